This is an optimization exercise on Yosys and OpenROAD, whose aim is small area, a short achievable clock period and few clock cycles per item, not a production implementation.
Where RTL was checked, it was by simulation tests only, not by an equivalence proof against the original.
Runs are listed by start time; runs that overlapped did not see each other's results, and the first one shown may already differ from the original design.
Some runs may be left out. An edit can pass the tests and still lose a function that they never use.
Function not checked in run 7: the RTL went through the layout flow alone.

[design.v]
module GaussFilter #(parameter rows = 8, cols = 8, ksize = 3, data_width = 8) (
    input wire clk,
    input wire rst,
    input wire start,
    input wire [data_width*rows*cols-1:0] image_in,
    output wire [data_width*rows*cols-1:0] image_out,
    output reg image_out_valid,
    output reg done,
    input wire image_ready
);
    reg waiting;
    wire go = (start | waiting) & image_ready;
    always @(posedge clk or posedge rst) begin
        if (rst) begin
            waiting <= 1'b0;
            image_out_valid <= 1'b0;
            done <= 1'b0;
        end else begin
            waiting <= (start | waiting) & ~image_ready;
            image_out_valid <= go;
            done <= image_out_valid;
        end
    end
    wire sel = image_out_valid;
    function [7:0] px;
        input [511:0] img;
        input integer r, c;
        px = img[8*(8*r+c) +: 8];
    endfunction
    wire [7:0]  x   [0:3][0:7];
    wire [8:0]  pp  [0:3][0:7];
    wire [9:0]  v   [0:3][0:7];
    wire [10:0] q   [0:3][0:6];
    wire [11:0] h   [0:3][0:7];
    reg  [7:0]  top [0:3][0:7];
    genvar u, c;
    generate
        for (u = 0; u < 4; u = u + 1) begin : g_row
            for (c = 0; c < 8; c = c + 1) begin : g_col
                assign x[u][c] = sel ? px(image_in, 7-u, c) : px(image_in, u, c);
                if (u < 3) begin : g_pp
                    assign pp[u][c] = x[u][c] + x[u+1][c];
                end else begin : g_pp3
                    assign pp[u][c] = px(image_in, 3, c) + px(image_in, 4, c);
                end
                if (u == 0) begin : g_v0
                    assign v[u][c] = pp[0][c] + (sel ? {x[0][c], 1'b0} : pp[0][c]);
                end else begin : g_v
                    assign v[u][c] = pp[u-1][c] + pp[u][c];
                end
                if (c < 7) begin : g_q
                    assign q[u][c] = v[u][c] + v[u][c+1];
                end
                if (c == 0) begin : g_h0
                    assign h[u][c] = {q[u][0], 1'b0};
                end else if (c < 7) begin : g_h
                    assign h[u][c] = q[u][c-1] + q[u][c];
                end else begin : g_h7
                    assign h[u][c] = q[u][6] + {v[u][7], 1'b0};
                end
                always @(posedge clk) top[u][c] <= h[u][c][11:4];
                assign image_out[8*(8*u+c) +: 8] = top[u][c];
                assign image_out[8*(8*(7-u)+c) +: 8] = h[u][c][11:4];
            end
        end
    endgenerate
endmodule
[run.sh]
#!/bin/bash
# synth_recipe.tcl (not shown) runs the flow's synth.tcl, then flattens the netlist and writes it again
# the make line also repeats each setting of config.mk as NAME=value (left out here)
make -C /OpenROAD-flow-scripts/flow DESIGN_CONFIG=/design/flow/config.mk WORK_HOME=/design/flow/orfs CLKGATE_MAP_FILE= SYNTH_SCRIPT=/design/flow/synth_recipe.tcl finish
[config.mk]
export PLATFORM = sky130hd
export DESIGN_NAME = GaussFilter
export DESIGN_NICKNAME = GaussFilter
export VERILOG_FILES = /design/flow/design.v
export SDC_FILE = /design/flow/constraint.sdc
export NUM_CORES = 4
export LEC_CHECK = 0
export CAP_MARGIN = 20
export CORE_MARGIN = 2
export CORE_UTILIZATION = 40
export PLACE_DENSITY = 0.6
export SLEW_MARGIN = 20
[constraint.sdc]
create_clock -name core_clock -period 12.0 [get_ports {clk}]
set_input_delay 2.4000 -clock core_clock [delete_from_list [all_inputs] [get_ports {clk}]]
set_output_delay 2.4000 -clock core_clock [all_outputs]
set_load 0.01 [all_outputs]
==> flow_metrics.env, run 1 <==
export IMPL_synth_area_mm2=0.0449
export IMPL_r2r_slack_ns=4.54
export IMPL_yosys_warnings=2
export IMPL_slew_headroom_pct=39.9
export IMPL_routedWlPerCell_um=22.9
export IMPL_root_buffer="clkbuf_16"
export IMPL_slew_violations=0
export IMPL_wl_met3_mm=10.3
export IMPL_synth_avg_cell_area_um2=8.44
export IMPL_die_area_mm2=0.115
export IMPL_met2_length_mm=84.4
export IMPL_grt_max_degree=71
export IMPL_whs_path_depth=2
export IMPL_r2r_end="top[19][6]$_DFF_P_"
export IMPL_num_fill_cells=10600
export IMPL_drt_met1_wl_mm=82.1
export IMPL_cts_sinks=259
export IMPL_drv_cap=0
export IMPL_cts_clk_slew_worst_paths_ns=0.06
export IMPL_dpl_instance_area_mm2=0.0574
export IMPL_drt_initial_drc_count=2497
export IMPL_cts_tree="done"
export IMPL_cts_resized=0
export IMPL_synth_common_cells="ha_1 (982), inv_1 (561), a21oi_1 (521)"
export IMPL_synthMostInstantiatedCell="ha_1"
export IMPL_skew_ns=0.0141
export IMPL_cts_buffers=30
export IMPL_synthFlopType="dfxtp_1"
export IMPL_initial_core_util_pct=40.5
export IMPL_hold_end="waiting$_DFF_PP0_"
export IMPL_rr_worst_depth=23
export IMPL_max_freq_ghz=0.0855
export IMPL_arrival_ns=9.30
export IMPL_outcome="timing/DRC/antenna clean"
export IMPL_ys_seq_elements=259
export IMPL_synth_edf_count=0
export IMPL_netlist_instances=5320
export IMPL_gp_congestion=0.974
export IMPL_post_cts_setup_buffers=0
export IMPL_hold_viol_final=0
export IMPL_min_path_type="register to register"
export IMPL_top_layer_used="met5"
export IMPL_start_kind="input port"
export IMPL_port_buffers=1029
export IMPL_vias=42200
export IMPL_first_global_vias=41000
export IMPL_fp_row_count=122
export IMPL_end_kind="primary output"
export IMPL_place_hpwl_mm=164
export IMPL_synth_top_area_share_pct=27.4
export IMPL_min_from="waiting$_DFF_PP0_"
export IMPL_htreeDepth=1
export IMPL_drcViolationCount=0
export IMPL_ys_types=69
export IMPL_core_area_mm2=0.111
export IMPL_synthToLayoutAreaGrowth_pct=30.4
export IMPL_clkLatencyLatePin_ns=0.60
export IMPL_cts_hold_buf=0
export IMPL_fp_dieH_um=339
export IMPL_setup_worst_path_class="input port to primary output"
export IMPL_antenna_found_initial=41
export IMPL_final_net_count=8072
export IMPL_finalCritPeriodShare_pct=97.5
export IMPL_tns_ns=0
export IMPL_worstPathMaxFanout=4
export IMPL_design_area_mm2=0.0586
export IMPL_setup_viol=0
export IMPL_wl_mm=181
export IMPL_synth_top_cell_by_area="ha_1"
export IMPL_worst_pin_slew_ns=0.902
export IMPL_cp_required_ns=9.60
export IMPL_pin_count=1030
export IMPL_r2r_start="image_out_valid$_DFF_PP0_"
export IMPL_hold_ws_ns=0.487
export IMPL_async_flop_share_pct=1.16
export IMPL_first_pass_iters=7
export IMPL_dieWidth_um=339
export IMPL_via_per_inst=5.32
export IMPL_ys_seq_area_share_pct=11.6
export IMPL_grt_use_total_pct=30.2
export IMPL_ant_nets=0
export IMPL_grt_pass1_wl_mm=260
export IMPL_grt_overflow=0
export IMPL_timing_final_crit_period_ns=11.70
export IMPL_clk_path_buf_depth=3
export IMPL_layout_drive_gt1_share_pct=5.67
export IMPL_synth_area_leaders="ha_1 (27%), dfxtp_1 (11%), xnor2_1 (8.5%), fa_1 (7.9%), a21oi_1 (5.8%)"
-- how the worst max path moves through the flow --
stage | start | endpoint | slack, ns
final | image_in[208] | image_out[278] | 0.30
after global routing | image_in[240] | image_out[310] | -0.06
after CTS | image_in[200] | image_out[270] | 0.03
after detailed placement | image_in[200] | image_out[270] | 0.04
after global placement | image_in[136] | image_out[270] | 0.22
after floorplan | image_in[200] | image_out[270] | 1.43
-- layout by cell type, fill, tap and decap left out, drive strengths merged, types with 26 or more instances in the layout --
| cell type | n |
|---|---|
| clkdlybuf4s50 | 1029 |
| ha | 982 |
| inv | 564 |
| a21oi | 521 |
| xnor2 | 436 |
| nand2 | 328 |
| o21ai | 302 |
| nor2 | 283 |
| dfxtp | 256 |
| xor2 | 223 |
| a21o | 186 |
| fa | 177 |
| mux2 | 169 |
| o21bai | 166 |
| nor3 | 91 |
| nor2b | 67 |
| nand2b | 65 |
| buf | 62 |
| nand3 | 49 |
| o21a | 39 |
| clkbuf | 38 |
| a31o | 26 |
-- registers in the layout, summed over array words and instances (netlist names) --
signal	cells
done	1
image_out_valid	1
top	256
waiting	1
-- per-layer routing --
metal	vias to the layer above	GRT usage, %
li1	20900	-
met1	19800	40.7
met2	1296	51.0
met3	178	3.87
met4	16	7.06
met5	-	0
-- through the flow --
| step | cells | worst slack, ns | util, % |
|---|---|---|---|
| final | 7929 | 0.301 | 52.8 |
| after global routing | 7925 | -0.0648 | 52.8 |
| after CTS | 7904 | 0.0333 | 52.6 |
| after detailed placement | 7853 | 0.0435 | 51.7 |
| after global placement | 7853 | 0.216 | 51.7 |
| after floorplan | 5320 | 1.43 | - |
-- cells by family (layout without fill, tap and decap cells) --
group	after synthesis	after routing	synth area share [%]
AND/OR/NAND/NOR	1010	1010	10.5
multiplexers	187	187	4.64
XOR/XNOR	660	660	12.9
flip-flops	259	259	11.6
other	0	25	0
AO/OA/AOI/OAI	1429	1429	19.8
buffers and inverters	608	1704	5.09
adder cells (fa/ha/maj)	1167	1167	35.4
-- critical path: stages --
cell and delay (ns):
clkdlybuf4s50_1 0.56, inv_1 0.11, o21ai_0 0.27, ha_1 0.22, inv_1 0.07, fa_1 0.59, inv_1 0.11, fa_1 0.44
ha_1 0.23, fa_1 0.56, ha_1 0.37, a21o_1 0.19, a21oi_1 0.24, o21bai_1 0.10, a21oi_1 0.23, o21bai_1 0.12
maj3_1 0.40, xor2_1 0.20, ha_1 0.26, a2111oi_2 0.39, nor4b_1 0.10, buf_4 0.16, o21ai_0 0.20, o31a_1 0.22
clkdlybuf4s50_1 0.55
-- layout make-up --
type	instances	area (um^2)	share of cell area [%]
Multi-Input combinational cell	4453	37600	64.2
Tap cell	1488	1860	3.18
Timing Repair Buffer	1091	10800	18.4
Sequential cell	259	5200	8.89
Clock buffer	38	862	1.47
Inverter	562	2110	3.60
Clock inverter	13	100	0.171
Antenna cell	25	62.6	0.107
Testbench counts, summed over its fixed seeds: cycles 120, frames 64.
Power of run 1 is left out: the tool's default activity adds up to more than one toggle a clock period on the data nets, which glitch-free logic cannot reach.
==> inputs of run 2 (changes only) <==
==> flow/run.sh (new file) <==
#!/bin/bash
set -e
export BUFFER_PORTS_ARGS="-buffer_cell sky130_fd_sc_hd__buf_1"
bash standard.sh > standard.log 2>&1
==> standard.sh (new file) <==
#!/bin/bash
# synth_recipe.tcl (not shown) runs the flow's synth.tcl, then flattens the netlist and writes it again
# the make line also repeats each setting of config.mk as NAME=value (left out here)
make -C /OpenROAD-flow-scripts/flow DESIGN_CONFIG=/design/flow/config.mk WORK_HOME=/design/flow/orfs CLKGATE_MAP_FILE= SYNTH_SCRIPT=/design/flow/synth_recipe.tcl "${@:-finish}"
--- a/config.mk
+++ b/config.mk
@@ -8,5 +8,5 @@
 export CAP_MARGIN = 20
 export CORE_MARGIN = 2
-export CORE_UTILIZATION = 40
-export PLACE_DENSITY = 0.6
+export CORE_UTILIZATION = 55
+export PLACE_DENSITY = 0.7
 export SLEW_MARGIN = 20
removed: run.sh
==> run 2 against run 1 <==
Against the previous run: still clean; flip-flop and latch count unchanged; maximum frequency increased by 4.4%; setup slack improved by 0.50 ns; non-clock buffer count decreased by 45; clock skew decreased by 0.0013 ns; critical endpoint is now image_out[271]; largest cell class unchanged; highest routed layer unchanged.
==> flow_metrics.env, run 2 <==
export IMPL_core_area_mm2=0.0807
export IMPL_fp_row_count=104
export IMPL_setup_slack_ns=0.799
export IMPL_outcome="timing/DRC/antenna clean"
export IMPL_cts_hold_buf=0
export IMPL_port_buffers=1029
export IMPL_use_met2_pct=61.8
export IMPL_finalCritPeriodShare_pct=93.3
export IMPL_synth_top_area_share_pct=27.4
export IMPL_path_buf_inv=6
export IMPL_grt_util_met3_pct=5.70
export IMPL_synth_edf_count=0
export IMPL_synth_area_mm2=0.0449
export IMPL_worst_pin_slew_ns=1.11
export IMPL_drv_cap=0
export IMPL_cts_buffers=29
export IMPL_min_path_type="register to register"
export IMPL_end_kind="primary output"
export IMPL_wl_mm=167
export IMPL_ys_seq_elements=259
export IMPL_drcViolationCount=0
export IMPL_mostFrequentLayoutCells="buf_1 (1029), ha_1 (982), inv_1 (561)"
export IMPL_via_per_inst=5.75
export IMPL_drt_initial_drc_count=2927
export IMPL_netlist_instances=5320
export IMPL_setup_worst_path_class="input port to primary output"
export IMPL_max_flop_register="top"
export IMPL_first_pass_iters=6
export IMPL_root_buffer="clkbuf_16"
export IMPL_cts_sinks=259
export IMPL_arrival_ns=8.80
export IMPL_htreeDepth=1
export IMPL_async_flop_share_pct=1.16
export IMPL_busiest_layer="met2"
export IMPL_ys_types=69
export IMPL_layout_drive_gt1_share_pct=4.61
export IMPL_antenna_found_initial=17
export IMPL_design_area_mm2=0.0510
export IMPL_final_net_count=8026
export IMPL_grt_overflow=0
export IMPL_dieWidth_um=290
export IMPL_place_hpwl_mm=150
export IMPL_crit_top_cell="o21ai_0"
export IMPL_slew_headroom_pct=25.3
export IMPL_yosys_warnings=2
export IMPL_clkLatencyLatePin_ns=0.60
export IMPL_initial_core_util_pct=55.6
export IMPL_slew_violations=0
export IMPL_start_kind="input port"
export IMPL_final_common_cell="buf_1"
export IMPL_critPathTopFamily="adder cells"
export IMPL_gp_congestion=1.00
export IMPL_fp_dieH_um=290
export IMPL_post_cts_setup_buffers=0
export IMPL_synth_avg_cell_area_um2=8.44
export IMPL_first_global_vias=40000
export IMPL_cp_required_ns=9.60
export IMPL_grt_setup_unrepaired="no"
export IMPL_synth_common_cells="ha_1 (982), inv_1 (561), a21oi_1 (521)"
export IMPL_synthToLayoutAreaGrowth_pct=13.6
export IMPL_utilization_pct=63.2
export IMPL_worstPathMaxFanout=5
export IMPL_timing_final_crit_period_ns=11.20
export IMPL_synthMostInstantiatedCell="ha_1"
export IMPL_ant_nets=0
export IMPL_cpPeakStageDelay_ns=0.55
export IMPL_synthFlopType="dfxtp_1"
export IMPL_grt_use_total_pct=38.1
export IMPL_clk_path_buf_depth=3
export IMPL_grt_max_degree=113
export IMPL_grt_use_met1_pct=51.5
export IMPL_die_area_mm2=0.0839
export IMPL_grt_pass1_wl_mm=240
export IMPL_skew_ns=0.0128
export IMPL_largest_reg_flops=256
export IMPL_synth_area_leaders="ha_1 (27%), dfxtp_1 (11%), xnor2_1 (8.5%), fa_1 (7.9%), a21oi_1 (5.8%)"
export IMPL_synth_top_cell_by_area="ha_1"
export IMPL_ys_seq_area_share_pct=11.6
export IMPL_cts_clk_slew_worst_paths_ns=0.06
export IMPL_max_freq_ghz=0.0893
export IMPL_vias=42800
export IMPL_cp_slowest_cell="nor4b_1"
export IMPL_hold_viol_final=0
export IMPL_pin_count=1030
export IMPL_preCtsSetupSlack_ns=0.809
export IMPL_cts_resized=0
export IMPL_routedWlPerCell_um=22.4
export IMPL_cts_tree="done"
export IMPL_dpl_instance_area_mm2=0.0501
export IMPL_setup_viol=0
export IMPL_tns_ns=0
-- run 2: metal layers --
layer,wire length [um],vias to the layer above
li1,-,20800
met1,72800,20000
met2,74900,1676
met3,13000,251
met4,6380,4
met5,27,-
-- run 2: logic make-up after synthesis --
| kind of cell | count (synthesis) | share of synthesized area, % |
|---|---|---|
| AND/OR/NAND/NOR | 1010 | 10.5 |
| adder cells (fa/ha/maj) | 1167 | 35.4 |
| flip-flops | 259 | 11.6 |
| buffers and inverters | 608 | 5.09 |
| XOR/XNOR | 660 | 12.9 |
| multiplexers | 187 | 4.64 |
| AO/OA/AOI/OAI | 1429 | 19.8 |
-- run 2: final timing paths --
path / cells after the start / startpoint / end / slack (ns)
setup / recovery: 29 / image_in[200] / image_out[271] / 0.80
hold / removal: 2 / waiting$_DFF_PP0_ / waiting$_DFF_PP0_ / 0.49
setup reg to reg: 26 / image_out_valid$_DFF_PP0_ / top[1][6]$_DFF_P_ / 4.13
hold reg to reg: 2 / waiting$_DFF_PP0_ / waiting$_DFF_PP0_ / 0.49
max in group asynchronous: 2 / rst / image_out_valid$_DFF_PP0_ / 10.14
min in group asynchronous: 2 / rst / image_out_valid$_DFF_PP0_ / 1.67
-- run 2: final cells by class --
class / instances / area [um^2]
diodes: 9 / 22.5
clock buffers: 36 / 792
clock inverters: 17 / 116
fillers: 7328 / 29700
inverters: 562 / 2110
multi-input cells: 4453 / 37400
flip-flops and latches: 259 / 5200
well taps: 1060 / 1330
repair buffers: 1046 / 4000
-- run 2: worst register-to-register path: cells and delay by family, from the launching register on --
kind                     cells  cell delay, ns
buffers and inverters        4            0.91
AND/OR/NAND/NOR              4            0.93
AO/OA/AOI/OAI               11            2.19
XOR/XNOR                     1            0.35
flip-flops                   1            0.90
multiplexers                 1            0.46
adder cells (fa/ha/maj)      5            2.00
-- run 2: through the flow --
step	cells	hold slack, ns
2_1_floorplan	5320	0.450
3_3_place_gp	7380	0.465
3_5_place_dp	7380	0.478
4_1_cts	7433	0.491
5_1_grt	7440	0.535
6_report	7442	0.489
Power of run 2 is left out for the same reason.
==> inputs of run 3 (changes only) <==
--- a/design.v
+++ b/design.v
@@ -40,22 +40,22 @@
                 assign x[u][c] = sel ? px(image_in, 7-u, c) : px(image_in, u, c);
                 if (u < 3) begin : g_pp
-                    assign pp[u][c] = x[u][c] + x[u+1][c];
+                    rca #(8) a_pp (.a(x[u][c]), .b(x[u+1][c]), .s(pp[u][c]));
                 end else begin : g_pp3
-                    assign pp[u][c] = px(image_in, 3, c) + px(image_in, 4, c);
+                    rca #(8) a_pp (.a(px(image_in, 3, c)), .b(px(image_in, 4, c)), .s(pp[u][c]));
                 end
                 if (u == 0) begin : g_v0
-                    assign v[u][c] = pp[0][c] + (sel ? {x[0][c], 1'b0} : pp[0][c]);
+                    rca #(9) a_v (.a(pp[0][c]), .b(sel ? {x[0][c], 1'b0} : pp[0][c]), .s(v[u][c]));
                 end else begin : g_v
-                    assign v[u][c] = pp[u-1][c] + pp[u][c];
+                    rca #(9) a_v (.a(pp[u-1][c]), .b(pp[u][c]), .s(v[u][c]));
                 end
                 if (c < 7) begin : g_q
-                    assign q[u][c] = v[u][c] + v[u][c+1];
+                    rca #(10) a_q (.a(v[u][c]), .b(v[u][c+1]), .s(q[u][c]));
                 end
                 if (c == 0) begin : g_h0
                     assign h[u][c] = {q[u][0], 1'b0};
                 end else if (c < 7) begin : g_h
-                    assign h[u][c] = q[u][c-1] + q[u][c];
+                    rca #(11) a_h (.a(q[u][c-1]), .b(q[u][c]), .s(h[u][c]));
                 end else begin : g_h7
-                    assign h[u][c] = q[u][6] + {v[u][7], 1'b0};
+                    rca #(11) a_h (.a(q[u][6]), .b({v[u][7], 1'b0}), .s(h[u][c]));
                 end
                 always @(posedge clk) top[u][c] <= h[u][c][11:4];
@@ -66,2 +66,18 @@
     endgenerate
 endmodule
+module rca #(parameter W = 8) (
+    input wire [W-1:0] a,
+    input wire [W-1:0] b,
+    output wire [W:0] s
+);
+    wire [W:0] cy;
+    assign cy[0] = 1'b0;
+    genvar i;
+    generate
+        for (i = 0; i < W; i = i + 1) begin : g_bit
+            assign s[i] = a[i] ^ b[i] ^ cy[i];
+            assign cy[i+1] = (a[i] & b[i]) | (cy[i] & (a[i] ^ b[i]));
+        end
+    endgenerate
+    assign s[W] = cy[W];
+endmodule
==> run 3 against run 2 <==
Against the previous run: the run now fails in I/O pin placement (3_2_place_iop); synthesized cell count fell by 47%; area after synthesis fell by 26%.
==> flow_metrics.env, run 3 <==
export IMPL_synthMostInstantiatedCell="fa_1"
export IMPL_initial_core_util_pct=55.4
export IMPL_synthFlopType="dfxtp_1"
export IMPL_lastStage="I/O pin placement (3_2_place_iop)"
export IMPL_synth_top_area_share_pct=54.1
export IMPL_synth_area_leaders="fa_1 (54%), dfxtp_1 (15%), inv_1 (9.1%), ha_1 (7.3%), mux2_2 (4.5%)"
export IMPL_netlist_instances=2829
export IMPL_yosys_warnings=3
export IMPL_synth_edf_count=0
export IMPL_fp_row_count=90
export IMPL_synth_common_cells="fa_1 (898), inv_1 (802), dfxtp_1 (256)"
export IMPL_ys_seq_area_share_pct=15.6
export IMPL_synth_top_cell_by_area="fa_1"
export IMPL_async_flop_share_pct=1.16
export IMPL_ys_seq_elements=259
export IMPL_fp_dieH_um=250
export IMPL_ys_types=27
export IMPL_dieWidth_um=250
export IMPL_synth_avg_cell_area_um2=11.7
export IMPL_outcome="stopped before the end"
export IMPL_firstError="[ERROR PPL-0024] Number of IO pins (1030) exceeds maximum number of available positions (900). Increase the die perimeter from 999.24um to 1400.80um."
export IMPL_synth_area_mm2=0.0332
-- run 3: cell types whose count changed after synthesis, moves of 43 or more --
cell	delta
fa_1	+721
xor2_1	-211
a21o_1	-173
nand2b_1	-63
nor2_1	-254
xnor2_1	-417
nor2b_1	-60
o21bai_1	-162
nor3_1	-43
nand2_1	-230
a21oi_1	-500
o21ai_0	-161
inv_1	+241
ha_1	-788
-- run 3: kinds of logic after synthesis --
group                      share of synthesized area [%]
adders and majority gates                           61.4
buffers and inverters                               9.98
DFF                                                 15.6
and+or+nand+nor                                     2.90
AOI/OAI and AO/OA                                   3.45
muxes                                               5.84
xor gates and xnor gates                           0.791
Testbench counts for the RTL of run 3, summed over its fixed seeds: cycles 120, frames 64.
==> inputs of run 4 (changes only) <==
--- a/config.mk
+++ b/config.mk
@@ -10,3 +10,4 @@
 export CORE_UTILIZATION = 55
 export PLACE_DENSITY = 0.7
+export SETUP_SLACK_MARGIN = 1.5
 export SLEW_MARGIN = 20
==> run 4 against run 3 <==
Against the previous run: the run again fails in I/O pin placement (3_2_place_iop); area after synthesis unchanged; synthesized cell count did not move.
==> flow_metrics.env, run 4 <==
export IMPL_synth_common_cells="fa_1 (898), inv_1 (802), dfxtp_1 (256)"
export IMPL_synthSimpleGateAreaFrac_pct=2.90
export IMPL_synth_edf_count=0
export IMPL_synth_compound_area_share_pct=3.45
export IMPL_synth_avg_cell_area_um2=11.7
export IMPL_synth_area_leaders="fa_1 (54%), dfxtp_1 (15%), inv_1 (9.1%), ha_1 (7.3%), mux2_2 (4.5%)"
export IMPL_fp_dieH_um=250
export IMPL_synthMostInstantiatedCell="fa_1"
export IMPL_synthXorXnorAreaFrac_pct=0.791
export IMPL_ys_seq_elements=259
export IMPL_netlist_instances=2829
export IMPL_synth_top_area_share_pct=54.1
export IMPL_ys_types=27
export IMPL_synth_top_family_by_area="adder cells"
export IMPL_initial_core_util_pct=55.4
export IMPL_outcome="stopped before the end"
export IMPL_yosys_warnings=3
export IMPL_synthFlopType="dfxtp_1"
export IMPL_ys_seq_area_share_pct=15.6
export IMPL_fp_row_count=90
export IMPL_lastStage="I/O pin placement (3_2_place_iop)"
export IMPL_synth_top_cell_by_area="fa_1"
export IMPL_synth_fa_ha_area_share_pct=61.4
export IMPL_dieWidth_um=250
export IMPL_firstError="[ERROR PPL-0024] Number of IO pins (1030) exceeds maximum number of available positions (900). Increase the die perimeter from 999.24um to 1400.80um."
export IMPL_synth_area_mm2=0.0332
export IMPL_muxShareOfSynthArea_pct=5.84
export IMPL_async_flop_share_pct=1.16
-- run 4: cell counts after synthesis --
No cell type changed its count.
-- run 4: kinds of logic after synthesis --
group,count (synthesis)
multiplexers,177
adder cells (fa/ha/maj),1092
XOR/XNOR,30
AO/OA/AOI/OAI,202
buffers and inverters,850
AND/OR/NAND/NOR,219
flip-flops,259
==> inputs of run 5 (changes only) <==
--- a/config.mk
+++ b/config.mk
@@ -7,7 +7,6 @@
 export LEC_CHECK = 0
 export CAP_MARGIN = 20
-export CORE_MARGIN = 2
-export CORE_UTILIZATION = 55
-export PLACE_DENSITY = 0.7
-export SETUP_SLACK_MARGIN = 1.5
+export CORE_AREA = 4 4 356 356
+export DIE_AREA = 0 0 360 360
+export PLACE_DENSITY = 0.6
 export SLEW_MARGIN = 20
==> run 5 against run 4 <==
Against the previous run: the run now finishes clean; area after synthesis is the same; synthesized cell count is the same.
==> flow_metrics.env, run 5 <==
export IMPL_netlist_instances=2829
export IMPL_design_area_mm2=0.0441
export IMPL_setup_viol=0
export IMPL_synth_edf_count=0
export IMPL_core_area_mm2=0.122
export IMPL_synthFlopType="dfxtp_1"
export IMPL_r2r_start="image_out_valid$_DFF_PP0_"
export IMPL_drcViolationCount=0
export IMPL_cts_tree="done"
export IMPL_cp_endpoint="image_out[270]"
export IMPL_start_kind="input port"
export IMPL_max_flop_register="top"
export IMPL_fp_row_count=128
export IMPL_setup_slack_ns=0.132
export IMPL_arrival_ns=9.47
export IMPL_antenna_found_initial=62
export IMPL_seqCellArea_mm2=0.00520
export IMPL_async_flop_share_pct=1.16
export IMPL_mostFrequentLayoutCells="buf_1 (1005), inv_1 (784), fa_1 (507)"
export IMPL_setup_worst_path_class="input port to primary output"
export IMPL_vias=25000
export IMPL_cp_required_ns=9.60
export IMPL_largest_reg_flops=256
export IMPL_synth_top_cell_by_area="fa_1"
export IMPL_drv_cap=0
export IMPL_drt_initial_drc_count=1252
export IMPL_skew_ns=0.0199
export IMPL_min_path_type="register to register"
export IMPL_clk_path_buf_depth=3
export IMPL_hold_viol_final=0
export IMPL_outcome="timing/DRC/antenna clean"
export IMPL_top_layer_used="met5"
export IMPL_r2r_end="top[17][6]$_DFF_P_"
export IMPL_yosys_warnings=3
export IMPL_layout_drive_gt1_share_pct=24.2
export IMPL_slew_violations=0
export IMPL_grt_pass1_wl_mm=214
export IMPL_synthToLayoutAreaGrowth_pct=32.6
export IMPL_cts_clk_slew_worst_paths_ns=0.05
export IMPL_multiInputGateArea_mm2=0.0259
export IMPL_routedWlPerCell_um=26.4
export IMPL_gp_congestion=0.978
export IMPL_cts_hold_buf=0
export IMPL_root_buffer="clkbuf_16"
export IMPL_htreeDepth=2
export IMPL_finalCritPeriodShare_pct=98.9
export IMPL_ys_types=27
export IMPL_pin_count=1030
export IMPL_synth_area_leaders="fa_1 (54%), dfxtp_1 (15%), inv_1 (9.1%), ha_1 (7.3%), mux2_2 (4.5%)"
export IMPL_slew_headroom_pct=45.9
export IMPL_wl_mm=155
export IMPL_first_global_vias=28100
export IMPL_via_per_inst=4.26
export IMPL_synth_area_mm2=0.0332
export IMPL_port_buffers=1029
export IMPL_final_common_cell="buf_1"
export IMPL_die_area_mm2=0.130
export IMPL_dieWidth_um=360
export IMPL_final_net_count=5801
export IMPL_num_fill_cells=12400
export IMPL_synth_avg_cell_area_um2=11.7
export IMPL_synth_common_cells="fa_1 (898), inv_1 (802), dfxtp_1 (256)"
export IMPL_ant_nets=0
export IMPL_ys_seq_area_share_pct=15.6
export IMPL_r2r_slack_ns=3.60
export IMPL_cts_buffers=35
export IMPL_initial_core_util_pct=27.2
export IMPL_cts_sinks=259
export IMPL_max_freq_ghz=0.0843
export IMPL_synthMostInstantiatedCell="fa_1"
export IMPL_end_kind="primary output"
export IMPL_grt_max_degree=66
export IMPL_clkLatencyLatePin_ns=0.63
export IMPL_rr_worst_depth=23
export IMPL_preCtsSetupSlack_ns=-0.810
export IMPL_crit_start="image_in[264]"
export IMPL_worst_pin_slew_ns=0.789
export IMPL_grt_overflow=0
export IMPL_fp_dieH_um=360
export IMPL_place_hpwl_mm=144
export IMPL_grt_use_total_pct=23.6
export IMPL_first_pass_iters=5
export IMPL_met2_length_mm=72.9
export IMPL_ys_seq_elements=259
export IMPL_timing_final_crit_period_ns=11.87
export IMPL_dpl_instance_area_mm2=0.0413
export IMPL_synth_top_area_share_pct=54.1
export IMPL_wl_met3_mm=12.7
export IMPL_hold_ws_ns=0.486
export IMPL_drt_met1_wl_mm=66.1
export IMPL_worstPathMaxFanout=3
==> run 5: area by class of cell <==
type                       count  share of cell area (%)
antenna                       25                   0.142
sequential                   259                    11.8
inverter                     802                    6.83
clock inverter                19                   0.656
clock buffer                  44                    2.18
tap                         1625                    4.61
timing repair buffer        1375                    15.0
multi-input combinational   1720                    58.8
==> run 5: critical path, stage by stage <==
cell and delay, ns:
buf_1 0.11, mux2_2 0.28, ha_1 0.22, fa_1 0.45, fa_2 0.51, fa_1 0.46
fa_2 0.63, inv_1 0.08, fa_1 0.41, fa_1 0.49, fa_1 0.46, fa_1 0.44
fa_1 0.43, fa_1 0.40, fa_1 0.51, xor2_1 0.17, ha_1 0.18, o21bai_1 0.16
fa_1 0.50, buf_1 0.17
==> run 5: stage by stage <==
stage	setup TNS, ns	std cells	utilization [%]
after floorplan	0	2829	-
after detailed placement	-20.05	5758	33.8
final	0	5869	36.0
after global placement	-16.73	5758	33.8
after global routing	-0.0987	5852	36.0
after CTS	0	5832	35.4
==> run 5: metal layers <==
layer,up-vias,GRT usage [%]
li1,11200,-
met1,12700,32.0
met2,921,38.3
met3,144,6.77
met4,32,4.11
met5,-,0
==> run 5: worst min path at each step <==
stage / startpoint / to / cells after the start
after floorplan: waiting$_DFF_PP0_ / waiting$_DFF_PP0_ / 2
after global placement: waiting$_DFF_PP0_ / waiting$_DFF_PP0_ / 2
after detailed placement: waiting$_DFF_PP0_ / waiting$_DFF_PP0_ / 2
after CTS: waiting$_DFF_PP0_ / waiting$_DFF_PP0_ / 2
after global routing: waiting$_DFF_PP0_ / waiting$_DFF_PP0_ / 2
final: waiting$_DFF_PP0_ / waiting$_DFF_PP0_ / 2
==> run 5: what timing repair did <==
item	in CTS	in global routing
endpoints found under the setup margin	56	51
pin swaps	96	150
endpoints found under the hold margin	0	0
resized for setup	310	224
buffers inserted	11	12
==> run 5: logic make-up after synthesis <==
group	synth area share [%]
DFF	15.6
adders and majority gates	61.4
buffers and inverters	9.98
muxes	5.84
and+or+nand+nor	2.90
xor gates and xnor gates	0.791
AOI/OAI and AO/OA	3.45
Power of run 5 is left out for the same reason.
==> inputs of run 6 (changes only) <==
--- a/config.mk
+++ b/config.mk
@@ -10,3 +10,4 @@
 export DIE_AREA = 0 0 360 360
 export PLACE_DENSITY = 0.6
+export SETUP_SLACK_MARGIN = 1.5
 export SLEW_MARGIN = 20
==> run 6 against run 5 <==
Against the previous run: synthesized cell count is the same; maximum frequency grew 1.9%; critical path depth grew 3; hold slack gained 0.0014 ns; flip-flop and latch count is the same; die area is the same; first-iteration DRC count grew 4.3%; cell count shrank 2.0%; register-to-register slack gained 0.22 ns; global-route usage grew 0.39 points; critical endpoint is now image_out[478].
==> flow_metrics.env, run 6 <==
export IMPL_grt_pass1_wl_mm=217
export IMPL_dpl_instance_area_mm2=0.0408
export IMPL_synth_top_area_share_pct=54.1
export IMPL_max_flop_register="top"
export IMPL_cts_buffers=36
export IMPL_wl_mm=158
export IMPL_drt_initial_drc_count=1306
export IMPL_slew_violations=0
export IMPL_num_fill_cells=11900
export IMPL_min_from="waiting$_DFF_PP0_"
export IMPL_hold_end="waiting$_DFF_PP0_"
export IMPL_first_global_vias=28400
export IMPL_synth_area_leaders="fa_1 (54%), dfxtp_1 (15%), inv_1 (9.1%), ha_1 (7.3%), mux2_2 (4.5%)"
export IMPL_synth_avg_cell_area_um2=11.7
export IMPL_design_area_mm2=0.0465
export IMPL_ys_seq_area_share_pct=15.6
export IMPL_first_pass_iters=5
export IMPL_setup_viol=0
export IMPL_place_hpwl_mm=145
export IMPL_min_path_type="register to register"
export IMPL_end_kind="primary output"
export IMPL_root_buffer="clkbuf_16"
export IMPL_cts_tree="done"
export IMPL_ys_types=27
export IMPL_drv_cap=0
export IMPL_pin_count=1030
export IMPL_synth_top_cell_by_area="fa_1"
export IMPL_tns_ns=0
export IMPL_r2r_slack_ns=3.82
export IMPL_placedCellCount=5449
export IMPL_worstPathMaxFanout=4
export IMPL_ys_seq_elements=259
export IMPL_synthToLayoutAreaGrowth_pct=39.9
export IMPL_gp_congestion=0.956
export IMPL_port_buffers=1029
export IMPL_cts_sinks=259
export IMPL_drcViolationCount=0
export IMPL_routedWlPerCell_um=27.4
export IMPL_grt_overflow=0
export IMPL_vias=25100
export IMPL_skew_ns=0.0414
export IMPL_preCtsSetupSlack_ns=0.0325
export IMPL_synthMostInstantiatedCell="fa_1"
export IMPL_mostFrequentLayoutCells="buf_1 (885), fa_2 (753), inv_1 (598)"
export IMPL_htreeDepth=2
export IMPL_r2r_start="image_out_valid$_DFF_PP0_"
export IMPL_setup_slack_ns=0.355
export IMPL_whs_path_depth=2
export IMPL_cts_hold_buf=0
export IMPL_arrival_ns=9.24
export IMPL_grt_setup_unrepaired="yes"
export IMPL_netlist_instances=2829
export IMPL_antenna_found_initial=54
export IMPL_final_common_cell="buf_1"
export IMPL_synthFlopType="dfxtp_1"
export IMPL_start_kind="input port"
export IMPL_largest_reg_flops=256
export IMPL_yosys_warnings=3
export IMPL_max_freq_ghz=0.0859
export IMPL_die_area_mm2=0.130
export IMPL_final_net_count=5688
export IMPL_fp_dieH_um=360
export IMPL_rr_worst_depth=24
export IMPL_grt_max_degree=71
export IMPL_finalCritPeriodShare_pct=97.0
export IMPL_timing_final_crit_period_ns=11.64
export IMPL_async_flop_share_pct=1.16
export IMPL_slew_headroom_pct=43.8
export IMPL_instances_no_fill=5750
export IMPL_cp_required_ns=9.60
export IMPL_synth_edf_count=0
export IMPL_worst_pin_slew_ns=0.843
export IMPL_cts_clk_slew_worst_paths_ns=0.05
export IMPL_setup_worst_path_class="input port to primary output"
export IMPL_fp_row_count=128
export IMPL_core_area_mm2=0.122
export IMPL_hold_viol_final=0
export IMPL_clk_path_buf_depth=3
export IMPL_synth_area_mm2=0.0332
export IMPL_via_per_inst=4.36
export IMPL_grt_use_total_pct=24.0
export IMPL_synth_common_cells="fa_1 (898), inv_1 (802), dfxtp_1 (256)"
export IMPL_clkLatencyLatePin_ns=0.62
export IMPL_outcome="timing/DRC/antenna clean"
export IMPL_r2r_end="top[19][6]$_DFF_P_"
export IMPL_dieWidth_um=360
export IMPL_layout_drive_gt1_share_pct=41.5
export IMPL_initial_core_util_pct=27.2
export IMPL_ant_nets=0
run 6: cell counts after synthesis:
Identical to the previous run, type by type.
run 6: metal layers:
metal / GRT usage [%] / vias up / wire length (um)
met3: 6.48 / 186 / 11900
met4: 4.33 / 36 / 3090
met2: 39.2 / 937 / 74900
met5: 0 / - / 253
li1: - / 10900 / -
met1: 32.5 / 13000 / 67600
run 6: cell type report:
class                   count  area [um^2]  share of cell area (%)
clock buffers              44          981                    2.11
well taps                1625         2030                    4.37
flip-flops and latches    259         5200                    11.2
diodes                     18         45.0                  0.0969
clock inverters            21          320                   0.689
repair buffers           1261         6840                    14.7
multi-input cells        1720        28000                    60.3
inverters                 802         3050                    6.56
run 6: cells by family (layout without fill, tap and decap cells):
logic type	Yosys count	in the layout	synth area share, %
other cells	0	18	0
flops	259	259	15.6
fa+ha+maj	1092	1092	61.4
buf+inv	850	2128	9.98
mux	177	177	5.84
compound gates	202	202	3.45
xor+xnor	30	30	0.791
simple gates	219	219	2.90
run 6: what timing repair did:
| action | 4_1_cts | 5_1_grt |
|---|---|---|
| pin swaps | 335 | 217 |
| gates resized for setup | 686 | 134 |
| setup buffers | 166 | 52 |
| endpoints found under the setup margin | 147 | 144 |
| endpoints found under the hold margin | 0 | 0 |
run 6: worst max-delay path, cell delays in order:
cell and delay, ns:
buf_1 0.07, mux2_4 0.31, ha_4 0.17, fa_2 0.37
fa_2 0.39, fa_2 0.38, fa_2 0.39, fa_2 0.47
fa_2 0.59, inv_2 0.04, o21ai_2 0.15, fa_2 0.48
buf_4 0.17, fa_2 0.33, fa_2 0.35, fa_2 0.65
xor2_2 0.11, ha_4 0.16, a21o_1 0.17, ha_4 0.16
a21o_1 0.20, fa_2 0.57, buf_2 0.14
run 6: worst max-delay path by stage:
stage | endpoint | start | cells after the start
3_5_place_dp | image_out[470] | image_in[24] | 25
5_1_grt | image_out[478] | image_in[88] | 23
3_3_place_gp | image_out[478] | image_in[24] | 25
2_1_floorplan | image_out[478] | image_in[88] | 20
6_report | image_out[478] | image_in[88] | 23
4_1_cts | image_out[478] | image_in[88] | 21
run 6: per-stage QoR:
stage / hold WS (ns) / util, %
after floorplan: 0.450 / -
after global placement: 0.464 / 33.4
after detailed placement: 0.483 / 33.4
after CTS: 0.495 / 37.3
after global routing: 0.537 / 38.0
final: 0.488 / 38.0
Power of run 6 is left out for the same reason.
## Run 7: large edit since run 6, in outline
design.v: 83 -> 2781 lines; modules unchanged: 0
  GaussFilter: edited, 67 -> 2781 lines, shown in part
  removed: rca
==> module GaussFilter as of run 7, first 39 of 2781 lines <==
module GaussFilter #(parameter rows = 8, cols = 8, ksize = 3, data_width = 8) (
    input wire clk,
    input wire rst,
    input wire start,
    input wire [data_width*rows*cols-1:0] image_in,
    output wire [data_width*rows*cols-1:0] image_out,
    output reg image_out_valid,
    output reg done,
    input wire image_ready
);
    reg waiting;
    wire go = (start | waiting) & image_ready;
    always @(posedge clk or posedge rst) begin
        if (rst) begin
            waiting <= 1'b0;
            image_out_valid <= 1'b0;
            done <= 1'b0;
        end else begin
            waiting <= (start | waiting) & ~image_ready;
            image_out_valid <= go;
            done <= image_out_valid;
        end
    end
    wire sel = image_out_valid;
    wire [7:0] x0_0 = sel ? image_in[455:448] : image_in[7:0];
    wire [7:0] x0_1 = sel ? image_in[463:456] : image_in[15:8];
    wire [7:0] x0_2 = sel ? image_in[471:464] : image_in[23:16];
    wire [7:0] x0_3 = sel ? image_in[479:472] : image_in[31:24];
    wire [7:0] x0_4 = sel ? image_in[487:480] : image_in[39:32];
    wire [7:0] x0_5 = sel ? image_in[495:488] : image_in[47:40];
    wire [7:0] x0_6 = sel ? image_in[503:496] : image_in[55:48];
    wire [7:0] x0_7 = sel ? image_in[511:504] : image_in[63:56];
    wire [7:0] x1_0 = sel ? image_in[391:384] : image_in[71:64];
    wire [7:0] x1_1 = sel ? image_in[399:392] : image_in[79:72];
    wire [7:0] x1_2 = sel ? image_in[407:400] : image_in[87:80];
    wire [7:0] x1_3 = sel ? image_in[415:408] : image_in[95:88];
    wire [7:0] x1_4 = sel ? image_in[423:416] : image_in[103:96];
    wire [7:0] x1_5 = sel ? image_in[431:424] : image_in[111:104];
    wire [7:0] x1_6 = sel ? image_in[439:432] : image_in[119:112];
==> flow/run.sh (replaced) <==
#!/bin/bash
# The standard layout with two changes:
#  1. synthesis maps the RTL's explicit full/half adders to the platform's
#     adder cells right after the coarse pass, before ABC restructures them
#     (otherwise ABC's re-encoding leaves an inverter on most adder pins);
#     everything else is synth_recipe.tcl / ORFS synth.tcl unchanged;
#  2. every I/O port gets the smallest buffer (buf_1) instead of a delay buffer.
set -euo pipefail
here=$(pwd)
python3 - "$FLOW_HOME/scripts/synth.tcl" "$here/synth_fa.tcl" <<'PY'
import sys
src = open(sys.argv[1]).read()
anchor = "  synth -flatten -run :fine {*}$synth_full_args\n"
assert src.count(anchor) == 1, "anchor not found in synth.tcl"
src = src.replace(anchor, anchor +
    "  techmap\n  opt -fast\n  extract_fa\n"
    "  techmap -map $::env(ADDER_MAP_FILE)\n  opt_clean\n")
open(sys.argv[2], "w").write(src)
PY
grep -q 'source $::env(SCRIPTS_DIR)/synth.tcl' synth_recipe.tcl
sed "s#source \$::env(SCRIPTS_DIR)/synth.tcl#source $here/synth_fa.tcl#" synth_recipe.tcl > synth_recipe_fa.tcl
grep -q "SYNTH_SCRIPT=$here/synth_recipe.tcl" standard.sh
sed "s#SYNTH_SCRIPT=$here/synth_recipe.tcl#SYNTH_SCRIPT=$here/synth_recipe_fa.tcl#" standard.sh > standard_fa.sh
export BUFFER_PORTS_ARGS="-buffer_cell sky130_fd_sc_hd__buf_1"
bash standard_fa.sh > standard.log 2>&1
--- a/config.mk
+++ b/config.mk
@@ -10,4 +10,3 @@
 export DIE_AREA = 0 0 360 360
 export PLACE_DENSITY = 0.6
-export SETUP_SLACK_MARGIN = 1.5
 export SLEW_MARGIN = 20
==> run 7 against run 6 <==
Against the previous run: non-clock buffer count shrank 203; critical path depth fell by 8; critical endpoint is now image_out[350]; largest cell class unchanged; global-route usage grew 3.0 points.
==> flow_metrics.env, run 7 <==
export IMPL_cts_sinks=259
export IMPL_max_freq_ghz=0.0950
export IMPL_via_per_inst=5.02
export IMPL_mostFrequentLayoutCells="fa_1 (1308), buf_1 (1029), nand2_1 (315)"
export IMPL_drcViolationCount=0
export IMPL_drt_initial_drc_count=1799
export IMPL_start_kind="input port"
export IMPL_cts_clk_slew_worst_paths_ns=0.06
export IMPL_first_pass_iters=5
export IMPL_dieWidth_um=360
export IMPL_clkLatencyLatePin_ns=0.60
export IMPL_fp_dieH_um=360
export IMPL_synth_common_cells="fa_1 (1308), nand2_1 (315), dfxtp_1 (256)"
export IMPL_synthMostInstantiatedCell="fa_1"
export IMPL_cts_resized=0
export IMPL_num_fill_cells=12000
export IMPL_ys_seq_elements=259
export IMPL_ys_types=33
export IMPL_vias=28500
export IMPL_timing_final_crit_period_ns=10.53
export IMPL_pin_count=1030
export IMPL_worstPathMaxFanout=6
export IMPL_final_net_count=6043
export IMPL_arrival_ns=8.13
export IMPL_setup_worst_path_class="input port to primary output"
export IMPL_outcome="timing/DRC/antenna clean"
export IMPL_fp_row_count=128
export IMPL_tns_ns=0
export IMPL_drv_cap=0
export IMPL_antenna_found_initial=17
export IMPL_ys_seq_area_share_pct=12.6
export IMPL_setup_viol=0
export IMPL_hold_viol_final=0
export IMPL_ant_nets=0
export IMPL_skew_ns=0.0286
export IMPL_grt_pass1_wl_mm=244
export IMPL_slew_headroom_pct=19.0
export IMPL_cts_buffers=36
export IMPL_synthFlopType="dfxtp_1"
export IMPL_min_path_type="register to register"
export IMPL_grt_setup_unrepaired="no"
export IMPL_synth_area_leaders="fa_1 (63%), dfxtp_1 (12%), ha_1 (5.9%), mux2_2 (4.8%), nand2_1 (2.9%)"
export IMPL_synth_area_mm2=0.0414
export IMPL_layout_drive_gt1_share_pct=7.22
export IMPL_synth_edf_count=0
export IMPL_yosys_warnings=1
export IMPL_synth_top_area_share_pct=63.3
export IMPL_root_buffer="clkbuf_16"
export IMPL_cp_required_ns=9.60
export IMPL_worst_pin_slew_ns=1.20
export IMPL_core_area_mm2=0.122
export IMPL_cts_tree="done"
export IMPL_slew_violations=0
export IMPL_grt_overflow=0
export IMPL_initial_core_util_pct=33.8
export IMPL_async_flop_share_pct=1.16
export IMPL_clk_path_buf_depth=3
export IMPL_final_common_cell="fa_1"
export IMPL_post_cts_setup_buffers=0
export IMPL_die_area_mm2=0.130
export IMPL_synthToLayoutAreaGrowth_pct=17.2
export IMPL_synth_avg_cell_area_um2=13.9
export IMPL_place_hpwl_mm=162
export IMPL_routedWlPerCell_um=30.6
export IMPL_cts_hold_buf=0
export IMPL_finalCritPeriodShare_pct=87.7
export IMPL_port_buffers=1029
export IMPL_end_kind="primary output"
export IMPL_wl_mm=174
export IMPL_gp_congestion=0.944
export IMPL_grt_use_total_pct=27.0
export IMPL_synth_top_cell_by_area="fa_1"
export IMPL_grt_max_degree=139
export IMPL_htreeDepth=2
export IMPL_first_global_vias=32900
export IMPL_netlist_instances=2977
[run 7: metrics by stage]
| step | cell area [um^2] | hold slack (ns) | instances | setup slack [ns] | util [%] |
|---|---|---|---|---|---|
| 6_report | 48500 | 0.491 | 5675 | 1.47 | 39.6 |
| 5_1_grt | 48500 | 0.551 | 5674 | 1.26 | 39.6 |
| 4_1_cts | 48500 | 0.498 | 5671 | 1.42 | 39.6 |
| 3_5_place_dp | 47300 | 0.483 | 5609 | 1.44 | 38.6 |
| 3_3_place_gp | 47300 | 0.467 | 5609 | 1.53 | 38.6 |
| 2_1_floorplan | 41400 | 0.450 | 2977 | 2.78 | - |
[run 7: cells by family after synthesis]
family	synth area share (%)
AOI/OAI and AO/OA	3.74
xor gates and xnor gates	2.12
adders and majority gates	69.2
buffers and inverters	1.67
DFF	12.6
muxes	5.46
and+or+nand+nor	5.29
[run 7: worst paths after layout]
path | start | to | slack (ns) | cells after the start
setup / recovery | image_in[336] | image_out[350] | 1.47 | 15
hold / removal | waiting$_DFF_PP0_ | waiting$_DFF_PP0_ | 0.49 | 2
setup reg to reg | image_out_valid$_DFF_PP0_ | t2_6[6]$_DFF_P_ | 4.94 | 14
hold reg to reg | waiting$_DFF_PP0_ | waiting$_DFF_PP0_ | 0.49 | 2
max in group asynchronous | rst | image_out_valid$_DFF_PP0_ | 10.20 | 2
min in group asynchronous | rst | waiting$_DFF_PP0_ | 1.66 | 2
[run 7: final cells by class]
| type | instances | area (um^2) | share of cell area, % |
|---|---|---|---|
| inverters | 115 | 432 | 0.890 |
| repair buffers | 1058 | 4100 | 8.46 |
| well taps | 1625 | 2030 | 4.19 |
| diodes | 3 | 7.51 | 0.0155 |
| clock inverters | 13 | 173 | 0.356 |
| multi-input cells | 2553 | 35500 | 73.2 |
| clock buffers | 49 | 1030 | 2.13 |
| flip-flops and latches | 259 | 5200 | 10.7 |
[run 7: metal layers]
metal / GRT usage [%] / routed length [um] / up-vias
met5: 0.980 / 267 / -
met4: 6.34 / 4440 / 10
met3: 8.03 / 14600 / 216
met2: 46.2 / 86600 / 1149
met1: 33.8 / 67600 / 15300
li1: - / - / 11800
[run 7: critical path: stages]
cell      delay [ns]
buf_1           0.08
mux2i_1         0.58
inv_1           0.54
fa_1            0.81
fa_1            0.49
fa_1            0.41
fa_1            0.45
fa_1            0.45
ha_1            0.30
nand2_1         0.06
o31ai_2         0.35
a21boi_1        0.15
o21ai_1         0.39
fa_1            0.50
buf_1           0.14
Power of run 7 is left out for the same reason.
==> inputs of run 8 (changes only) <==
==> design.v: back to that of run 3 <==
==> run 8 against run 7 <==
Against the previous run: synthesized cell count is 29% lower; core utilization is 6.1 points lower; register-to-register slack worse by 1.4 ns; area after synthesis is 23% lower; clock skew is 0.0049 ns lower; setup slack worse by 1.3 ns; maximum frequency is 11% lower; critical path type unchanged; largest cell class unchanged; highest routed layer unchanged.
==> flow_metrics.env, run 8 <==
export IMPL_hold_viol_final=0
export IMPL_clk_path_buf_depth=3
export IMPL_yosys_warnings=3
export IMPL_mostFrequentLayoutCells="buf_1 (1013), fa_1 (540), fa_2 (388)"
export IMPL_initial_core_util_pct=25.9
export IMPL_synth_area_mm2=0.0317
export IMPL_cts_tree="done"
export IMPL_synth_edf_count=0
export IMPL_drv_cap=0
export IMPL_dieWidth_um=360
export IMPL_pin_count=1030
export IMPL_busiest_layer="met2"
export IMPL_grt_use_total_pct=23.6
export IMPL_core_area_mm2=0.122
export IMPL_design_area_mm2=0.0410
export IMPL_ant_nets=0
export IMPL_final_common_cell="buf_1"
export IMPL_tns_ns=0
export IMPL_first_pass_iters=5
export IMPL_netlist_instances=2119
export IMPL_cts_clk_slew_worst_paths_ns=0.06
export IMPL_setup_worst_path_class="input port to primary output"
export IMPL_synth_top_area_share_pct=58.6
export IMPL_num_fill_cells=12300
export IMPL_cts_sinks=259
export IMPL_clkLatencyLatePin_ns=0.61
export IMPL_grt_util_met3_pct=6.16
export IMPL_min_path_type="register to register"
export IMPL_arrival_ns=9.47
export IMPL_timing_final_crit_period_ns=11.87
export IMPL_preCtsSetupSlack_ns=-0.633
export IMPL_routedWlPerCell_um=30.7
export IMPL_fp_row_count=128
export IMPL_antenna_found_initial=55
export IMPL_synth_top_cell_by_area="fa_1"
export IMPL_die_area_mm2=0.130
export IMPL_grt_setup_unrepaired="yes"
export IMPL_outcome="timing/DRC/antenna clean"
export IMPL_vias=22100
export IMPL_grt_pass1_wl_mm=209
export IMPL_synth_area_leaders="fa_1 (59%), dfxtp_1 (16%), mux2_4 (8.5%), ha_1 (6.8%), o21ai_0 (2.0%)"
export IMPL_synth_common_cells="fa_1 (928), dfxtp_1 (256), mux2_4 (180)"
export IMPL_use_met2_pct=38.0
export IMPL_synth_avg_cell_area_um2=15.0
export IMPL_cts_hold_buf=0
export IMPL_synthMostInstantiatedCell="fa_1"
export IMPL_synthToLayoutAreaGrowth_pct=29.2
export IMPL_place_hpwl_mm=144
export IMPL_max_flop_register="top"
export IMPL_cp_required_ns=9.60
export IMPL_drt_initial_drc_count=1306
export IMPL_drcViolationCount=0
export IMPL_port_buffers=1029
export IMPL_first_global_vias=25500
export IMPL_ys_types=22
export IMPL_async_flop_share_pct=1.16
export IMPL_slew_violations=0
export IMPL_slew_headroom_pct=44.2
export IMPL_skew_ns=0.0237
export IMPL_finalCritPeriodShare_pct=98.9
export IMPL_fp_dieH_um=360
export IMPL_max_freq_ghz=0.0842
export IMPL_worst_pin_slew_ns=0.837
export IMPL_cts_buffers=34
export IMPL_hold_ws_ns=0.496
export IMPL_start_kind="input port"
export IMPL_dpl_instance_area_mm2=0.0385
export IMPL_final_net_count=4938
export IMPL_setup_viol=0
export IMPL_worstPathMaxFanout=2
export IMPL_synthFlopType="dfxtp_1"
export IMPL_grt_use_met1_pct=32.6
export IMPL_htreeDepth=2
export IMPL_ys_seq_area_share_pct=16.4
export IMPL_largest_reg_flops=256
export IMPL_layout_drive_gt1_share_pct=27.6
export IMPL_via_per_inst=4.42
export IMPL_gp_congestion=0.941
export IMPL_grt_max_degree=60
export IMPL_root_buffer="clkbuf_16"
export IMPL_end_kind="primary output"
export IMPL_ys_seq_elements=259
export IMPL_wl_mm=153
export IMPL_setup_slack_ns=0.130
export IMPL_grt_overflow=0
==> run 8: cell families after synthesis <==
family          after synthesis  share of synthesized area, %
compound gates              156                          2.65
fa+ha+maj                  1100                          65.3
buf+inv                     233                          4.17
flops                       259                          16.4
mux                         192                          8.94
simple gates                179                          2.50
==> run 8: final timing paths <==
path	startpoint	endpoint	slack (ns)	cells past startpoint
worst max-delay path	image_in[112]	image_out[438]	0.13	18
worst min-delay path	waiting$_DFF_PP0_	waiting$_DFF_PP0_	0.50	2
worst max register to register	image_out_valid$_DFF_PP0_	top[31][6]$_DFF_P_	3.52	18
worst min register to register	waiting$_DFF_PP0_	waiting$_DFF_PP0_	0.50	2
max in group asynchronous	rst	image_out_valid$_DFF_PP0_	10.21	2
min in group asynchronous	rst	image_out_valid$_DFF_PP0_	1.64	2
==> run 8: worst max-delay path, cell delays in order <==
cell      delay (ns)
buf_1           0.07
mux2_4          0.28
ha_1            0.22
fa_1            0.47
fa_2            0.42
fa_2            0.45
fa_2            0.49
buf_4           0.16
fa_1            0.47
fa_1            0.43
fa_1            0.64
fa_2            0.54
fa_1            0.46
fa_1            0.39
fa_1            0.39
fa_1            0.39
fa_2            0.62
clkbuf_2        0.17
==> run 8: repair_timing <==
item	4_1_cts	5_1_grt
buffers inserted	14	3
setup endpoints to repair	59	48
gates resized for setup	270	214
pin swaps	78	73
==> run 8: final cells by class <==
class | count | area [um^2] | area share [%]
inverter | 129 | 484 | 1.18
clock buffer | 47 | 990 | 2.41
antenna | 16 | 40.0 | 0.0976
tap | 1625 | 2030 | 4.96
sequential | 259 | 5200 | 12.7
multi-input combinational | 1627 | 26300 | 64.1
timing repair buffer | 1271 | 5790 | 14.1
clock inverter | 12 | 170 | 0.415
==> run 8: routing by layer <==
metal	vias up	wire, um
li1	9277	-
met1	11700	66100
met2	899	72000
met3	139	12300
met4	30	2610
met5	-	184
==> run 8: through the flow <==
stage | utilization (%) | instances
after detailed placement | 31.5 | 4894
after floorplan | - | 2119
after global placement | 31.5 | 4894
final | 33.5 | 4986
after CTS | 33.0 | 4967
after global routing | 33.5 | 4975
Testbench counts for the RTL of run 8, summed over its fixed seeds: cycles 120, frames 64.
Power of run 8 is left out for the same reason.
==> inputs of run 9 (changes only) <==
--- a/config.mk
+++ b/config.mk
@@ -7,6 +7,7 @@
 export LEC_CHECK = 0
 export CAP_MARGIN = 20
-export CORE_AREA = 4 4 356 356
-export DIE_AREA = 0 0 360 360
-export PLACE_DENSITY = 0.6
+export CORE_AREA = 4 4 616 96
+export CTS_BUF_LIST = sky130_fd_sc_hd__clkbuf_4
+export DIE_AREA = 0 0 620 100
+export PLACE_DENSITY = 0.75
 export SLEW_MARGIN = 20
==> run 9 against run 8 <==
Against the previous run: synthesized cell count did not move; the flow now stops in global routing (5_1_grt); area after synthesis did not move.
==> flow_metrics.env, run 9 <==
export IMPL_outcome="stopped before the end"
export IMPL_lastStage="global routing (5_1_grt)"
export IMPL_firstError="[ERROR GRT-0116] Global routing finished with congestion. Check the congestion regions in the DRC Viewer."
export IMPL_cts_sinks=259
export IMPL_gp_congestion=1.21
export IMPL_fp_dieH_um=100
export IMPL_synth_top_cell_by_area="fa_1"
export IMPL_grt_max_degree=50
export IMPL_port_buffers=1029
export IMPL_synthMostInstantiatedCell="fa_1"
export IMPL_yosys_warnings=3
export IMPL_netlist_instances=2119
export IMPL_synth_top_area_share_pct=58.6
export IMPL_fp_row_count=33
export IMPL_cts_hold_buf=0
export IMPL_initial_core_util_pct=57.8
export IMPL_first_global_vias=29900
export IMPL_ys_seq_elements=259
export IMPL_grt_overflow=1
export IMPL_synthFlopType="dfxtp_1"
export IMPL_grt_pass1_wl_mm=247
export IMPL_grt_use_total_pct=61.4
export IMPL_ys_types=22
export IMPL_place_hpwl_mm=162
export IMPL_clk_path_buf_depth=3
export IMPL_synth_edf_count=0
export IMPL_dieWidth_um=620
export IMPL_synth_avg_cell_area_um2=15.0
export IMPL_cts_buffers=52
export IMPL_pin_count=1030
export IMPL_synth_common_cells="fa_1 (928), dfxtp_1 (256), mux2_4 (180)"
export IMPL_synth_area_mm2=0.0317
export IMPL_synth_area_leaders="fa_1 (59%), dfxtp_1 (16%), mux2_4 (8.5%), ha_1 (6.8%), o21ai_0 (2.0%)"
export IMPL_preCtsSetupSlack_ns=-0.843
export IMPL_ys_seq_area_share_pct=16.4
export IMPL_htreeDepth=2
export IMPL_async_flop_share_pct=1.16
export IMPL_root_buffer="clkbuf_4"
-- run 9: cell counts after synthesis --
Identical to the previous run, type by type.
-- run 9: metrics by stage --
stage                     cells  instance area [um^2]  TNS [ns]  hold slack [ns]
after floorplan            2119                 31700         0            0.450
after global placement     4161                 38400    -27.21            0.461
after detailed placement   4161                 38400    -33.54            0.503
after CTS                  4278                 40700   -0.0336            0.526
-- run 9: cells by family after synthesis --
group                      count (synthesis)  share of synthesized area, %
AOI/OAI and AO/OA                        156                          2.65
adders and majority gates               1100                          65.3
DFF                                      259                          16.4
buffers and inverters                    233                          4.17
and+or+nand+nor                          179                          2.50
muxes                                    192                          8.94
-- run 9: worst max-delay path by stage --
stage,startpoint,endpoint,slack (ns),cells after the start
detailed placement,image_in[424],image_out[494],-0.84,20
floorplan,image_in[72],image_out[462],0.24,17
CTS,image_in[424],image_out[494],-0.03,20
global placement,image_in[424],image_out[494],-0.72,20
-- run 9: timing repair --
action                                 in CTS
pin swaps                                 200
setup endpoints to repair                  84
endpoints found under the hold margin       0
resized for setup                         537
setup buffers                              19
-- run 9: metal layers --
layer | GRT overflow | GRT usage [%]
met5 | 1 | 52.7
met2 | 0 | 62.7
met3 | 0 | 65.9
met4 | 0 | 19.1
met1 | 0 | 74.3
==> inputs of run 10 (changes only) <==
--- a/flow/run.sh
+++ b/flow/run.sh
@@ -5,8 +5,10 @@
 #     (otherwise ABC's re-encoding leaves an inverter on most adder pins);
 #     everything else is synth_recipe.tcl / ORFS synth.tcl unchanged;
+#     2-input multiplexers are mapped to mux2_1 at the same point, so ABC
+#     does not turn the input-select muxes into wide, upsized cells;
 #  2. every I/O port gets the smallest buffer (buf_1) instead of a delay buffer.
 set -euo pipefail
 here=$(pwd)
-python3 - "$FLOW_HOME/scripts/synth.tcl" "$here/synth_fa.tcl" <<'PY'
+python3 - "$FLOW_HOME/scripts/synth.tcl" "$here/synth_fa.tcl" "$here/flow/mux_map.v" <<'PY'
 import sys
 src = open(sys.argv[1]).read()
@@ -15,5 +17,6 @@
 src = src.replace(anchor, anchor +
     "  techmap\n  opt -fast\n  extract_fa\n"
-    "  techmap -map $::env(ADDER_MAP_FILE)\n  opt_clean\n")
+    "  techmap -map $::env(ADDER_MAP_FILE)\n"
+    "  techmap -map " + sys.argv[3] + "\n  opt_clean\n")
 open(sys.argv[2], "w").write(src)
 PY
==> flow/mux_map.v (new file) <==
module \$_MUX_ (A, B, S, Y);
    input A, B, S;
    output Y;
    sky130_fd_sc_hd__mux2_1 _TECHMAP_REPLACE_ (.A0(A), .A1(B), .S(S), .X(Y));
endmodule
--- a/config.mk
+++ b/config.mk
@@ -7,7 +7,6 @@
 export LEC_CHECK = 0
 export CAP_MARGIN = 20
-export CORE_AREA = 4 4 616 96
-export CTS_BUF_LIST = sky130_fd_sc_hd__clkbuf_4
-export DIE_AREA = 0 0 620 100
-export PLACE_DENSITY = 0.75
+export CORE_AREA = 4 4 356 356
+export DIE_AREA = 0 0 360 360
+export PLACE_DENSITY = 0.6
 export SLEW_MARGIN = 20
==> run 10 against run 9 <==
Against the previous run: now clean on timing, DRC and antenna; synthesized cell count down 11%; area after synthesis shrank 2.6%.
==> flow_metrics.env, run 10 <==
export IMPL_hold_viol_final=0
export IMPL_crit_start="image_in[160]"
export IMPL_min_from="waiting$_DFF_PP0_"
export IMPL_mostFrequentLayoutCells="buf_1 (1007), fa_1 (532), fa_2 (396)"
export IMPL_fp_dieH_um=360
export IMPL_routedWlPerCell_um=30.4
export IMPL_timing_final_crit_period_ns=11.88
export IMPL_cts_sinks=259
export IMPL_dpl_instance_area_mm2=0.0382
export IMPL_setup_worst_path_class="input port to primary output"
export IMPL_worstPathCellList="buf_1 -> mux2_2 -> ha_1 -> fa_1 -> fa_1 -> fa_2 -> buf_4 -> fa_2 -> fa_1 -> ha_1 -> nor3_1 -> a211oi_2 -> fa_1 -> fa_1 -> fa_1 -> fa_1 -> fa_1 -> fa_2 -> fa_2 -> clkbuf_2"
export IMPL_synth_top_area_share_pct=60.1
export IMPL_ys_seq_elements=259
export IMPL_num_fill_cells=12200
export IMPL_die_area_mm2=0.130
export IMPL_synthToLayoutAreaGrowth_pct=31.7
export IMPL_via_per_inst=4.35
export IMPL_grt_max_degree=31
export IMPL_fp_row_count=128
export IMPL_synth_common_cells="fa_1 (928), mux2_1 (328), dfxtp_1 (256)"
export IMPL_pin_count=1030
export IMPL_port_buffers=1029
export IMPL_end_kind="primary output"
export IMPL_synthFlopType="dfxtp_1"
export IMPL_slew_headroom_pct=63.4
export IMPL_layout_drive_gt1_share_pct=24.7
export IMPL_place_hpwl_mm=138
export IMPL_preCtsSetupSlack_ns=-0.543
export IMPL_ys_seq_area_share_pct=16.8
export IMPL_placedCellCount=4721
export IMPL_worst_pin_slew_ns=0.551
export IMPL_worstPathMaxFanout=3
export IMPL_cp_required_ns=9.60
export IMPL_grt_setup_unrepaired="yes"
export IMPL_synth_avg_cell_area_um2=16.4
export IMPL_wl_mm=146
export IMPL_arrival_ns=9.48
export IMPL_gp_congestion=0.960
export IMPL_clk_path_buf_depth=3
export IMPL_core_area_mm2=0.122
export IMPL_cts_hold_buf=0
export IMPL_start_kind="input port"
export IMPL_drt_initial_drc_count=1004
export IMPL_grt_overflow=0
export IMPL_netlist_instances=1884
export IMPL_hold_ws_ns=0.493
export IMPL_cp_slowest_cell="fa_2"
export IMPL_root_buffer="clkbuf_16"
export IMPL_drcViolationCount=0
export IMPL_r2r_start="image_out_valid$_DFF_PP0_"
export IMPL_cts_clk_slew_worst_paths_ns=0.06
export IMPL_ant_nets=0
export IMPL_first_global_vias=24400
export IMPL_cpPeakStageDelay_ns=0.60
export IMPL_cts_tree="done"
export IMPL_setup_viol=0
export IMPL_ys_types=17
export IMPL_slew_violations=0
export IMPL_synth_area_mm2=0.0309
export IMPL_setup_slack_ns=0.119
export IMPL_htreeDepth=2
export IMPL_vias=20900
export IMPL_finalCritPeriodShare_pct=99.0
export IMPL_design_area_mm2=0.0407
export IMPL_synthMostInstantiatedCell="fa_1"
export IMPL_skew_ns=0.0388
export IMPL_synth_top_cell_by_area="fa_1"
export IMPL_drv_cap=0
export IMPL_first_pass_iters=5
export IMPL_grt_use_total_pct=22.5
export IMPL_max_freq_ghz=0.0842
export IMPL_final_net_count=4755
export IMPL_min_path_type="register to register"
export IMPL_initial_core_util_pct=25.3
export IMPL_largest_reg_flops=256
export IMPL_final_common_cell="buf_1"
export IMPL_grt_pass1_wl_mm=200
export IMPL_async_flop_share_pct=1.16
export IMPL_max_flop_register="top"
export IMPL_clkLatencyLatePin_ns=0.62
export IMPL_crit_top_cell="fa_1"
export IMPL_dieWidth_um=360
export IMPL_synth_edf_count=0
export IMPL_cts_buffers=34
export IMPL_yosys_warnings=3
export IMPL_antenna_found_initial=46
export IMPL_outcome="timing/DRC/antenna clean"
export IMPL_synth_area_leaders="fa_1 (60%), dfxtp_1 (17%), mux2_1 (12%), ha_1 (7.0%), buf_4 (1.5%)"
export IMPL_instances_no_fill=4816
[run 10: changes by cell type after synthesis, moves of 12 or more]
cell | previous run | this run
inv_1 | 129 | 1
a211oi_2 | 0 | 24
clkbuf_1 | 12 | 0
mux2_2 | 12 | 0
a211oi_1 | 24 | 0
mux2_1 | 0 | 328
nand2_1 | 68 | 4
o21ai_0 | 128 | 0
mux2_4 | 180 | 0
[run 10: area by class of cell]
class | count | area (um^2) | area share [%]
Clock inverter | 20 | 263 | 0.646
Tap cell | 1625 | 2030 | 5.00
Timing Repair Buffer | 1272 | 5810 | 14.3
Antenna cell | 27 | 67.6 | 0.166
Clock buffer | 41 | 917 | 2.25
Inverter | 1 | 3.75 | 0.00922
Sequential cell | 259 | 5200 | 12.8
Multi-Input combinational cell | 1571 | 26400 | 64.9
[run 10: through the flow]
stage               setup TNS [ns]  util, %
floorplan                        0        -
global route               -0.0964     33.2
global placement            -11.38     31.2
CTS                              0     32.8
finish                           0     33.3
detailed placement          -14.15     31.2
[run 10: path summary, 6_finish.rpt]
kind / end / slack, ns / cells past startpoint
min reg2reg: waiting$_DFF_PP0_ / 0.49 / 2
min in group asynchronous: image_out_valid$_DFF_PP0_ / 1.64 / 2
max in group asynchronous: image_out_valid$_DFF_PP0_ / 10.22 / 2
max reg2reg: top[10][6]$_DFF_P_ / 3.75 / 21
min: waiting$_DFF_PP0_ / 0.49 / 2
max: image_out[366] / 0.12 / 20
[run 10: per-layer routing]
metal  vias to the layer above  part of all wire [%]  global-route usage, %
li1                       8870                     -                      -
met1                     11100                    44                   30.8
met2                       748                    47                   36.5
met3                       153                   6.6                   5.52
met4                        28                   2.1                   4.16
met5                         -                  0.12                      0
[run 10: kinds of logic after synthesis]
kind of cell / count (synthesis) / synth area share (%)
mux: 328 / 11.9
other cells: 1 / 0.0121
compound gates: 28 / 1.04
simple gates: 107 / 1.65
fa+ha+maj: 1100 / 67.1
buf+inv: 61 / 1.47
flops: 259 / 16.8
[run 10: timing repair]
item,in CTS,in global routing
setup endpoints to repair,57,40
resized for setup,297,161
setup buffers,6,1
pin swaps,46,50
[run 10: worst max-delay path: cells and delay by family]
kind | cells | cell delay (ns)
compound gates | 1 | 0.16
fa+ha+maj | 14 | 5.95
buf+inv | 3 | 0.41
mux | 1 | 0.33
simple gates | 1 | 0.22
Power of run 10 is left out for the same reason.
==> inputs of run 11 (changes only) <==
--- a/config.mk
+++ b/config.mk
@@ -9,4 +9,5 @@
 export CORE_AREA = 4 4 356 356
 export DIE_AREA = 0 0 360 360
-export PLACE_DENSITY = 0.6
+export GPL_TIMING_DRIVEN = 0
+export PLACE_DENSITY = 0.8
 export SLEW_MARGIN = 20
==> run 11 against run 10 <==
Against the previous run: register-to-register slack worse by 0.31 ns; non-clock buffer count is 153 lower; final area is 2.7% lower; area after synthesis stayed put; routed wire length is 2.4% higher; cell count is 3.3% lower; critical endpoint is now image_out[510]; core utilization is 0.90 points lower; synthesized cell count stayed put; flip-flop and latch count stayed put.
==> flow_metrics.env, run 11 <==
export IMPL_outcome="timing/DRC/antenna clean"
export IMPL_gp_congestion=0.982
export IMPL_drv_cap=0
export IMPL_routedWlPerCell_um=32.2
export IMPL_whs_path_depth=2
export IMPL_initial_core_util_pct=25.3
export IMPL_worstPathMaxFanout=3
export IMPL_cts_sinks=259
export IMPL_setup_worst_path_class="input port to primary output"
export IMPL_netlist_instances=1884
export IMPL_port_buffers=1029
export IMPL_clk_path_buf_depth=3
export IMPL_first_pass_iters=6
export IMPL_cts_hold_buf=0
export IMPL_min_path_type="register to register"
export IMPL_synth_area_leaders="fa_1 (60%), dfxtp_1 (17%), mux2_1 (12%), ha_1 (7.0%), buf_4 (1.5%)"
export IMPL_drt_initial_drc_count=1445
export IMPL_final_common_cell="buf_1"
export IMPL_dieWidth_um=360
export IMPL_grt_overflow=0
export IMPL_pin_count=1030
export IMPL_synth_top_cell_by_area="fa_1"
export IMPL_arrival_ns=9.48
export IMPL_cts_buffers=34
export IMPL_fp_row_count=128
export IMPL_drcViolationCount=0
export IMPL_finalCritPeriodShare_pct=99.0
export IMPL_hold_ws_ns=0.484
export IMPL_yosys_warnings=3
export IMPL_fp_dieH_um=360
export IMPL_num_fill_cells=12100
export IMPL_place_hpwl_mm=140
export IMPL_cts_clk_slew_worst_paths_ns=0.06
export IMPL_setup_viol=0
export IMPL_root_buffer="clkbuf_16"
export IMPL_clkLatencyLatePin_ns=0.62
export IMPL_first_global_vias=24100
export IMPL_synthToLayoutAreaGrowth_pct=28.1
export IMPL_mostFrequentLayoutCells="buf_1 (1012), fa_1 (512), fa_2 (416)"
export IMPL_worst_pin_slew_ns=0.586
export IMPL_synth_edf_count=0
export IMPL_synth_common_cells="fa_1 (928), mux2_1 (328), dfxtp_1 (256)"
export IMPL_synthFlopType="dfxtp_1"
export IMPL_slew_headroom_pct=61.1
export IMPL_skew_ns=0.0335
export IMPL_synthMostInstantiatedCell="fa_1"
export IMPL_synth_avg_cell_area_um2=16.4
export IMPL_layout_drive_gt1_share_pct=21.0
export IMPL_final_net_count=4602
export IMPL_ys_seq_area_share_pct=16.8
export IMPL_antenna_found_initial=59
export IMPL_hold_viol_final=0
export IMPL_grt_pass1_wl_mm=202
export IMPL_ys_seq_elements=259
export IMPL_start_kind="input port"
export IMPL_grt_max_degree=61
export IMPL_max_freq_ghz=0.0842
export IMPL_ys_types=17
export IMPL_setup_slack_ns=0.117
export IMPL_via_per_inst=4.55
export IMPL_grt_use_total_pct=22.9
export IMPL_preCtsSetupSlack_ns=-0.979
export IMPL_ant_nets=0
export IMPL_end_kind="primary output"
export IMPL_rr_worst_depth=22
export IMPL_slew_violations=0
export IMPL_die_area_mm2=0.130
export IMPL_cts_tree="done"
export IMPL_timing_final_crit_period_ns=11.88
export IMPL_largest_reg_flops=256
export IMPL_vias=21200
export IMPL_htreeDepth=2
export IMPL_wl_mm=150
export IMPL_utilization_pct=32.4
export IMPL_async_flop_share_pct=1.16
export IMPL_max_flop_register="top"
export IMPL_cp_required_ns=9.60
export IMPL_synth_top_area_share_pct=60.1
export IMPL_synth_area_mm2=0.0309
export IMPL_core_area_mm2=0.122
==> run 11: changes by cell type in the layout (fill, tap and decap cells not counted), moves of 5 or more <==
cell,before,now
mux2_1,311,317
buf_16,0,5
buf_2,11,6
fa_1,532,512
buf_4,240,83
fa_2,396,416
buf_1,1007,1012
clkbuf_1,3,9
==> run 11: kinds of logic (layout without fill, tap and decap cells) <==
group / count (synthesis) / count (layout) / synth area share, %
compound gates: 28 / 28 / 1.04
fa+ha+maj: 1100 / 1100 / 67.1
buf+inv: 61 / 1181 / 1.47
flops: 259 / 259 / 16.8
mux: 328 / 328 / 11.9
other cells: 1 / 31 / 0.0121
simple gates: 107 / 107 / 1.65
==> run 11: final timing paths <==
kind / endpoint / startpoint / slack [ns]
min: waiting$_DFF_PP0_ / waiting$_DFF_PP0_ / 0.48
min reg2reg: waiting$_DFF_PP0_ / waiting$_DFF_PP0_ / 0.48
max reg2reg: top[5][6]$_DFF_P_ / image_out_valid$_DFF_PP0_ / 3.44
max: image_out[510] / image_in[440] / 0.12
min in group asynchronous: image_out_valid$_DFF_PP0_ / rst / 1.61
max in group asynchronous: image_out_valid$_DFF_PP0_ / rst / 10.25
==> run 11: layout make-up <==
cell class                 count  area, um^2  area share (%)
sequential                   259        5200            13.1
antenna                       23        57.6           0.145
multi-input combinational   1571       26400            66.7
inverter                       1        3.75         0.00948
timing repair buffer        1059        4270            10.8
clock buffer                  46         926            2.34
buffer                        60         450            1.14
tap                         1625        2030            5.13
clock inverter                15         229           0.578
==> run 11: per-layer routing <==
layer	vias to the layer above	global-route usage, %	wire (um)
met1	11300	32.0	64400
met2	1079	36.2	69100
met5	-	0	149
met3	191	5.81	12700
met4	24	4.99	3600
li1	8551	-	-
==> run 11: timing repair <==
item | 4_1_cts | 5_1_grt
gates cloned | 0 | 0
pin swaps | 50 | 37
endpoints found under the setup margin | 77 | 55
setup buffers | 11 | 13
resized for setup | 313 | 157
==> run 11: critical path, cell delays in order <==
cell and delay, ns:
buf_1 0.07, mux2_1 0.37, ha_2 0.23, fa_2 0.40
fa_2 0.50, mux2_1 0.32, fa_2 0.39, fa_2 0.61
fa_2 0.46, ha_1 0.32, a21oi_1 0.15, nand2_1 0.13
fa_1 0.41, fa_2 0.38, fa_1 0.41, fa_2 0.38
fa_1 0.39, fa_1 0.39, fa_2 0.60, buf_2 0.16
==> run 11: through the flow <==
step / cell area, um^2 / TNS [ns] / cells
final: 39600 / 0 / 4659
after floorplan: 30900 / 0 / 1891
after detailed placement: 37000 / -24.55 / 4551
after CTS: 39000 / 0 / 4623
after global routing: 39600 / -0.0176 / 4640
after global placement: 36800 / -196.39 / 4545
Power of run 11 is left out for the same reason.
==> inputs of run 12 (changes only) <==
--- a/config.mk
+++ b/config.mk
@@ -10,4 +10,4 @@
 export DIE_AREA = 0 0 360 360
 export GPL_TIMING_DRIVEN = 0
-export PLACE_DENSITY = 0.8
+export PLACE_DENSITY = 0.6
 export SLEW_MARGIN = 20
==> run 12 against run 11 <==
Against the previous run: die area is the same; via count down 3.7%; critical path depth down 3; synthesized cell count did not move; area after synthesis unchanged; core utilization barely moved; still clean on timing, DRC and antenna; register-to-register slack got worse by 0.17 ns; maximum frequency is essentially flat.
==> flow_metrics.env, run 12 <==
export IMPL_place_hpwl_mm=135
export IMPL_synthMostInstantiatedCell="fa_1"
export IMPL_layout_drive_gt1_share_pct=21.5
export IMPL_cts_buffers=35
export IMPL_core_area_mm2=0.122
export IMPL_ys_seq_elements=259
export IMPL_netlist_instances=1884
export IMPL_routedWlPerCell_um=30.8
export IMPL_final_net_count=4596
export IMPL_grt_util_met3_pct=4.85
export IMPL_synthFlopType="dfxtp_1"
export IMPL_port_buffers=1029
export IMPL_use_met2_pct=35.6
export IMPL_synth_area_mm2=0.0309
export IMPL_clk_path_buf_depth=3
export IMPL_synth_top_cell_by_area="fa_1"
export IMPL_min_path_type="register to register"
export IMPL_async_flop_share_pct=1.16
export IMPL_pin_count=1030
export IMPL_initial_core_util_pct=25.3
export IMPL_htreeDepth=2
export IMPL_first_global_vias=23600
export IMPL_fp_row_count=128
export IMPL_cts_tree="done"
export IMPL_hold_ws_ns=0.501
export IMPL_min_from="waiting$_DFF_PP0_"
export IMPL_ys_seq_area_share_pct=16.8
export IMPL_worstPathMaxFanout=2
export IMPL_finalCritPeriodShare_pct=98.9
export IMPL_final_common_cell="buf_1"
export IMPL_mostFrequentLayoutCells="buf_1 (1020), fa_1 (490), fa_2 (438)"
export IMPL_synth_top_area_share_pct=60.1
export IMPL_outcome="timing/DRC/antenna clean"
export IMPL_grt_setup_unrepaired="yes"
export IMPL_max_freq_ghz=0.0842
export IMPL_busiest_layer="met2"
export IMPL_seqCellArea_mm2=0.00520
export IMPL_hold_viol_final=0
export IMPL_gp_congestion=0.959
export IMPL_r2r_end="top[3][6]$_DFF_P_"
export IMPL_clkLatencyLatePin_ns=0.62
export IMPL_synth_area_leaders="fa_1 (60%), dfxtp_1 (17%), mux2_1 (12%), ha_1 (7.0%), buf_4 (1.5%)"
export IMPL_grt_overflow=0
export IMPL_end_kind="primary output"
export IMPL_setup_worst_path_class="input port to primary output"
export IMPL_ys_types=17
export IMPL_grt_pass1_wl_mm=196
export IMPL_start_kind="input port"
export IMPL_r2r_start="image_out_valid$_DFF_PP0_"
export IMPL_r2r_slack_ns=3.27
export IMPL_cp_endpoint="image_out[294]"
export IMPL_cts_clk_slew_worst_paths_ns=0.06
export IMPL_grt_use_total_pct=22.1
export IMPL_utilization_pct=32.3
export IMPL_grt_max_degree=55
export IMPL_first_pass_iters=5
export IMPL_setup_viol=0
export IMPL_root_buffer="clkbuf_16"
export IMPL_largest_reg_flops=256
export IMPL_die_area_mm2=0.130
export IMPL_synthToLayoutAreaGrowth_pct=28.0
export IMPL_yosys_warnings=3
export IMPL_via_per_inst=4.39
export IMPL_synth_edf_count=0
export IMPL_arrival_ns=9.47
export IMPL_drt_initial_drc_count=1204
export IMPL_crit_start="image_in[160]"
export IMPL_grt_use_met1_pct=30.9
export IMPL_synth_avg_cell_area_um2=16.4
export IMPL_max_flop_register="top"
export IMPL_cts_hold_buf=0
export IMPL_timing_final_crit_period_ns=11.87
export IMPL_fp_dieH_um=360
export IMPL_rr_worst_depth=20
export IMPL_num_fill_cells=12300
export IMPL_slew_violations=0
export IMPL_vias=20400
export IMPL_drv_cap=0
export IMPL_ant_nets=0
export IMPL_worst_pin_slew_ns=0.560
export IMPL_slew_headroom_pct=62.8
export IMPL_drcViolationCount=0
export IMPL_wl_mm=143
export IMPL_synth_common_cells="fa_1 (928), mux2_1 (328), dfxtp_1 (256)"
export IMPL_multiInputGateArea_mm2=0.0265
export IMPL_cp_required_ns=9.60
export IMPL_cts_sinks=259
export IMPL_skew_ns=0.0315
export IMPL_dieWidth_um=360
export IMPL_antenna_found_initial=42
[run 12: logic make-up (layout without fill, tap and decap cells)]
kind of cell	Yosys count	after routing	share of synthesized area [%]
AO/OA/AOI/OAI	28	28	1.04
adder cells (fa/ha/maj)	1100	1100	67.1
buffers and inverters	61	1176	1.47
flip-flops	259	259	16.8
multiplexers	328	328	11.9
other	1	30	0.0121
AND/OR/NAND/NOR	107	107	1.65
[run 12: critical path, cell delays in order]
cell and delay [ns]:
buf_1 0.10, mux2_2 0.34, ha_1 0.25, fa_2 0.37, fa_1 0.42, fa_2 0.44
fa_2 0.38, fa_1 0.43, fa_1 0.44, fa_1 0.54, fa_1 0.72, fa_2 0.57
fa_1 0.46, fa_1 0.39, fa_1 0.39, fa_2 0.62, buf_1 0.17
[run 12: per-layer routing]
layer  up-vias  routed length, um
li1       8541                  -
met1     11000              63300
met2       771              67900
met3       115               9960
met4        22               2180
met5         -                139
[run 12: stage by stage]
| stage | TNS [ns] | setup WS, ns | instances | area, um^2 |
|---|---|---|---|---|
| final | 0 | 0.127 | 4653 | 39600 |
| after global routing | -0.0528 | -0.0300 | 4637 | 39500 |
| after CTS | 0 | 0.00263 | 4622 | 39000 |
| after detailed placement | -24.42 | -0.885 | 4552 | 37000 |
| after global placement | -218.91 | -2.40 | 4545 | 36800 |
| after floorplan | 0 | 0.000671 | 1891 | 30900 |
[run 12: worst min path at each step]
stage / to / slack, ns / cells after the start
2_1_floorplan: waiting$_DFF_PP0_ / 0.45 / 2
3_5_place_dp: waiting$_DFF_PP0_ / 0.49 / 2
5_1_grt: waiting$_DFF_PP0_ / 0.56 / 2
4_1_cts: waiting$_DFF_PP0_ / 0.51 / 2
3_3_place_gp: waiting$_DFF_PP0_ / 0.47 / 2
6_report: waiting$_DFF_PP0_ / 0.50 / 2
[run 12: cell type report]
cell class | instances | share of cell area [%]
plain buffers | 60 | 1.14
multi-input cells | 1571 | 66.9
diodes | 22 | 0.139
clock inverters | 20 | 0.556
repair buffers | 1052 | 10.6
inverters | 1 | 0.00948
well taps | 1625 | 5.14
flip-flops and latches | 259 | 13.1
clock buffers | 43 | 2.34
[run 12: what timing repair did]
action | CTS | global route
endpoints found under the setup margin | 72 | 55
pin swaps | 42 | 55
buffers inserted | 7 | 9
resized for setup | 316 | 163
Power of run 12 is left out for the same reason.
==> inputs of run 13 (changes only) <==
--- a/config.mk
+++ b/config.mk
@@ -7,6 +7,7 @@
 export LEC_CHECK = 0
 export CAP_MARGIN = 20
-export CORE_AREA = 4 4 356 356
-export DIE_AREA = 0 0 360 360
+export CORE_AREA = 4 4 348 348
+export CTS_BUF_LIST = sky130_fd_sc_hd__clkbuf_8
+export DIE_AREA = 0 0 352 352
 export GPL_TIMING_DRIVEN = 0
 export PLACE_DENSITY = 0.6
==> run 13 against run 12 <==
Against the previous run: still clean; area after synthesis stayed put; setup slack improved by 0.0030 ns; clock-buffer cell count grew 11; first-iteration DRC count is 3.7% higher; clock skew about the same; global-route usage up 0.67 points; core utilization grew 1.1 points; via count increased by 0.69%; die area is 4.4% lower; largest cell class unchanged; highest routed layer unchanged.
==> flow_metrics.env, run 13 <==
export IMPL_outcome="timing/DRC/antenna clean"
export IMPL_ant_nets=0
export IMPL_drcViolationCount=0
export IMPL_fp_row_count=125
export IMPL_root_buffer="clkbuf_8"
export IMPL_routedWlPerCell_um=30.8
export IMPL_worstPathCellList="buf_1 -> mux2_1 -> ha_1 -> fa_1 -> fa_1 -> fa_1 -> fa_1 -> fa_1 -> ha_1 -> a21oi_1 -> nand2_1 -> fa_1 -> fa_1 -> fa_1 -> fa_1 -> fa_1 -> fa_1 -> fa_1 -> buf_1"
export IMPL_synth_area_mm2=0.0309
export IMPL_pin_count=1030
export IMPL_hold_viol_final=0
export IMPL_vias=20500
export IMPL_placedCellCount=4451
export IMPL_top_layer_used="met5"
export IMPL_cts_hold_buf=0
export IMPL_r2r_end="top[4][6]$_DFF_P_"
export IMPL_layout_drive_gt1_share_pct=20.6
export IMPL_critPathTopFamily="adder cells"
export IMPL_largest_reg_flops=256
export IMPL_async_flop_share_pct=1.16
export IMPL_drt_met1_wl_mm=62.6
export IMPL_core_area_mm2=0.117
export IMPL_via_per_inst=4.50
export IMPL_preCtsSetupSlack_ns=-0.881
export IMPL_cp_slowest_cell="fa_1"
export IMPL_hold_end="waiting$_DFF_PP0_"
export IMPL_finalCritPeriodShare_pct=98.9
export IMPL_wl_mm=141
export IMPL_ys_types=17
export IMPL_cts_clk_slew_worst_paths_ns=0.05
export IMPL_synthMostInstantiatedCell="fa_1"
export IMPL_drt_initial_drc_count=1248
export IMPL_crit_top_cell="fa_1"
export IMPL_synth_avg_cell_area_um2=16.4
export IMPL_initial_core_util_pct=26.5
export IMPL_clk_path_buf_depth=3
export IMPL_cpPeakStageDelay_ns=0.64
export IMPL_yosys_warnings=3
export IMPL_end_kind="primary output"
export IMPL_slew_violations=0
export IMPL_worstPathMaxFanout=2
export IMPL_die_area_mm2=0.124
export IMPL_cts_buffers=47
export IMPL_dieWidth_um=352
export IMPL_grt_setup_unrepaired="yes"
export IMPL_met2_length_mm=66.1
export IMPL_first_global_vias=24100
export IMPL_synth_top_cell_by_area="fa_1"
export IMPL_synth_edf_count=0
export IMPL_max_freq_ghz=0.0842
export IMPL_final_common_cell="buf_1"
export IMPL_max_flop_register="top"
export IMPL_ys_seq_elements=259
export IMPL_whs_path_depth=2
export IMPL_grt_pass1_wl_mm=194
export IMPL_start_kind="input port"
export IMPL_worst_pin_slew_ns=0.586
export IMPL_r2r_start="image_out_valid$_DFF_PP0_"
export IMPL_synth_area_leaders="fa_1 (60%), dfxtp_1 (17%), mux2_1 (12%), ha_1 (7.0%), buf_4 (1.5%)"
export IMPL_ys_seq_area_share_pct=16.8
export IMPL_timing_final_crit_period_ns=11.87
export IMPL_cp_required_ns=9.60
export IMPL_setup_worst_path_class="input port to primary output"
export IMPL_htreeDepth=2
export IMPL_grt_overflow=0
export IMPL_synthFlopType="dfxtp_1"
export IMPL_r2r_slack_ns=3.42
export IMPL_grt_max_degree=60
export IMPL_clkLatencyLatePin_ns=0.67
export IMPL_rr_worst_depth=22
export IMPL_final_net_count=4604
export IMPL_min_path_type="register to register"
export IMPL_skew_ns=0.0319
export IMPL_synthToLayoutAreaGrowth_pct=26.4
export IMPL_drv_cap=0
export IMPL_mostFrequentLayoutCells="buf_1 (1019), fa_1 (510), fa_2 (418)"
export IMPL_instances_no_fill=4568
export IMPL_slew_headroom_pct=61.1
export IMPL_wl_met3_mm=9.21
export IMPL_fp_dieH_um=352
export IMPL_path_buf_inv=2
export IMPL_setup_viol=0
export IMPL_min_from="waiting$_DFF_PP0_"
export IMPL_antenna_found_initial=41
export IMPL_setup_slack_ns=0.130
export IMPL_place_hpwl_mm=133
export IMPL_netlist_instances=1884
export IMPL_cts_tree="done"
export IMPL_gp_congestion=0.946
export IMPL_arrival_ns=9.47
export IMPL_port_buffers=1029
export IMPL_cts_sinks=259
export IMPL_synth_top_area_share_pct=60.1
export IMPL_grt_use_total_pct=22.7
export IMPL_synth_common_cells="fa_1 (928), mux2_1 (328), dfxtp_1 (256)"
export IMPL_first_pass_iters=7
run 13: cell counts after synthesis:
No cell type changed its count.
run 13: cell type report:
cell class | count | area (um^2)
Fill cell | 11600 | 77700
Multi-Input combinational cell | 1571 | 26400
Sequential cell | 259 | 5200
Timing Repair Buffer | 1048 | 4150
Tap cell | 1524 | 1910
Clock buffer | 54 | 743
Buffer | 60 | 450
Clock inverter | 29 | 169
Antenna cell | 22 | 55.1
Inverter | 1 | 3.75
run 13: metal layers:
| layer | track usage [%] | up-vias |
|---|---|---|
| met5 | 0 | - |
| met4 | 4.38 | 4 |
| met3 | 4.51 | 136 |
| met2 | 36.6 | 870 |
| met1 | 32.0 | 11000 |
| li1 | - | 8555 |
run 13: worst register-to-register path, stage by stage, from the launching register on:
cell	delay, ns
dfrtp_4	0.43
buf_4	0.36
buf_16	0.34
buf_16	0.35
mux2_2	0.50
ha_1	0.23
fa_2	0.36
fa_2	0.53
mux2_1	0.32
fa_2	0.37
fa_2	0.61
fa_1	0.50
ha_1	0.27
nor3_2	0.15
a211oi_2	0.11
fa_2	0.38
fa_2	0.47
fa_2	0.43
fa_2	0.36
fa_2	0.35
fa_2	0.36
fa_2	0.62
buf_4	0.13
run 13: repair_timing:
item | in CTS | in global routing
endpoints found under the setup margin | 71 | 54
pin swaps | 43 | 48
buffers inserted | 6 | 6
gates resized for setup | 283 | 173
run 13: worst max-delay path by stage:
stage / to / start / cells after the start / slack, ns
5_1_grt: image_out[382] / image_in[440] / 19 / -0.04
4_1_cts: image_out[486] / image_in[416] / 18 / -0.04
2_1_floorplan: image_out[462] / image_out_valid$_DFF_PP0_ / 16 / 0.0007
6_report: image_out[382] / image_in[440] / 19 / 0.13
3_3_place_gp: image_out[486] / image_out_valid$_DFF_PP0_ / 17 / -2.38
3_5_place_dp: image_out[486] / image_in[480] / 18 / -0.88
run 13: kinds of logic (layout without fill, tap and decap cells):
| kind of cell | after synthesis | in the layout | synth area share (%) |
|---|---|---|---|
| adder cells (fa/ha/maj) | 1100 | 1100 | 67.1 |
| multiplexers | 328 | 328 | 11.9 |
| flip-flops | 259 | 259 | 16.8 |
| AND/OR/NAND/NOR | 107 | 107 | 1.65 |
| buffers and inverters | 61 | 1192 | 1.47 |
| AO/OA/AOI/OAI | 28 | 28 | 1.04 |
| other | 1 | 30 | 0.0121 |
run 13: stage by stage:
| step | setup TNS [ns] | hold slack [ns] | instance area, um^2 | utilization (%) |
|---|---|---|---|---|
| floorplan | 0 | 0.450 | 30900 | - |
| global placement | -212.32 | 0.469 | 36700 | 31.4 |
| detailed placement | -23.83 | 0.487 | 36900 | 31.6 |
| CTS | -0.0399 | 0.499 | 38500 | 33.0 |
| global route | -0.0482 | 0.529 | 39000 | 33.4 |
| finish | 0 | 0.489 | 39100 | 33.5 |
Power of run 13 is left out for the same reason.
==> inputs of run 14 (changes only) <==
==> config.mk (replaced) <==
export PLATFORM = sky130hd
export DESIGN_NAME = GaussFilter
export DESIGN_NICKNAME = GaussFilter
export VERILOG_FILES = /design/flow/design.v
export SDC_FILE = /design/flow/constraint.sdc
export NUM_CORES = 4
export LEC_CHECK = 0
export CAP_MARGIN = 5
export CORE_AREA = 4 4 356 356
export DIE_AREA = 0 0 360 360
export GPL_TIMING_DRIVEN = 0
export PLACE_DENSITY = 0.6
export SLEW_MARGIN = 5
==> run 14 against run 13 <==
Against the previous run: final area increased by 1.4%; first-iteration DRC count is 11% lower; synthesized cell count unchanged; hold slack improved by 0.017 ns; core utilization down 1.1 points; via count barely moved; area after synthesis did not move.
==> flow_metrics.env, run 14 <==
export IMPL_worstPathMaxFanout=2
export IMPL_synthMostInstantiatedCell="fa_1"
export IMPL_cts_tree="done"
export IMPL_ys_seq_area_share_pct=16.8
export IMPL_routedWlPerCell_um=31.1
export IMPL_fp_dieH_um=360
export IMPL_num_fill_cells=12300
export IMPL_synthXorXnorAreaFrac_pct=0
export IMPL_grt_setup_unrepaired="yes"
export IMPL_r2r_slack_ns=3.36
export IMPL_dpl_instance_area_mm2=0.0370
export IMPL_root_buffer="clkbuf_16"
export IMPL_drt_initial_drc_count=1112
export IMPL_crit_top_cell="fa_2"
export IMPL_antenna_found_initial=51
export IMPL_netlist_instances=1884
export IMPL_min_path_type="register to register"
export IMPL_grt_use_total_pct=22.2
export IMPL_wl_mm=145
export IMPL_cts_hold_buf=0
export IMPL_cpPeakStageDelay_ns=0.75
export IMPL_path_buf_inv=2
export IMPL_pin_count=1030
export IMPL_dieWidth_um=360
export IMPL_drv_cap=0
export IMPL_ant_nets=0
export IMPL_drcViolationCount=0
export IMPL_worst_pin_slew_ns=0.562
export IMPL_synth_area_mm2=0.0309
export IMPL_clkLatencyLatePin_ns=0.62
export IMPL_fp_row_count=128
export IMPL_core_area_mm2=0.122
export IMPL_synth_edf_count=0
export IMPL_slew_headroom_pct=62.7
export IMPL_design_area_mm2=0.0396
export IMPL_htreeDepth=2
export IMPL_final_net_count=4596
export IMPL_cp_required_ns=9.60
export IMPL_critPathTopFamily="adder cells"
export IMPL_cts_sinks=259
export IMPL_start_kind="input port"
export IMPL_arrival_ns=9.51
export IMPL_place_hpwl_mm=135
export IMPL_cp_slowest_cell="fa_2"
export IMPL_setup_viol=0
export IMPL_synth_top_cell_by_area="fa_1"
export IMPL_grt_max_degree=61
export IMPL_end_kind="primary output"
export IMPL_port_buffers=1029
export IMPL_final_common_cell="buf_1"
export IMPL_hold_viol_final=0
export IMPL_cts_clk_slew_worst_paths_ns=0.05
export IMPL_via_per_inst=4.42
export IMPL_timing_final_crit_period_ns=11.91
export IMPL_grt_overflow=0
export IMPL_max_freq_ghz=0.0839
export IMPL_ys_types=17
export IMPL_yosys_warnings=3
export IMPL_setup_worst_path_class="input port to primary output"
export IMPL_skew_ns=0.0357
export IMPL_mostFrequentLayoutCells="buf_1 (1016), fa_1 (503), fa_2 (425)"
export IMPL_first_global_vias=23800
export IMPL_synth_top_area_share_pct=60.1
export IMPL_initial_core_util_pct=25.3
export IMPL_synth_compound_area_share_pct=1.04
export IMPL_layout_drive_gt1_share_pct=21.3
export IMPL_first_pass_iters=4
export IMPL_synth_common_cells="fa_1 (928), mux2_1 (328), dfxtp_1 (256)"
export IMPL_largest_reg_flops=256
export IMPL_ys_seq_elements=259
export IMPL_synth_fa_ha_area_share_pct=67.1
export IMPL_instances_no_fill=4653
export IMPL_vias=20500
export IMPL_synth_top_family_by_area="adder cells"
export IMPL_max_flop_register="top"
export IMPL_placedCellCount=4551
export IMPL_clk_path_buf_depth=3
export IMPL_muxShareOfSynthArea_pct=11.9
export IMPL_worstPathCellList="buf_1 -> mux2_2 -> ha_1 -> fa_2 -> fa_2 -> fa_2 -> fa_2 -> fa_2 -> fa_2 -> fa_2 -> fa_1 -> fa_1 -> fa_1 -> fa_1 -> fa_2 -> fa_2 -> clkbuf_2"
export IMPL_synthToLayoutAreaGrowth_pct=28.2
export IMPL_synthFlopType="dfxtp_1"
export IMPL_gp_congestion=0.959
export IMPL_synth_avg_cell_area_um2=16.4
export IMPL_cts_buffers=35
export IMPL_slew_violations=0
export IMPL_async_flop_share_pct=1.16
export IMPL_finalCritPeriodShare_pct=99.3
export IMPL_outcome="timing/DRC/antenna clean"
export IMPL_preCtsSetupSlack_ns=-0.894
export IMPL_synth_area_leaders="fa_1 (60%), dfxtp_1 (17%), mux2_1 (12%), ha_1 (7.0%), buf_4 (1.5%)"
export IMPL_hold_ws_ns=0.507
export IMPL_grt_pass1_wl_mm=196
export IMPL_setup_slack_ns=0.0864
export IMPL_synthSimpleGateAreaFrac_pct=1.65
export IMPL_die_area_mm2=0.130
[run 14: cell counts after synthesis]
No cell type changed its count.
[run 14: kinds of logic after synthesis]
family | Yosys count
flops | 259
fa+ha+maj | 1100
compound gates | 28
other cells | 1
buf+inv | 61
mux | 328
simple gates | 107
[run 14: worst paths after layout]
path | startpoint | to | cells past startpoint
setup reg to reg | image_out_valid$_DFF_PP0_ | top[20][6]$_DFF_P_ | 20
hold reg to reg | waiting$_DFF_PP0_ | waiting$_DFF_PP0_ | 2
hold / removal | waiting$_DFF_PP0_ | waiting$_DFF_PP0_ | 2
min in group asynchronous | rst | image_out_valid$_DFF_PP0_ | 2
setup / recovery | image_in[160] | image_out[294] | 17
max in group asynchronous | rst | image_out_valid$_DFF_PP0_ | 2
[run 14: per-stage QoR]
step	TNS [ns]	util [%]
after global placement	-218.91	30.1
after global routing	-0.0213	32.4
final	0	32.4
after detailed placement	-24.52	30.2
after floorplan	0	-
after CTS	0	32.0
[run 14: worst min-delay path, stage by stage (launching register included)]
cell and delay, ns:
dfrtp_1 0.33, nor2_1 0.05, nor2_1 0.08
[run 14: per-layer routing]
| metal | vias up | global-route usage, % | routed length, um |
|---|---|---|---|
| li1 | 8563 | - | - |
| met1 | 11000 | 30.9 | 64000 |
| met2 | 784 | 35.9 | 68400 |
| met3 | 126 | 5.24 | 9650 |
| met4 | 28 | 3.41 | 2360 |
| met5 | - | 0 | 162 |
[run 14: repair_timing]
action | 4_1_cts | 5_1_grt
cloned | 0 | 1
resized for setup | 326 | 143
setup endpoints to repair | 78 | 55
buffers inserted | 9 | 7
pin swaps | 51 | 45
[run 14: layout make-up]
type | count | area [um^2] | area share (%)
multi-input cells | 1571 | 26400 | 66.7
repair buffers | 1052 | 4190 | 10.6
inverters | 1 | 3.75 | 0.00947
diodes | 21 | 52.6 | 0.133
clock buffers | 44 | 980 | 2.47
plain buffers | 60 | 450 | 1.14
flip-flops and latches | 259 | 5200 | 13.1
well taps | 1625 | 2030 | 5.13
clock inverters | 20 | 268 | 0.676
Power of run 14 is left out for the same reason.
==> inputs of run 15 (changes only) <==
--- a/design.v
+++ b/design.v
@@ -32,5 +32,5 @@
     wire [9:0]  v   [0:3][0:7];
     wire [10:0] q   [0:3][0:6];
-    wire [11:0] h   [0:3][0:7];
+    wire [7:0]  o   [0:3][0:7];
     reg  [7:0]  top [0:3][0:7];
     genvar u, c;
@@ -53,13 +53,13 @@
                 end
                 if (c == 0) begin : g_h0
-                    assign h[u][c] = {q[u][0], 1'b0};
+                    assign o[u][c] = q[u][0][10:3];
                 end else if (c < 7) begin : g_h
-                    rca #(11) a_h (.a(q[u][c-1]), .b(q[u][c]), .s(h[u][c]));
+                    rca_hi #(11, 4) a_h (.a(q[u][c-1]), .b(q[u][c]), .s(o[u][c]));
                 end else begin : g_h7
-                    rca #(11) a_h (.a(q[u][6]), .b({v[u][7], 1'b0}), .s(h[u][c]));
+                    rca_hi #(10, 3) a_h (.a(q[u][6][10:1]), .b(v[u][7]), .s(o[u][c]));
                 end
-                always @(posedge clk) top[u][c] <= h[u][c][11:4];
+                always @(posedge clk) top[u][c] <= o[u][c];
                 assign image_out[8*(8*u+c) +: 8] = top[u][c];
-                assign image_out[8*(8*(7-u)+c) +: 8] = h[u][c][11:4];
+                assign image_out[8*(8*(7-u)+c) +: 8] = o[u][c];
             end
         end
@@ -72,12 +72,53 @@
 );
     wire [W:0] cy;
-    assign cy[0] = 1'b0;
     genvar i;
     generate
         for (i = 0; i < W; i = i + 1) begin : g_bit
-            assign s[i] = a[i] ^ b[i] ^ cy[i];
-            assign cy[i+1] = (a[i] & b[i]) | (cy[i] & (a[i] ^ b[i]));
+            if (i == 0) begin : g_h
+                ha_bit u_ha (.a(a[i]), .b(b[i]), .s(s[i]), .co(cy[i+1]));
+            end else begin : g_f
+                fa_bit u_fa (.a(a[i]), .b(b[i]), .ci(cy[i]), .s(s[i]), .co(cy[i+1]));
+            end
         end
     endgenerate
     assign s[W] = cy[W];
 endmodule
+module rca_hi #(parameter W = 11, L = 4) (
+    input wire [W-1:0] a,
+    input wire [W-1:0] b,
+    output wire [W:L] s
+);
+    wire [W:0] cy;
+    genvar i;
+    generate
+        for (i = 0; i < W; i = i + 1) begin : g_bit
+            if (i == 0) begin : g_c0
+                assign cy[1] = a[0] & b[0];
+            end else if (i < L) begin : g_c
+                assign cy[i+1] = (a[i] & b[i]) | (cy[i] & (a[i] | b[i]));
+            end else begin : g_f
+                fa_bit u_fa (.a(a[i]), .b(b[i]), .ci(cy[i]), .s(s[i]), .co(cy[i+1]));
+            end
+        end
+    endgenerate
+    assign s[W] = cy[W];
+endmodule
+module fa_bit (
+    input wire a,
+    input wire b,
+    input wire ci,
+    output wire s,
+    output wire co
+);
+    assign s = a ^ b ^ ci;
+    assign co = (a & b) | (ci & (a ^ b));
+endmodule
+module ha_bit (
+    input wire a,
+    input wire b,
+    output wire s,
+    output wire co
+);
+    assign s = a ^ b;
+    assign co = a & b;
+endmodule
==> flow/run.sh (replaced) <==
#!/bin/bash
# The standard layout with these changes:
#  1. synthesis (synth_recipe.tcl / ORFS synth.tcl otherwise unchanged):
#     - the RTL's one-bit adders (fa_bit, ha_bit) are mapped to the platform's
#       adder cells first, with the ripple carry on the fast CIN pin;
#     - after the coarse pass, any other full/half adders are extracted and
#       mapped, and 2-input multiplexers are mapped to mux2_1, before ABC;
#  2. every I/O port gets the smallest buffer (buf_1) instead of a delay buffer.
set -euo pipefail
here=$(pwd)
python3 - "$FLOW_HOME/scripts/synth.tcl" "$here/synth_fa.tcl" "$here/flow/mux_map.v" "$here/flow/cell_map.v" <<'PY'
import sys
src = open(sys.argv[1]).read()
anchor = "  synth -flatten -run :fine {*}$synth_full_args\n"
assert src.count(anchor) == 1, "anchor not found in synth.tcl"
src = src.replace(anchor, anchor +
    "  techmap\n  opt -fast\n  extract_fa\n"
    "  techmap -map $::env(ADDER_MAP_FILE)\n"
    "  techmap -map " + sys.argv[3] + "\n  opt_clean\n")
anchor = "hierarchy -check -top $::env(DESIGN_NAME)\n"
assert src.count(anchor) == 1, "hierarchy anchor not found in synth.tcl"
src = src.replace(anchor, anchor + "techmap -map " + sys.argv[4] + "\n")
open(sys.argv[2], "w").write(src)
PY
grep -q 'source $::env(SCRIPTS_DIR)/synth.tcl' synth_recipe.tcl
sed "s#source \$::env(SCRIPTS_DIR)/synth.tcl#source $here/synth_fa.tcl#" synth_recipe.tcl > synth_recipe_fa.tcl
grep -q "SYNTH_SCRIPT=$here/synth_recipe.tcl" standard.sh
sed "s#SYNTH_SCRIPT=$here/synth_recipe.tcl#SYNTH_SCRIPT=$here/synth_recipe_fa.tcl#" standard.sh > standard_fa.sh
export BUFFER_PORTS_ARGS="-buffer_cell sky130_fd_sc_hd__buf_1"
bash standard_fa.sh > standard.log 2>&1
==> flow/cell_map.v (new file) <==
// Maps the RTL's one-bit adders to the platform's adder cells, with the
// ripple carry on the full adder's fast carry input.
(* techmap_celltype = "fa_bit" *)
module _map_fa_bit (a, b, ci, s, co);
    input a, b, ci;
    output s, co;
    sky130_fd_sc_hd__fa_1 _TECHMAP_REPLACE_ (.A(a), .B(b), .CIN(ci), .SUM(s), .COUT(co));
endmodule

(* techmap_celltype = "ha_bit" *)
module _map_ha_bit (a, b, s, co);
    input a, b;
    output s, co;
    sky130_fd_sc_hd__ha_1 _TECHMAP_REPLACE_ (.A(a), .B(b), .SUM(s), .COUT(co));
endmodule
--- a/config.mk
+++ b/config.mk
@@ -6,8 +6,9 @@
 export NUM_CORES = 4
 export LEC_CHECK = 0
-export CAP_MARGIN = 5
-export CORE_AREA = 4 4 356 356
-export DIE_AREA = 0 0 360 360
+export CAP_MARGIN = 20
+export CORE_AREA = 4 4 348 348
+export CTS_BUF_LIST = sky130_fd_sc_hd__clkbuf_4
+export DIE_AREA = 0 0 352 352
 export GPL_TIMING_DRIVEN = 0
 export PLACE_DENSITY = 0.6
-export SLEW_MARGIN = 5
+export SLEW_MARGIN = 20
==> run 15 against run 14 <==
Against the previous run: core utilization grew 0.36 points; non-clock buffer count rose by 10; register-to-register slack gained 0.40 ns; area after synthesis shrank 1.7%; via count grew 1.7%; global-route usage rose by 0.71 points; largest cell class unchanged; highest routed layer unchanged.
==> flow_metrics.env, run 15 <==
export IMPL_timing_final_crit_period_ns=11.87
export IMPL_cts_buffers=77
export IMPL_clkLatencyLatePin_ns=1.01
export IMPL_outcome="timing/DRC/antenna clean"
export IMPL_slew_headroom_pct=55.2
export IMPL_cts_tree="done"
export IMPL_crit_start="image_in[168]"
export IMPL_wl_mm=143
export IMPL_htreeDepth=3
export IMPL_synth_avg_cell_area_um2=16.2
export IMPL_num_fill_cells=11700
export IMPL_ys_seq_elements=259
export IMPL_crit_top_cell="fa_1"
export IMPL_die_area_mm2=0.124
export IMPL_setup_worst_path_class="input port to primary output"
export IMPL_netlist_instances=1879
export IMPL_min_path_type="register to register"
export IMPL_mostFrequentLayoutCells="buf_1 (1022), fa_1 (699), mux2_1 (316)"
export IMPL_cts_clk_slew_worst_paths_ns=0.07
export IMPL_ant_nets=0
export IMPL_r2r_start="image_out_valid$_DFF_PP0_"
export IMPL_clk_path_buf_depth=3
export IMPL_synthFlopType="dfxtp_1"
export IMPL_end_kind="primary output"
export IMPL_drv_cap=0
export IMPL_pin_count=1030
export IMPL_yosys_warnings=3
export IMPL_cp_slowest_cell="fa_2"
export IMPL_antenna_found_initial=46
export IMPL_preCtsSetupSlack_ns=-0.819
export IMPL_synth_edf_count=0
export IMPL_hold_viol_final=0
export IMPL_fp_dieH_um=352
export IMPL_hold_ws_ns=0.496
export IMPL_synth_area_mm2=0.0304
export IMPL_synthMostInstantiatedCell="fa_1"
export IMPL_slew_violations=0
export IMPL_port_buffers=1029
export IMPL_wl_met3_mm=12.4
export IMPL_initial_core_util_pct=26.0
export IMPL_drt_initial_drc_count=1394
export IMPL_max_flop_register="top"
export IMPL_arrival_ns=9.47
export IMPL_grt_use_total_pct=22.9
export IMPL_met2_length_mm=66.7
export IMPL_start_kind="input port"
export IMPL_cts_sinks=259
export IMPL_core_area_mm2=0.117
export IMPL_dieWidth_um=352
export IMPL_first_pass_iters=5
export IMPL_worst_pin_slew_ns=0.674
export IMPL_worstPathMaxFanout=6
export IMPL_first_global_vias=24300
export IMPL_vias=20900
export IMPL_fp_row_count=125
export IMPL_root_buffer="clkbuf_4"
export IMPL_grt_pass1_wl_mm=194
export IMPL_routedWlPerCell_um=30.9
export IMPL_synth_common_cells="fa_1 (928), mux2_1 (328), dfxtp_1 (256)"
export IMPL_ys_seq_area_share_pct=17.1
export IMPL_max_freq_ghz=0.0842
export IMPL_path_buf_inv=2
export IMPL_ys_types=27
export IMPL_final_common_cell="buf_1"
export IMPL_via_per_inst=4.52
export IMPL_top_layer_used="met5"
export IMPL_synth_top_cell_by_area="fa_1"
export IMPL_drt_met1_wl_mm=60.8
export IMPL_synth_top_area_share_pct=61.1
export IMPL_cts_hold_buf=0
export IMPL_drcViolationCount=0
export IMPL_grt_overflow=0
export IMPL_place_hpwl_mm=133
export IMPL_async_flop_share_pct=1.16
export IMPL_finalCritPeriodShare_pct=98.9
export IMPL_skew_ns=0.0710
export IMPL_final_net_count=4560
export IMPL_min_from="waiting$_DFF_PP0_"
export IMPL_worstPathCellList="buf_1 -> mux2_1 -> ha_1 -> fa_1 -> fa_2 -> fa_2 -> fa_1 -> fa_2 -> o211ai_1 -> o31ai_1 -> a211o_1 -> fa_1 -> fa_1 -> fa_1 -> fa_1 -> fa_1 -> fa_1 -> fa_2 -> buf_1"
export IMPL_critPathTopFamily="adder cells"
export IMPL_largest_reg_flops=256
export IMPL_layout_drive_gt1_share_pct=15.3
export IMPL_synthToLayoutAreaGrowth_pct=25.9
export IMPL_setup_slack_ns=0.129
export IMPL_setup_viol=0
export IMPL_cpPeakStageDelay_ns=0.61
export IMPL_synth_area_leaders="fa_1 (61%), dfxtp_1 (17%), mux2_1 (12%), ha_1 (3.8%), buf_4 (1.5%)"
export IMPL_gp_congestion=0.962
export IMPL_grt_max_degree=59
export IMPL_cp_required_ns=9.60
[run 15: cell count changes in the layout (fill, tap and decap cells not counted), sizes merged, moves of 28 or more]
cell and delta:
ha -80, clkbuf +60, nor3 -36, a21oi +35
o21ai +28
[run 15: per-layer routing]
layer | up-vias | global-route usage, %
li1 | 8703 | -
met1 | 11000 | 31.1
met2 | 958 | 36.7
met3 | 158 | 6.57
met4 | 26 | 4.45
met5 | - | 0
[run 15: worst register-to-register path: stages, from the launching register on]
cell and delay, ns:
dfrtp_4 0.43, buf_4 0.17, buf_16 0.22, buf_16 0.26, buf_16 0.21, mux2_1 0.42
ha_1 0.23, fa_1 0.52, fa_1 0.46, fa_1 0.44, fa_2 0.63, fa_1 0.56
a21oi_1 0.21, o221ai_1 0.12, nor3b_2 0.21, fa_1 0.42, fa_1 0.43, fa_1 0.42
fa_1 0.45, fa_1 0.40, fa_1 0.39, fa_1 0.50
[run 15: metrics by stage]
| step | utilization, % | instance area (um^2) | setup TNS, ns | cells |
|---|---|---|---|---|
| after floorplan | - | 30400 | 0 | 1886 |
| after global placement | 31.0 | 36200 | -165.10 | 4439 |
| after detailed placement | 31.1 | 36400 | -13.20 | 4446 |
| after CTS | 32.4 | 37900 | 0 | 4588 |
| after global routing | 32.7 | 38200 | -0.00280 | 4608 |
| final | 32.7 | 38300 | 0 | 4624 |
[run 15: what timing repair did]
| item | 4_1_cts | 5_1_grt |
|---|---|---|
| pin swaps | 22 | 35 |
| buffers inserted | 8 | 10 |
| endpoints found under the setup margin | 63 | 48 |
| cloned | 4 | 1 |
| hold endpoints to repair | 0 | 0 |
| resized for setup | 153 | 101 |
[run 15: cells by family (layout without fill, tap and decap cells)]
| group | after synthesis | in the layout | share of synthesized area, % |
|---|---|---|---|
| multiplexers | 328 | 328 | 12.2 |
| adder cells (fa/ha/maj) | 1023 | 1023 | 65.0 |
| AND/OR/NAND/NOR | 49 | 49 | 0.926 |
| flip-flops | 259 | 259 | 17.1 |
| AO/OA/AOI/OAI | 148 | 148 | 3.15 |
| other | 1 | 33 | 0.0123 |
| buffers and inverters | 71 | 1260 | 1.63 |
[run 15: final cells by class]
cell class | instances | area, um^2 | area share [%]
Antenna cell | 25 | 62.6 | 0.164
Clock buffer | 106 | 796 | 2.08
Clock inverter | 24 | 129 | 0.337
Multi-Input combinational cell | 1556 | 25300 | 66.2
Inverter | 8 | 30.0 | 0.0785
Buffer | 63 | 465 | 1.22
Sequential cell | 259 | 5200 | 13.6
Tap cell | 1524 | 1910 | 4.98
Timing Repair Buffer | 1059 | 4360 | 11.4
[run 15: final timing paths]
| kind | to | slack [ns] | cells after the start |
|---|---|---|---|
| min in group asynchronous | image_out_valid$_DFF_PP0_ | 1.30 | 2 |
| worst max register to register | top[25][6]$_DFF_P_ | 3.76 | 21 |
| worst min register to register | waiting$_DFF_PP0_ | 0.50 | 2 |
| max in group asynchronous | image_out_valid$_DFF_PP0_ | 10.54 | 2 |
| worst min-delay path | waiting$_DFF_PP0_ | 0.50 | 2 |
| worst max-delay path | image_out[310] | 0.13 | 19 |
Testbench counts for the RTL of run 15, summed over its fixed seeds: cycles 120, frames 64.
Power of run 15 is left out for the same reason.
==> inputs of run 16 (changes only) <==
--- a/config.mk
+++ b/config.mk
@@ -8,5 +8,5 @@
 export CAP_MARGIN = 20
 export CORE_AREA = 4 4 348 348
-export CTS_BUF_LIST = sky130_fd_sc_hd__clkbuf_4
+export CTS_BUF_LIST = sky130_fd_sc_hd__clkbuf_8
 export DIE_AREA = 0 0 352 352
 export GPL_TIMING_DRIVEN = 0
==> run 16 against run 15 <==
Against the previous run: critical path depth did not move; routed wire length fell by 1.2%; die area did not move; global-route usage fell by 0.28 points; first-iteration DRC count fell by 5.7%; non-clock buffer count fell by 7; clock skew fell by 0.020 ns; synthesized cell count did not move; area after synthesis did not move; sequential share of layout area rose by 0.054 points.
==> flow_metrics.env, run 16 <==
export IMPL_max_freq_ghz=0.0841
export IMPL_async_flop_share_pct=1.16
export IMPL_root_buffer="clkbuf_8"
export IMPL_synthFlopType="dfxtp_1"
export IMPL_fp_dieH_um=352
export IMPL_via_per_inst=4.50
export IMPL_htreeDepth=2
export IMPL_arrival_ns=9.49
export IMPL_dieWidth_um=352
export IMPL_grt_use_total_pct=22.6
export IMPL_fp_row_count=125
export IMPL_clk_path_buf_depth=3
export IMPL_antenna_found_initial=44
export IMPL_ant_nets=0
export IMPL_min_path_type="register to register"
export IMPL_ys_types=27
export IMPL_hold_viol_final=0
export IMPL_drv_cap=0
export IMPL_cts_buffers=49
export IMPL_worst_pin_slew_ns=0.659
export IMPL_grt_use_met1_pct=31.1
export IMPL_cp_required_ns=9.60
export IMPL_port_buffers=1029
export IMPL_cts_clk_slew_worst_paths_ns=0.06
export IMPL_routedWlPerCell_um=30.9
export IMPL_final_common_cell="buf_1"
export IMPL_synth_area_mm2=0.0304
export IMPL_drcViolationCount=0
export IMPL_synth_common_cells="fa_1 (928), mux2_1 (328), dfxtp_1 (256)"
export IMPL_synth_edf_count=0
export IMPL_synth_avg_cell_area_um2=16.2
export IMPL_instances_no_fill=4568
export IMPL_largest_reg_flops=256
export IMPL_start_kind="input port"
export IMPL_pin_count=1030
export IMPL_initial_core_util_pct=26.0
export IMPL_first_pass_iters=5
export IMPL_clkLatencyLatePin_ns=0.74
export IMPL_synth_area_leaders="fa_1 (61%), dfxtp_1 (17%), mux2_1 (12%), ha_1 (3.8%), buf_4 (1.5%)"
export IMPL_netlist_instances=1879
export IMPL_design_area_mm2=0.0381
export IMPL_setup_worst_path_class="input port to primary output"
export IMPL_gp_congestion=0.962
export IMPL_vias=20600
export IMPL_max_flop_register="top"
export IMPL_wl_mm=141
export IMPL_r2r_start="image_out_valid$_DFF_PP0_"
export IMPL_dpl_instance_area_mm2=0.0364
export IMPL_grt_pass1_wl_mm=193
export IMPL_layout_drive_gt1_share_pct=13.6
export IMPL_setup_viol=0
export IMPL_placedCellCount=4446
export IMPL_busiest_layer="met2"
export IMPL_yosys_warnings=3
export IMPL_final_net_count=4525
export IMPL_timing_final_crit_period_ns=11.89
export IMPL_first_global_vias=24000
export IMPL_cts_hold_buf=0
export IMPL_end_kind="primary output"
export IMPL_slew_headroom_pct=56.2
export IMPL_ys_seq_elements=259
export IMPL_hold_ws_ns=0.494
export IMPL_mostFrequentLayoutCells="buf_1 (1022), fa_1 (706), mux2_1 (315)"
export IMPL_min_from="waiting$_DFF_PP0_"
export IMPL_skew_ns=0.0511
export IMPL_synthToLayoutAreaGrowth_pct=25.4
export IMPL_drt_initial_drc_count=1315
export IMPL_preCtsSetupSlack_ns=-0.819
export IMPL_synth_top_cell_by_area="fa_1"
export IMPL_crit_start="image_in[392]"
export IMPL_slew_violations=0
export IMPL_outcome="timing/DRC/antenna clean"
export IMPL_cts_sinks=259
export IMPL_synthMostInstantiatedCell="fa_1"
export IMPL_core_area_mm2=0.117
export IMPL_use_met2_pct=36.4
export IMPL_worstPathMaxFanout=6
export IMPL_cts_tree="done"
export IMPL_ys_seq_area_share_pct=17.1
export IMPL_grt_util_met3_pct=5.97
export IMPL_finalCritPeriodShare_pct=99.1
export IMPL_place_hpwl_mm=133
export IMPL_num_fill_cells=11700
export IMPL_setup_slack_ns=0.113
export IMPL_die_area_mm2=0.124
export IMPL_grt_overflow=0
export IMPL_grt_max_degree=59
export IMPL_synth_top_area_share_pct=61.1
## run 16: logic make-up after synthesis
| family | synth area share [%] |
|---|---|
| AO/OA/AOI/OAI | 3.15 |
| adder cells (fa/ha/maj) | 65.0 |
| buffers and inverters | 1.63 |
| flip-flops | 17.1 |
| multiplexers | 12.2 |
| other | 0.0123 |
| AND/OR/NAND/NOR | 0.926 |
## run 16: final timing paths
check                                             to  slack (ns)  cells past startpoint
hold reg to reg                    waiting$_DFF_PP0_        0.49                      2
max in group asynchronous  image_out_valid$_DFF_PP0_       10.28                      2
hold / removal                     waiting$_DFF_PP0_        0.49                      2
min in group asynchronous             done$_DFF_PP0_        1.56                      2
setup reg to reg                  top[17][6]$_DFF_P_        3.44                     20
setup / recovery                      image_out[334]        0.11                     19
## run 16: through the flow
stage	utilization, %	setup TNS, ns
floorplan	-	0
global placement	31.0	-165.10
detailed placement	31.1	-13.20
CTS	32.3	0
global route	32.6	-0.00288
finish	32.6	0
## run 16: worst max-delay path, stage by stage
cell,delay [ns]
buf_1,0.07
mux2_1,0.35
ha_1,0.23
fa_1,0.38
fa_1,0.52
fa_1,0.51
fa_1,0.54
fa_1,0.62
o211ai_1,0.22
o31ai_1,0.10
a211o_1,0.32
fa_1,0.42
fa_1,0.48
fa_1,0.41
fa_1,0.39
fa_1,0.38
fa_1,0.39
fa_1,0.57
buf_1,0.18
## run 16: metal layers
metal | wire, um | vias to the layer above | share of wire, %
li1 | - | 8594 | -
met2 | 65900 | 895 | 47
met1 | 61000 | 10900 | 43
met3 | 11700 | 132 | 8.3
met4 | 2320 | 22 | 1.6
met5 | 143 | - | 0.10
## run 16: what timing repair did
action,4_1_cts,5_1_grt
gates resized for setup,155,91
pin swaps,23,32
endpoints found under the setup margin,48,48
gates cloned,1,0
setup buffers,6,9
## run 16: area by class of cell
type,count,area [um^2],area share [%]
tap,1524,1910,5.00
multi-input combinational,1556,25300,66.4
clock buffer,55,757,1.99
antenna,20,50.0,0.131
timing repair buffer,1052,4200,11.0
sequential,259,5200,13.7
inverter,8,30.0,0.0788
clock inverter,31,205,0.538
buffer,63,465,1.22
Power of run 16 is left out for the same reason.
==> inputs of run 17 (changes only) <==
--- a/flow/run.sh
+++ b/flow/run.sh
@@ -6,5 +6,6 @@
 #     - after the coarse pass, any other full/half adders are extracted and
 #       mapped, and 2-input multiplexers are mapped to mux2_1, before ABC;
-#  2. every I/O port gets the smallest buffer (buf_1) instead of a delay buffer.
+#  2. every I/O port gets the smallest buffer (buf_1) instead of a delay buffer;
+#  3. I/O pins may be placed one track apart.
 set -euo pipefail
 here=$(pwd)
@@ -28,3 +29,6 @@
 sed "s#SYNTH_SCRIPT=$here/synth_recipe.tcl#SYNTH_SCRIPT=$here/synth_recipe_fa.tcl#" standard.sh > standard_fa.sh
 export BUFFER_PORTS_ARGS="-buffer_cell sky130_fd_sc_hd__buf_1"
+# I/O pins may sit one routing track apart (ORFS default: two), so the pin
+# count no longer sets the die size.
+export PLACE_PINS_ARGS="-min_distance 1 -min_distance_in_tracks"
 bash standard_fa.sh > standard.log 2>&1
--- a/config.mk
+++ b/config.mk
@@ -7,8 +7,8 @@
 export LEC_CHECK = 0
 export CAP_MARGIN = 20
-export CORE_AREA = 4 4 348 348
+export CORE_AREA = 4 4 228 228
 export CTS_BUF_LIST = sky130_fd_sc_hd__clkbuf_8
-export DIE_AREA = 0 0 352 352
+export DIE_AREA = 0 0 232 232
 export GPL_TIMING_DRIVEN = 0
-export PLACE_DENSITY = 0.6
+export PLACE_DENSITY = 0.78
 export SLEW_MARGIN = 20
==> run 17 against run 16 <==
Against the previous run: synthesized cell count is the same; global-route usage up 18 points; largest cell class unchanged; cell count is 18% lower.
==> flow_metrics.env, run 17 <==
export IMPL_first_pass_iters=6
export IMPL_fp_row_count=81
export IMPL_ys_types=27
export IMPL_grt_max_degree=66
export IMPL_mostFrequentLayoutCells="buf_1 (1025), fa_1 (842), mux2_1 (327)"
export IMPL_synth_edf_count=0
export IMPL_final_common_cell="buf_1"
export IMPL_yosys_warnings=3
export IMPL_max_freq_ghz=0.0840
export IMPL_via_per_inst=5.83
export IMPL_hold_ws_ns=0.516
export IMPL_worst_pin_slew_ns=0.609
export IMPL_grt_setup_unrepaired="yes"
export IMPL_async_flop_share_pct=1.16
export IMPL_dpl_instance_area_mm2=0.0353
export IMPL_slew_headroom_pct=59.0
export IMPL_end_kind="primary output"
export IMPL_synth_common_cells="fa_1 (928), mux2_1 (328), dfxtp_1 (256)"
export IMPL_synth_top_area_share_pct=61.1
export IMPL_min_path_type="register to register"
export IMPL_grt_pass1_wl_mm=157
export IMPL_synth_top_cell_by_area="fa_1"
export IMPL_utilization_pct=74.8
export IMPL_vias=21700
export IMPL_skew_ns=0.0584
export IMPL_routedWlPerCell_um=29.5
export IMPL_outcome="timing/DRC/antenna clean"
export IMPL_synthToLayoutAreaGrowth_pct=21.2
export IMPL_die_area_mm2=0.0538
export IMPL_seqCellArea_mm2=0.00520
export IMPL_pin_count=1030
export IMPL_hold_viol_final=0
export IMPL_grt_overflow=0
export IMPL_arrival_ns=9.50
export IMPL_worstPathMaxFanout=3
export IMPL_ys_seq_elements=259
export IMPL_root_buffer="clkbuf_8"
export IMPL_gp_congestion=1.05
export IMPL_first_global_vias=25200
export IMPL_max_flop_register="top"
export IMPL_clk_path_buf_depth=3
export IMPL_htreeDepth=2
export IMPL_drv_cap=0
export IMPL_core_area_mm2=0.0493
export IMPL_cts_sinks=259
export IMPL_placedCellCount=3585
export IMPL_instances_no_fill=3728
export IMPL_netlist_instances=1879
export IMPL_cts_tree="done"
export IMPL_timing_final_crit_period_ns=11.90
export IMPL_num_fill_cells=3317
export IMPL_synth_area_mm2=0.0304
export IMPL_antenna_found_initial=47
export IMPL_dieWidth_um=232
export IMPL_ys_seq_area_share_pct=17.1
export IMPL_drt_initial_drc_count=1552
export IMPL_layout_drive_gt1_share_pct=8.43
export IMPL_drcViolationCount=0
export IMPL_largest_reg_flops=256
export IMPL_setup_viol=0
export IMPL_cts_buffers=47
export IMPL_synthMostInstantiatedCell="fa_1"
export IMPL_synth_avg_cell_area_um2=16.2
export IMPL_multiInputGateArea_mm2=0.0249
export IMPL_wl_mm=110
export IMPL_initial_core_util_pct=61.7
export IMPL_fp_dieH_um=232
export IMPL_crit_top_cell="fa_1"
export IMPL_synth_area_leaders="fa_1 (61%), dfxtp_1 (17%), mux2_1 (12%), ha_1 (3.8%), buf_4 (1.5%)"
export IMPL_clkLatencyLatePin_ns=0.67
export IMPL_cpPeakStageDelay_ns=0.64
export IMPL_start_kind="input port"
export IMPL_design_area_mm2=0.0368
export IMPL_cts_clk_slew_worst_paths_ns=0.06
export IMPL_grt_use_total_pct=40.7
export IMPL_cp_required_ns=9.60
export IMPL_port_buffers=1029
export IMPL_place_hpwl_mm=99.9
export IMPL_synthFlopType="dfxtp_1"
export IMPL_final_net_count=4513
export IMPL_finalCritPeriodShare_pct=99.2
export IMPL_cts_hold_buf=0
export IMPL_ant_nets=0
export IMPL_worstPathCellList="buf_1 -> mux2_1 -> ha_1 -> fa_2 -> fa_2 -> fa_2 -> fa_1 -> fa_1 -> mux2_1 -> fa_1 -> fa_1 -> fa_1 -> fa_1 -> fa_1 -> fa_1 -> fa_1 -> fa_1 -> buf_1"
export IMPL_slew_violations=0
export IMPL_setup_worst_path_class="input port to primary output"
export IMPL_cp_slowest_cell="fa_1"
run 17: worst max-delay path, delay by kind of cell:
family,cells,cell delay [ns]
adder cells (fa/ha/maj),14,6.15
buffers and inverters,2,0.27
multiplexers,2,0.68
run 17: path summary, 6_finish.rpt:
check,start,endpoint,slack [ns],cells after the start
worst min-delay path,waiting$_DFF_PP0_,waiting$_DFF_PP0_,0.52,2
worst min register to register,waiting$_DFF_PP0_,waiting$_DFF_PP0_,0.52,2
worst max register to register,image_out_valid$_DFF_PP0_,top[5][6]$_DFF_P_,3.25,21
max in group asynchronous,rst,image_out_valid$_DFF_PP0_,10.24,2
worst max-delay path,image_in[400],image_out[470],0.1,18
min in group asynchronous,rst,done$_DFF_PP0_,1.60,2
run 17: metal layers:
layer / vias to the layer above / global-route usage (%) / wire, um
li1: 8601 / - / -
met1: 11300 / 50.0 / 38000
met2: 1478 / 63.5 / 51400
met3: 376 / 13.2 / 12000
met4: 4 / 24.8 / 8520
met5: - / 0 / 26
run 17: final cells by class:
type	count	area share [%]
Multi-Input combinational cell	1556	67.7
Timing Repair Buffer	1042	11.1
Sequential cell	259	14.1
Buffer	63	1.26
Antenna cell	50	0.340
Clock inverter	26	0.859
Tap cell	664	2.26
Clock buffer	60	2.24
Inverter	8	0.0815
run 17: repair_timing:
item / CTS / global route
buffers inserted: 3 / 4
gates cloned: 0 / 0
pin swaps: 3 / 13
resized for setup: 38 / 55
setup endpoints to repair: 14 / 24
run 17: cell families after synthesis:
group                    after synthesis  share of synthesized area, %
flip-flops                           259                          17.1
other                                  1                        0.0123
AND/OR/NAND/NOR                       49                         0.926
multiplexers                         328                          12.2
buffers and inverters                 71                          1.63
AO/OA/AOI/OAI                        148                          3.15
adder cells (fa/ha/maj)             1023                          65.0
run 17: through the flow:
step	setup slack [ns]	TNS, ns
after floorplan	0.287	0
after global placement	-1.44	-75.16
after detailed placement	-0.344	-2.45
after CTS	0.00327	0
after global routing	-0.0289	-0.0968
final	0.0961	0
Power of run 17 is left out for the same reason.
==> inputs of run 18 (changes only) <==
--- a/config.mk
+++ b/config.mk
@@ -7,8 +7,8 @@
 export LEC_CHECK = 0
 export CAP_MARGIN = 20
-export CORE_AREA = 4 4 228 228
+export CORE_AREA = 4 4 246 246
 export CTS_BUF_LIST = sky130_fd_sc_hd__clkbuf_8
-export DIE_AREA = 0 0 232 232
+export DIE_AREA = 0 0 250 250
 export GPL_TIMING_DRIVEN = 0
-export PLACE_DENSITY = 0.78
+export PLACE_DENSITY = 0.7
 export SLEW_MARGIN = 20
==> run 18 against run 17 <==
Against the previous run: still clean; register-to-register slack better by 0.19 ns; final area down 0.22%; setup slack improved by 0.032 ns; core utilization down 11 points; cell count rose by 2.1%; global-route usage shrank 5.7 points; critical endpoint is now image_out[479]; largest cell class unchanged.
==> flow_metrics.env, run 18 <==
export IMPL_outcome="timing/DRC/antenna clean"
export IMPL_setup_worst_path_class="input port to primary output"
export IMPL_synth_edf_count=0
export IMPL_end_kind="primary output"
export IMPL_r2r_slack_ns=3.44
export IMPL_cts_clk_slew_worst_paths_ns=0.05
export IMPL_first_global_vias=24800
export IMPL_drt_initial_drc_count=1340
export IMPL_antenna_found_initial=41
export IMPL_synthFlopType="dfxtp_1"
export IMPL_num_fill_cells=4491
export IMPL_ant_nets=0
export IMPL_synth_area_mm2=0.0304
export IMPL_cts_sinks=259
export IMPL_wl_mm=110
export IMPL_hold_end="waiting$_DFF_PP0_"
export IMPL_multiInputGateArea_mm2=0.0250
export IMPL_worstPathMaxFanout=3
export IMPL_synthToLayoutAreaGrowth_pct=20.9
export IMPL_ys_seq_elements=259
export IMPL_grt_pass1_wl_mm=159
export IMPL_synthMostInstantiatedCell="fa_1"
export IMPL_drv_cap=0
export IMPL_grt_max_degree=63
export IMPL_fp_row_count=88
export IMPL_synth_area_leaders="fa_1 (61%), dfxtp_1 (17%), mux2_1 (12%), ha_1 (3.8%), buf_4 (1.5%)"
export IMPL_grt_overflow=0
export IMPL_start_kind="input port"
export IMPL_first_pass_iters=23
export IMPL_r2r_end="top[1][6]$_DFF_P_"
export IMPL_routedWlPerCell_um=28.8
export IMPL_cts_buffers=49
export IMPL_preCtsSetupSlack_ns=-0.273
export IMPL_max_freq_ghz=0.0842
export IMPL_clk_path_buf_depth=3
export IMPL_synth_common_cells="fa_1 (928), mux2_1 (328), dfxtp_1 (256)"
export IMPL_final_common_cell="buf_1"
export IMPL_clkLatencyLatePin_ns=0.67
export IMPL_pin_count=1030
export IMPL_placedCellCount=3686
export IMPL_initial_core_util_pct=52.6
export IMPL_gp_congestion=0.992
export IMPL_final_net_count=4513
export IMPL_cts_hold_buf=0
export IMPL_via_per_inst=5.57
export IMPL_timing_final_crit_period_ns=11.87
export IMPL_dieWidth_um=250
export IMPL_yosys_warnings=3
export IMPL_async_flop_share_pct=1.16
export IMPL_synth_avg_cell_area_um2=16.2
export IMPL_layout_drive_gt1_share_pct=8.61
export IMPL_skew_ns=0.0404
export IMPL_ys_types=27
export IMPL_ys_seq_area_share_pct=17.1
export IMPL_grt_use_total_pct=35.0
export IMPL_hold_ws_ns=0.492
export IMPL_arrival_ns=9.47
export IMPL_slew_headroom_pct=64.3
export IMPL_max_flop_register="top"
export IMPL_min_from="waiting$_DFF_PP0_"
export IMPL_hold_viol_final=0
export IMPL_finalCritPeriodShare_pct=98.9
export IMPL_min_path_type="register to register"
export IMPL_die_area_mm2=0.0625
export IMPL_synth_top_cell_by_area="fa_1"
export IMPL_vias=21200
export IMPL_instances_no_fill=3808
export IMPL_synth_top_area_share_pct=61.1
export IMPL_place_hpwl_mm=101
export IMPL_drcViolationCount=0
export IMPL_core_area_mm2=0.0578
export IMPL_netlist_instances=1879
export IMPL_fp_dieH_um=250
export IMPL_largest_reg_flops=256
export IMPL_cp_required_ns=9.60
export IMPL_cts_tree="done"
export IMPL_whs_path_depth=2
export IMPL_root_buffer="clkbuf_8"
export IMPL_htreeDepth=2
export IMPL_mostFrequentLayoutCells="buf_1 (1025), fa_1 (827), mux2_1 (328)"
export IMPL_rr_worst_depth=19
export IMPL_setup_viol=0
export IMPL_utilization_pct=63.6
export IMPL_port_buffers=1029
export IMPL_r2r_start="image_out_valid$_DFF_PP0_"
export IMPL_slew_violations=0
export IMPL_seqCellArea_mm2=0.00520
export IMPL_setup_slack_ns=0.128
export IMPL_worst_pin_slew_ns=0.529
run 18: cell counts after synthesis:
No cell type changed its count.
run 18: critical path: stages:
cell,delay (ns)
buf_1,0.07
mux2_1,0.32
ha_1,0.22
fa_2,0.34
fa_2,0.39
fa_2,0.36
fa_1,0.42
fa_1,0.54
mux2_1,0.35
fa_1,0.43
fa_1,0.57
fa_1,0.51
fa_1,0.58
fa_1,0.49
fa_1,0.39
fa_1,0.39
fa_1,0.41
buf_4,0.17
buf_1,0.13
run 18: kinds of logic (layout without fill, tap and decap cells):
group,count (synthesis),count (layout),share of synthesized area [%]
other,1,44,0.0123
buffers and inverters,71,1192,1.63
adders and majority gates,1023,1023,65.0
and+or+nand+nor,49,49,0.926
DFF,259,259,17.1
muxes,328,328,12.2
AOI/OAI and AO/OA,148,148,3.15
run 18: worst max path at each step:
stage,start,to,cells past startpoint
floorplan,image_out_valid$_DFF_PP0_,image_out[494],18
global placement,image_out_valid$_DFF_PP0_,image_out[478],19
detailed placement,image_in[464],image_out[479],21
CTS,image_in[480],image_out[479],21
global route,image_in[480],image_out[478],20
finish,image_in[464],image_out[479],19
run 18: metrics by stage:
step           setup TNS (ns)  area, um^2
5_1_grt               -0.0317       36800
2_1_floorplan               0       30400
4_1_cts                     0       36500
6_report                    0       36800
3_3_place_gp           -77.99       35200
3_5_place_dp            -1.55       35400
run 18: layout make-up:
class                      instances  area share [%]
multi-input combinational       1556            67.9
sequential                       259            14.2
timing repair buffer            1040            11.1
tap                              765            2.60
clock buffer                      58            2.17
buffer                            63            1.27
clock inverter                    23           0.456
antenna                           36           0.245
inverter                           8          0.0817
run 18: timing repair:
action,CTS,global route
setup buffers,2,3
pin swaps,1,6
endpoints found under the setup margin,11,30
resized for setup,33,73
run 18: routing by layer:
layer / wire length, um / vias up / track usage [%]
li1: - / 8597 / -
met1: 41300 / 11000 / 45.3
met2: 50300 / 1249 / 53.5
met3: 10400 / 328 / 10.1
met4: 7510 / 12 / 19.6
met5: 151 / - / 1.08
Power of run 18 is left out for the same reason.
==> inputs of run 19 (changes only) <==
--- a/config.mk
+++ b/config.mk
@@ -8,5 +8,7 @@
 export CAP_MARGIN = 20
 export CORE_AREA = 4 4 246 246
-export CTS_BUF_LIST = sky130_fd_sc_hd__clkbuf_8
+export CTS_BUF_LIST = sky130_fd_sc_hd__clkbuf_16
+export CTS_CLUSTER_DIAMETER = 60
+export CTS_CLUSTER_SIZE = 20
 export DIE_AREA = 0 0 250 250
 export GPL_TIMING_DRIVEN = 0
==> run 19 against run 18 <==
Against the previous run: die area unchanged; critical path depth unchanged; flip-flop and latch count did not move; hold slack better by 0.029 ns; via count down 0.87%; maximum frequency grew 0.26%; setup slack better by 0.031 ns; area after synthesis did not move; clock skew down 0.0079 ns.
==> flow_metrics.env, run 19 <==
export IMPL_synthMostInstantiatedCell="fa_1"
export IMPL_fp_dieH_um=250
export IMPL_ys_seq_elements=259
export IMPL_fp_row_count=88
export IMPL_synth_avg_cell_area_um2=16.2
export IMPL_finalCritPeriodShare_pct=98.7
export IMPL_cts_tree="done"
export IMPL_place_hpwl_mm=101
export IMPL_ys_types=27
export IMPL_outcome="timing/DRC/antenna clean"
export IMPL_slew_violations=0
export IMPL_cts_sinks=259
export IMPL_slew_headroom_pct=63.4
export IMPL_arrival_ns=9.44
export IMPL_async_flop_share_pct=1.16
export IMPL_first_global_vias=24500
export IMPL_hold_viol_final=0
export IMPL_synth_top_cell_by_area="fa_1"
export IMPL_drt_initial_drc_count=1480
export IMPL_first_pass_iters=24
export IMPL_synth_common_cells="fa_1 (928), mux2_1 (328), dfxtp_1 (256)"
export IMPL_end_kind="primary output"
export IMPL_start_kind="input port"
export IMPL_instances_no_fill=3786
export IMPL_layout_drive_gt1_share_pct=8.15
export IMPL_core_area_mm2=0.0578
export IMPL_largest_reg_flops=256
export IMPL_setup_worst_path_class="input port to primary output"
export IMPL_drv_cap=0
export IMPL_timing_final_crit_period_ns=11.84
export IMPL_seqCellArea_mm2=0.00520
export IMPL_met2_length_mm=50.0
export IMPL_grt_pass1_wl_mm=158
export IMPL_gp_congestion=0.992
export IMPL_grt_use_total_pct=34.8
export IMPL_wl_mm=109
export IMPL_antenna_found_initial=44
export IMPL_routedWlPerCell_um=28.8
export IMPL_grt_overflow=0
export IMPL_die_area_mm2=0.0625
export IMPL_via_per_inst=5.55
export IMPL_final_net_count=4494
export IMPL_num_fill_cells=4492
export IMPL_cts_clk_slew_worst_paths_ns=0.08
export IMPL_drcViolationCount=0
export IMPL_worst_pin_slew_ns=0.543
export IMPL_dieWidth_um=250
export IMPL_multiInputGateArea_mm2=0.0250
export IMPL_min_path_type="register to register"
export IMPL_r2r_slack_ns=3.47
export IMPL_synth_area_leaders="fa_1 (61%), dfxtp_1 (17%), mux2_1 (12%), ha_1 (3.8%), buf_4 (1.5%)"
export IMPL_pin_count=1030
export IMPL_final_common_cell="buf_1"
export IMPL_ys_seq_area_share_pct=17.1
export IMPL_netlist_instances=1879
export IMPL_wl_met3_mm=9.43
export IMPL_max_freq_ghz=0.0845
export IMPL_cts_buffers=29
export IMPL_top_layer_used="met5"
export IMPL_synth_edf_count=0
export IMPL_mostFrequentLayoutCells="buf_1 (1025), fa_1 (822), mux2_1 (328)"
export IMPL_skew_ns=0.0325
export IMPL_grt_max_degree=63
export IMPL_drt_met1_wl_mm=41.8
export IMPL_synth_area_mm2=0.0304
export IMPL_max_flop_register="top"
export IMPL_cp_required_ns=9.60
export IMPL_htreeDepth=1
export IMPL_port_buffers=1029
export IMPL_synthToLayoutAreaGrowth_pct=21.2
export IMPL_clkLatencyLatePin_ns=0.61
export IMPL_initial_core_util_pct=52.6
export IMPL_synthFlopType="dfxtp_1"
export IMPL_clk_path_buf_depth=3
export IMPL_setup_viol=0
export IMPL_cts_hold_buf=0
export IMPL_worstPathMaxFanout=6
export IMPL_root_buffer="clkbuf_16"
export IMPL_yosys_warnings=3
export IMPL_ant_nets=0
export IMPL_placedCellCount=3686
export IMPL_vias=21000
export IMPL_synth_top_area_share_pct=61.1
-- run 19: worst paths after layout --
kind                       cells past startpoint                         to                      start
max in group asynchronous                      2  image_out_valid$_DFF_PP0_                        rst
max reg2reg                                   18         top[25][6]$_DFF_P_  image_out_valid$_DFF_PP0_
min in group asynchronous                      2             done$_DFF_PP0_                        rst
max                                           19             image_out[366]              image_in[424]
min                                            2          waiting$_DFF_PP0_          waiting$_DFF_PP0_
min reg2reg                                    2          waiting$_DFF_PP0_          waiting$_DFF_PP0_
-- run 19: stage by stage --
step | setup TNS [ns] | area (um^2) | utilization, % | worst slack (ns) | hold WS (ns)
floorplan | 0 | 30400 | - | 0.287 | 0.450
global placement | -77.99 | 35200 | 61.0 | -1.40 | 0.468
detailed placement | -1.55 | 35400 | 61.2 | -0.273 | 0.485
CTS | 0 | 36500 | 63.1 | 0.00780 | 0.523
global route | -0.0165 | 36800 | 63.7 | -0.00845 | 0.574
finish | 0 | 36800 | 63.7 | 0.159 | 0.520
-- run 19: critical path, stage by stage --
cell and delay (ns):
buf_1 0.08, mux2_1 0.35, ha_1 0.23, fa_1 0.41, fa_1 0.41, fa_1 0.53
fa_2 0.67, fa_1 0.52, o211ai_1 0.21, o31ai_1 0.09, a211o_1 0.33, fa_1 0.42
fa_1 0.42, fa_1 0.43, fa_1 0.40, fa_1 0.42, fa_1 0.41, fa_1 0.54
buf_1 0.18
-- run 19: cell type report --
type / count / area share (%)
multi-input cells: 1556 / 67.9
flip-flops and latches: 259 / 14.1
repair buffers: 1041 / 11.1
well taps: 765 / 2.60
clock buffers: 29 / 1.97
plain buffers: 63 / 1.26
clock inverters: 25 / 0.741
diodes: 40 / 0.272
inverters: 8 / 0.0816
-- run 19: cell families after synthesis --
group	share of synthesized area, %
fa+ha+maj	65.0
mux	12.2
flops	17.1
compound gates	3.15
buf+inv	1.63
simple gates	0.926
other cells	0.0123
-- run 19: timing repair --
action | CTS | global route
setup endpoints to repair | 11 | 30
setup buffers | 2 | 4
pin swaps | 1 | 8
resized for setup | 33 | 78
-- run 19: metal layers --
metal / vias up / track usage (%)
met5: - / 0
met4: 8 / 20.2
met3: 305 / 9.30
met2: 1188 / 53.1
met1: 11000 / 45.4
li1: 8546 / -
Power of run 19 is left out for the same reason.
==> inputs of run 20 (changes only) <==
--- a/design.v
+++ b/design.v
@@ -96,5 +96,5 @@
                 assign cy[1] = a[0] & b[0];
             end else if (i < L) begin : g_c
-                assign cy[i+1] = (a[i] & b[i]) | (cy[i] & (a[i] | b[i]));
+                maj_bit u_mj (.a(a[i]), .b(b[i]), .ci(cy[i]), .co(cy[i+1]));
             end else begin : g_f
                 fa_bit u_fa (.a(a[i]), .b(b[i]), .ci(cy[i]), .s(s[i]), .co(cy[i+1]));
@@ -114,4 +114,12 @@
     assign co = (a & b) | (ci & (a ^ b));
 endmodule
+module maj_bit (
+    input wire a,
+    input wire b,
+    input wire ci,
+    output wire co
+);
+    assign co = (a & b) | (ci & (a | b));
+endmodule
 module ha_bit (
     input wire a,
--- a/flow/run.sh
+++ b/flow/run.sh
@@ -2,8 +2,9 @@
 # The standard layout with these changes:
 #  1. synthesis (synth_recipe.tcl / ORFS synth.tcl otherwise unchanged):
-#     - the RTL's one-bit adders (fa_bit, ha_bit) are mapped to the platform's
+#     - the RTL's one-bit adders (fa_bit, ha_bit, maj_bit) are mapped to the platform's
 #       adder cells first, with the ripple carry on the fast CIN pin;
 #     - after the coarse pass, any other full/half adders are extracted and
-#       mapped, and 2-input multiplexers are mapped to mux2_1, before ABC;
+#       mapped, and 2-input multiplexers are mapped to a22o_1 (AND-OR) cells with a
+#       shared inverted select, before ABC;
 #  2. every I/O port gets the smallest buffer (buf_1) instead of a delay buffer;
 #  3. I/O pins may be placed one track apart.
--- a/flow/cell_map.v
+++ b/flow/cell_map.v
@@ -14,2 +14,9 @@
     sky130_fd_sc_hd__ha_1 _TECHMAP_REPLACE_ (.A(a), .B(b), .SUM(s), .COUT(co));
 endmodule
+
+(* techmap_celltype = "maj_bit" *)
+module _map_maj_bit (a, b, ci, co);
+    input a, b, ci;
+    output co;
+    sky130_fd_sc_hd__maj3_1 _TECHMAP_REPLACE_ (.A(a), .B(b), .C(ci), .X(co));
+endmodule
==> flow/mux_map.v (replaced) <==
// 2-input multiplexer as an AND-OR cell with a shared inverted select
// (the $_NOT_ cells of the same select are merged into one by opt).
module \$_MUX_ (A, B, S, Y);
    input A, B, S;
    output Y;
    wire Sn;
    \$_NOT_ u_inv (.A(S), .Y(Sn));
    sky130_fd_sc_hd__a22o_1 _TECHMAP_REPLACE_ (.A1(B), .A2(S), .B1(A), .B2(Sn), .X(Y));
endmodule
==> config.mk (replaced) <==
export PLATFORM = sky130hd
export DESIGN_NAME = GaussFilter
export DESIGN_NICKNAME = GaussFilter
export VERILOG_FILES = /design/flow/design.v
export SDC_FILE = /design/flow/constraint.sdc
export NUM_CORES = 4
export LEC_CHECK = 0
export CAP_MARGIN = 20
export CORE_AREA = 4 4 266 266
export CTS_BUF_LIST = sky130_fd_sc_hd__clkbuf_8
export DIE_AREA = 0 0 270 270
export GPL_TIMING_DRIVEN = 0
export PLACE_DENSITY = 0.65
export SLEW_MARGIN = 20
==> run 20 against run 19 <==
Against the previous run: core utilization fell by 7.8 points; critical path depth increased by 1; still clean on timing, DRC and antenna; via count shrank 1.2%; maximum frequency up 0.87%; global-route usage is 3.5 points lower; register-to-register slack got worse by 0.07 ns; hold slack lost 0.015 ns; clock-buffer cell count is 30 higher; non-clock buffer count shrank 8.
==> flow_metrics.env, run 20 <==
export IMPL_outcome="timing/DRC/antenna clean"
export IMPL_fp_dieH_um=270
export IMPL_layout_drive_gt1_share_pct=32.8
export IMPL_drv_cap=0
export IMPL_slew_violations=0
export IMPL_synth_area_leaders="fa_1 (63%), dfxtp_1 (18%), a22o_1 (9.8%), ha_1 (3.9%), maj3_1 (2.7%)"
export IMPL_placedCellCount=3696
export IMPL_pin_count=1030
export IMPL_synthMostInstantiatedCell="fa_1"
export IMPL_mostFrequentLayoutCells="buf_1 (1029), fa_2 (781), a22o_1 (328)"
export IMPL_max_freq_ghz=0.0852
export IMPL_slew_headroom_pct=53.7
export IMPL_largest_reg_flops=256
export IMPL_synth_avg_cell_area_um2=16.4
export IMPL_grt_setup_unrepaired="no"
export IMPL_min_from="waiting$_DFF_PP0_"
export IMPL_cp_required_ns=9.60
export IMPL_hold_end="image_out_valid$_DFF_PP0_"
export IMPL_ys_seq_area_share_pct=17.8
export IMPL_final_net_count=4409
export IMPL_grt_overflow=0
export IMPL_clkLatencyLatePin_ns=0.66
export IMPL_arrival_ns=9.34
export IMPL_preCtsSetupSlack_ns=0.492
export IMPL_final_common_cell="buf_1"
export IMPL_r2r_slack_ns=3.40
export IMPL_synth_common_cells="fa_1 (928), a22o_1 (328), dfxtp_1 (256)"
export IMPL_hold_viol_final=0
export IMPL_synthToLayoutAreaGrowth_pct=29.1
export IMPL_tns_ns=0
export IMPL_drcViolationCount=0
export IMPL_netlist_instances=1780
export IMPL_ys_types=12
export IMPL_ys_seq_elements=259
export IMPL_drt_initial_drc_count=1317
export IMPL_setup_worst_path_class="register to primary output"
export IMPL_r2r_end="top[21][6]$_DFF_P_"
export IMPL_whs_path_depth=1
export IMPL_initial_core_util_pct=43.3
export IMPL_min_path_type="register to register"
export IMPL_synth_edf_count=0
export IMPL_gp_congestion=0.965
export IMPL_async_flop_share_pct=1.16
export IMPL_r2r_start="image_out_valid$_DFF_PP0_"
export IMPL_end_kind="primary output"
export IMPL_max_flop_register="top"
export IMPL_yosys_warnings=3
export IMPL_instances_no_fill=3812
export IMPL_design_area_mm2=0.0378
export IMPL_routedWlPerCell_um=30.0
export IMPL_synth_area_mm2=0.0293
export IMPL_dpl_instance_area_mm2=0.0366
export IMPL_worst_pin_slew_ns=0.694
export IMPL_cts_sinks=259
export IMPL_worstPathMaxFanout=135
export IMPL_timing_final_crit_period_ns=11.74
export IMPL_root_buffer="clkbuf_8"
export IMPL_wl_mm=114
export IMPL_dieWidth_um=270
export IMPL_clk_path_buf_depth=3
export IMPL_grt_max_degree=136
export IMPL_vias=20800
export IMPL_grt_pass1_wl_mm=166
export IMPL_port_buffers=1029
export IMPL_skew_ns=0.0392
export IMPL_setup_viol=0
export IMPL_synthFlopType="dfxtp_1"
export IMPL_first_pass_iters=5
export IMPL_core_area_mm2=0.0676
export IMPL_via_per_inst=5.44
export IMPL_cts_clk_slew_worst_paths_ns=0.06
export IMPL_grt_use_total_pct=31.3
export IMPL_fp_row_count=95
export IMPL_htreeDepth=2
export IMPL_rr_worst_depth=19
export IMPL_synth_top_area_share_pct=63.5
export IMPL_place_hpwl_mm=104
export IMPL_setup_slack_ns=0.262
export IMPL_finalCritPeriodShare_pct=97.8
export IMPL_antenna_found_initial=40
export IMPL_die_area_mm2=0.0729
export IMPL_ant_nets=0
export IMPL_synth_top_cell_by_area="fa_1"
export IMPL_start_kind="register"
export IMPL_first_global_vias=24800
export IMPL_cts_buffers=48
export IMPL_cts_tree="done"
run 20: cell count changes after synthesis, sizes merged, moves of 16 or more:
cell,before,now
o21ai,28,0
a31oi,16,0
a22o,0,328
mux2,328,0
a21oi,39,0
and2,0,28
maj3,3,80
run 20: stage by stage:
step	hold slack, ns	utilization [%]
4_1_cts	0.519	55.7
3_3_place_gp	0.474	53.8
6_report	0.505	55.9
3_5_place_dp	0.488	54.1
5_1_grt	0.536	55.8
2_1_floorplan	0.465	-
run 20: layout make-up:
class	count	area, um^2
fill	5555	29900
buffer	60	571
clock buffer	59	812
multi-input combinational	1466	25600
antenna	36	90.1
clock inverter	21	302
inverter	2	20.0
tap	873	1090
timing repair buffer	1036	4050
sequential	259	5200
run 20: kinds of logic after synthesis:
logic type | synth area share (%)
adders and majority gates | 70.2
AOI/OAI and AO/OA | 9.88
DFF | 17.8
buffers and inverters | 1.57
and+or+nand+nor | 0.599
other | 0.0128
run 20: worst max-delay path by stage:
stage | from | to | cells after the start
after floorplan | image_out_valid$_DFF_PP0_ | image_out[350] | 16
after global placement | image_out_valid$_DFF_PP0_ | image_out[462] | 18
after detailed placement | image_in[456] | image_out[462] | 18
after CTS | image_out_valid$_DFF_PP0_ | image_out[366] | 20
after global routing | image_out_valid$_DFF_PP0_ | image_out[366] | 20
final | image_out_valid$_DFF_PP0_ | image_out[366] | 20
run 20: what timing repair did:
item / in CTS / in global routing
hold buffers: 0 / 0
resized for setup: 0 / 2
setup endpoints to repair: 0 / 10
buffers inserted: 0 / 0
run 20: per-layer routing:
layer | global-route usage, % | part of all wire, % | vias to the layer above | routed length (um)
li1 | - | - | 8406 | -
met1 | 40.5 | 39 | 10800 | 44500
met2 | 47.9 | 46 | 1193 | 52600
met3 | 8.16 | 7.9 | 336 | 9010
met4 | 18.3 | 7.1 | 8 | 8070
met5 | 0.921 | 0.13 | - | 145
run 20: worst max-delay path: stages (launching register included):
cell and delay (ns):
dfrtp_4 0.66, buf_16 0.29, buf_16 0.23, inv_12 0.38
buf_16 0.46, a22o_1 0.31, ha_2 0.20, fa_2 0.47
fa_2 0.40, fa_2 0.36, fa_1 0.41, fa_1 0.43
fa_1 0.61, fa_2 0.52, fa_2 0.41, fa_2 0.43
fa_2 0.43, fa_2 0.40, fa_2 0.34, fa_2 0.55
buf_1 0.17
Testbench counts for the RTL of run 20, summed over its fixed seeds: cycles 120, frames 64.
Power of run 20 is left out for the same reason.

## afterwards: timing with drivers on the ports
Ports are ideal in the flow. The routed layouts listed here were re-timed in OpenROAD.
Step 1 (the two cells are an assumption about what drives the block):
set clk [get_ports {clk}]
set_driving_cell -lib_cell sky130_fd_sc_hd__clkbuf_16 $clk
set_driving_cell -lib_cell sky130_fd_sc_hd__buf_2 [delete_from_list [all_inputs] $clk]
Step 2 adds t to the input delays and takes it off the output delays; t is the mean of the earliest and latest rising clock arrival at the registers after step 1. Input paths then give back, and output paths get back, about the clock's delay inside the block.
Slacks: no drivers / after step 1 / after step 2; pairs: no drivers / after step 1.
run | t, ns | setup WS [ns] | worst setup path after step 2 | slew at the worst register clock pin (ns) | worst slew at a driven data input, ns
run 1 | 0.681 | 0.301 / 0.227 / 0.227 | input to output | 0.06 / 0.06 | 0.24
run 2 | 0.665 | 0.799 / 0.750 / 0.750 | input to output | 0.08 / 0.08 | 0.18
run 5 | 0.676 | 0.132 / 0.090 / 0.090 | input to output | 0.07 / 0.07 | 0.22
run 6 | 0.677 | 0.355 / 0.335 / 0.335 | input to output | 0.08 / 0.08 | 0.27
run 7 | 0.661 | 1.475 / 1.451 / 1.451 | input to output | 0.08 / 0.08 | 0.22
run 8 | 0.657 | 0.130 / 0.081 / 0.081 | input to output | 0.07 / 0.07 | 0.25
run 10 | 0.664 | 0.119 / 0.092 / 0.092 | input to output | 0.07 / 0.07 | 0.22
run 11 | 0.676 | 0.117 / 0.087 / 0.087 | input to output | 0.07 / 0.07 | 0.25
run 12 | 0.664 | 0.127 / 0.099 / 0.099 | input to output | 0.07 / 0.07 | 0.18
run 13 | 0.732 | 0.130 / 0.089 / 0.089 | input to output | 0.07 / 0.07 | 0.20
run 14 | 0.668 | 0.086 / 0.058 / 0.058 | input to output | 0.07 / 0.07 | 0.20
run 15 | 1.016 | 0.129 / 0.105 / 0.105 | input to output | 0.09 / 0.09 | 0.23
run 16 | 0.771 | 0.113 / 0.091 / 0.091 | input to output | 0.07 / 0.07 | 0.22
run 17 | 0.693 | 0.096 / 0.069 / 0.069 | input to output | 0.08 / 0.08 | 0.19
run 18 | 0.695 | 0.128 / 0.099 / 0.099 | input to output | 0.07 / 0.07 | 0.19
run 19 | 0.657 | 0.159 / 0.129 / 0.129 | input to output | 0.08 / 0.08 | 0.14
run 20 | 0.697 | 0.262 / 0.205 / 0.462 | input to output | 0.08 / 0.08 | 0.13
After both steps setup and hold are still met in every run listed. For run 1, which loses most, drivers alone change the setup slack by -0.074 ns; drivers and shift together by -0.074 ns.
